What follows belongs to an exercise in optimizing a design on an open flow for small area; a production flow would make more cautious choices.
Only simulation tests tie the RTL to the original design; equivalence was not proved.
The runs stand in the order in which they began. Some may have run side by side, so a run need not build on the results above it, and the first need not be the original design.
The series may have gaps, and a smaller design here may also do less where the tests do not look.

==> run.sh <==
#!/bin/bash
# synth_recipe.tcl (not shown) runs the flow's synth.tcl, then flattens the netlist and writes it again
# the make line also repeats each setting of config.mk as NAME=value (left out here)
make -C /OpenROAD-flow-scripts/flow DESIGN_CONFIG=/design/flow/config.mk WORK_HOME=/design/flow/orfs CLKGATE_MAP_FILE= SYNTH_SCRIPT=/design/flow/synth_recipe.tcl finish
==> constraint.sdc <==
create_clock -name core_clock -period 36.0 [get_ports {clk}]
set_input_delay 7.2000 -clock core_clock [delete_from_list [all_inputs] [get_ports {clk}]]
set_output_delay 7.2000 -clock core_clock [all_outputs]
set_load 0.01 [all_outputs]
==> config.mk <==
export PLATFORM = sky130hd
export DESIGN_NAME = top
export DESIGN_NICKNAME = top
export VERILOG_FILES = /design/flow/design.v
export SDC_FILE = /design/flow/constraint.sdc
export NUM_CORES = 4
export LEC_CHECK = 0
export CAP_MARGIN = 20
export CORE_MARGIN = 2
export CORE_UTILIZATION = 40
export SLEW_MARGIN = 20
==> design.v <==
module mux( in0, in1, select, out );
input select;
input [7:0] in0, in1;
output reg [7:0] out;
always @(*)
	out = (select)?in1:in0;
endmodule
module min_of_3(in_a, in_b, in_c, out);
input [7:0] in_a, in_b, in_c;
output reg [7:0] out;
always @(*)
begin
	if(in_a > in_b)
		begin
			if(in_b > in_c)
				out = in_c;
			else
				out = in_b;
		end
	else
		begin
			if(in_a > in_c)
				out = in_c;
			else
				out = in_a;
		end
end
endmodule
module min_of_3_20b(in_a, in_b, in_c, out);
input [19:0] in_a, in_b, in_c;
output reg [19:0] out;
always @(*)
begin
	if(in_a > in_b)
		begin
			if(in_a > in_c)
				out = in_a;
			else
				out = in_c;
		end
	else
		begin
			if(in_b > in_c)
				out = in_b;
			else
				out = in_c;
		end
end
endmodule
module p(d,clk,q);
input [7:0]d;
input clk;
output reg [7:0]q;
always @(posedge clk)
	q <= d;
endmodule
module p_en(d,clk,en,q);
input [7:0]d;
input clk, en;
output reg [7:0]q;
always @(posedge clk)
	if (en)
		q <= d;
endmodule
module lut(number,inverse);
 input [7:0] number;
 output reg [11:0] inverse;
always @(*)
begin
case(number)
8'b00000001 : inverse = 12'b111111111111;
8'b00000010 : inverse = 12'b100000000000;
8'b00000011 : inverse = 12'b010101010101;
8'b00000100 : inverse = 12'b010000000000;
8'b00000101 : inverse = 12'b001100110011;
8'b00000110 : inverse = 12'b001010101010;
8'b00000111 : inverse = 12'b001001001001;
8'b00001000 : inverse = 12'b001000000000;
8'b00001001 : inverse = 12'b000111000111;
8'b00001010 : inverse = 12'b000110011001;
8'b00001011 : inverse = 12'b000101110100;
8'b00001100 : inverse = 12'b000101010101;
8'b00001101 : inverse = 12'b000100111011;
8'b00001110 : inverse = 12'b000100100100;
8'b00001111 : inverse = 12'b000100010001;
8'b00010000 : inverse = 12'b000100000000;
8'b00010001 : inverse = 12'b000011110000;
8'b00010010 : inverse = 12'b000011100011;
8'b00010011 : inverse = 12'b000011010111;
8'b00010100 : inverse = 12'b000011001100;
8'b00010101 : inverse = 12'b000011000011;
8'b00010110 : inverse = 12'b000010111010;
8'b00010111 : inverse = 12'b000010110010;
8'b00011000 : inverse = 12'b000010101010;
8'b00011001 : inverse = 12'b000010100011;
8'b00011010 : inverse = 12'b000010011101;
8'b00011011 : inverse = 12'b000010010111;
8'b00011100 : inverse = 12'b000010010010;
8'b00011101 : inverse = 12'b000010001101;
8'b00011110 : inverse = 12'b000010001000;
8'b00011111 : inverse = 12'b000010000100;
8'b00100000 : inverse = 12'b000010000000;
8'b00100001 : inverse = 12'b000001111100;
8'b00100010 : inverse = 12'b000001111000;
8'b00100011 : inverse = 12'b000001110101;
8'b00100100 : inverse = 12'b000001110001;
8'b00100101 : inverse = 12'b000001101110;
8'b00100110 : inverse = 12'b000001101011;
8'b00100111 : inverse = 12'b000001101001;
8'b00101000 : inverse = 12'b000001100110;
8'b00101001 : inverse = 12'b000001100011;
8'b00101010 : inverse = 12'b000001100001;
8'b00101011 : inverse = 12'b000001011111;
8'b00101100 : inverse = 12'b000001011101;
8'b00101101 : inverse = 12'b000001011011;
8'b00101110 : inverse = 12'b000001011001;
8'b00101111 : inverse = 12'b000001010111;
8'b00110000 : inverse = 12'b000001010101;
8'b00110001 : inverse = 12'b000001010011;
8'b00110010 : inverse = 12'b000001010001;
8'b00110011 : inverse = 12'b000001010000;
8'b00110100 : inverse = 12'b000001001110;
8'b00110101 : inverse = 12'b000001001101;
8'b00110110 : inverse = 12'b000001001011;
8'b00110111 : inverse = 12'b000001001010;
8'b00111000 : inverse = 12'b000001001001;
8'b00111001 : inverse = 12'b000001000111;
8'b00111010 : inverse = 12'b000001000110;
8'b00111011 : inverse = 12'b000001000101;
8'b00111100 : inverse = 12'b000001000100;
8'b00111101 : inverse = 12'b000001000011;
8'b00111110 : inverse = 12'b000001000010;
8'b00111111 : inverse = 12'b000001000001;
8'b01000000 : inverse = 12'b000001000000;
8'b01000001 : inverse = 12'b000000111111;
8'b01000010 : inverse = 12'b000000111110;
8'b01000011 : inverse = 12'b000000111101;
8'b01000100 : inverse = 12'b000000111100;
8'b01000101 : inverse = 12'b000000111011;
8'b01000110 : inverse = 12'b000000111010;
8'b01000111 : inverse = 12'b000000111001;
8'b01001000 : inverse = 12'b000000111000;
8'b01001001 : inverse = 12'b000000111000;
8'b01001010 : inverse = 12'b000000110111;
8'b01001011 : inverse = 12'b000000110110;
8'b01001100 : inverse = 12'b000000110101;
8'b01001101 : inverse = 12'b000000110101;
8'b01001110 : inverse = 12'b000000110100;
8'b01001111 : inverse = 12'b000000110011;
8'b01010000 : inverse = 12'b000000110011;
8'b01010001 : inverse = 12'b000000110010;
8'b01010010 : inverse = 12'b000000110001;
8'b01010011 : inverse = 12'b000000110001;
8'b01010100 : inverse = 12'b000000110000;
8'b01010101 : inverse = 12'b000000110000;
8'b01010110 : inverse = 12'b000000101111;
8'b01010111 : inverse = 12'b000000101111;
8'b01011000 : inverse = 12'b000000101110;
8'b01011001 : inverse = 12'b000000101110;
8'b01011010 : inverse = 12'b000000101101;
8'b01011011 : inverse = 12'b000000101101;
8'b01011100 : inverse = 12'b000000101100;
8'b01011101 : inverse = 12'b000000101100;
8'b01011110 : inverse = 12'b000000101011;
8'b01011111 : inverse = 12'b000000101011;
8'b01100000 : inverse = 12'b000000101010;
8'b01100001 : inverse = 12'b000000101010;
8'b01100010 : inverse = 12'b000000101001;
8'b01100011 : inverse = 12'b000000101001;
8'b01100100 : inverse = 12'b000000101000;
8'b01100101 : inverse = 12'b000000101000;
8'b01100110 : inverse = 12'b000000101000;
8'b01100111 : inverse = 12'b000000100111;
8'b01101000 : inverse = 12'b000000100111;
8'b01101001 : inverse = 12'b000000100111;
8'b01101010 : inverse = 12'b000000100110;
8'b01101011 : inverse = 12'b000000100110;
8'b01101100 : inverse = 12'b000000100101;
8'b01101101 : inverse = 12'b000000100101;
8'b01101110 : inverse = 12'b000000100101;
8'b01101111 : inverse = 12'b000000100100;
8'b01110000 : inverse = 12'b000000100100;
8'b01110001 : inverse = 12'b000000100100;
8'b01110010 : inverse = 12'b000000100011;
8'b01110011 : inverse = 12'b000000100011;
8'b01110100 : inverse = 12'b000000100011;
8'b01110101 : inverse = 12'b000000100011;
8'b01110110 : inverse = 12'b000000100010;
8'b01110111 : inverse = 12'b000000100010;
8'b01111000 : inverse = 12'b000000100010;
8'b01111001 : inverse = 12'b000000100001;
8'b01111010 : inverse = 12'b000000100001;
8'b01111011 : inverse = 12'b000000100001;
8'b01111100 : inverse = 12'b000000100001;
8'b01111101 : inverse = 12'b000000100000;
8'b01111110 : inverse = 12'b000000100000;
8'b01111111 : inverse = 12'b000000100000;
8'b10000000 : inverse = 12'b000000100000;
8'b10000001 : inverse = 12'b000000011111;
8'b10000010 : inverse = 12'b000000011111;
8'b10000011 : inverse = 12'b000000011111;
8'b10000100 : inverse = 12'b000000011111;
8'b10000101 : inverse = 12'b000000011110;
8'b10000110 : inverse = 12'b000000011110;
8'b10000111 : inverse = 12'b000000011110;
8'b10001000 : inverse = 12'b000000011110;
8'b10001001 : inverse = 12'b000000011101;
8'b10001010 : inverse = 12'b000000011101;
8'b10001011 : inverse = 12'b000000011101;
8'b10001100 : inverse = 12'b000000011101;
8'b10001101 : inverse = 12'b000000011101;
8'b10001110 : inverse = 12'b000000011100;
8'b10001111 : inverse = 12'b000000011100;
8'b10010000 : inverse = 12'b000000011100;
8'b10010001 : inverse = 12'b000000011100;
8'b10010010 : inverse = 12'b000000011100;
8'b10010011 : inverse = 12'b000000011011;
8'b10010100 : inverse = 12'b000000011011;
8'b10010101 : inverse = 12'b000000011011;
8'b10010110 : inverse = 12'b000000011011;
8'b10010111 : inverse = 12'b000000011011;
8'b10011000 : inverse = 12'b000000011010;
8'b10011001 : inverse = 12'b000000011010;
8'b10011010 : inverse = 12'b000000011010;
8'b10011011 : inverse = 12'b000000011010;
8'b10011100 : inverse = 12'b000000011010;
8'b10011101 : inverse = 12'b000000011010;
8'b10011110 : inverse = 12'b000000011001;
8'b10011111 : inverse = 12'b000000011001;
8'b10100000 : inverse = 12'b000000011001;
8'b10100001 : inverse = 12'b000000011001;
8'b10100010 : inverse = 12'b000000011001;
8'b10100011 : inverse = 12'b000000011001;
8'b10100100 : inverse = 12'b000000011000;
8'b10100101 : inverse = 12'b000000011000;
8'b10100110 : inverse = 12'b000000011000;
8'b10100111 : inverse = 12'b000000011000;
8'b10101000 : inverse = 12'b000000011000;
8'b10101001 : inverse = 12'b000000011000;
8'b10101010 : inverse = 12'b000000011000;
8'b10101011 : inverse = 12'b000000010111;
8'b10101100 : inverse = 12'b000000010111;
8'b10101101 : inverse = 12'b000000010111;
8'b10101110 : inverse = 12'b000000010111;
8'b10101111 : inverse = 12'b000000010111;
8'b10110000 : inverse = 12'b000000010111;
8'b10110001 : inverse = 12'b000000010111;
8'b10110010 : inverse = 12'b000000010111;
8'b10110011 : inverse = 12'b000000010110;
8'b10110100 : inverse = 12'b000000010110;
8'b10110101 : inverse = 12'b000000010110;
8'b10110110 : inverse = 12'b000000010110;
8'b10110111 : inverse = 12'b000000010110;
8'b10111000 : inverse = 12'b000000010110;
8'b10111001 : inverse = 12'b000000010110;
8'b10111010 : inverse = 12'b000000010110;
8'b10111011 : inverse = 12'b000000010101;
8'b10111100 : inverse = 12'b000000010101;
8'b10111101 : inverse = 12'b000000010101;
8'b10111110 : inverse = 12'b000000010101;
8'b10111111 : inverse = 12'b000000010101;
8'b11000000 : inverse = 12'b000000010101;
8'b11000001 : inverse = 12'b000000010101;
8'b11000010 : inverse = 12'b000000010101;
8'b11000011 : inverse = 12'b000000010101;
8'b11000100 : inverse = 12'b000000010100;
8'b11000101 : inverse = 12'b000000010100;
8'b11000110 : inverse = 12'b000000010100;
8'b11000111 : inverse = 12'b000000010100;
8'b11001000 : inverse = 12'b000000010100;
8'b11001001 : inverse = 12'b000000010100;
8'b11001010 : inverse = 12'b000000010100;
8'b11001011 : inverse = 12'b000000010100;
8'b11001100 : inverse = 12'b000000010100;
8'b11001101 : inverse = 12'b000000010011;
8'b11001110 : inverse = 12'b000000010011;
8'b11001111 : inverse = 12'b000000010011;
8'b11010000 : inverse = 12'b000000010011;
8'b11010001 : inverse = 12'b000000010011;
8'b11010010 : inverse = 12'b000000010011;
8'b11010011 : inverse = 12'b000000010011;
8'b11010100 : inverse = 12'b000000010011;
8'b11010101 : inverse = 12'b000000010011;
8'b11010110 : inverse = 12'b000000010011;
8'b11010111 : inverse = 12'b000000010011;
8'b11011000 : inverse = 12'b000000010010;
8'b11011001 : inverse = 12'b000000010010;
8'b11011010 : inverse = 12'b000000010010;
8'b11011011 : inverse = 12'b000000010010;
8'b11011100 : inverse = 12'b000000010010;
8'b11011101 : inverse = 12'b000000010010;
8'b11011110 : inverse = 12'b000000010010;
8'b11011111 : inverse = 12'b000000010010;
8'b11100000 : inverse = 12'b000000010010;
8'b11100001 : inverse = 12'b000000010010;
8'b11100010 : inverse = 12'b000000010010;
8'b11100011 : inverse = 12'b000000010010;
8'b11100100 : inverse = 12'b000000010001;
8'b11100101 : inverse = 12'b000000010001;
8'b11100110 : inverse = 12'b000000010001;
8'b11100111 : inverse = 12'b000000010001;
8'b11101000 : inverse = 12'b000000010001;
8'b11101001 : inverse = 12'b000000010001;
8'b11101010 : inverse = 12'b000000010001;
8'b11101011 : inverse = 12'b000000010001;
8'b11101100 : inverse = 12'b000000010001;
8'b11101101 : inverse = 12'b000000010001;
8'b11101110 : inverse = 12'b000000010001;
8'b11101111 : inverse = 12'b000000010001;
8'b11110000 : inverse = 12'b000000010001;
8'b11110001 : inverse = 12'b000000010000;
8'b11110010 : inverse = 12'b000000010000;
8'b11110011 : inverse = 12'b000000010000;
8'b11110100 : inverse = 12'b000000010000;
8'b11110101 : inverse = 12'b000000010000;
8'b11110110 : inverse = 12'b000000010000;
8'b11110111 : inverse = 12'b000000010000;
8'b11111000 : inverse = 12'b000000010000;
8'b11111001 : inverse = 12'b000000010000;
8'b11111010 : inverse = 12'b000000010000;
8'b11111011 : inverse = 12'b000000010000;
8'b11111100 : inverse = 12'b000000010000;
8'b11111101 : inverse = 12'b000000010000;
8'b11111110 : inverse = 12'b000000010000;
default : inverse = 12'b1111_1111_1111;
endcase 
end
endmodule
module ED(en, a, b, c, d, e, f, g, h, i, out);
input [7:0] a,b,c,d,e,f,g,h,i;
input en;
output reg out;
reg [7:0] edge_1, edge_2, edge_3, edge_4;
always @(*)
	begin
			edge_1 = (a>i)?(a-i):(i-a);
			edge_2 = (b>h)?(b-h):(h-b);
			edge_3 = (c>g)?(c-g):(g-c);
			edge_4 = (d>f)?(d-f):(f-d);
			out = ( (edge_1 > 'd50) || (edge_2 > 'd50) || (edge_3 > 'd50) || (edge_4 > 'd50) );
	end
endmodule
module alpha_calculation(dark_diff,denom,alpha);
input [7:0] dark_diff, denom;
output reg [6:0] alpha;
reg [15:0] temp;
integer i;
always @(*)
	begin
		temp = dark_diff<<1;
		for(i=6;i>=1;i=i-1)
			begin
				alpha[i] = temp>=denom;
				temp = (temp>=denom)?((temp-denom)<<1):(temp<<1);	
			end 
		alpha[0] = temp>denom;
	end
endmodule
module three_channel_edge_detection(en,a,b,c,d,e,f,g,h,i,out);
input [23:0] a,b,c,d,e,f,g,h,i;
input en;
output reg out;
wire  EDr_o,EDg_o,EDb_o;
ED EDr(en, a[23:16],b[23:16],c[23:16],d[23:16],e[23:16],f[23:16],g[23:16],h[23:16],i[23:16],EDr_o);
ED EDg(en, a[15:8],b[15:8],c[15:8],d[15:8],e[15:8],f[15:8],g[15:8],h[15:8],i[15:8],EDg_o);
ED EDb(en, a[7:0],b[7:0],c[7:0],d[7:0],e[7:0],f[7:0],g[7:0],h[7:0],i[7:0],EDb_o);
always @(*) begin
if (en == 0 )
	out = EDr_o || EDg_o || EDb_o;
else
	out = 1'b0;
end
endmodule
module modified_dark_channel(ED_in, a, b, c, d, e, f, g, h, i, out,mr,mg,mb,min_all);  
input [23:0] a,b,c,d,e,f,g,h,i;
input ED_in;
output [7:0]out;  
wire [7:0] mr_1, mr_2, mr_3, mg_1, mg_2, mg_3,mb_1, mb_2, mb_3;
wire [7:0] dc_r, dc_g, dc_b;
output [7:0] mr, mg, mb, min_all;
		min_of_3 min_r_1(a[7:0],b[7:0],c[7:0],mr_1);
		min_of_3 min_r_2(d[7:0],e[7:0],f[7:0],mr_2);
		min_of_3 min_r_3(g[7:0],h[7:0],i[7:0],mr_3);
		min_of_3 min_r(mr_1, mr_2, mr_3, mr);
		min_of_3 min_g_1(a[15:8],b[15:8],c[15:8],mg_1);
		min_of_3 min_g_2(d[15:8],e[15:8],f[15:8],mg_2);
		min_of_3 min_g_3(g[15:8],h[15:8],i[15:8],mg_3);
		min_of_3 min_g(mg_1, mg_2, mg_3, mg);
		min_of_3 min_b_1(a[23:16],b[23:16],c[23:16],mb_1);
		min_of_3 min_b_2(d[23:16],e[23:16],f[23:16],mb_2);
		min_of_3 min_b_3(g[23:16],h[23:16],i[23:16],mb_3);
		min_of_3 min_b(mb_1, mb_2, mb_3, mb);
		min_of_3 min_all1(mr,mg,mb,min_all);
	mux mux_r(mr, e[7:0], ED_in, dc_r);
	mux mux_g(mg, e[15:8], ED_in, dc_g);
	mux mux_b(mb, e[23:16], ED_in, dc_b);
	min_of_3 dark_channel_op(dc_r,dc_g, dc_b, out);
endmodule
module transmission_calculation(en, I_dark, Ar_local, Ag_local, Ab_local,clk, tx_inv,w);  
input [7:0] Ar_local, Ag_local, Ab_local, I_dark;
input clk, en;
output reg [11:0] tx_inv;
wire [7:0]Ar_localo, Ag_localo, Ab_localo, wr, wg, wb,wro,wgo,wbo;
wire [19:0] min_r_in, min_g_in, min_b_in,shift_w;
input [4:0] w;
wire [11:0] wro_inv, wgo_inv, wbo_inv;
wire [7:0]shiftedwxI_dark;
wire [12:0] I_darkxw;
assign I_darkxw = (I_dark*w)>>5;
assign shiftedwxI_dark = I_darkxw[7:0];
assign wr = Ar_local - shiftedwxI_dark;
assign wg = Ag_local - shiftedwxI_dark;
assign wb = Ab_local - shiftedwxI_dark;
p p1(wr,clk,wro);
p p2(Ar_local,clk,Ar_localo);
p p3(wg,clk,wgo);
p_en p4(Ag_local,clk,en,Ag_localo);
p p5(wb,clk,wbo);
p_en p6(Ab_local,clk,en,Ab_localo);
lut lut1(wro,wro_inv);
lut lut2(wgo,wgo_inv);
lut lut3(wbo,wbo_inv);
assign min_r_in = wro_inv*Ar_localo;
assign min_g_in = wgo_inv*Ag_localo;
assign min_b_in = wbo_inv*Ab_localo;
min_of_3_20b min(min_r_in, min_g_in, min_b_in, shift_w);
always @(*)
begin
	if (en == 1)
	tx_inv = shift_w>>9;  
	else 
	tx_inv = min_r_in>>9;
end
endmodule
module local_atmospheric_light_calculation_alternate(Ar_global, Ag_global, Ab_global, I_dark, clk, clk_en, Ar_local,Ag_local, Ab_local);
input [7:0] Ar_global, Ag_global, Ab_global, I_dark;
input clk, clk_en;
output reg [7:0] Ar_local, Ag_local, Ab_local;
wire [7:0] Ar_go, Ag_go, Ab_go, Ar_dark, Ag_dark, Ab_dark, Ar_darko, Ag_darko, Ab_darko, Ar_go_o, Ag_go_o, Ab_go_o, w_min, w_mino;
wire [7:0] dark_diff, Th_dark;
wire [6:0] al;
wire [7:0] one_minus_al, Ar_alpha_o, Ag_alpha_o, Ab_alpha_o;
wire [15:0] Ar_alpha_s1, Ag_alpha_s1, Ab_alpha_s1;
wire [11:0] alt_varr, alt_varg, alt_varb;
min_of_3 min_rgb(Ar_global, Ag_global, Ab_global, w_min);
p_en p1(w_min,clk,clk_en,w_mino);
p_en p2(Ar_global, clk,clk_en, Ar_go);
p_en p3(Ag_global, clk,clk_en, Ag_go);
p_en p4(Ab_global, clk,clk_en, Ab_go);
assign  alt_varr = Ar_go*4'b1111;
assign  alt_varg = Ag_go*4'b1111;
assign  alt_varb = Ab_go*4'b1111;
assign Ar_dark = alt_varr [11:4];
assign Ag_dark = alt_varg [11:4];
assign Ab_dark = alt_varb [11:4];
p_en p5(Ar_dark, clk,clk_en, Ar_darko);
p_en p6(Ar_go, clk,clk_en, Ar_go_o);
p_en p7(Ag_dark, clk,clk_en, Ag_darko);
p_en p8(Ag_go, clk,clk_en, Ag_go_o);
p_en p9(Ab_dark, clk,clk_en, Ab_darko);
p_en p10(Ab_go, clk,clk_en, Ab_go_o);
assign Th_dark = w_mino>>1;
assign dark_diff = I_dark - Th_dark;
alpha_calculation alc1(dark_diff,Th_dark,al);
assign one_minus_al = 8'd128 - al;
assign Ar_alpha_s1 = ((Ar_go_o*al) + (one_minus_al*Ar_darko));
assign Ag_alpha_s1 = ((Ag_go_o*al) + (one_minus_al*Ag_darko));
assign Ab_alpha_s1 = ((Ab_go_o*al) + (one_minus_al*Ab_darko));
assign Ar_alpha_o = Ar_alpha_s1>>7;
assign Ag_alpha_o = Ag_alpha_s1>>7;
assign Ab_alpha_o = Ab_alpha_s1>>7;
always @(*)
	begin
		if(I_dark > 2'd2*Th_dark)
			begin
				Ar_local = Ar_go_o;
				Ag_local = Ag_go_o;
				Ab_local = Ab_go_o;
			end
		else if (2'd2*Th_dark > I_dark && I_dark >= Th_dark)
			begin
				Ar_local = Ar_alpha_o;	
				Ag_local = Ag_alpha_o;	
				Ab_local = Ab_alpha_o;	
			end
		else
			begin
				Ar_local = Ar_darko;
				Ag_local = Ag_darko;
				Ab_local = Ab_darko;
			end
	end
endmodule
module global_atmospheric_light_calculation(clk, rst, min_all, rmin, gmin, bmin, Ar_global, Ag_global, Ab_global);
input clk, rst;
input [7:0] min_all, rmin, gmin, bmin;
output reg [7:0] Ar_global, Ag_global, Ab_global;
reg [7:0] maxt, Ar_held, Ag_held, Ab_held;
always @(*)
	begin
		if(maxt > min_all)
			begin
				Ar_global = Ar_held;
				Ag_global = Ag_held;
				Ab_global = Ab_held;
			end
		else
			begin
				Ar_global = rmin;
				Ag_global = gmin;
				Ab_global = bmin;
			end 
	end
always @(posedge clk)
	begin
		if (rst)
			maxt <= 8'd0;
		else if (!(maxt > min_all))
			maxt <= min_all;
		Ar_held <= Ar_global;
		Ag_held <= Ag_global;
		Ab_held <= Ab_global;
	end
endmodule
module register_bank (load, w, clk, R_window, G_window, B_window);  
input  [215:0] w;
input load,clk;
output reg [71:0] R_window, G_window, B_window;
always @(posedge clk)
	begin
		if(load)
		begin
			R_window <= {w[215:208],w[191:184],w[167:160],w[143:136],w[119:112],w[95:88],w[71:64],w[47:40],w[23:16]};  
			G_window <= {w[207:200],w[183:176],w[159:152],w[135:128],w[111:104],w[87:80],w[63:56],w[39:32],w[15:8]};  
			B_window <= {w[199:192],w[175:168],w[151:144],w[127:120],w[103:96],w[79:72],w[55:48],w[31:24],w[7:0]};   
		end
		else 
		begin
			R_window <= R_window;
			G_window <= G_window;
			B_window <= B_window;
		end
	end
endmodule
module p_9bit(d,clk,q);
input [7:0]d;
input clk;
output reg [7:0]q;
always @(posedge clk)
	q <= d;
endmodule
module restoration(en, t_inv, clk, er, eg, eb, Ar_local, Ag_local, Ab_local, O_R, O_G, O_B);
input [11:0] t_inv;
input [7:0] er, eg, eb, Ar_local, Ag_local, Ab_local;
wire [7:0] Ag,Ab;
input clk, en;
output reg [7:0] O_R, O_G, O_B;
wire [7:0] wsrp, wsgp, wsbp, wsrop, wsgop, wsbop;
assign wsrp = Ar_local - er;
assign wsgp = Ag - eg;
assign wsbp = Ab - eb;
p_9bit p1(wsrp,clk,wsrop);
p_9bit p2(wsgp,clk,wsgop);
p_9bit p3(wsbp,clk,wsbop);
assign Ag = en?Ar_local:Ag_local;
assign Ab = en?Ar_local:Ab_local;
always @(*)
begin
  O_R = Ar_local - ((wsrop*t_inv)>>3);
  O_G = Ag - ((wsgop*t_inv)>>3);
  O_B = Ab - ((wsbop*t_inv)>>3);
end
endmodule
module Transmission_Map_Estimation (en,a,b,c,d,e,f,g,h,i,Ar_local, Ag_local, Ab_local,clk, tx_inv, mr, mg, mb, I_dark, min_all,w,w1);
input [23:0] a,b,c,d,e,f,g,h,i;
input clk, en;
input [4:0] w;
input [7:0] Ar_local, Ag_local, Ab_local;
output [7:0] mr, mg, mb, min_all, I_dark;  
output [11:0] tx_inv; 
output w1;
wire [7:0] I_dark_w, I_dark_tc;
wire en_inv, w2;
wire [7:0] Ag_local_en, Ab_local_en;
three_channel_edge_detection tced(en, a, b, c, d, e, f, g, h, i, w1);
and edge_output_control(w2, en_inv, w1);
modified_dark_channel mdc(w2,a,b,c,d,e,f,g,h,i,I_dark_w,mr,mg,mb,min_all);
p p_I_dark(I_dark_w,clk,I_dark);
p p_I_dark_to_tc(I_dark,clk,I_dark_tc);
assign Ag_local_en = en?Ar_local:Ag_local;
assign Ab_local_en = en?Ar_local:Ab_local;
assign en_inv = ~en;
transmission_calculation tc(en_inv,I_dark_tc, Ar_local, Ag_local_en, Ab_local_en,clk, tx_inv, w);
endmodule
module Dynamic_Atmosphere_Light_Estimation (en, rst, min_all, rmin, gmin, bmin,Ar_global_in, Ag_global_in, Ab_global_in,I_dark, clk, Ar_global_o, Ag_global_o, Ab_global_o,Ar_local_o, Ag_local_o, Ab_local_o);
input [7:0] Ar_global_in, Ag_global_in, Ab_global_in, I_dark, min_all, rmin, gmin, bmin;
input clk, en, rst;
output [7:0] Ar_local_o, Ag_local_o, Ab_local_o, Ar_global_o, Ag_global_o, Ab_global_o;
wire [7:0] min_all_o, rmin_o, gmin_o, bmin_o;
wire [7:0] Ar_global, Ag_global, Ab_global, Ar_local_tomux;
wire en_inv;
assign en_inv = ~en;
local_atmospheric_light_calculation_alternate lalc(Ar_global_in, Ag_global_in, Ab_global_in, I_dark, clk, en_inv, Ar_local_tomux, Ag_local_o, Ab_local_o);
assign Ar_local_o = en?Ar_global_in:Ar_local_tomux;
p p_DALE_to_GALC_1(min_all,clk,min_all_o);
p p_DALE_to_GALC_2(rmin,clk,rmin_o);
p p_DALE_to_GALC_3(gmin,clk,gmin_o);
p p_DALE_to_GALC_4(bmin,clk,bmin_o);
global_atmospheric_light_calculation galc(clk, rst, min_all_o, rmin_o, gmin_o, bmin_o, Ar_global, Ag_global, Ab_global);
p p_DALE_from_GALC_1(Ar_global,clk,Ar_global_o);
p_en p_DALE_from_GALC_2(Ag_global,clk,en_inv,Ag_global_o);
p_en p_DALE_from_GALC_3(Ab_global,clk,en_inv,Ab_global_o);
endmodule
module p_24_bit(d,clk,q);
input [23:0]d;
input clk;
output reg [23:0]q;
always @(posedge clk)
	q <= d;
endmodule
module p_72bit(in,clk,out);
input [71:0]in;
input clk;
output reg [71:0]out;
always @(posedge clk)
	out <= in;
endmodule
module top(mode, clk, rst, load, RGB_window, w, Ar_global_prev, Ag_global_prev, Ab_global_prev, Ar_global, Ag_global, Ab_global, O_R, O_G, O_B,tx_invxhundred, ed_bit);  
input clk, rst, load, mode;  
input [215:0] RGB_window;
input [7:0] Ar_global_prev, Ag_global_prev, Ab_global_prev;
input [4:0] w;
output [7:0] Ar_global, Ag_global, Ab_global, O_R, O_G, O_B;
output ed_bit;
wire [71:0] R_window, G_window, B_window, R_window_o, G_window_o, B_window_o;
wire [23:0] a,b,c,d,e,f,g,h,i,e3,e4,e5,e6;
wire [11:0] tx_inv; 
wire [7:0] mr, mg, mb, min_all, I_dark; 
wire [7:0] Ar_local, Ag_local, Ab_local;
output wire [11:0] tx_invxhundred;
assign tx_invxhundred = tx_inv;
register_bank  register_bank1(load,RGB_window, clk,R_window, G_window, B_window);
p_72bit p1_top_rwindow(R_window, clk, R_window_o);
p_72bit p2_top_gwindow(G_window, clk, G_window_o);
p_72bit p3_top_bwindow(B_window, clk, B_window_o);
Transmission_Map_Estimation tme (mode ,a,b,c,d,e,f,g,h,i,Ar_local,Ag_local,Ab_local,clk,tx_inv, mr,mg,mb,I_dark,min_all,w,ed_bit); 
Dynamic_Atmosphere_Light_Estimation dale(mode, rst, min_all,mr,mg,mb,Ar_global_prev, Ag_global_prev, Ab_global_prev, I_dark, clk, Ar_global, Ag_global, Ab_global, Ar_local, Ag_local, Ab_local);
restoration Scene_Recovery(mode ,tx_invxhundred, clk,e6[23:16], e6[15:8], e6[7:0], Ar_local, Ag_local, Ab_local, O_R, O_G, O_B);
assign a = {R_window_o[71:64], G_window_o[71:64], B_window_o[71:64]};
assign b = {R_window_o[63:56], G_window_o[63:56], B_window_o[63:56]};
assign c = {R_window_o[55:48], G_window_o[55:48], B_window_o[55:48]};
assign d = {R_window_o[47:40], G_window_o[47:40], B_window_o[47:40]};
assign e = {R_window_o[39:32], G_window_o[39:32], B_window_o[39:32]}; 
assign f = {R_window_o[31:24], G_window_o[31:24], B_window_o[31:24]};
assign g = {R_window_o[23:16], G_window_o[23:16], B_window_o[23:16]};
assign h = {R_window_o[15:8], G_window_o[15:8], B_window_o[15:8]};
assign i = {R_window_o[7:0], G_window_o[7:0], B_window_o[7:0]};
p_24_bit e23(e,clk,e3);
p_24_bit e34(e3,clk,e4);
p_24_bit e45(e4,clk,e5);
p_24_bit e56(e5,clk,e6);
endmodule
==> flow_summary.toml, run 1 <==
[clock_network]
cts_sinks = 787
cts_max_level = 3
cts_buffers = 89
clock_latency_ps = 750
clk_pin_slew_worst_paths_ps = 60
cts_tree = "yes"
root_buffer = "clkbuf_16"
max-clock-path-buffers = 3

[floorplanning]
die_area_sq_mm = 0.198
die-width_um = 445
die_height_um = 445
start_util_pct = 40.3
placement_rows = 161
core_sq_mm = 0.193
ios = 310

[synth]
syn_area_sq_mm = 0.0777
synthXorXnorAreaFrac_pct = 3.57
yosysSeqAreaShare_pct = 24.6
synthMuxAreaShare_pct = 2.47
ys.flop_type = "dfxtp_1"
synth_compound_area_share_pct = 14.3
synth_area_leader_cell = "ha_1"
synth_area_leaders = "ha_1 (18%), fa_1 (16%), edfxtp_1 (13%)"
synthSimpleGateAreaFrac_pct = 14.0
yosysUniqueCellTypes = 99
synth_seq_cells = 787
syn_inst = 8373
async_reset_ff_share_pct = 0
synth_top_family_by_area = "adder cells"
yosysWarnings = 17
synth.top_cell.area_share_pct = 18.1
synth_edf_count = 335
synthAdderAreaFrac_pct = 34.1
synth_area_per_cell_sq_um = 9.27

[worst_setup_path]
critPathCaptureType = "output pin"
cp_slowest_cell = "or4b_2"
cpPeakStageDelay_ps = 640
crit_required_ps = 28800
crit_start = "dale.lalc.p1.q[2]"
critPathArrivalTime_ps = 27050
critPathLaunchType = "register"
critical_path_class = "reg -> out"
r2r-start = "dale.lalc.p1.q[2]"
reg2regPathDepth = 103
cp_max_fo = 37

[sta]
clock-skew-final_ps = 46.4
rsz0062_at_grt = "false"
slew_headroom_pct = 24.7
setup_viol = 0
min_period_over_period_pct = 95.1
fmax_mhz = 29.2
worstMarginPinSlew_ps = 1130
hold_viol_final = 0
finalSetupTns_ps = 0
post-route-min-period_ps = 34250
setup_slack_ps = 1750
slew_violations = 0

[placement]
gp_congestion = 0.917
pre_cts_slack_ps = 1410
io_buffers = 308
hpwlAfterDp_um = 184000

[route]
vias = 61100
drt_drc_violations_left = 0
drt_first_pass_iters = 8
drt_iter0_drc = 4443
via_per_inst = 5.43
wl_per_cell_um = 20.5
finalWirelength_um = 231000
antenna_left = 0

[grt]
grt_pass1_wl_um = 362000
met3_usage_pct = 2.74
antenna_found_initial = 7
busiest_layer = "met2"
track_usage_pct = 23.3
grt_overflow = 0
use_met1_pct = 29.5
grt_max_degree = 88
grt_pass1_vias = 63000
met2_usage_pct = 40.4

[hold_path]
min_path_cells = 0
hp-class = "reg -> reg"
min_from = "register_bank1.B_window[47]"

[finish]
nNetsFinal = 10600
ff_latch_area_sq_mm = 0.0191
drive_gt1_share_pct = 4.47
fin_util_pct = 45.2
syn2layout_area_growth_pct = 12.1
multi_input_area_sq_mm = 0.0534
fillers = 18400

[job]
maxCapViolations = 0

[run_status]
status = "complete, no violations"
## cells in the mapped netlist, types with 13 or more instances
| library cell | n |
|---|---|
| o31ai_1 | 33 |
| a22o_1 | 17 |
| a21oi_1 | 451 |
| xor2_1 | 84 |
| clkbuf_1 | 199 |
| o221ai_1 | 23 |
| and3_1 | 32 |
| nor3_1 | 87 |
| a22oi_1 | 55 |
| and2_1 | 444 |
| mux2i_1 | 131 |
| a311oi_1 | 16 |
| o211ai_1 | 49 |
| or3_1 | 15 |
| o21a_1 | 93 |
| inv_1 | 1180 |
| buf_1 | 32 |
| xnor2_1 | 229 |
| nor4_1 | 16 |
| a211oi_1 | 73 |
| a31oi_1 | 38 |
| fa_1 | 616 |
| a222oi_1 | 13 |
| a21o_1 | 187 |
| nor2_1 | 374 |
| o21ai_0 | 369 |
| nand2_1 | 737 |
| o21bai_1 | 58 |
| dfxtp_1 | 452 |
| o22ai_1 | 43 |
| edfxtp_1 | 335 |
| nor2b_1 | 149 |
| a221oi_1 | 63 |
| nand4_1 | 71 |
| nand2b_1 | 82 |
| nand3_1 | 129 |
| o22a_1 | 17 |
| ha_1 | 1125 |
| a221o_1 | 16 |
| o311ai_0 | 16 |
| mux2_2 | 43 |
## cell usage in the layout, fill, tap and decap left out, types with 93 or more instances in the layout
cell | Yosys | routed
dfxtp_1 | 452 | 452
nand3_1 | 129 | 129
fa_1 | 616 | 616
inv_1 | 1180 | 1177
o21a_1 | 93 | 93
buf_4 | 3 | 107
ha_1 | 1125 | 1123
edfxtp_1 | 335 | 335
a21oi_1 | 451 | 448
and2_1 | 444 | 444
clkdlybuf4s50_1 | 0 | 306
a21o_1 | 187 | 187
clkbuf_16 | 0 | 93
nand2_1 | 737 | 736
o21ai_0 | 369 | 365
nor2b_1 | 149 | 149
mux2i_1 | 131 | 131
xnor2_1 | 229 | 216
nor2_1 | 374 | 374
## stage by stage
step	cell area, sq um	hold slack (ps)	cells
after floorplan	77700	310	8373
after global placement	83800	311	11100
after detailed placement	83900	312	11100
after CTS	86900	323	11200
after global routing	87000	326	11200
final	87000	321	11200
## state kept, by name, indices dropped and copies added (netlist names), 12 cells and up
signal                   cells
tme.tc.wgo_inv              12
register_bank1.G_window     72
tme.tc.wro_inv              12
e56.q                       24
register_bank1.B_window     72
tme.tc.wbo_inv              12
e23.q                       24
e34.q                       24
register_bank1.R_window     72
p1_top_rwindow.out          72
e45.q                       24
p2_top_gwindow.out          72
p3_top_bwindow.out          72
## final timing paths
| path | slack, ps | endpoint |
|---|---|---|
| setup / recovery | 1750 | O_R[7] |
| hold / removal | 320 | p3_top_bwindow.out[47] |
| setup reg to reg | 9120 | tme.tc.wgo_inv[0] |
| hold reg to reg | 320 | p3_top_bwindow.out[47] |
## per-layer routing
metal,vias to the layer above,routed length [um]
li1,29000,-
met3,404,11500
met5,-,0
met2,1839,112000
met4,0,10300
met1,29800,96900
## final cells by class
type	instances	area share, %
clock buffer	122	2.90
clock inverter	45	0.555
antenna	6	0.0172
sequential	787	22.0
timing repair buffer	417	4.49
inverter	1184	5.12
tap	2526	3.63
multi-input combinational	6156	61.3
## worst max-delay path: cells and delay by family (launching register included)
family	cells	cell delay, ps
mux	4	1430
compound gates	44	8570
simple gates	25	5430
flops	1	510
buf+inv	9	2260
xor+xnor	9	1710
fa+ha+maj	17	6340
## timing repair
item                                    4_1_cts  5_1_grt
endpoints found under the setup margin        0       10
gates resized for setup                       0       19
hold buffers                                  0        0
setup buffers                                 0       10
## kinds of logic after synthesis
kind of cell               after synthesis
DFF                                    787
muxes                                  180
buffers and inverters                 1430
and+or+nand+nor                       2197
adders and majority gates             1748
AOI/OAI and AO/OA                     1716
other                                    1
xor gates and xnor gates               314
Power of run 1 is left out: the tool's default activity adds up to more than one toggle a clock period on the data nets, which glitch-free logic cannot reach.
==> run 2, diff against run 1 <==
==> design.v (replaced) <==
module minN #(parameter N = 3) (input [8*N-1:0] v, output reg [7:0] m);
	reg [N-1:0] alive;
	integer i, k;
	always @(*) begin
		alive = {N{1'b1}};
		for (k = 7; k >= 0; k = k - 1) begin
			m[k] = 1'b1;
			for (i = 0; i < N; i = i + 1) m[k] = m[k] & (~alive[i] | v[8*i+k]);
			for (i = 0; i < N; i = i + 1) alive[i] = alive[i] & (~v[8*i+k] | m[k]);
		end
	end
endmodule
module maxN #(parameter N = 3, parameter W = 11) (input [W*N-1:0] v, output reg [W-1:0] m);
	reg [N-1:0] alive;
	integer i, k;
	always @(*) begin
		alive = {N{1'b1}};
		for (k = W-1; k >= 0; k = k - 1) begin
			m[k] = 1'b0;
			for (i = 0; i < N; i = i + 1) m[k] = m[k] | (alive[i] & v[W*i+k]);
			for (i = 0; i < N; i = i + 1) alive[i] = alive[i] & (v[W*i+k] | ~m[k]);
		end
	end
endmodule
module subW #(parameter W = 8) (input [W-1:0] x, input [W-1:0] y, output reg [W-1:0] d, output reg b);
	integer i;
	reg c;
	always @(*) begin
		c = 1'b1;
		for (i = 0; i < W; i = i + 1) begin
			d[i] = x[i] ^ ~y[i] ^ c;
			c = (x[i] & ~y[i]) | (x[i] & c) | (~y[i] & c);
		end
		b = ~c;
	end
endmodule
module addW #(parameter W = 8) (input [W-1:0] x, input [W-1:0] y, output reg [W-1:0] s);
	integer i;
	reg c;
	always @(*) begin
		c = 1'b0;
		for (i = 0; i < W; i = i + 1) begin
			s[i] = x[i] ^ y[i] ^ c;
			c = (x[i] & y[i]) | (x[i] & c) | (y[i] & c);
		end
	end
endmodule
module ltW #(parameter W = 8) (input [W-1:0] x, input [W-1:0] y, output reg lt);
	integer i;
	always @(*) begin
		lt = 1'b0;
		for (i = 0; i < W; i = i + 1)
			lt = (~x[i] & y[i]) | (~x[i] & lt) | (y[i] & lt);
	end
endmodule
module edge1 (input [7:0] x, input [7:0] y, output e);
	wire [7:0] d;
	wire b;
	subW #(8) s (x, y, d, b);
	assign e = b ? (d < 8'd206) : (d > 8'd50);
endmodule
module ed_ch (input [71:0] v, output e);
	wire e1, e2, e3, e4;
	edge1 u1 (v[71:64], v[7:0], e1);
	edge1 u2 (v[63:56], v[15:8], e2);
	edge1 u3 (v[55:48], v[23:16], e3);
	edge1 u4 (v[47:40], v[31:24], e4);
	assign e = e1 | e2 | e3 | e4;
endmodule
module inv_lut (input [7:0] x, output reg [11:0] inv);
	always @(*)
		case (x)
		8'd2: inv = 12'd2048;
		8'd3: inv = 12'd1365;
		8'd4: inv = 12'd1024;
		8'd5: inv = 12'd819;
		8'd6: inv = 12'd682;
		8'd7: inv = 12'd585;
		8'd8: inv = 12'd512;
		8'd9: inv = 12'd455;
		8'd10: inv = 12'd409;
		8'd11: inv = 12'd372;
		8'd12: inv = 12'd341;
		8'd13: inv = 12'd315;
		8'd14: inv = 12'd292;
		8'd15: inv = 12'd273;
		8'd16: inv = 12'd256;
		8'd17: inv = 12'd240;
		8'd18: inv = 12'd227;
		8'd19: inv = 12'd215;
		8'd20: inv = 12'd204;
		8'd21: inv = 12'd195;
		8'd22: inv = 12'd186;
		8'd23: inv = 12'd178;
		8'd24: inv = 12'd170;
		8'd25: inv = 12'd163;
		8'd26: inv = 12'd157;
		8'd27: inv = 12'd151;
		8'd28: inv = 12'd146;
		8'd29: inv = 12'd141;
		8'd30: inv = 12'd136;
		8'd31: inv = 12'd132;
		8'd32: inv = 12'd128;
		8'd33: inv = 12'd124;
		8'd34: inv = 12'd120;
		8'd35: inv = 12'd117;
		8'd36: inv = 12'd113;
		8'd37: inv = 12'd110;
		8'd38: inv = 12'd107;
		8'd39: inv = 12'd105;
		8'd40: inv = 12'd102;
		8'd41: inv = 12'd99;
		8'd42: inv = 12'd97;
		8'd43: inv = 12'd95;
		8'd44: inv = 12'd93;
		8'd45: inv = 12'd91;
		8'd46: inv = 12'd89;
		8'd47: inv = 12'd87;
		8'd48: inv = 12'd85;
		8'd49: inv = 12'd83;
		8'd50: inv = 12'd81;
		8'd51: inv = 12'd80;
		8'd52: inv = 12'd78;
		8'd53: inv = 12'd77;
		8'd54: inv = 12'd75;
		8'd55: inv = 12'd74;
		8'd56: inv = 12'd73;
		8'd57: inv = 12'd71;
		8'd58: inv = 12'd70;
		8'd59: inv = 12'd69;
		8'd60: inv = 12'd68;
		8'd61: inv = 12'd67;
		8'd62: inv = 12'd66;
		8'd63: inv = 12'd65;
		8'd64: inv = 12'd64;
		8'd65: inv = 12'd63;
		8'd66: inv = 12'd62;
		8'd67: inv = 12'd61;
		8'd68: inv = 12'd60;
		8'd69: inv = 12'd59;
		8'd70: inv = 12'd58;
		8'd71: inv = 12'd57;
		8'd72: inv = 12'd56;
		8'd73: inv = 12'd56;
		8'd74: inv = 12'd55;
		8'd75: inv = 12'd54;
		8'd76: inv = 12'd53;
		8'd77: inv = 12'd53;
		8'd78: inv = 12'd52;
		8'd79: inv = 12'd51;
		8'd80: inv = 12'd51;
		8'd81: inv = 12'd50;
		8'd82: inv = 12'd49;
		8'd83: inv = 12'd49;
		8'd84: inv = 12'd48;
		8'd85: inv = 12'd48;
		8'd86: inv = 12'd47;
		8'd87: inv = 12'd47;
		8'd88: inv = 12'd46;
		8'd89: inv = 12'd46;
		8'd90: inv = 12'd45;
		8'd91: inv = 12'd45;
		8'd92: inv = 12'd44;
		8'd93: inv = 12'd44;
		8'd94: inv = 12'd43;
		8'd95: inv = 12'd43;
		8'd96: inv = 12'd42;
		8'd97: inv = 12'd42;
		8'd98: inv = 12'd41;
		8'd99: inv = 12'd41;
		8'd100: inv = 12'd40;
		8'd101: inv = 12'd40;
		8'd102: inv = 12'd40;
		8'd103: inv = 12'd39;
		8'd104: inv = 12'd39;
		8'd105: inv = 12'd39;
		8'd106: inv = 12'd38;
		8'd107: inv = 12'd38;
		8'd108: inv = 12'd37;
		8'd109: inv = 12'd37;
		8'd110: inv = 12'd37;
		8'd111: inv = 12'd36;
		8'd112: inv = 12'd36;
		8'd113: inv = 12'd36;
		8'd114: inv = 12'd35;
		8'd115: inv = 12'd35;
		8'd116: inv = 12'd35;
		8'd117: inv = 12'd35;
		8'd118: inv = 12'd34;
		8'd119: inv = 12'd34;
		8'd120: inv = 12'd34;
		8'd121: inv = 12'd33;
		8'd122: inv = 12'd33;
		8'd123: inv = 12'd33;
		8'd124: inv = 12'd33;
		8'd125: inv = 12'd32;
		8'd126: inv = 12'd32;
		8'd127: inv = 12'd32;
		8'd128: inv = 12'd32;
		8'd129: inv = 12'd31;
		8'd130: inv = 12'd31;
		8'd131: inv = 12'd31;
		8'd132: inv = 12'd31;
		8'd133: inv = 12'd30;
		8'd134: inv = 12'd30;
		8'd135: inv = 12'd30;
		8'd136: inv = 12'd30;
		8'd137: inv = 12'd29;
		8'd138: inv = 12'd29;
		8'd139: inv = 12'd29;
		8'd140: inv = 12'd29;
		8'd141: inv = 12'd29;
		8'd142: inv = 12'd28;
		8'd143: inv = 12'd28;
		8'd144: inv = 12'd28;
		8'd145: inv = 12'd28;
		8'd146: inv = 12'd28;
		8'd147: inv = 12'd27;
		8'd148: inv = 12'd27;
		8'd149: inv = 12'd27;
		8'd150: inv = 12'd27;
		8'd151: inv = 12'd27;
		8'd152: inv = 12'd26;
		8'd153: inv = 12'd26;
		8'd154: inv = 12'd26;
		8'd155: inv = 12'd26;
		8'd156: inv = 12'd26;
		8'd157: inv = 12'd26;
		8'd158: inv = 12'd25;
		8'd159: inv = 12'd25;
		8'd160: inv = 12'd25;
		8'd161: inv = 12'd25;
		8'd162: inv = 12'd25;
		8'd163: inv = 12'd25;
		8'd164: inv = 12'd24;
		8'd165: inv = 12'd24;
		8'd166: inv = 12'd24;
		8'd167: inv = 12'd24;
		8'd168: inv = 12'd24;
		8'd169: inv = 12'd24;
		8'd170: inv = 12'd24;
		8'd171: inv = 12'd23;
		8'd172: inv = 12'd23;
		8'd173: inv = 12'd23;
		8'd174: inv = 12'd23;
		8'd175: inv = 12'd23;
		8'd176: inv = 12'd23;
		8'd177: inv = 12'd23;
		8'd178: inv = 12'd23;
		8'd179: inv = 12'd22;
		8'd180: inv = 12'd22;
		8'd181: inv = 12'd22;
		8'd182: inv = 12'd22;
		8'd183: inv = 12'd22;
		8'd184: inv = 12'd22;
		8'd185: inv = 12'd22;
		8'd186: inv = 12'd22;
		8'd187: inv = 12'd21;
		8'd188: inv = 12'd21;
		8'd189: inv = 12'd21;
		8'd190: inv = 12'd21;
		8'd191: inv = 12'd21;
		8'd192: inv = 12'd21;
		8'd193: inv = 12'd21;
		8'd194: inv = 12'd21;
		8'd195: inv = 12'd21;
		8'd196: inv = 12'd20;
		8'd197: inv = 12'd20;
		8'd198: inv = 12'd20;
		8'd199: inv = 12'd20;
		8'd200: inv = 12'd20;
		8'd201: inv = 12'd20;
		8'd202: inv = 12'd20;
		8'd203: inv = 12'd20;
		8'd204: inv = 12'd20;
		8'd205: inv = 12'd19;
		8'd206: inv = 12'd19;
		8'd207: inv = 12'd19;
		8'd208: inv = 12'd19;
		8'd209: inv = 12'd19;
		8'd210: inv = 12'd19;
		8'd211: inv = 12'd19;
		8'd212: inv = 12'd19;
		8'd213: inv = 12'd19;
		8'd214: inv = 12'd19;
		8'd215: inv = 12'd19;
		8'd216: inv = 12'd18;
		8'd217: inv = 12'd18;
		8'd218: inv = 12'd18;
		8'd219: inv = 12'd18;
		8'd220: inv = 12'd18;
		8'd221: inv = 12'd18;
		8'd222: inv = 12'd18;
		8'd223: inv = 12'd18;
		8'd224: inv = 12'd18;
		8'd225: inv = 12'd18;
		8'd226: inv = 12'd18;
		8'd227: inv = 12'd18;
		8'd228: inv = 12'd17;
		8'd229: inv = 12'd17;
		8'd230: inv = 12'd17;
		8'd231: inv = 12'd17;
		8'd232: inv = 12'd17;
		8'd233: inv = 12'd17;
		8'd234: inv = 12'd17;
		8'd235: inv = 12'd17;
		8'd236: inv = 12'd17;
		8'd237: inv = 12'd17;
		8'd238: inv = 12'd17;
		8'd239: inv = 12'd17;
		8'd240: inv = 12'd17;
		8'd241: inv = 12'd16;
		8'd242: inv = 12'd16;
		8'd243: inv = 12'd16;
		8'd244: inv = 12'd16;
		8'd245: inv = 12'd16;
		8'd246: inv = 12'd16;
		8'd247: inv = 12'd16;
		8'd248: inv = 12'd16;
		8'd249: inv = 12'd16;
		8'd250: inv = 12'd16;
		8'd251: inv = 12'd16;
		8'd252: inv = 12'd16;
		8'd253: inv = 12'd16;
		8'd254: inv = 12'd16;
		default: inv = 12'd4095;
		endcase
endmodule
module tx_chan (input [7:0] wv, input [7:0] a, output [10:0] q);
	wire [11:0] l;
	inv_lut u (wv, l);
	wire [19:0] p = l * a;
	assign q = p[19:9];
endmodule
module restore_chan (input [7:0] a, input [7:0] ws, input [10:0] t, output [7:0] o);
	wire [10:0] p = ws * t;
	wire [7:0] d;
	wire b;
	subW #(8) s (a, p[10:3], d, b);
	assign o = d;
endmodule
module local_chan (input [7:0] x, input [6:0] al, input sg, input sa, output [7:0] o);
	wire [4:0] c = x[7:4] + (x[3:0] != 4'd0);
	wire [7:0] xd;
	wire bb;
	subW #(8) s (x, {3'd0, c}, xd, bb);
	wire [11:0] pr = al * c;
	wire [7:0] xa;
	addW #(8) a (xd, {3'd0, pr[11:7]}, xa);
	assign o = sg ? x : sa ? xa : xd;
endmodule
module top(mode, clk, rst, load, RGB_window, w, Ar_global_prev, Ag_global_prev, Ab_global_prev,
           Ar_global, Ag_global, Ab_global, O_R, O_G, O_B, tx_invxhundred, ed_bit);
input clk, rst, load, mode;
input [215:0] RGB_window;
input [7:0] Ar_global_prev, Ag_global_prev, Ab_global_prev;
input [4:0] w;
output [7:0] Ar_global, Ag_global, Ab_global, O_R, O_G, O_B;
output [11:0] tx_invxhundred;
output ed_bit;
wire [71:0] ch0, ch1, ch2;
genvar n;
generate
	for (n = 0; n < 9; n = n + 1) begin : g_px
		assign ch2[71-8*n -: 8] = RGB_window[215 - 24*n -: 8];
		assign ch1[71-8*n -: 8] = RGB_window[207 - 24*n -: 8];
		assign ch0[71-8*n -: 8] = RGB_window[199 - 24*n -: 8];
	end
endgenerate
wire [7:0] mn0, mn1, mn2;
minN #(9) u_mn0 (ch0, mn0);
minN #(9) u_mn1 (ch1, mn1);
minN #(9) u_mn2 (ch2, mn2);
wire ed0, ed1, ed2;
ed_ch u_ed0 (ch0, ed0);
ed_ch u_ed1 (ch1, ed1);
ed_ch u_ed2 (ch2, ed2);
reg [7:0] m0_1, m1_1, m2_1, m0_2, m1_2, m2_2;
reg [23:0] e_1, e_2, e_3, e_4, e_5, e_6;
reg ed_1, ed_2;
always @(posedge clk) begin
	if (load) begin
		m0_1 <= mn0;
		m1_1 <= mn1;
		m2_1 <= mn2;
		e_1 <= RGB_window[119:96];
		ed_1 <= ed0 | ed1 | ed2;
	end
	m0_2 <= m0_1; m1_2 <= m1_1; m2_2 <= m2_1;
	e_2 <= e_1; ed_2 <= ed_1;
	e_3 <= e_2; e_4 <= e_3; e_5 <= e_4; e_6 <= e_5;
end
assign ed_bit = ~mode & ed_2;
wire [7:0] min_all2, min_e2;
minN #(3) u_mall (ed_bit ? e_2 : {m2_2, m1_2, m0_2}, min_all2);
wire [7:0] I_dark_w = min_all2;
reg [7:0] I_dark, I_dark_tc, Dr, Dg, Db;
always @(posedge clk) begin
	I_dark <= I_dark_w;
	I_dark_tc <= I_dark;
	Dr <= m0_2; Dg <= m1_2; Db <= m2_2;
end
wire [7:0] Dall;
minN #(3) u_dall ({Dr, Dg, Db}, Dall);
reg [7:0] maxt, Ar_g, Ag_h, Ab_h, Ag_g, Ab_g;
wire keep;
ltW #(8) u_keep (Dall, maxt, keep);
wire [7:0] Ar_c = keep ? Ar_g : Dr;
wire [7:0] Ag_c = keep ? Ag_h : Dg;
wire [7:0] Ab_c = keep ? Ab_h : Db;
always @(posedge clk) begin
	if (rst) maxt <= 8'd0;
	else if (!keep) maxt <= Dall;
	Ar_g <= Ar_c;
	Ag_h <= Ag_c;
	Ab_h <= Ab_c;
	if (!mode) begin
		Ag_g <= Ag_c;
		Ab_g <= Ab_c;
	end
end
assign Ar_global = Ar_g;
assign Ag_global = Ag_g;
assign Ab_global = Ab_g;
reg [7:0] Ar_go, Ag_go, Ab_go, Ar_go2, Ag_go2, Ab_go2;
always @(posedge clk)
	if (!mode) begin
		Ar_go <= Ar_global_prev; Ag_go <= Ag_global_prev; Ab_go <= Ab_global_prev;
		Ar_go2 <= Ar_go; Ag_go2 <= Ag_go; Ab_go2 <= Ab_go;
	end
wire [7:0] wmin;
minN #(3) u_wmin ({Ar_go, Ag_go, Ab_go}, wmin);
wire [6:0] Th = wmin[7:1];
wire [7:0] Th2 = {Th, 1'b0};
wire [7:0] dd;
wire i_lt_th;
subW #(8) u_dd (I_dark, {1'b0, Th}, dd, i_lt_th);
wire i_gt_th2, th2_gt_i;
ltW #(8) u_c1 (Th2, I_dark, i_gt_th2);
ltW #(8) u_c2 (I_dark, Th2, th2_gt_i);
wire sel_go = i_gt_th2;
wire sel_al = th2_gt_i & ~i_lt_th;
wire [6:0] al;
wire [7:0] t6 = {dd[6:0], 1'b0};
wire [7:0] r6, r5, r4, r3, r2, r1;
wire b6, b5, b4, b3, b2, b1;
subW #(8) u_q6 (t6, {1'b0, Th}, r6, b6);
wire [7:0] t5 = {(b6 ? t6[6:0] : r6[6:0]), 1'b0};
subW #(8) u_q5 (t5, {1'b0, Th}, r5, b5);
wire [7:0] t4 = {(b5 ? t5[6:0] : r5[6:0]), 1'b0};
subW #(8) u_q4 (t4, {1'b0, Th}, r4, b4);
wire [7:0] t3 = {(b4 ? t4[6:0] : r4[6:0]), 1'b0};
subW #(8) u_q3 (t3, {1'b0, Th}, r3, b3);
wire [7:0] t2 = {(b3 ? t3[6:0] : r3[6:0]), 1'b0};
subW #(8) u_q2 (t2, {1'b0, Th}, r2, b2);
wire [7:0] t1 = {(b2 ? t2[6:0] : r2[6:0]), 1'b0};
subW #(8) u_q1 (t1, {1'b0, Th}, r1, b1);
wire [7:0] t0 = {(b1 ? t1[6:0] : r1[6:0]), 1'b0};
wire b0;
ltW #(8) u_q0 ({1'b0, Th}, t0, b0);
assign al = {~b6, ~b5, ~b4, ~b3, ~b2, ~b1, b0};
wire [7:0] Ar_ll, Ag_ll, Ab_ll;
local_chan u_lr (Ar_go2, al, sel_go, sel_al, Ar_ll);
local_chan u_lg (Ag_go2, al, sel_go, sel_al, Ag_ll);
local_chan u_lb (Ab_go2, al, sel_go, sel_al, Ab_ll);
wire [7:0] Ar_local = mode ? Ar_global_prev : Ar_ll;
wire [7:0] Ag_m = mode ? Ar_local : Ag_ll;
wire [7:0] Ab_m = mode ? Ar_local : Ab_ll;
wire [12:0] Ixw = I_dark_tc * w;
wire [7:0] s = Ixw[12:5];
wire [7:0] wr, wg, wb;
wire xr, xg, xb;
subW #(8) u_wr (Ar_local, s, wr, xr);
subW #(8) u_wg (Ag_m, s, wg, xg);
subW #(8) u_wb (Ab_m, s, wb, xb);
reg [7:0] wro, wgo, wbo, Arlo, Aglo, Ablo;
always @(posedge clk) begin
	wro <= wr;
	wgo <= wg;
	wbo <= wb;
	Arlo <= Ar_local;
	if (!mode) begin
		Aglo <= Ag_ll;
		Ablo <= Ab_ll;
	end
end
wire [10:0] Qr, Qg, Qb, Qmax;
tx_chan u_tr (wro, Arlo, Qr);
tx_chan u_tg (wgo, Aglo, Qg);
tx_chan u_tb (wbo, Ablo, Qb);
maxN #(3, 11) u_qmax ({Qr, Qg, Qb}, Qmax);
wire [10:0] tx = mode ? Qr : Qmax;
assign tx_invxhundred = {1'b0, tx};
wire [7:0] sr, sg, sb;
wire yr, yg, yb;
subW #(8) u_sr (Ar_local, e_6[23:16], sr, yr);
subW #(8) u_sg (Ag_m, e_6[15:8], sg, yg);
subW #(8) u_sb (Ab_m, e_6[7:0], sb, yb);
reg [7:0] wsro, wsgo, wsbo;
always @(posedge clk) begin
	wsro <= sr;
	wsgo <= sg;
	wsbo <= sb;
end
restore_chan u_or (Ar_local, wsro, tx, O_R);
restore_chan u_og (Ag_m, wsgo, tx, O_G);
restore_chan u_ob (Ab_m, wsbo, tx, O_B);
endmodule
--- a/config.mk
+++ b/config.mk
@@ -7,5 +7,5 @@
 export LEC_CHECK = 0
 export CAP_MARGIN = 20
 export CORE_MARGIN = 2
-export CORE_UTILIZATION = 40
+export CORE_UTILIZATION = 60
 export SLEW_MARGIN = 20
==> run 2 against run 1 <==
Clock skew fell by 14 ps. Global-route usage increased by 12 points. Routed wire length fell by 36%. Still clean. Utilization up 24 points. Clock-buffer cell count down 65. Critical path depth is 12 higher. Via count fell by 31%. Largest cell class unchanged. Sequential cell count fell by 373. Hold slack got worse by 16 ps. Highest routed layer is now met5. Register-to-register slack worse by 810 ps. Final area fell by 37%.
==> flow_summary.toml, run 2 <==
[synth]
synth.top_cell.area_share_pct = 20.7
synth_seq_cells = 414
syn_inst = 5397
synth_common_cells = "inv_1 (677), nand2_1 (599), fa_1 (489), ha_1 (349), dfxtp_1 (277)"
async_reset_ff_share_pct = 0
synth_area_leaders = "fa_1 (21%), dfxtp_1 (12%), ha_1 (9.2%)"
yosysWarnings = 8
yosysSeqAreaShare_pct = 20.4
synth_area_leader_cell = "fa_1"
ys.flop_type = "dfxtp_1"
synth.most_common_cell = "inv_1"
synth_edf_count = 137
yosysUniqueCellTypes = 115
syn_area_sq_mm = 0.0474
synth_area_per_cell_sq_um = 8.78

[worst_setup_path]
critical_path_class = "reg -> out"
cp_common_cell = "fa_2"
cpPeakStageDelay_ps = 530
critPathArrivalTime_ps = 27840
critPathLaunchType = "register"
critPathCaptureType = "output pin"
crit_required_ps = 28800
r2r-start = "Ag_go[6]"
cp_max_fo = 5
reg2regPathDepth = 116
cp_slowest_cell = "fa_2"
reg2reg_slack_ps = 8310
path_delay_family = "adder cells"
cp.buffers_inverters = 20
r2r_end = "u_tg.l[5]"

[finish]
layout.cells.most_common = "inv_1"
fin_util_pct = 69.3
syn2layout_area_growth_pct = 15.0
drive_gt1_share_pct = 9.09
nNetsFinal = 6817
final_cell_mix = "inv_1 (664), nand2_1 (597), fa_1 (441), ha_1 (345), clkdlybuf4s50_1 (303)"

[route]
antenna_left = 0
drt_drc_violations_left = 0
wl_per_cell_um = 21.5
vias = 42400
finalWirelength_um = 147000
drt_iter0_drc = 4462
drt_first_pass_iters = 7
via_per_inst = 6.23

[floorplanning]
die_height_um = 285
placement_rows = 103
die-width_um = 285
start_util_pct = 60.3
core_sq_mm = 0.0786
die_area_sq_mm = 0.0813
ios = 310

[sta]
clock-skew-final_ps = 32.7
min_period_over_period_pct = 97.3
rsz0062_at_grt = "true"
slew_violations = 0
hold_viol_final = 0
setup_viol = 0
hold-worst-slack_ps = 305
finalSetupTns_ps = 0
slew_headroom_pct = 28.1
post-route-min-period_ps = 35040
worstMarginPinSlew_ps = 1070
fmax_mhz = 28.5

[hold_path]
hp-class = "reg -> reg"
holdPathEnd = "e_5[15]"
min_from = "e_4[15]"
min_path_cells = 0

[grt]
grt_pass1_vias = 41500
grt_max_degree = 60
antenna_found_initial = 5
grt_overflow = 0
track_usage_pct = 35.6
grt_pass1_wl_um = 231000

[clock_network]
max-clock-path-buffers = 3
clock_latency_ps = 620
cts_buffers = 43
clk_pin_slew_worst_paths_ps = 70
cts_max_level = 2
cts_sinks = 414
cts_tree = "yes"
root_buffer = "clkbuf_16"

[placement]
io_buffers = 308
hpwlAfterDp_um = 117000
gp_congestion = 0.978

[job]
maxCapViolations = 0

[run_status]
status = "complete, no violations"
run 2: cell types whose count changed after synthesis, moves of 94 or more:
cell | previous run | this run
a21oi_1 | 451 | 229
nor2_1 | 374 | 256
dfxtp_1 | 452 | 277
edfxtp_1 | 335 | 137
xnor2_1 | 229 | 135
nand2_1 | 737 | 599
and2_1 | 444 | 266
fa_1 | 616 | 489
a21o_1 | 187 | 66
o21ai_0 | 369 | 199
inv_1 | 1180 | 677
ha_1 | 1125 | 349
run 2: stage by stage:
| stage | instances | setup WS [ps] | cell area, sq um |
|---|---|---|---|
| floorplan | 5397 | -104 | 47600 |
| global placement | 6716 | -688 | 52500 |
| detailed placement | 6716 | -1190 | 52500 |
| CTS | 6799 | -18.8 | 54100 |
| global route | 6816 | -200 | 54500 |
| finish | 6817 | 963 | 54500 |
run 2: kinds of logic (layout without fill, tap and decap cells):
kind of cell | Yosys count | in the layout | share of synthesized area, %
flops | 414 | 414 | 20.4
simple gates | 1691 | 1691 | 17.7
xor+xnor | 200 | 200 | 3.84
fa+ha+maj | 847 | 847 | 30.1
compound gates | 1263 | 1263 | 18.9
mux | 76 | 76 | 1.70
other cells | 1 | 3 | 0.00791
buf+inv | 905 | 1273 | 7.38
run 2: layout make-up:
type	count	area, sq um
Multi-Input combinational cell	4078	34800
Fill cell	6406	24100
Sequential cell	414	9660
Timing Repair Buffer	512	4640
Inverter	681	2560
Tap cell	1050	1310
Clock buffer	57	1270
Clock inverter	23	229
Antenna cell	2	5.00
run 2: worst max path at each step:
stage | end | startpoint | cells after the start
4_1_cts | O_B[7] | Ag_go[6] | 114
6_report | O_G[7] | Ag_go[6] | 120
5_1_grt | O_G[7] | Ag_go[6] | 120
3_3_place_gp | O_B[7] | Ag_go[6] | 113
2_1_floorplan | O_B[7] | Ag_go[6] | 114
3_5_place_dp | O_B[7] | Ag_go[6] | 113
run 2: layer usage:
layer / GRT usage [%] / vias to the layer above / routed length [um]
li1: - / 19500 / -
met1: 48.0 / 20600 / 59900
met2: 58.6 / 2063 / 68600
met3: 4.85 / 340 / 11800
met4: 13.4 / 6 / 6350
met5: 0 / - / 41
run 2: repair_timing:
action	CTS	global route
endpoints found under the setup margin	3	3
buffers inserted	3	16
gates resized for setup	43	84
endpoints found under the hold margin	0	0
hold buffers	0	0
pin swaps	34	83
Power of run 2 is left out for the same reason.
==> run 3, diff against run 2 <==
==> design.v (replaced) <==
module minN #(parameter N = 3) (input [8*N-1:0] v, output reg [7:0] m);
	reg [N-1:0] alive;
	integer i, k;
	always @(*) begin
		alive = {N{1'b1}};
		for (k = 7; k >= 0; k = k - 1) begin
			m[k] = 1'b1;
			for (i = 0; i < N; i = i + 1) m[k] = m[k] & (~alive[i] | v[8*i+k]);
			for (i = 0; i < N; i = i + 1) alive[i] = alive[i] & (~v[8*i+k] | m[k]);
		end
	end
endmodule
module maxN #(parameter N = 3, parameter W = 11) (input [W*N-1:0] v, output reg [W-1:0] m);
	reg [N-1:0] alive;
	integer i, k;
	always @(*) begin
		alive = {N{1'b1}};
		for (k = W-1; k >= 0; k = k - 1) begin
			m[k] = 1'b0;
			for (i = 0; i < N; i = i + 1) m[k] = m[k] | (alive[i] & v[W*i+k]);
			for (i = 0; i < N; i = i + 1) alive[i] = alive[i] & (v[W*i+k] | ~m[k]);
		end
	end
endmodule
module subW #(parameter W = 8) (input [W-1:0] x, input [W-1:0] y, output reg [W-1:0] d, output reg b);
	integer i;
	reg c;
	always @(*) begin
		c = 1'b1;
		for (i = 0; i < W; i = i + 1) begin
			d[i] = x[i] ^ ~y[i] ^ c;
			c = (x[i] & ~y[i]) | (x[i] & c) | (~y[i] & c);
		end
		b = ~c;
	end
endmodule
module ltW #(parameter W = 8) (input [W-1:0] x, input [W-1:0] y, output reg lt);
	integer i;
	always @(*) begin
		lt = 1'b0;
		for (i = 0; i < W; i = i + 1)
			lt = (~x[i] & y[i]) | (~x[i] & lt) | (y[i] & lt);
	end
endmodule
module edge1 (input [7:0] x, input [7:0] y, output e);
	wire [7:0] d;
	wire b;
	subW #(8) s (x, y, d, b);
	assign e = b ? (d < 8'd206) : (d > 8'd50);
endmodule
module ed_ch (input [71:0] v, output e);
	wire e1, e2, e3, e4;
	edge1 u1 (v[71:64], v[7:0], e1);
	edge1 u2 (v[63:56], v[15:8], e2);
	edge1 u3 (v[55:48], v[23:16], e3);
	edge1 u4 (v[47:40], v[31:24], e4);
	assign e = e1 | e2 | e3 | e4;
endmodule
module alpha (input [6:0] dd, input [6:0] th, output [6:0] al);
	wire [7:0] t6 = {dd, 1'b0};
	wire [7:0] r6, r5, r4, r3, r2, r1;
	wire b6, b5, b4, b3, b2, b1, b0;
	subW #(8) u_q6 (t6, {1'b0, th}, r6, b6);
	wire [7:0] t5 = {(b6 ? t6[6:0] : r6[6:0]), 1'b0};
	subW #(8) u_q5 (t5, {1'b0, th}, r5, b5);
	wire [7:0] t4 = {(b5 ? t5[6:0] : r5[6:0]), 1'b0};
	subW #(8) u_q4 (t4, {1'b0, th}, r4, b4);
	wire [7:0] t3 = {(b4 ? t4[6:0] : r4[6:0]), 1'b0};
	subW #(8) u_q3 (t3, {1'b0, th}, r3, b3);
	wire [7:0] t2 = {(b3 ? t3[6:0] : r3[6:0]), 1'b0};
	subW #(8) u_q2 (t2, {1'b0, th}, r2, b2);
	wire [7:0] t1 = {(b2 ? t2[6:0] : r2[6:0]), 1'b0};
	subW #(8) u_q1 (t1, {1'b0, th}, r1, b1);
	wire [7:0] t0 = {(b1 ? t1[6:0] : r1[6:0]), 1'b0};
	ltW #(8) u_q0 ({1'b0, th}, t0, b0);
	assign al = {~b6, ~b5, ~b4, ~b3, ~b2, ~b1, b0};
endmodule
module tx_chan (input [7:0] wv, input [7:0] a, output [10:0] q);
	reg [11:0] l;
	always @(*)
		case (wv)
		8'd2: l = 12'd2048;
		8'd3: l = 12'd1365;
		8'd4: l = 12'd1024;
		8'd5: l = 12'd819;
		8'd6: l = 12'd682;
		8'd7: l = 12'd585;
		8'd8: l = 12'd512;
		8'd9: l = 12'd455;
		8'd10: l = 12'd409;
		8'd11: l = 12'd372;
		8'd12: l = 12'd341;
		8'd13: l = 12'd315;
		8'd14: l = 12'd292;
		8'd15: l = 12'd273;
		8'd16: l = 12'd256;
		8'd17: l = 12'd240;
		8'd18: l = 12'd227;
		8'd19: l = 12'd215;
		8'd20: l = 12'd204;
		8'd21: l = 12'd195;
		8'd22: l = 12'd186;
		8'd23: l = 12'd178;
		8'd24: l = 12'd170;
		8'd25: l = 12'd163;
		8'd26: l = 12'd157;
		8'd27: l = 12'd151;
		8'd28: l = 12'd146;
		8'd29: l = 12'd141;
		8'd30: l = 12'd136;
		8'd31: l = 12'd132;
		8'd32: l = 12'd128;
		8'd33: l = 12'd124;
		8'd34: l = 12'd120;
		8'd35: l = 12'd117;
		8'd36: l = 12'd113;
		8'd37: l = 12'd110;
		8'd38: l = 12'd107;
		8'd39: l = 12'd105;
		8'd40: l = 12'd102;
		8'd41: l = 12'd99;
		8'd42: l = 12'd97;
		8'd43: l = 12'd95;
		8'd44: l = 12'd93;
		8'd45: l = 12'd91;
		8'd46: l = 12'd89;
		8'd47: l = 12'd87;
		8'd48: l = 12'd85;
		8'd49: l = 12'd83;
		8'd50: l = 12'd81;
		8'd51: l = 12'd80;
		8'd52: l = 12'd78;
		8'd53: l = 12'd77;
		8'd54: l = 12'd75;
		8'd55: l = 12'd74;
		8'd56: l = 12'd73;
		8'd57: l = 12'd71;
		8'd58: l = 12'd70;
		8'd59: l = 12'd69;
		8'd60: l = 12'd68;
		8'd61: l = 12'd67;
		8'd62: l = 12'd66;
		8'd63: l = 12'd65;
		8'd64: l = 12'd64;
		8'd65: l = 12'd63;
		8'd66: l = 12'd62;
		8'd67: l = 12'd61;
		8'd68: l = 12'd60;
		8'd69: l = 12'd59;
		8'd70: l = 12'd58;
		8'd71: l = 12'd57;
		8'd72: l = 12'd56;
		8'd73: l = 12'd56;
		8'd74: l = 12'd55;
		8'd75: l = 12'd54;
		8'd76: l = 12'd53;
		8'd77: l = 12'd53;
		8'd78: l = 12'd52;
		8'd79: l = 12'd51;
		8'd80: l = 12'd51;
		8'd81: l = 12'd50;
		8'd82: l = 12'd49;
		8'd83: l = 12'd49;
		8'd84: l = 12'd48;
		8'd85: l = 12'd48;
		8'd86: l = 12'd47;
		8'd87: l = 12'd47;
		8'd88: l = 12'd46;
		8'd89: l = 12'd46;
		8'd90: l = 12'd45;
		8'd91: l = 12'd45;
		8'd92: l = 12'd44;
		8'd93: l = 12'd44;
		8'd94: l = 12'd43;
		8'd95: l = 12'd43;
		8'd96: l = 12'd42;
		8'd97: l = 12'd42;
		8'd98: l = 12'd41;
		8'd99: l = 12'd41;
		8'd100: l = 12'd40;
		8'd101: l = 12'd40;
		8'd102: l = 12'd40;
		8'd103: l = 12'd39;
		8'd104: l = 12'd39;
		8'd105: l = 12'd39;
		8'd106: l = 12'd38;
		8'd107: l = 12'd38;
		8'd108: l = 12'd37;
		8'd109: l = 12'd37;
		8'd110: l = 12'd37;
		8'd111: l = 12'd36;
		8'd112: l = 12'd36;
		8'd113: l = 12'd36;
		8'd114: l = 12'd35;
		8'd115: l = 12'd35;
		8'd116: l = 12'd35;
		8'd117: l = 12'd35;
		8'd118: l = 12'd34;
		8'd119: l = 12'd34;
		8'd120: l = 12'd34;
		8'd121: l = 12'd33;
		8'd122: l = 12'd33;
		8'd123: l = 12'd33;
		8'd124: l = 12'd33;
		8'd125: l = 12'd32;
		8'd126: l = 12'd32;
		8'd127: l = 12'd32;
		8'd128: l = 12'd32;
		8'd129: l = 12'd31;
		8'd130: l = 12'd31;
		8'd131: l = 12'd31;
		8'd132: l = 12'd31;
		8'd133: l = 12'd30;
		8'd134: l = 12'd30;
		8'd135: l = 12'd30;
		8'd136: l = 12'd30;
		8'd137: l = 12'd29;
		8'd138: l = 12'd29;
		8'd139: l = 12'd29;
		8'd140: l = 12'd29;
		8'd141: l = 12'd29;
		8'd142: l = 12'd28;
		8'd143: l = 12'd28;
		8'd144: l = 12'd28;
		8'd145: l = 12'd28;
		8'd146: l = 12'd28;
		8'd147: l = 12'd27;
		8'd148: l = 12'd27;
		8'd149: l = 12'd27;
		8'd150: l = 12'd27;
		8'd151: l = 12'd27;
		8'd152: l = 12'd26;
		8'd153: l = 12'd26;
		8'd154: l = 12'd26;
		8'd155: l = 12'd26;
		8'd156: l = 12'd26;
		8'd157: l = 12'd26;
		8'd158: l = 12'd25;
		8'd159: l = 12'd25;
		8'd160: l = 12'd25;
		8'd161: l = 12'd25;
		8'd162: l = 12'd25;
		8'd163: l = 12'd25;
		8'd164: l = 12'd24;
		8'd165: l = 12'd24;
		8'd166: l = 12'd24;
		8'd167: l = 12'd24;
		8'd168: l = 12'd24;
		8'd169: l = 12'd24;
		8'd170: l = 12'd24;
		8'd171: l = 12'd23;
		8'd172: l = 12'd23;
		8'd173: l = 12'd23;
		8'd174: l = 12'd23;
		8'd175: l = 12'd23;
		8'd176: l = 12'd23;
		8'd177: l = 12'd23;
		8'd178: l = 12'd23;
		8'd179: l = 12'd22;
		8'd180: l = 12'd22;
		8'd181: l = 12'd22;
		8'd182: l = 12'd22;
		8'd183: l = 12'd22;
		8'd184: l = 12'd22;
		8'd185: l = 12'd22;
		8'd186: l = 12'd22;
		8'd187: l = 12'd21;
		8'd188: l = 12'd21;
		8'd189: l = 12'd21;
		8'd190: l = 12'd21;
		8'd191: l = 12'd21;
		8'd192: l = 12'd21;
		8'd193: l = 12'd21;
		8'd194: l = 12'd21;
		8'd195: l = 12'd21;
		8'd196: l = 12'd20;
		8'd197: l = 12'd20;
		8'd198: l = 12'd20;
		8'd199: l = 12'd20;
		8'd200: l = 12'd20;
		8'd201: l = 12'd20;
		8'd202: l = 12'd20;
		8'd203: l = 12'd20;
		8'd204: l = 12'd20;
		8'd205: l = 12'd19;
		8'd206: l = 12'd19;
		8'd207: l = 12'd19;
		8'd208: l = 12'd19;
		8'd209: l = 12'd19;
		8'd210: l = 12'd19;
		8'd211: l = 12'd19;
		8'd212: l = 12'd19;
		8'd213: l = 12'd19;
		8'd214: l = 12'd19;
		8'd215: l = 12'd19;
		8'd216: l = 12'd18;
		8'd217: l = 12'd18;
		8'd218: l = 12'd18;
		8'd219: l = 12'd18;
		8'd220: l = 12'd18;
		8'd221: l = 12'd18;
		8'd222: l = 12'd18;
		8'd223: l = 12'd18;
		8'd224: l = 12'd18;
		8'd225: l = 12'd18;
		8'd226: l = 12'd18;
		8'd227: l = 12'd18;
		8'd228: l = 12'd17;
		8'd229: l = 12'd17;
		8'd230: l = 12'd17;
		8'd231: l = 12'd17;
		8'd232: l = 12'd17;
		8'd233: l = 12'd17;
		8'd234: l = 12'd17;
		8'd235: l = 12'd17;
		8'd236: l = 12'd17;
		8'd237: l = 12'd17;
		8'd238: l = 12'd17;
		8'd239: l = 12'd17;
		8'd240: l = 12'd17;
		8'd241: l = 12'd16;
		8'd242: l = 12'd16;
		8'd243: l = 12'd16;
		8'd244: l = 12'd16;
		8'd245: l = 12'd16;
		8'd246: l = 12'd16;
		8'd247: l = 12'd16;
		8'd248: l = 12'd16;
		8'd249: l = 12'd16;
		8'd250: l = 12'd16;
		8'd251: l = 12'd16;
		8'd252: l = 12'd16;
		8'd253: l = 12'd16;
		8'd254: l = 12'd16;
		default: l = 12'd4095;
		endcase
	wire t_1 = (l[0] & a[6]) ^ (l[1] & a[5]);
	wire t_2 = (l[0] & a[6]) & (l[1] & a[5]);
	wire t_3 = (l[0] & a[7]) ^ (l[1] & a[6]) ^ (l[2] & a[5]);
	wire t_4 = ((l[0] & a[7]) & (l[1] & a[6])) | ((l[0] & a[7]) & (l[2] & a[5])) | ((l[1] & a[6]) & (l[2] & a[5]));
	wire t_5 = (l[3] & a[4]) ^ (l[4] & a[3]);
	wire t_6 = (l[3] & a[4]) & (l[4] & a[3]);
	wire t_7 = (l[1] & a[7]) ^ (l[2] & a[6]) ^ (l[3] & a[5]);
	wire t_8 = ((l[1] & a[7]) & (l[2] & a[6])) | ((l[1] & a[7]) & (l[3] & a[5])) | ((l[2] & a[6]) & (l[3] & a[5]));
	wire t_9 = (l[4] & a[4]) ^ (l[5] & a[3]) ^ (l[6] & a[2]);
	wire t_10 = ((l[4] & a[4]) & (l[5] & a[3])) | ((l[4] & a[4]) & (l[6] & a[2])) | ((l[5] & a[3]) & (l[6] & a[2]));
	wire t_11 = (l[2] & a[7]) ^ (l[3] & a[6]) ^ (l[4] & a[5]);
	wire t_12 = ((l[2] & a[7]) & (l[3] & a[6])) | ((l[2] & a[7]) & (l[4] & a[5])) | ((l[3] & a[6]) & (l[4] & a[5]));
	wire t_13 = (l[5] & a[4]) ^ (l[6] & a[3]) ^ (l[7] & a[2]);
	wire t_14 = ((l[5] & a[4]) & (l[6] & a[3])) | ((l[5] & a[4]) & (l[7] & a[2])) | ((l[6] & a[3]) & (l[7] & a[2]));
	wire t_15 = (l[3] & a[7]) ^ (l[4] & a[6]) ^ (l[5] & a[5]);
	wire t_16 = ((l[3] & a[7]) & (l[4] & a[6])) | ((l[3] & a[7]) & (l[5] & a[5])) | ((l[4] & a[6]) & (l[5] & a[5]));
	wire t_17 = (l[6] & a[4]) ^ (l[7] & a[3]) ^ (l[8] & a[2]);
	wire t_18 = ((l[6] & a[4]) & (l[7] & a[3])) | ((l[6] & a[4]) & (l[8] & a[2])) | ((l[7] & a[3]) & (l[8] & a[2]));
	wire t_19 = (l[4] & a[7]) ^ (l[5] & a[6]) ^ (l[6] & a[5]);
	wire t_20 = ((l[4] & a[7]) & (l[5] & a[6])) | ((l[4] & a[7]) & (l[6] & a[5])) | ((l[5] & a[6]) & (l[6] & a[5]));
	wire t_21 = (l[7] & a[4]) ^ (l[8] & a[3]) ^ (l[9] & a[2]);
	wire t_22 = ((l[7] & a[4]) & (l[8] & a[3])) | ((l[7] & a[4]) & (l[9] & a[2])) | ((l[8] & a[3]) & (l[9] & a[2]));
	wire t_23 = (l[5] & a[7]) ^ (l[6] & a[6]) ^ (l[7] & a[5]);
	wire t_24 = ((l[5] & a[7]) & (l[6] & a[6])) | ((l[5] & a[7]) & (l[7] & a[5])) | ((l[6] & a[6]) & (l[7] & a[5]));
	wire t_25 = (l[8] & a[4]) ^ (l[9] & a[3]);
	wire t_26 = (l[8] & a[4]) & (l[9] & a[3]);
	wire t_27 = (l[6] & a[7]) ^ (l[7] & a[6]) ^ (l[8] & a[5]);
	wire t_28 = ((l[6] & a[7]) & (l[7] & a[6])) | ((l[6] & a[7]) & (l[8] & a[5])) | ((l[7] & a[6]) & (l[8] & a[5]));
	wire t_29 = (l[0] & a[4]) ^ (l[1] & a[3]);
	wire t_30 = (l[0] & a[4]) & (l[1] & a[3]);
	wire t_31 = (l[0] & a[5]) ^ (l[1] & a[4]) ^ (l[2] & a[3]);
	wire t_32 = ((l[0] & a[5]) & (l[1] & a[4])) | ((l[0] & a[5]) & (l[2] & a[3])) | ((l[1] & a[4]) & (l[2] & a[3]));
	wire t_33 = (l[3] & a[2]) ^ (l[4] & a[1]);
	wire t_34 = (l[3] & a[2]) & (l[4] & a[1]);
	wire t_35 = (l[2] & a[4]) ^ (l[3] & a[3]) ^ (l[4] & a[2]);
	wire t_36 = ((l[2] & a[4]) & (l[3] & a[3])) | ((l[2] & a[4]) & (l[4] & a[2])) | ((l[3] & a[3]) & (l[4] & a[2]));
	wire t_37 = (l[5] & a[1]) ^ (l[6] & a[0]) ^ t_1;
	wire t_38 = ((l[5] & a[1]) & (l[6] & a[0])) | ((l[5] & a[1]) & t_1) | ((l[6] & a[0]) & t_1);
	wire t_39 = (l[5] & a[2]) ^ (l[6] & a[1]) ^ (l[7] & a[0]);
	wire t_40 = ((l[5] & a[2]) & (l[6] & a[1])) | ((l[5] & a[2]) & (l[7] & a[0])) | ((l[6] & a[1]) & (l[7] & a[0]));
	wire t_41 = t_2 ^ t_3 ^ t_5;
	wire t_42 = (t_2 & t_3) | (t_2 & t_5) | (t_3 & t_5);
	wire t_43 = (l[7] & a[1]) ^ (l[8] & a[0]) ^ t_4;
	wire t_44 = ((l[7] & a[1]) & (l[8] & a[0])) | ((l[7] & a[1]) & t_4) | ((l[8] & a[0]) & t_4);
	wire t_45 = t_6 ^ t_7 ^ t_9;
	wire t_46 = (t_6 & t_7) | (t_6 & t_9) | (t_7 & t_9);
	wire t_47 = (l[8] & a[1]) ^ (l[9] & a[0]) ^ t_8;
	wire t_48 = ((l[8] & a[1]) & (l[9] & a[0])) | ((l[8] & a[1]) & t_8) | ((l[9] & a[0]) & t_8);
	wire t_49 = t_10 ^ t_11 ^ t_13;
	wire t_50 = (t_10 & t_11) | (t_10 & t_13) | (t_11 & t_13);
	wire t_51 = (l[9] & a[1]) ^ (l[10] & a[0]) ^ t_12;
	wire t_52 = ((l[9] & a[1]) & (l[10] & a[0])) | ((l[9] & a[1]) & t_12) | ((l[10] & a[0]) & t_12);
	wire t_53 = t_14 ^ t_15 ^ t_17;
	wire t_54 = (t_14 & t_15) | (t_14 & t_17) | (t_15 & t_17);
	wire t_55 = (l[10] & a[1]) ^ (l[11] & a[0]) ^ t_16;
	wire t_56 = ((l[10] & a[1]) & (l[11] & a[0])) | ((l[10] & a[1]) & t_16) | ((l[11] & a[0]) & t_16);
	wire t_57 = t_18 ^ t_19 ^ t_21;
	wire t_58 = (t_18 & t_19) | (t_18 & t_21) | (t_19 & t_21);
	wire t_59 = (l[10] & a[2]) ^ (l[11] & a[1]) ^ t_20;
	wire t_60 = ((l[10] & a[2]) & (l[11] & a[1])) | ((l[10] & a[2]) & t_20) | ((l[11] & a[1]) & t_20);
	wire t_61 = t_22 ^ t_23 ^ t_25;
	wire t_62 = (t_22 & t_23) | (t_22 & t_25) | (t_23 & t_25);
	wire t_63 = (l[9] & a[4]) ^ (l[10] & a[3]) ^ (l[11] & a[2]);
	wire t_64 = ((l[9] & a[4]) & (l[10] & a[3])) | ((l[9] & a[4]) & (l[11] & a[2])) | ((l[10] & a[3]) & (l[11] & a[2]));
	wire t_65 = t_24 ^ t_26 ^ t_27;
	wire t_66 = (t_24 & t_26) | (t_24 & t_27) | (t_26 & t_27);
	wire t_67 = (l[7] & a[7]) ^ (l[8] & a[6]) ^ (l[9] & a[5]);
	wire t_68 = ((l[7] & a[7]) & (l[8] & a[6])) | ((l[7] & a[7]) & (l[9] & a[5])) | ((l[8] & a[6]) & (l[9] & a[5]));
	wire t_69 = (l[10] & a[4]) ^ (l[11] & a[3]) ^ t_28;
	wire t_70 = ((l[10] & a[4]) & (l[11] & a[3])) | ((l[10] & a[4]) & t_28) | ((l[11] & a[3]) & t_28);
	wire t_71 = (l[8] & a[7]) ^ (l[9] & a[6]) ^ (l[10] & a[5]);
	wire t_72 = ((l[8] & a[7]) & (l[9] & a[6])) | ((l[8] & a[7]) & (l[10] & a[5])) | ((l[9] & a[6]) & (l[10] & a[5]));
	wire t_73 = (l[0] & a[3]) ^ (l[1] & a[2]);
	wire t_74 = (l[0] & a[3]) & (l[1] & a[2]);
	wire t_75 = (l[2] & a[2]) ^ (l[3] & a[1]) ^ (l[4] & a[0]);
	wire t_76 = ((l[2] & a[2]) & (l[3] & a[1])) | ((l[2] & a[2]) & (l[4] & a[0])) | ((l[3] & a[1]) & (l[4] & a[0]));
	wire t_77 = (l[5] & a[0]) ^ t_30 ^ t_31;
	wire t_78 = ((l[5] & a[0]) & t_30) | ((l[5] & a[0]) & t_31) | (t_30 & t_31);
	wire t_79 = t_32 ^ t_34 ^ t_35;
	wire t_80 = (t_32 & t_34) | (t_32 & t_35) | (t_34 & t_35);
	wire t_81 = t_36 ^ t_38 ^ t_39;
	wire t_82 = (t_36 & t_38) | (t_36 & t_39) | (t_38 & t_39);
	wire t_83 = t_40 ^ t_42 ^ t_43;
	wire t_84 = (t_40 & t_42) | (t_40 & t_43) | (t_42 & t_43);
	wire t_85 = t_44 ^ t_46 ^ t_47;
	wire t_86 = (t_44 & t_46) | (t_44 & t_47) | (t_46 & t_47);
	wire t_87 = t_48 ^ t_50 ^ t_51;
	wire t_88 = (t_48 & t_50) | (t_48 & t_51) | (t_50 & t_51);
	wire t_89 = t_52 ^ t_54 ^ t_55;
	wire t_90 = (t_52 & t_54) | (t_52 & t_55) | (t_54 & t_55);
	wire t_91 = t_56 ^ t_58 ^ t_59;
	wire t_92 = (t_56 & t_58) | (t_56 & t_59) | (t_58 & t_59);
	wire t_93 = t_60 ^ t_62 ^ t_63;
	wire t_94 = (t_60 & t_62) | (t_60 & t_63) | (t_62 & t_63);
	wire t_95 = t_64 ^ t_66 ^ t_67;
	wire t_96 = (t_64 & t_66) | (t_64 & t_67) | (t_66 & t_67);
	wire t_97 = (l[11] & a[4]) ^ t_68 ^ t_70;
	wire t_98 = ((l[11] & a[4]) & t_68) | ((l[11] & a[4]) & t_70) | (t_68 & t_70);
	wire t_99 = (l[9] & a[7]) ^ (l[10] & a[6]) ^ (l[11] & a[5]);
	wire t_100 = ((l[9] & a[7]) & (l[10] & a[6])) | ((l[9] & a[7]) & (l[11] & a[5])) | ((l[10] & a[6]) & (l[11] & a[5]));
	wire t_101 = (l[0] & a[2]) ^ (l[1] & a[1]);
	wire t_102 = (l[0] & a[2]) & (l[1] & a[1]);
	wire t_103 = (l[2] & a[1]) ^ (l[3] & a[0]) ^ t_73;
	wire t_104 = ((l[2] & a[1]) & (l[3] & a[0])) | ((l[2] & a[1]) & t_73) | ((l[3] & a[0]) & t_73);
	wire t_105 = t_29 ^ t_74 ^ t_75;
	wire t_106 = (t_29 & t_74) | (t_29 & t_75) | (t_74 & t_75);
	wire t_107 = t_33 ^ t_76 ^ t_77;
	wire t_108 = (t_33 & t_76) | (t_33 & t_77) | (t_76 & t_77);
	wire t_109 = t_37 ^ t_78 ^ t_79;
	wire t_110 = (t_37 & t_78) | (t_37 & t_79) | (t_78 & t_79);
	wire t_111 = t_41 ^ t_80 ^ t_81;
	wire t_112 = (t_41 & t_80) | (t_41 & t_81) | (t_80 & t_81);
	wire t_113 = t_45 ^ t_82 ^ t_83;
	wire t_114 = (t_45 & t_82) | (t_45 & t_83) | (t_82 & t_83);
	wire t_115 = t_49 ^ t_84 ^ t_85;
	wire t_116 = (t_49 & t_84) | (t_49 & t_85) | (t_84 & t_85);
	wire t_117 = t_53 ^ t_86 ^ t_87;
	wire t_118 = (t_53 & t_86) | (t_53 & t_87) | (t_86 & t_87);
	wire t_119 = t_57 ^ t_88 ^ t_89;
	wire t_120 = (t_57 & t_88) | (t_57 & t_89) | (t_88 & t_89);
	wire t_121 = t_61 ^ t_90 ^ t_91;
	wire t_122 = (t_61 & t_90) | (t_61 & t_91) | (t_90 & t_91);
	wire t_123 = t_65 ^ t_92 ^ t_93;
	wire t_124 = (t_65 & t_92) | (t_65 & t_93) | (t_92 & t_93);
	wire t_125 = t_69 ^ t_94 ^ t_95;
	wire t_126 = (t_69 & t_94) | (t_69 & t_95) | (t_94 & t_95);
	wire t_127 = t_71 ^ t_96 ^ t_97;
	wire t_128 = (t_71 & t_96) | (t_71 & t_97) | (t_96 & t_97);
	wire t_129 = t_72 ^ t_98 ^ t_99;
	wire t_130 = (t_72 & t_98) | (t_72 & t_99) | (t_98 & t_99);
	wire t_131 = (l[10] & a[7]) ^ (l[11] & a[6]) ^ t_100;
	wire t_132 = ((l[10] & a[7]) & (l[11] & a[6])) | ((l[10] & a[7]) & t_100) | ((l[11] & a[6]) & t_100);
	wire t_133 = (l[0] & a[1]) ^ (l[1] & a[0]);
	wire t_134 = (l[0] & a[1]) & (l[1] & a[0]);
	wire t_135 = (l[2] & a[0]) ^ t_101 ^ t_134;
	wire t_136 = ((l[2] & a[0]) & t_101) | ((l[2] & a[0]) & t_134) | (t_101 & t_134);
	wire t_137 = t_102 ^ t_103 ^ t_136;
	wire t_138 = (t_102 & t_103) | (t_102 & t_136) | (t_103 & t_136);
	wire t_139 = t_104 ^ t_105 ^ t_138;
	wire t_140 = (t_104 & t_105) | (t_104 & t_138) | (t_105 & t_138);
	wire t_141 = t_106 ^ t_107 ^ t_140;
	wire t_142 = (t_106 & t_107) | (t_106 & t_140) | (t_107 & t_140);
	wire t_143 = t_108 ^ t_109 ^ t_142;
	wire t_144 = (t_108 & t_109) | (t_108 & t_142) | (t_109 & t_142);
	wire t_145 = t_110 ^ t_111 ^ t_144;
	wire t_146 = (t_110 & t_111) | (t_110 & t_144) | (t_111 & t_144);
	wire t_147 = t_112 ^ t_113 ^ t_146;
	wire t_148 = (t_112 & t_113) | (t_112 & t_146) | (t_113 & t_146);
	wire t_149 = t_114 ^ t_115 ^ t_148;
	wire t_150 = (t_114 & t_115) | (t_114 & t_148) | (t_115 & t_148);
	wire t_151 = t_116 ^ t_117 ^ t_150;
	wire t_152 = (t_116 & t_117) | (t_116 & t_150) | (t_117 & t_150);
	wire t_153 = t_118 ^ t_119 ^ t_152;
	wire t_154 = (t_118 & t_119) | (t_118 & t_152) | (t_119 & t_152);
	wire t_155 = t_120 ^ t_121 ^ t_154;
	wire t_156 = (t_120 & t_121) | (t_120 & t_154) | (t_121 & t_154);
	wire t_157 = t_122 ^ t_123 ^ t_156;
	wire t_158 = (t_122 & t_123) | (t_122 & t_156) | (t_123 & t_156);
	wire t_159 = t_124 ^ t_125 ^ t_158;
	wire t_160 = (t_124 & t_125) | (t_124 & t_158) | (t_125 & t_158);
	wire t_161 = t_126 ^ t_127 ^ t_160;
	wire t_162 = (t_126 & t_127) | (t_126 & t_160) | (t_127 & t_160);
	wire t_163 = t_128 ^ t_129 ^ t_162;
	wire t_164 = (t_128 & t_129) | (t_128 & t_162) | (t_129 & t_162);
	wire t_165 = t_130 ^ t_131 ^ t_164;
	wire t_166 = (t_130 & t_131) | (t_130 & t_164) | (t_131 & t_164);
	wire t_167 = (l[11] & a[7]) ^ t_132 ^ t_166;
	wire t_168 = ((l[11] & a[7]) & t_132) | ((l[11] & a[7]) & t_166) | (t_132 & t_166);
	assign q = {t_168, t_167, t_165, t_163, t_161, t_159, t_157, t_155, t_153, t_151, t_149};
endmodule
module restore_chan (input [7:0] a, input [7:0] ws, input [10:0] t, output [7:0] o);
	wire r_1 = ~(ws[0] & t[8]) ^ ~(ws[1] & t[7]);
	wire r_2 = ~(ws[0] & t[8]) & ~(ws[1] & t[7]);
	wire r_3 = ~(ws[0] & t[9]) ^ ~(ws[1] & t[8]);
	wire r_4 = ~(ws[0] & t[9]) & ~(ws[1] & t[8]);
	wire r_5 = ~(ws[0] & t[10]) ^ ~(ws[1] & t[9]);
	wire r_6 = ~(ws[0] & t[10]) & ~(ws[1] & t[9]);
	wire r_7 = ~(ws[0] & t[5]) ^ ~(ws[1] & t[4]);
	wire r_8 = ~(ws[0] & t[5]) & ~(ws[1] & t[4]);
	wire r_9 = ~(ws[0] & t[6]) ^ ~(ws[1] & t[5]) ^ ~(ws[2] & t[4]);
	wire r_10 = (~(ws[0] & t[6]) & ~(ws[1] & t[5])) | (~(ws[0] & t[6]) & ~(ws[2] & t[4])) | (~(ws[1] & t[5]) & ~(ws[2] & t[4]));
	wire r_11 = ~(ws[3] & t[3]) ^ ~(ws[4] & t[2]);
	wire r_12 = ~(ws[3] & t[3]) & ~(ws[4] & t[2]);
	wire r_13 = ~(ws[0] & t[7]) ^ ~(ws[1] & t[6]) ^ ~(ws[2] & t[5]);
	wire r_14 = (~(ws[0] & t[7]) & ~(ws[1] & t[6])) | (~(ws[0] & t[7]) & ~(ws[2] & t[5])) | (~(ws[1] & t[6]) & ~(ws[2] & t[5]));
	wire r_15 = ~(ws[3] & t[4]) ^ ~(ws[4] & t[3]) ^ ~(ws[5] & t[2]);
	wire r_16 = (~(ws[3] & t[4]) & ~(ws[4] & t[3])) | (~(ws[3] & t[4]) & ~(ws[5] & t[2])) | (~(ws[4] & t[3]) & ~(ws[5] & t[2]));
	wire r_17 = ~(ws[6] & t[1]) ^ ~(ws[7] & t[0]);
	wire r_18 = ~(ws[6] & t[1]) & ~(ws[7] & t[0]);
	wire r_19 = ~(ws[2] & t[6]) ^ ~(ws[3] & t[5]) ^ ~(ws[4] & t[4]);
	wire r_20 = (~(ws[2] & t[6]) & ~(ws[3] & t[5])) | (~(ws[2] & t[6]) & ~(ws[4] & t[4])) | (~(ws[3] & t[5]) & ~(ws[4] & t[4]));
	wire r_21 = ~(ws[5] & t[3]) ^ ~(ws[6] & t[2]) ^ ~(ws[7] & t[1]);
	wire r_22 = (~(ws[5] & t[3]) & ~(ws[6] & t[2])) | (~(ws[5] & t[3]) & ~(ws[7] & t[1])) | (~(ws[6] & t[2]) & ~(ws[7] & t[1]));
	wire r_23 = a[5] ^ 1'b1 ^ r_1;
	wire r_24 = (a[5] & 1'b1) | (a[5] & r_1) | (1'b1 & r_1);
	wire r_25 = ~(ws[2] & t[7]) ^ ~(ws[3] & t[6]) ^ ~(ws[4] & t[5]);
	wire r_26 = (~(ws[2] & t[7]) & ~(ws[3] & t[6])) | (~(ws[2] & t[7]) & ~(ws[4] & t[5])) | (~(ws[3] & t[6]) & ~(ws[4] & t[5]));
	wire r_27 = ~(ws[5] & t[4]) ^ ~(ws[6] & t[3]) ^ ~(ws[7] & t[2]);
	wire r_28 = (~(ws[5] & t[4]) & ~(ws[6] & t[3])) | (~(ws[5] & t[4]) & ~(ws[7] & t[2])) | (~(ws[6] & t[3]) & ~(ws[7] & t[2]));
	wire r_29 = a[6] ^ r_2 ^ r_3;
	wire r_30 = (a[6] & r_2) | (a[6] & r_3) | (r_2 & r_3);
	wire r_31 = ~(ws[2] & t[8]) ^ ~(ws[3] & t[7]) ^ ~(ws[4] & t[6]);
	wire r_32 = (~(ws[2] & t[8]) & ~(ws[3] & t[7])) | (~(ws[2] & t[8]) & ~(ws[4] & t[6])) | (~(ws[3] & t[7]) & ~(ws[4] & t[6]));
	wire r_33 = ~(ws[5] & t[5]) ^ ~(ws[6] & t[4]) ^ ~(ws[7] & t[3]);
	wire r_34 = (~(ws[5] & t[5]) & ~(ws[6] & t[4])) | (~(ws[5] & t[5]) & ~(ws[7] & t[3])) | (~(ws[6] & t[4]) & ~(ws[7] & t[3]));
	wire r_35 = a[7] ^ r_4 ^ r_5;
	wire r_36 = (a[7] & r_4) | (a[7] & r_5) | (r_4 & r_5);
	wire r_37 = ~(ws[0] & t[3]) ^ ~(ws[1] & t[2]);
	wire r_38 = ~(ws[0] & t[3]) & ~(ws[1] & t[2]);
	wire r_39 = ~(ws[0] & t[4]) ^ ~(ws[1] & t[3]) ^ ~(ws[2] & t[2]);
	wire r_40 = (~(ws[0] & t[4]) & ~(ws[1] & t[3])) | (~(ws[0] & t[4]) & ~(ws[2] & t[2])) | (~(ws[1] & t[3]) & ~(ws[2] & t[2]));
	wire r_41 = ~(ws[3] & t[1]) ^ ~(ws[4] & t[0]);
	wire r_42 = ~(ws[3] & t[1]) & ~(ws[4] & t[0]);
	wire r_43 = ~(ws[2] & t[3]) ^ ~(ws[3] & t[2]) ^ ~(ws[4] & t[1]);
	wire r_44 = (~(ws[2] & t[3]) & ~(ws[3] & t[2])) | (~(ws[2] & t[3]) & ~(ws[4] & t[1])) | (~(ws[3] & t[2]) & ~(ws[4] & t[1]));
	wire r_45 = ~(ws[5] & t[0]) ^ a[2] ^ r_7;
	wire r_46 = (~(ws[5] & t[0]) & a[2]) | (~(ws[5] & t[0]) & r_7) | (a[2] & r_7);
	wire r_47 = ~(ws[5] & t[1]) ^ ~(ws[6] & t[0]) ^ a[3];
	wire r_48 = (~(ws[5] & t[1]) & ~(ws[6] & t[0])) | (~(ws[5] & t[1]) & a[3]) | (~(ws[6] & t[0]) & a[3]);
	wire r_49 = r_8 ^ r_9 ^ r_11;
	wire r_50 = (r_8 & r_9) | (r_8 & r_11) | (r_9 & r_11);
	wire r_51 = a[4] ^ r_10 ^ r_12;
	wire r_52 = (a[4] & r_10) | (a[4] & r_12) | (r_10 & r_12);
	wire r_53 = r_13 ^ r_15 ^ r_17;
	wire r_54 = (r_13 & r_15) | (r_13 & r_17) | (r_15 & r_17);
	wire r_55 = r_14 ^ r_16 ^ r_18;
	wire r_56 = (r_14 & r_16) | (r_14 & r_18) | (r_16 & r_18);
	wire r_57 = r_19 ^ r_21 ^ r_23;
	wire r_58 = (r_19 & r_21) | (r_19 & r_23) | (r_21 & r_23);
	wire r_59 = r_20 ^ r_22 ^ r_24;
	wire r_60 = (r_20 & r_22) | (r_20 & r_24) | (r_22 & r_24);
	wire r_61 = r_25 ^ r_27 ^ r_29;
	wire r_62 = (r_25 & r_27) | (r_25 & r_29) | (r_27 & r_29);
	wire r_63 = r_26 ^ r_28 ^ r_30;
	wire r_64 = (r_26 & r_28) | (r_26 & r_30) | (r_28 & r_30);
	wire r_65 = r_31 ^ r_33 ^ r_35;
	wire r_66 = (r_31 & r_33) | (r_31 & r_35) | (r_33 & r_35);
	wire r_67 = ~(ws[0] & t[2]) ^ ~(ws[1] & t[1]);
	wire r_68 = ~(ws[0] & t[2]) & ~(ws[1] & t[1]);
	wire r_69 = ~(ws[2] & t[1]) ^ ~(ws[3] & t[0]) ^ a[0];
	wire r_70 = (~(ws[2] & t[1]) & ~(ws[3] & t[0])) | (~(ws[2] & t[1]) & a[0]) | (~(ws[3] & t[0]) & a[0]);
	wire r_71 = a[1] ^ r_38 ^ r_39;
	wire r_72 = (a[1] & r_38) | (a[1] & r_39) | (r_38 & r_39);
	wire r_73 = r_40 ^ r_42 ^ r_43;
	wire r_74 = (r_40 & r_42) | (r_40 & r_43) | (r_42 & r_43);
	wire r_75 = r_44 ^ r_46 ^ r_47;
	wire r_76 = (r_44 & r_46) | (r_44 & r_47) | (r_46 & r_47);
	wire r_77 = r_48 ^ r_50 ^ r_51;
	wire r_78 = (r_48 & r_50) | (r_48 & r_51) | (r_50 & r_51);
	wire r_79 = r_52 ^ r_54 ^ r_55;
	wire r_80 = (r_52 & r_54) | (r_52 & r_55) | (r_54 & r_55);
	wire r_81 = r_56 ^ r_58 ^ r_59;
	wire r_82 = (r_56 & r_58) | (r_56 & r_59) | (r_58 & r_59);
	wire r_83 = r_60 ^ r_62 ^ r_63;
	wire r_84 = (r_60 & r_62) | (r_60 & r_63) | (r_62 & r_63);
	wire r_85 = ~(ws[0] & t[1]) ^ ~(ws[1] & t[0]);
	wire r_86 = ~(ws[0] & t[1]) & ~(ws[1] & t[0]);
	wire r_87 = ~(ws[2] & t[0]) ^ 1'b1 ^ r_67;
	wire r_88 = (~(ws[2] & t[0]) & 1'b1) | (~(ws[2] & t[0]) & r_67) | (1'b1 & r_67);
	wire r_89 = r_37 ^ r_68 ^ r_69;
	wire r_90 = (r_37 & r_68) | (r_37 & r_69) | (r_68 & r_69);
	wire r_91 = r_41 ^ r_70 ^ r_71;
	wire r_92 = (r_41 & r_70) | (r_41 & r_71) | (r_70 & r_71);
	wire r_93 = r_45 ^ r_72 ^ r_73;
	wire r_94 = (r_45 & r_72) | (r_45 & r_73) | (r_72 & r_73);
	wire r_95 = r_49 ^ r_74 ^ r_75;
	wire r_96 = (r_49 & r_74) | (r_49 & r_75) | (r_74 & r_75);
	wire r_97 = r_53 ^ r_76 ^ r_77;
	wire r_98 = (r_53 & r_76) | (r_53 & r_77) | (r_76 & r_77);
	wire r_99 = r_57 ^ r_78 ^ r_79;
	wire r_100 = (r_57 & r_78) | (r_57 & r_79) | (r_78 & r_79);
	wire r_101 = r_61 ^ r_80 ^ r_81;
	wire r_102 = (r_61 & r_80) | (r_61 & r_81) | (r_80 & r_81);
	wire r_103 = r_65 ^ r_82 ^ r_83;
	wire r_104 = (r_65 & r_82) | (r_65 & r_83) | (r_82 & r_83);
	wire r_105 = 1'b1 ^ r_85;
	wire r_106 = 1'b1 & r_85;
	wire r_107 = r_86 ^ r_87 ^ r_106;
	wire r_108 = (r_86 & r_87) | (r_86 & r_106) | (r_87 & r_106);
	wire r_109 = r_88 ^ r_89 ^ r_108;
	wire r_110 = (r_88 & r_89) | (r_88 & r_108) | (r_89 & r_108);
	wire r_111 = r_90 ^ r_91 ^ r_110;
	wire r_112 = (r_90 & r_91) | (r_90 & r_110) | (r_91 & r_110);
	wire r_113 = r_92 ^ r_93 ^ r_112;
	wire r_114 = (r_92 & r_93) | (r_92 & r_112) | (r_93 & r_112);
	wire r_115 = r_94 ^ r_95 ^ r_114;
	wire r_116 = (r_94 & r_95) | (r_94 & r_114) | (r_95 & r_114);
	wire r_117 = r_96 ^ r_97 ^ r_116;
	wire r_118 = (r_96 & r_97) | (r_96 & r_116) | (r_97 & r_116);
	wire r_119 = r_98 ^ r_99 ^ r_118;
	wire r_120 = (r_98 & r_99) | (r_98 & r_118) | (r_99 & r_118);
	wire r_121 = r_100 ^ r_101 ^ r_120;
	wire r_122 = (r_100 & r_101) | (r_100 & r_120) | (r_101 & r_120);
	wire r_123 = r_102 ^ r_103 ^ r_122;
	wire r_124 = (r_102 & r_103) | (r_102 & r_122) | (r_103 & r_122);
	assign o = {r_123, r_121, r_119, r_117, r_115, r_113, r_111, r_109};
endmodule
module local_chan (input [7:0] x, input [6:0] al, input sg, input sa, output [7:0] o);
	wire [4:0] c = x[7:4] + {3'd0, x[3:0] != 4'd0};
	wire [7:0] xd;
	wire bb;
	subW #(8) s (x, {3'd0, c}, xd, bb);
	wire b_1 = (al[0] & c[4]) ^ (al[1] & c[3]);
	wire b_2 = (al[0] & c[4]) & (al[1] & c[3]);
	wire b_3 = (al[1] & c[4]) ^ (al[2] & c[3]) ^ (al[3] & c[2]);
	wire b_4 = ((al[1] & c[4]) & (al[2] & c[3])) | ((al[1] & c[4]) & (al[3] & c[2])) | ((al[2] & c[3]) & (al[3] & c[2]));
	wire b_5 = (al[2] & c[4]) ^ (al[3] & c[3]) ^ (al[4] & c[2]);
	wire b_6 = ((al[2] & c[4]) & (al[3] & c[3])) | ((al[2] & c[4]) & (al[4] & c[2])) | ((al[3] & c[3]) & (al[4] & c[2]));
	wire b_7 = (al[3] & c[4]) ^ (al[4] & c[3]) ^ (al[5] & c[2]);
	wire b_8 = ((al[3] & c[4]) & (al[4] & c[3])) | ((al[3] & c[4]) & (al[5] & c[2])) | ((al[4] & c[3]) & (al[5] & c[2]));
	wire b_9 = (al[4] & c[4]) ^ (al[5] & c[3]);
	wire b_10 = (al[4] & c[4]) & (al[5] & c[3]);
	wire b_11 = (al[0] & c[3]) ^ (al[1] & c[2]);
	wire b_12 = (al[0] & c[3]) & (al[1] & c[2]);
	wire b_13 = (al[2] & c[2]) ^ (al[3] & c[1]) ^ (al[4] & c[0]);
	wire b_14 = ((al[2] & c[2]) & (al[3] & c[1])) | ((al[2] & c[2]) & (al[4] & c[0])) | ((al[3] & c[1]) & (al[4] & c[0]));
	wire b_15 = (al[4] & c[1]) ^ (al[5] & c[0]) ^ b_2;
	wire b_16 = ((al[4] & c[1]) & (al[5] & c[0])) | ((al[4] & c[1]) & b_2) | ((al[5] & c[0]) & b_2);
	wire b_17 = (al[5] & c[1]) ^ (al[6] & c[0]) ^ b_4;
	wire b_18 = ((al[5] & c[1]) & (al[6] & c[0])) | ((al[5] & c[1]) & b_4) | ((al[6] & c[0]) & b_4);
	wire b_19 = (al[6] & c[1]) ^ xd[0] ^ b_6;
	wire b_20 = ((al[6] & c[1]) & xd[0]) | ((al[6] & c[1]) & b_6) | (xd[0] & b_6);
	wire b_21 = (al[6] & c[2]) ^ xd[1] ^ b_8;
	wire b_22 = ((al[6] & c[2]) & xd[1]) | ((al[6] & c[2]) & b_8) | (xd[1] & b_8);
	wire b_23 = (al[5] & c[4]) ^ (al[6] & c[3]) ^ xd[2];
	wire b_24 = ((al[5] & c[4]) & (al[6] & c[3])) | ((al[5] & c[4]) & xd[2]) | ((al[6] & c[3]) & xd[2]);
	wire b_25 = (al[0] & c[2]) ^ (al[1] & c[1]);
	wire b_26 = (al[0] & c[2]) & (al[1] & c[1]);
	wire b_27 = (al[2] & c[1]) ^ (al[3] & c[0]) ^ b_11;
	wire b_28 = ((al[2] & c[1]) & (al[3] & c[0])) | ((al[2] & c[1]) & b_11) | ((al[3] & c[0]) & b_11);
	wire b_29 = b_1 ^ b_12 ^ b_13;
	wire b_30 = (b_1 & b_12) | (b_1 & b_13) | (b_12 & b_13);
	wire b_31 = b_3 ^ b_14 ^ b_15;
	wire b_32 = (b_3 & b_14) | (b_3 & b_15) | (b_14 & b_15);
	wire b_33 = b_5 ^ b_16 ^ b_17;
	wire b_34 = (b_5 & b_16) | (b_5 & b_17) | (b_16 & b_17);
	wire b_35 = b_7 ^ b_18 ^ b_19;
	wire b_36 = (b_7 & b_18) | (b_7 & b_19) | (b_18 & b_19);
	wire b_37 = b_9 ^ b_20 ^ b_21;
	wire b_38 = (b_9 & b_20) | (b_9 & b_21) | (b_20 & b_21);
	wire b_39 = b_10 ^ b_22 ^ b_23;
	wire b_40 = (b_10 & b_22) | (b_10 & b_23) | (b_22 & b_23);
	wire b_41 = (al[6] & c[4]) ^ xd[3] ^ b_24;
	wire b_42 = ((al[6] & c[4]) & xd[3]) | ((al[6] & c[4]) & b_24) | (xd[3] & b_24);
	wire b_43 = (al[0] & c[1]) ^ (al[1] & c[0]);
	wire b_44 = (al[0] & c[1]) & (al[1] & c[0]);
	wire b_45 = (al[2] & c[0]) ^ b_25 ^ b_44;
	wire b_46 = ((al[2] & c[0]) & b_25) | ((al[2] & c[0]) & b_44) | (b_25 & b_44);
	wire b_47 = b_26 ^ b_27 ^ b_46;
	wire b_48 = (b_26 & b_27) | (b_26 & b_46) | (b_27 & b_46);
	wire b_49 = b_28 ^ b_29 ^ b_48;
	wire b_50 = (b_28 & b_29) | (b_28 & b_48) | (b_29 & b_48);
	wire b_51 = b_30 ^ b_31 ^ b_50;
	wire b_52 = (b_30 & b_31) | (b_30 & b_50) | (b_31 & b_50);
	wire b_53 = b_32 ^ b_33 ^ b_52;
	wire b_54 = (b_32 & b_33) | (b_32 & b_52) | (b_33 & b_52);
	wire b_55 = b_34 ^ b_35 ^ b_54;
	wire b_56 = (b_34 & b_35) | (b_34 & b_54) | (b_35 & b_54);
	wire b_57 = b_36 ^ b_37 ^ b_56;
	wire b_58 = (b_36 & b_37) | (b_36 & b_56) | (b_37 & b_56);
	wire b_59 = b_38 ^ b_39 ^ b_58;
	wire b_60 = (b_38 & b_39) | (b_38 & b_58) | (b_39 & b_58);
	wire b_61 = b_40 ^ b_41 ^ b_60;
	wire b_62 = (b_40 & b_41) | (b_40 & b_60) | (b_41 & b_60);
	wire b_63 = xd[4] ^ b_42 ^ b_62;
	wire b_64 = (xd[4] & b_42) | (xd[4] & b_62) | (b_42 & b_62);
	wire b_65 = xd[5] ^ b_64;
	wire b_66 = xd[5] & b_64;
	wire b_67 = xd[6] ^ b_66;
	wire b_68 = xd[6] & b_66;
	wire b_69 = xd[7] ^ b_68;
	wire b_70 = xd[7] & b_68;
	wire [7:0] xa = {b_69, b_67, b_65, b_63, b_61, b_59, b_57, b_55};
	assign o = sg ? x : sa ? xa : xd;
endmodule
module ixw (input [7:0] x, input [4:0] w, output [7:0] s);
	wire i_1 = (x[0] & w[4]) ^ (x[1] & w[3]);
	wire i_2 = (x[0] & w[4]) & (x[1] & w[3]);
	wire i_3 = (x[1] & w[4]) ^ (x[2] & w[3]) ^ (x[3] & w[2]);
	wire i_4 = ((x[1] & w[4]) & (x[2] & w[3])) | ((x[1] & w[4]) & (x[3] & w[2])) | ((x[2] & w[3]) & (x[3] & w[2]));
	wire i_5 = (x[2] & w[4]) ^ (x[3] & w[3]) ^ (x[4] & w[2]);
	wire i_6 = ((x[2] & w[4]) & (x[3] & w[3])) | ((x[2] & w[4]) & (x[4] & w[2])) | ((x[3] & w[3]) & (x[4] & w[2]));
	wire i_7 = (x[3] & w[4]) ^ (x[4] & w[3]) ^ (x[5] & w[2]);
	wire i_8 = ((x[3] & w[4]) & (x[4] & w[3])) | ((x[3] & w[4]) & (x[5] & w[2])) | ((x[4] & w[3]) & (x[5] & w[2]));
	wire i_9 = (x[4] & w[4]) ^ (x[5] & w[3]);
	wire i_10 = (x[4] & w[4]) & (x[5] & w[3]);
	wire i_11 = (x[0] & w[3]) ^ (x[1] & w[2]);
	wire i_12 = (x[0] & w[3]) & (x[1] & w[2]);
	wire i_13 = (x[2] & w[2]) ^ (x[3] & w[1]) ^ (x[4] & w[0]);
	wire i_14 = ((x[2] & w[2]) & (x[3] & w[1])) | ((x[2] & w[2]) & (x[4] & w[0])) | ((x[3] & w[1]) & (x[4] & w[0]));
	wire i_15 = (x[4] & w[1]) ^ (x[5] & w[0]) ^ i_2;
	wire i_16 = ((x[4] & w[1]) & (x[5] & w[0])) | ((x[4] & w[1]) & i_2) | ((x[5] & w[0]) & i_2);
	wire i_17 = (x[5] & w[1]) ^ (x[6] & w[0]) ^ i_4;
	wire i_18 = ((x[5] & w[1]) & (x[6] & w[0])) | ((x[5] & w[1]) & i_4) | ((x[6] & w[0]) & i_4);
	wire i_19 = (x[6] & w[1]) ^ (x[7] & w[0]) ^ i_6;
	wire i_20 = ((x[6] & w[1]) & (x[7] & w[0])) | ((x[6] & w[1]) & i_6) | ((x[7] & w[0]) & i_6);
	wire i_21 = (x[6] & w[2]) ^ (x[7] & w[1]) ^ i_8;
	wire i_22 = ((x[6] & w[2]) & (x[7] & w[1])) | ((x[6] & w[2]) & i_8) | ((x[7] & w[1]) & i_8);
	wire i_23 = (x[5] & w[4]) ^ (x[6] & w[3]) ^ (x[7] & w[2]);
	wire i_24 = ((x[5] & w[4]) & (x[6] & w[3])) | ((x[5] & w[4]) & (x[7] & w[2])) | ((x[6] & w[3]) & (x[7] & w[2]));
	wire i_25 = (x[0] & w[2]) ^ (x[1] & w[1]);
	wire i_26 = (x[0] & w[2]) & (x[1] & w[1]);
	wire i_27 = (x[2] & w[1]) ^ (x[3] & w[0]) ^ i_11;
	wire i_28 = ((x[2] & w[1]) & (x[3] & w[0])) | ((x[2] & w[1]) & i_11) | ((x[3] & w[0]) & i_11);
	wire i_29 = i_1 ^ i_12 ^ i_13;
	wire i_30 = (i_1 & i_12) | (i_1 & i_13) | (i_12 & i_13);
	wire i_31 = i_3 ^ i_14 ^ i_15;
	wire i_32 = (i_3 & i_14) | (i_3 & i_15) | (i_14 & i_15);
	wire i_33 = i_5 ^ i_16 ^ i_17;
	wire i_34 = (i_5 & i_16) | (i_5 & i_17) | (i_16 & i_17);
	wire i_35 = i_7 ^ i_18 ^ i_19;
	wire i_36 = (i_7 & i_18) | (i_7 & i_19) | (i_18 & i_19);
	wire i_37 = i_9 ^ i_20 ^ i_21;
	wire i_38 = (i_9 & i_20) | (i_9 & i_21) | (i_20 & i_21);
	wire i_39 = i_10 ^ i_22 ^ i_23;
	wire i_40 = (i_10 & i_22) | (i_10 & i_23) | (i_22 & i_23);
	wire i_41 = (x[6] & w[4]) ^ (x[7] & w[3]) ^ i_24;
	wire i_42 = ((x[6] & w[4]) & (x[7] & w[3])) | ((x[6] & w[4]) & i_24) | ((x[7] & w[3]) & i_24);
	wire i_43 = (x[0] & w[1]) ^ (x[1] & w[0]);
	wire i_44 = (x[0] & w[1]) & (x[1] & w[0]);
	wire i_45 = (x[2] & w[0]) ^ i_25 ^ i_44;
	wire i_46 = ((x[2] & w[0]) & i_25) | ((x[2] & w[0]) & i_44) | (i_25 & i_44);
	wire i_47 = i_26 ^ i_27 ^ i_46;
	wire i_48 = (i_26 & i_27) | (i_26 & i_46) | (i_27 & i_46);
	wire i_49 = i_28 ^ i_29 ^ i_48;
	wire i_50 = (i_28 & i_29) | (i_28 & i_48) | (i_29 & i_48);
	wire i_51 = i_30 ^ i_31 ^ i_50;
	wire i_52 = (i_30 & i_31) | (i_30 & i_50) | (i_31 & i_50);
	wire i_53 = i_32 ^ i_33 ^ i_52;
	wire i_54 = (i_32 & i_33) | (i_32 & i_52) | (i_33 & i_52);
	wire i_55 = i_34 ^ i_35 ^ i_54;
	wire i_56 = (i_34 & i_35) | (i_34 & i_54) | (i_35 & i_54);
	wire i_57 = i_36 ^ i_37 ^ i_56;
	wire i_58 = (i_36 & i_37) | (i_36 & i_56) | (i_37 & i_56);
	wire i_59 = i_38 ^ i_39 ^ i_58;
	wire i_60 = (i_38 & i_39) | (i_38 & i_58) | (i_39 & i_58);
	wire i_61 = i_40 ^ i_41 ^ i_60;
	wire i_62 = (i_40 & i_41) | (i_40 & i_60) | (i_41 & i_60);
	wire i_63 = (x[7] & w[4]) ^ i_42 ^ i_62;
	wire i_64 = ((x[7] & w[4]) & i_42) | ((x[7] & w[4]) & i_62) | (i_42 & i_62);
	assign s = {i_64, i_63, i_61, i_59, i_57, i_55, i_53, i_51};
endmodule
module top(mode, clk, rst, load, RGB_window, w, Ar_global_prev, Ag_global_prev, Ab_global_prev,
           Ar_global, Ag_global, Ab_global, O_R, O_G, O_B, tx_invxhundred, ed_bit);
input clk, rst, load, mode;
input [215:0] RGB_window;
input [7:0] Ar_global_prev, Ag_global_prev, Ab_global_prev;
input [4:0] w;
output [7:0] Ar_global, Ag_global, Ab_global, O_R, O_G, O_B;
output [11:0] tx_invxhundred;
output ed_bit;
wire [71:0] ch0, ch1, ch2;
genvar n;
generate
	for (n = 0; n < 9; n = n + 1) begin : g_px
		assign ch2[71-8*n -: 8] = RGB_window[215 - 24*n -: 8];
		assign ch1[71-8*n -: 8] = RGB_window[207 - 24*n -: 8];
		assign ch0[71-8*n -: 8] = RGB_window[199 - 24*n -: 8];
	end
endgenerate
wire [7:0] mn0, mn1, mn2;
minN #(9) u_mn0 (ch0, mn0);
minN #(9) u_mn1 (ch1, mn1);
minN #(9) u_mn2 (ch2, mn2);
wire ed0, ed1, ed2;
ed_ch u_ed0 (ch0, ed0);
ed_ch u_ed1 (ch1, ed1);
ed_ch u_ed2 (ch2, ed2);
reg [7:0] m0_1, m1_1, m2_1, m0_2, m1_2, m2_2;
reg [23:0] e_1, e_2, e_3, e_4, e_5, e_6;
reg ed_1, ed_2;
always @(posedge clk) begin
	if (load) begin
		m0_1 <= mn0;
		m1_1 <= mn1;
		m2_1 <= mn2;
		e_1 <= RGB_window[119:96];
		ed_1 <= ed0 | ed1 | ed2;
	end
	m0_2 <= m0_1; m1_2 <= m1_1; m2_2 <= m2_1;
	e_2 <= e_1; ed_2 <= ed_1;
	e_3 <= e_2; e_4 <= e_3; e_5 <= e_4; e_6 <= e_5;
end
assign ed_bit = ~mode & ed_2;
wire [7:0] I_dark_w;
minN #(3) u_idark (ed_bit ? e_2 : {m2_2, m1_2, m0_2}, I_dark_w);
reg [7:0] I_dark, I_dark_tc, Dr, Dg, Db;
always @(posedge clk) begin
	I_dark <= I_dark_w;
	I_dark_tc <= I_dark;
	Dr <= m0_2; Dg <= m1_2; Db <= m2_2;
end
wire [7:0] Dall;
minN #(3) u_dall ({Dr, Dg, Db}, Dall);
reg [7:0] maxt, Ar_g, Ag_h, Ab_h, Ag_g, Ab_g;
wire keep;
ltW #(8) u_keep (Dall, maxt, keep);
wire [7:0] Ar_c = keep ? Ar_g : Dr;
wire [7:0] Ag_c = keep ? Ag_h : Dg;
wire [7:0] Ab_c = keep ? Ab_h : Db;
always @(posedge clk) begin
	if (rst) maxt <= 8'd0;
	else if (!keep) maxt <= Dall;
	Ar_g <= Ar_c;
	Ag_h <= Ag_c;
	Ab_h <= Ab_c;
	if (!mode) begin
		Ag_g <= Ag_c;
		Ab_g <= Ab_c;
	end
end
assign Ar_global = Ar_g;
assign Ag_global = Ag_g;
assign Ab_global = Ab_g;
reg [7:0] Ar_go, Ag_go, Ab_go, Ar_go2, Ag_go2, Ab_go2;
always @(posedge clk)
	if (!mode) begin
		Ar_go <= Ar_global_prev; Ag_go <= Ag_global_prev; Ab_go <= Ab_global_prev;
		Ar_go2 <= Ar_go; Ag_go2 <= Ag_go; Ab_go2 <= Ab_go;
	end
wire [7:0] wmin_n;
minN #(3) u_wmin (mode ? {Ar_go, Ag_go, Ab_go} : {Ar_global_prev, Ag_global_prev, Ab_global_prev}, wmin_n);
wire [6:0] th_n = wmin_n[7:1];
wire [7:0] th2_n = {th_n, 1'b0};
wire [7:0] dd_n;
wire i_lt_th_n, i_gt_th2_n, th2_gt_i_n;
subW #(8) u_dd (I_dark_w, {1'b0, th_n}, dd_n, i_lt_th_n);
ltW #(8) u_c1 (th2_n, I_dark_w, i_gt_th2_n);
ltW #(8) u_c2 (I_dark_w, th2_n, th2_gt_i_n);
wire [6:0] al_n;
alpha u_alpha (dd_n[6:0], th_n, al_n);
reg [6:0] al;
reg sel_go, sel_al;
always @(posedge clk) begin
	al <= al_n;
	sel_go <= i_gt_th2_n;
	sel_al <= th2_gt_i_n & ~i_lt_th_n;
end
wire [7:0] Ar_ll, Ag_ll, Ab_ll;
local_chan u_lr (Ar_go2, al, sel_go, sel_al, Ar_ll);
local_chan u_lg (Ag_go2, al, sel_go, sel_al, Ag_ll);
local_chan u_lb (Ab_go2, al, sel_go, sel_al, Ab_ll);
wire [7:0] Ar_local = mode ? Ar_global_prev : Ar_ll;
wire [7:0] Ag_m = mode ? Ar_local : Ag_ll;
wire [7:0] Ab_m = mode ? Ar_local : Ab_ll;
wire [7:0] s;
ixw u_ixw (I_dark_tc, w, s);
wire [7:0] wr, wg, wb;
wire xr, xg, xb;
subW #(8) u_wr (Ar_local, s, wr, xr);
subW #(8) u_wg (Ag_m, s, wg, xg);
subW #(8) u_wb (Ab_m, s, wb, xb);
reg [7:0] Aglo, Ablo;
wire [7:0] Ag_n = mode ? Aglo : Ag_ll;
wire [7:0] Ab_n = mode ? Ablo : Ab_ll;
always @(posedge clk)
	if (!mode) begin
		Aglo <= Ag_ll;
		Ablo <= Ab_ll;
	end
wire [10:0] Qr_n, Qg_n, Qb_n;
tx_chan u_tr (wr, Ar_local, Qr_n);
tx_chan u_tg (wg, Ag_n, Qg_n);
tx_chan u_tb (wb, Ab_n, Qb_n);
reg [10:0] Qr, Qg, Qb;
always @(posedge clk) begin
	Qr <= Qr_n;
	Qg <= Qg_n;
	Qb <= Qb_n;
end
wire [10:0] Qmax;
maxN #(3, 11) u_qmax ({Qr, Qg, Qb}, Qmax);
wire [10:0] tx = mode ? Qr : Qmax;
assign tx_invxhundred = {1'b0, tx};
wire [7:0] sr, sg, sb;
wire yr, yg, yb;
subW #(8) u_sr (Ar_local, e_6[23:16], sr, yr);
subW #(8) u_sg (Ag_m, e_6[15:8], sg, yg);
subW #(8) u_sb (Ab_m, e_6[7:0], sb, yb);
reg [7:0] wsro, wsgo, wsbo;
always @(posedge clk) begin
	wsro <= sr;
	wsgo <= sg;
	wsbo <= sb;
end
restore_chan u_or (Ar_local, wsro, tx, O_R);
restore_chan u_og (Ag_m, wsgo, tx, O_G);
restore_chan u_ob (Ab_m, wsbo, tx, O_B);
endmodule
==> flow/run.sh (new file) <==
#!/bin/bash
# Own flow: the standard synthesis, then the combinational logic between
# the registers (and full adders) is re-mapped by ABC with an area script;
# registers keep their cells and names. The rest is the standard layout.
set -euo pipefail
W=$(pwd)
F=$W/flow
R=$W/orfs/results/${FLOW_PLATFORM}/top/base
L=$W/orfs/logs/${FLOW_PLATFORM}/top/base
LIB=$FLOW_HOME/platforms/${FLOW_PLATFORM}/lib/sky130_fd_sc_hd__tt_025C_1v80.lib

bash standard.sh synth > $W/std_synth.log 2>&1

cp $R/1_2_yosys.v $W/std_1_2_yosys.v
python3 $F/mkmap.py $LIB $W/comb_map.v > $W/mkmap.log 2>&1
DU=$(grep -o -- '-dont_use [A-Za-z0-9_]*' $L/1_2_yosys.log | sort -u | tr '\n' ' ')
SCRIPT=$(cat $F/abc.script)
cat > $W/reopt.ys <<EOF
read_liberty -lib $LIB
read_verilog $W/std_1_2_yosys.v
hierarchy -top $FLOW_TOP
techmap -map $W/comb_map.v
techmap
opt -fast
abc -liberty $LIB $DU -script "+$SCRIPT"
opt_clean -purge
hilomap -singleton -hicell sky130_fd_sc_hd__conb_1 HI -locell sky130_fd_sc_hd__conb_1 LO
insbuf -buf sky130_fd_sc_hd__buf_4 A X
stat -liberty $LIB
check -assert
write_verilog -noattr -nohex -nodec $W/reopt_1_2_yosys.v
EOF
yosys -s $W/reopt.ys > $W/reopt.log 2>&1
cp $W/reopt_1_2_yosys.v $R/1_2_yosys.v
rm -f $R/1_synth.odb $R/1_synth.sdc
touch $R/1_2_yosys.v
bash standard.sh > $W/std_layout.log 2>&1
==> flow/abc.script (new file) <==
strash;&get,-n;&deepsyn,-T,60;&put;dch,-f;map,-a;topo
==> flow/mkmap.py (new file) <==
# Writes a Yosys techmap file that turns each combinational cell of the
# liberty file (except full adders and tie cells) back into logic.
import re, sys
lib = open(sys.argv[1]).read()
keep_fa = True
out = []

def block(s, i):
    d = 1
    while d:
        c = s[i]
        if c == '{': d += 1
        elif c == '}': d -= 1
        i += 1
    return i

def conv(f):
    f = f.replace('!', '~').replace('*', '&').replace('+', '|')
    f = re.sub(r'\)\s*\(', ')&(', f)
    f = re.sub(r'(\w|\))\s+(?=[\w~(])', r'\1&', f)
    return f

for m in re.finditer(r'\n\s*cell\s*\(\s*"?(\w+)"?\s*\)\s*\{', lib):
    name = m.group(1)
    body = lib[m.end():block(lib, m.end())]
    if re.search(r'\b(ff|latch|statetable)\s*\(', body):
        continue
    if re.search(r'__(fa|fah|fahcin|fahcon)_\d', name) or 'conb' in name:
        continue
    pins = []
    for pm in re.finditer(r'\n\s*pin\s*\(\s*"?(\w+)"?\s*\)\s*\{', body):
        pb = body[pm.end():block(body, pm.end())]
        dm = re.search(r'direction\s*:\s*"?(\w+)"?', pb)
        fm = re.search(r'function\s*:\s*"([^"]*)"', pb)
        pins.append((pm.group(1), dm.group(1) if dm else None, fm.group(1) if fm else None))
    ins = [p for p in pins if p[1] == 'input']
    outs = [p for p in pins if p[1] == 'output']
    if not outs or any(o[2] is None for o in outs):
        continue
    s = '(* techmap_celltype = "%s" *)\nmodule _tm_%s(%s);\n' % (name, name, ",".join(p[0] for p in ins + outs))
    for p in ins:
        s += "input %s;\n" % p[0]
    for p in outs:
        s += "output %s;\nassign %s = %s;\n" % (p[0], p[0], conv(p[2]))
    s += "endmodule\n"
    out.append(s)
open(sys.argv[2], 'w').write("\n".join(out))
==> standard.sh (new file) <==
#!/bin/bash
# synth_recipe.tcl (not shown) runs the flow's synth.tcl, then flattens the netlist and writes it again
# the make line also repeats each setting of config.mk as NAME=value (left out here)
make -C /OpenROAD-flow-scripts/flow DESIGN_CONFIG=/design/flow/config.mk WORK_HOME=/design/flow/orfs CLKGATE_MAP_FILE= SYNTH_SCRIPT=/design/flow/synth_recipe.tcl "${@:-finish}"
removed: run.sh
==> run 3 against run 2 <==
Still clean on timing, DRC and antenna. Critical path depth is 14 lower. Via count shrank 18%. Routed wire length down 17%. Non-clock buffer count down 178. Global-route usage up 1.6 points. Hold slack improved by 5.0 ps. Utilization grew 0.50 points. Highest routed layer unchanged.
==> flow_summary.toml, run 3 <==
[worst_setup_path]
cp_common_cell = "fa_1"
path_delay_family = "adder cells"
critPathCaptureType = "register"
cpPeakStageDelay_ps = 840
cp_max_fo = 57
critPathLaunchType = "input pin"
critical_path_class = "in -> reg"
reg2reg_slack_ps = 10810
cp.buffers_inverters = 25
crit_required_ps = 36480
critPathArrivalTime_ps = 33090
cp_slowest_cell = "nand2_1"

[sta]
slew_headroom_pct = 29.3
post-route-min-period_ps = 32610
hold_viol_final = 0
worstMarginPinSlew_ps = 1050
rsz0062_at_grt = "false"
min_period_over_period_pct = 90.6
clock-skew-final_ps = 43.8
hold-worst-slack_ps = 310
slew_violations = 0
fmax_mhz = 30.7
finalSetupTns_ps = 0
setup_viol = 0

[clock_network]
cts_resized = 0
post_cts_buffers = 0
max-clock-path-buffers = 3
cts_tree = "yes"
clk_pin_slew_worst_paths_ps = 60
cts_sinks = 412
hold_buffers = 0
cts_max_level = 2
clock_latency_ps = 600
cts_buffers = 45
root_buffer = "clkbuf_16"

[synth]
syn_area_sq_mm = 0.0386
synth_area_per_cell_sq_um = 8.08
yosysWarnings = 7
syn_inst = 4774

[grt]
grt_overflow = 0
antenna_found_initial = 1
grt_pass1_vias = 35500
grt_max_degree = 59
track_usage_pct = 37.2
grt_pass1_wl_um = 192000

[finish]
num_antenna_cells = 0
syn2layout_area_growth_pct = 14.7
drive_gt1_share_pct = 2.98
nNetsFinal = 5964
final_cell_mix = "clkinv_1 (1077), nor2_1 (776), nand2_1 (675), fa_1 (590), clkdlybuf4s50_1 (306)"
layout.cells.most_common = "clkinv_1"

[floorplanning]
die_area_sq_mm = 0.0663
ios = 310
core_sq_mm = 0.0633
start_util_pct = 60.9
die_height_um = 258
die-width_um = 258
placement_rows = 92

[route]
wl_per_cell_um = 20.3
antenna_left = 0
drt_drc_violations_left = 0
drt_first_pass_iters = 7
drt_iter0_drc = 3583
finalWirelength_um = 122000
via_per_inst = 5.81
vias = 34900

[run_status]
status = "complete, no violations"

[hold_path]
hp-class = "reg -> reg"

[placement]
hpwlAfterDp_um = 101000
io_buffers = 308
gp_congestion = 1.05

[job]
maxCapViolations = 0
-- run 3: layout make-up --
cell class              count  area, sq um
flip-flops and latches    412         9460
clock inverters            21          206
multi-input cells        3256        24800
well taps                 846         1060
fillers                  5131        19100
inverters                1076         4040
clock buffers              61         1370
repair buffers            334         3270
-- run 3: path summary, 6_finish.rpt --
kind | cells past startpoint | startpoint | endpoint
hold / removal | 0 | e_4[16] | e_5[16]
hold reg to reg | 0 | e_4[16] | e_5[16]
setup / recovery | 106 | mode | al[0]
setup reg to reg | 102 | Ab_go[7] | al[0]
-- run 3: metrics by stage --
stage,area (sq um),setup WS (ps),std cells,utilization (%)
floorplan,38600,3500,4778,-
global placement,42700,3620,5924,67.4
detailed placement,42700,3070,5924,67.4
CTS,44200,3620,6006,69.8
global route,44200,1360,6006,69.8
finish,44200,3390,6006,69.8
-- run 3: routing by layer --
layer	track usage, %	vias up	share of wire [%]
met5	0	-	0.012
met4	23.2	2	7.6
met3	6.24	455	9.0
met2	60.5	1986	46
met1	46.7	16600	37
li1	-	15900	-
Power of run 3 is left out for the same reason.
==> run 4, diff against run 3 <==
--- a/config.mk
+++ b/config.mk
@@ -7,5 +7,5 @@
 export LEC_CHECK = 0
 export CAP_MARGIN = 20
 export CORE_MARGIN = 2
-export CORE_UTILIZATION = 60
+export CORE_UTILIZATION = 75
 export SLEW_MARGIN = 20
==> run 4 against run 3 <==
Still clean on timing, DRC and antenna. Sequential share of layout area is 0.20 points higher. Die area down 20%. Critical path depth did not move. Global-route usage rose by 14 points. Worst setup slack got worse by 1000 ps. Utilization increased by 16 points. Critical endpoint unchanged.
==> flow_summary.toml, run 4 <==
[run_status]
status = "complete, no violations"

[floorplanning]
core_sq_mm = 0.0511
placement_rows = 83
die_area_sq_mm = 0.0532
ios = 310
die-width_um = 231
die_height_um = 231
start_util_pct = 75.5

[finish]
syn2layout_area_growth_pct = 13.7
layout.cells.most_common = "clkinv_1"
fin_util_pct = 85.8
final_cell_mix = "clkinv_1 (1076), nor2_1 (776), nand2_1 (674), fa_1 (590), clkdlybuf4s50_1 (306)"
nNetsFinal = 5960
drive_gt1_share_pct = 2.91

[clock_network]
root_buffer = "clkbuf_16"
cts_buffers = 42
cts_tree = "yes"
hold_buffers = 0
max-clock-path-buffers = 3
cts_sinks = 412
cts_resized = 0
clk_pin_slew_worst_paths_ps = 70
clock_latency_ps = 600
cts_max_level = 2
post_cts_buffers = 0

[grt]
grt_pass1_vias = 39400
grt_overflow = 0
track_usage_pct = 50.8
grt_pass1_wl_um = 208000
grt_max_degree = 50
antenna_found_initial = 7

[route]
finalWirelength_um = 134000
drt_first_pass_iters = 13
via_per_inst = 6.59
wl_per_cell_um = 22.9
vias = 38500
antenna_left = 0
drt_iter0_drc = 5911
drt_drc_violations_left = 0

[worst_setup_path]
critPathLaunchType = "input pin"
cp_common_cell = "fa_1"
cpPeakStageDelay_ps = 810
critPathArrivalTime_ps = 34120
critical_path_class = "in -> reg"
cp_slowest_cell = "nand2_1"
crit_required_ps = 36470
cp.buffers_inverters = 25
critPathCaptureType = "register"
path_delay_family = "adder cells"
cp_max_fo = 38

[sta]
clock-skew-final_ps = 24.3
setup_viol = 0
hold_viol_final = 0
fmax_mhz = 29.7
post-route-min-period_ps = 33650
slew_headroom_pct = 18.8
min_period_over_period_pct = 93.5
rsz0062_at_grt = "false"
finalSetupTns_ps = 0
worstMarginPinSlew_ps = 1210
slew_violations = 0

[synth]
syn_inst = 4774
syn_area_sq_mm = 0.0386
synth_area_per_cell_sq_um = 8.08
yosysWarnings = 7

[placement]
hpwlAfterDp_um = 99900
gp_congestion = 1.16
io_buffers = 308

[job]
maxCapViolations = 0

[hold_path]
hp-class = "reg -> reg"
## run 4: final timing paths
check / start / to / slack, ps / cells after the start
min: e_4[10] / e_5[10] / 320 / 0
max reg2reg: Ab_go[7] / al[0] / 9600 / 104
max: mode / al[0] / 2350 / 106
min reg2reg: e_4[10] / e_5[10] / 320 / 0
## run 4: area by class of cell
cell class	instances	area, sq um
diodes	4	10.0
clock buffers	53	1160
clock inverters	25	209
fillers	2763	7270
inverters	1076	4040
multi-input cells	3256	24800
flip-flops and latches	412	9460
well taps	680	851
repair buffers	333	3260
## run 4: through the flow
| step | hold WS (ps) | cell area (sq um) | cells | setup WS, ps |
|---|---|---|---|---|
| 6_report | 316 | 43800 | 5839 | 2350 |
| 5_1_grt | 318 | 43800 | 5835 | 935 |
| 4_1_cts | 319 | 43800 | 5835 | 2830 |
| 3_5_place_dp | 312 | 42400 | 5757 | 2770 |
| 3_3_place_gp | 310 | 42400 | 5757 | 4010 |
| 2_1_floorplan | 310 | 38600 | 4778 | 3500 |
## run 4: layer usage
layer / global-route usage, % / share of wire (%)
met1: 56.5 / 31
met2: 79.9 / 44
met3: 17.2 / 14
met4: 41.3 / 11
met5: 0 / 0.13
Power of run 4 is left out for the same reason.
==> run 5, diff against run 4 <==
==> flow/run.sh (replaced) <==
#!/bin/bash
# Own flow: the standard synthesis, then the combinational logic between
# the registers and full adders is re-mapped: full-adder polarities are chosen
# to drop inverters (fapol.py) and ABC maps the rest with an area script.
# Registers keep their cells and names. The rest is the standard layout.
set -euo pipefail
W=$(pwd)
F=$W/flow
R=$W/orfs/results/${FLOW_PLATFORM}/top/base
L=$W/orfs/logs/${FLOW_PLATFORM}/top/base
LIB=$FLOW_HOME/platforms/${FLOW_PLATFORM}/lib/sky130_fd_sc_hd__tt_025C_1v80.lib

bash standard.sh synth > $W/std_synth.log 2>&1

cp $R/1_2_yosys.v $W/std_1_2_yosys.v
python3 $F/mkmap.py $LIB $W/comb_map.v > $W/mkmap.log 2>&1
DU=$(grep -o -- '-dont_use [A-Za-z0-9_]*' $L/1_2_yosys.log | sort -u | tr '\n' ' ')
SCRIPT=$(cat $F/abc.script)
cat > $W/reopt_a.ys <<EOF
read_liberty -lib $LIB
read_verilog $W/std_1_2_yosys.v
hierarchy -top $FLOW_TOP
techmap -map $W/comb_map.v
techmap
opt -fast
write_json $W/reopt_a.json
EOF
yosys -s $W/reopt_a.ys > $W/reopt_a.log 2>&1
python3 $F/fapol.py $W/reopt_a.json $W/reopt_b.json $FLOW_TOP > $W/fapol.log 2>&1
cat > $W/reopt_b.ys <<EOF
read_liberty -lib $LIB
read_json $W/reopt_b.json
hierarchy -top $FLOW_TOP
opt_clean
abc -liberty $LIB $DU -script "+$SCRIPT"
opt_clean -purge
hilomap -singleton -hicell sky130_fd_sc_hd__conb_1 HI -locell sky130_fd_sc_hd__conb_1 LO
insbuf -buf sky130_fd_sc_hd__buf_4 A X
stat -liberty $LIB
check -assert
write_verilog -noattr -nohex -nodec $W/reopt_1_2_yosys.v
EOF
yosys -s $W/reopt_b.ys > $W/reopt_b.log 2>&1
cp $W/reopt_1_2_yosys.v $R/1_2_yosys.v
rm -f $R/1_synth.odb $R/1_synth.sdc
touch $R/1_2_yosys.v
# every port still gets a buffer, of the smallest buffer cell
export BUFFER_PORTS_ARGS="-buffer_cell sky130_fd_sc_hd__buf_1"
bash standard.sh > $W/std_layout.log 2>&1
==> flow/fapol.py (new file) <==
# Chooses the polarity of each full-adder cell so that fewer inverters sit
# between full adders: fa(~a,~b,~c) = ~fa(a,b,c). Reads and writes Yosys JSON.
import json, sys
FA = ('sky130_fd_sc_hd__fa_1', 'sky130_fd_sc_hd__fa_2', 'sky130_fd_sc_hd__fa_4')
IN, OUT = ('A', 'B', 'CIN'), ('SUM', 'COUT')
d = json.load(open(sys.argv[1]))
top = [m for m in d['modules'].values() if m.get('attributes', {}).get('top')][0] \
    if any(m.get('attributes', {}).get('top') for m in d['modules'].values()) else d['modules'][sys.argv[3]]
cells = top['cells']
nxt = [max([b for n in top['netnames'].values() for b in n['bits'] if isinstance(b, int)] + [1]) + 1]
def newbit():
    nxt[0] += 1
    top['netnames']['$fapol_w%d' % nxt[0]] = {'hide_name': 1, 'bits': [nxt[0]], 'attributes': {}}
    return nxt[0]
LOGIC = lambda t: t.startswith('$_')
drv = {}
cons = {}
for name, c in cells.items():
    for p, bits in c['connections'].items():
        dirn = c.get('port_directions', {}).get(p)
        if dirn is None:
            dirn = 'output' if p in ('Y', 'X', 'Q', 'Q_N', 'SUM', 'COUT', 'HI', 'LO') else 'input'
        for b in bits:
            if not isinstance(b, int):
                continue
            if dirn == 'output':
                drv[b] = (name, p)
            else:
                cons.setdefault(b, []).append((name, p))
for pn, p in top['ports'].items():
    for b in p['bits']:
        if isinstance(b, int):
            if p['direction'] == 'input':
                drv[b] = ('$port', pn)
            else:
                cons.setdefault(b, []).append(('$port', pn))
# root of a bit through NOT gates: (root bit, inversion)
def root(b):
    q = 0
    while isinstance(b, int) and b in drv and cells.get(drv[b][0], {}).get('type') == '$_NOT_':
        b = cells[drv[b][0]]['connections']['A'][0]
        q ^= 1
    return b, q
fas = [n for n, c in cells.items() if c['type'] in FA]
f = {n: 0 for n in fas}
# for each fa input pin: (root, q)
pin = {}
users = {}  # root -> list of (fa, pin)
for n in fas:
    for p in IN:
        b = cells[n]['connections'][p][0]
        r, q = root(b)
        pin[(n, p)] = (r, q)
        users.setdefault(r, []).append((n, p))
# rigid consumers of a root (flops, ports, other black boxes) that read the root itself or via NOTs
def rigid_needs(r):
    # polarities needed by non-logic, non-fa consumers, following NOT chains
    need = set()
    stack = [(r, 0)]
    seen = set()
    while stack:
        b, q = stack.pop()
        if (b, q) in seen or not isinstance(b, int):
            continue
        seen.add((b, q))
        for (cn, p) in cons.get(b, []):
            if cn == '$port':
                need.add(q)
                continue
            t = cells[cn]['type']
            if t == '$_NOT_':
                stack.append((cells[cn]['connections']['Y'][0], q ^ 1))
            elif t in FA:
                pass
            elif LOGIC(t):
                pass
            else:
                need.add(q)
    return need
rig = {}
def produced(r):
    if isinstance(r, int) and r in drv:
        cn = drv[r][0]
        if cn != '$port':
            t = cells[cn]['type']
            if t in FA:
                return f[cn]
            if LOGIC(t):
                return None  # either
    return 0
def cost(r):
    if r not in rig:
        rig[r] = rigid_needs(r)
    needs = set(rig[r])
    for (n, p) in users.get(r, []):
        needs.add(pin[(n, p)][1] ^ f[n])
    pr = produced(r)
    if pr is None:
        return 1 if len(needs) == 2 else 0
    return 1 if (pr ^ 1) in needs else 0
def fa_roots(n):
    rs = set(pin[(n, p)][0] for p in IN)
    for p in OUT:
        rs.add(cells[n]['connections'][p][0])
    return rs
changed = True
it = 0
while changed and it < 50:
    changed = False
    it += 1
    for n in fas:
        rs = fa_roots(n)
        before = sum(cost(r) for r in rs)
        f[n] ^= 1
        after = sum(cost(r) for r in rs)
        if after < before:
            changed = True
        else:
            f[n] ^= 1
base = sum(1 for n in fas if f[n])
# rebuild: flipped fa outputs get new bits; old bits driven by NOT of the new ones
phys = {}  # root -> (bit carrying root ^ pol, pol)
k = [0]
def add_not(a):
    y = newbit()
    k[0] += 1
    cells['$fapol_not_%d' % k[0]] = {'hide_name': 1, 'type': '$_NOT_', 'parameters': {}, 'attributes': {},
                                     'port_directions': {'A': 'input', 'Y': 'output'},
                                     'connections': {'A': [a], 'Y': [y]}}
    return y
for n in fas:
    if f[n]:
        for p in OUT:
            old = cells[n]['connections'][p][0]
            nb = newbit()
            cells[n]['connections'][p] = [nb]
            k[0] += 1
            cells['$fapol_not_%d' % k[0]] = {'hide_name': 1, 'type': '$_NOT_', 'parameters': {}, 'attributes': {},
                                             'port_directions': {'A': 'input', 'Y': 'output'},
                                             'connections': {'A': [nb], 'Y': [old]}}
            phys[old] = (nb, 1)
inv_cache = {}
for n in fas:
    for p in IN:
        r, q = pin[(n, p)]
        want = q ^ f[n]
        if not isinstance(r, int):
            v = r if want == 0 else {'0': '1', '1': '0'}.get(r, r)
            cells[n]['connections'][p] = [v]
            continue
        b, pol = phys.get(r, (r, 0))
        if pol == want:
            cells[n]['connections'][p] = [b]
        else:
            if b not in inv_cache:
                inv_cache[b] = add_not(b)
            cells[n]['connections'][p] = [inv_cache[b]]
d['modules'] = {k: v for k, v in d['modules'].items() if v is top}
json.dump(d, open(sys.argv[2], 'w'))
print("fa cells %d, flipped %d, iterations %d" % (len(fas), base, it))
--- a/config.mk
+++ b/config.mk
@@ -7,5 +7,6 @@
 export LEC_CHECK = 0
 export CAP_MARGIN = 20
 export CORE_MARGIN = 2
-export CORE_UTILIZATION = 75
+export CORE_UTILIZATION = 70
+export CTS_BUF_LIST = sky130_fd_sc_hd__clkbuf_4 sky130_fd_sc_hd__clkbuf_8
 export SLEW_MARGIN = 20
==> run 5 against run 4 <==
Still clean. Worst setup slack improved by 120 ps. Non-clock buffer count increased by 6. Routed wire length rose by 2.3%. Clock-buffer cell count is 25 higher. Die area increased by 4.4%. Critical endpoint unchanged.
==> flow_summary.toml, run 5 <==
[clock_network]
clk_pin_slew_worst_paths_ps = 70
cts_max_level = 2
cts_resized = 0
hold_buffers = 0
cts_sinks = 412
clock_latency_ps = 720
post_cts_buffers = 0
cts_buffers = 59
max-clock-path-buffers = 3
cts_tree = "yes"
root_buffer = "clkbuf_8"

[worst_setup_path]
r2r_end = "al[0]"
cp.buffers_inverters = 24
critPathCaptureType = "register"
crit_required_ps = 36520
critPathLaunchType = "input pin"
critical_path_class = "in -> reg"
cpPeakStageDelay_ps = 670
reg2reg_slack_ps = 9530
reg2regPathDepth = 107
critPathArrivalTime_ps = 34050
cp.depth = 109
cp_max_fo = 60
cp_common_cell = "fa_1"
r2r-start = "Ag_go[7]"
path_delay_family = "adder cells"
cp_slowest_cell = "clkinv_1"

[finish]
multi_input_area_sq_mm = 0.0248
syn2layout_area_growth_pct = 9.09
final_cell_mix = "clkinv_1 (819), nand2_1 (757), nor2_1 (693), fa_1 (590), buf_1 (306)"
fillers = 3439
layout.cells.most_common = "clkinv_1"
nNetsFinal = 5718
drive_gt1_share_pct = 3.92
ff_latch_area_sq_mm = 0.00946

[grt]
grt_max_degree = 65
grt_pass1_vias = 37700
track_usage_pct = 49.7
grt_pass1_wl_um = 210000
grt_overflow = 0
antenna_found_initial = 13

[run_status]
status = "complete, no violations"

[job]
maxCapViolations = 0

[hold_path]
hp-class = "reg -> reg"
min_path_cells = 0
min_from = "e_5[12]"
holdPathEnd = "e_6[12]"

[route]
wl_per_cell_um = 24.3
drt_first_pass_iters = 14
finalWirelength_um = 137000
drt_drc_violations_left = 0
via_per_inst = 6.64
antenna_left = 0
drt_iter0_drc = 5247
vias = 37400

[floorplanning]
placement_rows = 84
die_height_um = 236
die-width_um = 236
core_sq_mm = 0.0529
die_area_sq_mm = 0.0556
start_util_pct = 71.1
ios = 310

[sta]
hold_viol_final = 0
setup_viol = 0
slew_violations = 0
rsz0062_at_grt = "false"
min_period_over_period_pct = 93.1
fmax_mhz = 29.8
clock-skew-final_ps = 81.5
slew_headroom_pct = 12.8
finalSetupTns_ps = 0
worstMarginPinSlew_ps = 1310
post-route-min-period_ps = 33530

[synth]
yosysWarnings = 7
synth_area_per_cell_sq_um = 8.33
syn_inst = 4513
syn_area_sq_mm = 0.0376

[placement]
hpwlAfterDp_um = 102000
io_buffers = 308
gp_congestion = 1.05
-- run 5: cell types whose count changed in the layout (fill, tap and decap cells not counted), sizes merged, moves of 10 or more --
cell / before / now
clkinv: 1089 / 833
nand2: 675 / 757
a21oi: 270 / 234
buf: 27 / 337
o21ai: 241 / 259
nor2: 776 / 695
xor2: 69 / 51
xnor2: 24 / 34
a31oi: 35 / 50
clkbuf: 53 / 80
clkdlybuf4s50: 306 / 0
-- run 5: cell type report --
class / count / area share [%]
well taps: 688 / 2.10
diodes: 9 / 0.0549
repair buffers: 339 / 3.41
multi-input cells: 3251 / 60.6
clock inverters: 31 / 0.824
inverters: 816 / 7.48
flip-flops and latches: 412 / 23.1
clock buffers: 78 / 2.50
-- run 5: worst max-delay path by stage --
stage | from | end | slack, ps
after floorplan | mode | al[0] | 3510
after global placement | mode | al[0] | 3090
after detailed placement | mode | al[0] | 2380
after CTS | mode | al[0] | 2930
after global routing | mode | al[0] | 570
final | mode | al[0] | 2470
-- run 5: worst reg2reg max path: cells and delay by family, from the launching register on --
family,cells,cell delay [ps]
AO/OA/AOI/OAI,23,3930
XOR/XNOR,1,230
adder cells (fa/ha/maj),34,12720
buffers and inverters,22,4320
flip-flops,1,360
multiplexers,1,90
AND/OR/NAND/NOR,26,4710
-- run 5: through the flow --
step	instance area [sq um]	setup WS, ps	hold WS (ps)	std cells	util, %
final	41000	2470	277	5624	77.6
after global routing	41000	571	282	5621	77.5
after CTS	40900	2930	292	5614	77.5
after detailed placement	39600	2380	312	5505	74.9
after global placement	39600	3090	310	5504	74.9
after floorplan	37600	3510	310	4517	-
-- run 5: metal layers --
metal | global-route usage (%) | share of wire (%) | vias up
met2 | 73.5 | 43 | 3528
met1 | 56.4 | 31 | 17300
met5 | 0.952 | 0.11 | -
li1 | - | - | 15400
met4 | 42.0 | 11 | 14
met3 | 20.1 | 15 | 1136
Power of run 5 is left out for the same reason.
==> run 6, diff against run 5 <==
--- a/design.v
+++ b/design.v
@@ -898,14 +898,13 @@
 tx_chan u_tr (wr, Ar_local, Qr_n);
 tx_chan u_tg (wg, Ag_n, Qg_n);
 tx_chan u_tb (wb, Ab_n, Qb_n);
-reg [10:0] Qr, Qg, Qb;
+wire [10:0] Qmax_n;
+maxN #(3, 11) u_qmax ({Qr_n, Qg_n, Qb_n}, Qmax_n);
+reg [10:0] Qr, Qmax;
 always @(posedge clk) begin
 	Qr <= Qr_n;
-	Qg <= Qg_n;
-	Qb <= Qb_n;
+	Qmax <= Qmax_n;
 end
-wire [10:0] Qmax;
-maxN #(3, 11) u_qmax ({Qr, Qg, Qb}, Qmax);
 wire [10:0] tx = mode ? Qr : Qmax;
 assign tx_invxhundred = {1'b0, tx};
 wire [7:0] sr, sg, sb;
==> flow/abc.script (replaced) <==
strash;&get,-n;&deepsyn,-T,300;&put;dch,-f;amap;topo
--- a/config.mk
+++ b/config.mk
@@ -7,6 +7,8 @@
 export LEC_CHECK = 0
 export CAP_MARGIN = 20
 export CORE_MARGIN = 2
-export CORE_UTILIZATION = 70
-export CTS_BUF_LIST = sky130_fd_sc_hd__clkbuf_4 sky130_fd_sc_hd__clkbuf_8
+export CORE_UTILIZATION = 50
+export CTS_BUF_LIST = sky130_fd_sc_hd__clkbuf_8
+export CTS_CLUSTER_DIAMETER = 60
+export CTS_CLUSTER_SIZE = 12
 export SLEW_MARGIN = 20
==> run 6 against run 5 <==
Still clean. Sequential share of layout area increased by 0.27 points. Hold slack improved by 46 ps. Non-clock buffer count increased by 19. Synthesized area is 3.2% lower. Global-route usage down 18 points. Critical endpoint unchanged. Largest cell class unchanged. Highest routed layer is now met4.
==> flow_summary.toml, run 6 <==
[grt]
antenna_found_initial = 4
grt_pass1_wl_um = 183000
track_usage_pct = 31.8
grt_max_degree = 55
grt_pass1_vias = 32000
grt_overflow = 0

[floorplanning]
die-width_um = 274
ios = 310
core_sq_mm = 0.0717
die_height_um = 274
start_util_pct = 50.7
placement_rows = 98
die_area_sq_mm = 0.0749

[worst_setup_path]
cp_max_fo = 54
critical_path_class = "in -> reg"
cp_slowest_cell = "buf_4"
critPathCaptureType = "register"
critPathLaunchType = "input pin"
crit_required_ps = 36570
critPathArrivalTime_ps = 33090
cpPeakStageDelay_ps = 600
cp_common_cell = "fa_1"

[clock_network]
clock_latency_ps = 620
cts_buffers = 41
hold_buffers = 0
cts_tree = "yes"
clk_pin_slew_worst_paths_ps = 90
cts_resized = 0
max-clock-path-buffers = 3
cts_sinks = 401
root_buffer = "clkbuf_8"
post_cts_buffers = 0
cts_max_level = 2

[route]
finalWirelength_um = 118000
vias = 31700
drt_drc_violations_left = 0
wl_per_cell_um = 22.0
antenna_left = 0
drt_first_pass_iters = 6
drt_iter0_drc = 2922
via_per_inst = 5.90

[sta]
post-route-min-period_ps = 32520
worstMarginPinSlew_ps = 1090
finalSetupTns_ps = 0
rsz0062_at_grt = "false"
slew_violations = 0
setup_viol = 0
clock-skew-final_ps = 26.6
fmax_mhz = 30.8
hold_viol_final = 0
min_period_over_period_pct = 90.3
slew_headroom_pct = 26.7

[job]
maxCapViolations = 0

[placement]
gp_congestion = 0.993
hpwlAfterDp_um = 96900
io_buffers = 308

[finish]
drive_gt1_share_pct = 2.38
final_cell_mix = "nor2_1 (663), fa_1 (590), clkinv_1 (573), nand2_1 (332), buf_1 (306)"
syn2layout_area_growth_pct = 8.83
layout.cells.most_common = "nor2_1"
nNetsFinal = 5233

[synth]
synth_area_per_cell_sq_um = 9.03
yosysWarnings = 7
syn_area_sq_mm = 0.0364
syn_inst = 4027

[run_status]
status = "complete, no violations"

[hold_path]
hp-class = "reg -> reg"
-- run 6: layout make-up --
type,count,area (sq um)
diodes,4,10.0
clock buffers,43,592
clock inverters,25,120
fillers,6821,32100
inverters,574,2160
multi-input cells,3018,24700
flip-flops and latches,401,9240
well taps,950,1190
repair buffers,358,1530
-- run 6: stage by stage --
stage               setup slack [ps]  hold slack (ps)  instance area (sq um)  util (%)  std cells
floorplan                       3130              310                  36400         -       4031
global placement                3060              310                  38900      54.2       5301
detailed placement              2920              312                  38900      54.2       5301
CTS                             3530              323                  39600      55.2       5369
global route                    1220              328                  39600      55.2       5373
finish                          3480              323                  39600      55.2       5373
-- run 6: metal layers --
| layer | vias up | GRT usage (%) | routed length (um) |
|---|---|---|---|
| met3 | 294 | 5.52 | 9010 |
| met5 | - | 0 | 0 |
| li1 | 14600 | - | - |
| met2 | 1495 | 53.8 | 56600 |
| met1 | 15400 | 40.2 | 46800 |
| met4 | 0 | 13.6 | 5690 |
-- run 6: worst max-delay path: cells and delay by family --
family | cells | cell delay (ps)
AOI/OAI and AO/OA | 28 | 4320
adders and majority gates | 34 | 12390
buffers and inverters | 21 | 5020
and+or+nand+nor | 20 | 4130
-- run 6: path summary, 6_finish.rpt --
check	endpoint	slack, ps	startpoint	cells after the start
worst min-delay path	e_5[3]	320	e_4[3]	0
worst max register to register	al[0]	10200	ed_2	99
worst min register to register	e_5[3]	320	e_4[3]	0
worst max-delay path	al[0]	3480	mode	103
Power of run 6 is left out for the same reason.
==> run 7, diff against run 6 <==
--- a/flow/run.sh
+++ b/flow/run.sh
@@ -46,4 +46,5 @@
 touch $R/1_2_yosys.v
 # every port still gets a buffer, of the smallest buffer cell
 export BUFFER_PORTS_ARGS="-buffer_cell sky130_fd_sc_hd__buf_1"
+export CTS_ARGS="-sink_clustering_enable -repair_clock_nets -dont_use_dummy_load -buf_list {sky130_fd_sc_hd__clkbuf_8} -sink_clustering_size 12 -sink_clustering_max_diameter 60"
 bash standard.sh > $W/std_layout.log 2>&1
==> run 7 against run 6 <==
Final area down 0.37%. Global-route usage about the same. Largest cell class unchanged. Register-to-register slack about the same. Via count about the same. Routed wire length down 0.16%. Critical path depth unchanged. Sequential cell count unchanged. Final cell count down 0.50%. First-iteration DRC count up 2.1%. Clock skew up 16 ps. Worst setup slack better by 7.4 ps.
==> flow_summary.toml, run 7 <==
[run_status]
status = "complete, no violations"

[floorplanning]
core_sq_mm = 0.0717
die-width_um = 274
die_height_um = 274
ios = 310
die_area_sq_mm = 0.0749
start_util_pct = 50.7
placement_rows = 98

[route]
via_per_inst = 5.93
wl_met3_um = 9230
antenna_left = 0
drt_drc_violations_left = 0
drt_iter0_drc = 2983
finalWirelength_um = 118000
highest_layer = "met4"
vias = 31700
wl_met1_um = 46500
route.met2.wl_um = 56500
wl_per_cell_um = 22.1
drt_first_pass_iters = 7

[grt]
grt_max_degree = 55
grt_overflow = 0
track_usage_pct = 31.8
antenna_found_initial = 4
grt_pass1_wl_um = 183000
grt_pass1_vias = 32000

[hold_path]
hp-class = "reg -> reg"

[sta]
post-route-min-period_ps = 32510
slew_violations = 0
fmax_mhz = 30.8
setup_slack_ps = 3490
clock-skew-final_ps = 42.3
worstMarginPinSlew_ps = 1120
slew_headroom_pct = 24.8
hold_viol_final = 0
min_period_over_period_pct = 90.3
finalSetupTns_ps = 0
rsz0062_at_grt = "false"
setup_viol = 0

[clock_network]
cts_tree = "yes"
clock_latency_ps = 610
clk_pin_slew_worst_paths_ps = 90
cts_resized = 0
hold_buffers = 0
cts_buffers = 41
post_cts_buffers = 0
cts_sinks = 401
cts_max_level = 2
root_buffer = "clkbuf_8"
max-clock-path-buffers = 3

[synth]
synth_area_per_cell_sq_um = 9.03
syn_area_sq_mm = 0.0364
syn_inst = 4027
yosysWarnings = 7

[placement]
io_buffers = 308
hpwlAfterDp_um = 96900
pre_cts_slack_ps = 2920
gp_congestion = 0.993

[finish]
drive_gt1_share_pct = 2.21
syn2layout_area_growth_pct = 8.43
final_cell_mix = "nor2_1 (663), fa_1 (590), clkinv_1 (573), nand2_1 (332), buf_1 (306)"
layout.cells.most_common = "nor2_1"
nNetsFinal = 5233

[worst_setup_path]
cp_max_fo = 54
critPathArrivalTime_ps = 33060
critPathCaptureType = "register"
crit_required_ps = 36550
critPathLaunchType = "input pin"
cp_slowest_cell = "buf_4"
cpPeakStageDelay_ps = 600
cp_common_cell = "fa_1"
critical_path_class = "in -> reg"

[job]
maxCapViolations = 0
-- run 7: stage by stage --
stage	cells	util, %	hold WS [ps]	instance area (sq um)
5_1_grt	5346	55.0	320	39400
6_report	5346	55.0	308	39400
2_1_floorplan	4031	-	310	36400
3_5_place_dp	5301	54.2	312	38900
4_1_cts	5342	55.0	312	39400
3_3_place_gp	5301	54.2	310	38900
-- run 7: worst paths after layout --
check	endpoint	slack (ps)	from	cells after the start
setup / recovery	al[0]	3490	mode	103
hold / removal	e_5[13]	310	e_4[13]	0
setup reg to reg	al[0]	10190	ed_2	99
hold reg to reg	e_5[13]	310	e_4[13]	0
-- run 7: final cells by class --
cell class	count	area [sq um]
fill	6816	32300
multi-input combinational	3018	24700
sequential	401	9240
inverter	574	2160
timing repair buffer	358	1530
tap	950	1190
clock buffer	41	564
antenna	4	10.0
-- run 7: routing by layer --
layer	global-route usage [%]	vias up
li1	-	14500
met1	40.2	15400
met2	53.6	1510
met3	5.54	294
met4	13.8	0
met5	0	-
-- run 7: worst max-delay path: cells and delay by family --
kind / cells / cell delay [ps]
fa+ha+maj: 34 / 12390
buf+inv: 21 / 5020
compound gates: 28 / 4300
simple gates: 20 / 4120
Power of run 7 is left out for the same reason.
==> run 8, diff against run 7 <==
--- a/design.v
+++ b/design.v
@@ -631,7 +631,7 @@
 	wire r_124 = (r_102 & r_103) | (r_102 & r_122) | (r_103 & r_122);
 	assign o = {r_123, r_121, r_119, r_117, r_115, r_113, r_111, r_109};
 endmodule
-module local_chan (input [7:0] x, input [6:0] al, input sg, input sa, output [7:0] o);
+module local_chan (input [7:0] x, input [6:0] al, input sg, output [7:0] o);
 	wire [4:0] c = x[7:4] + {3'd0, x[3:0] != 4'd0};
 	wire [7:0] xd;
 	wire bb;
@@ -707,7 +707,7 @@
 	wire b_69 = xd[7] ^ b_68;
 	wire b_70 = xd[7] & b_68;
 	wire [7:0] xa = {b_69, b_67, b_65, b_63, b_61, b_59, b_57, b_55};
-	assign o = sg ? x : sa ? xa : xd;
+	assign o = sg ? x : xa;
 endmodule
 module ixw (input [7:0] x, input [4:0] w, output [7:0] s);
 	wire i_1 = (x[0] & w[4]) ^ (x[1] & w[3]);
@@ -866,16 +866,15 @@
 wire [6:0] al_n;
 alpha u_alpha (dd_n[6:0], th_n, al_n);
 reg [6:0] al;
-reg sel_go, sel_al;
+reg sel_go;
 always @(posedge clk) begin
-	al <= al_n;
+	al <= al_n & {7{th2_gt_i_n & ~i_lt_th_n}};
 	sel_go <= i_gt_th2_n;
-	sel_al <= th2_gt_i_n & ~i_lt_th_n;
 end
 wire [7:0] Ar_ll, Ag_ll, Ab_ll;
-local_chan u_lr (Ar_go2, al, sel_go, sel_al, Ar_ll);
-local_chan u_lg (Ag_go2, al, sel_go, sel_al, Ag_ll);
-local_chan u_lb (Ab_go2, al, sel_go, sel_al, Ab_ll);
+local_chan u_lr (Ar_go2, al, sel_go, Ar_ll);
+local_chan u_lg (Ag_go2, al, sel_go, Ag_ll);
+local_chan u_lb (Ab_go2, al, sel_go, Ab_ll);
 wire [7:0] Ar_local = mode ? Ar_global_prev : Ar_ll;
 wire [7:0] Ag_m = mode ? Ar_local : Ag_ll;
 wire [7:0] Ab_m = mode ? Ar_local : Ab_ll;
==> run 8 against run 7 <==
Final cell count is 1.0% higher. Hold slack worse by 4.6 ps. First-iteration DRC count shrank 6.2%. Non-clock buffer count shrank 3. Final area rose by 0.31%. Register-to-register slack better by 650 ps. Still clean.
==> flow_summary.toml, run 8 <==
[route]
drt_drc_violations_left = 0
drt_first_pass_iters = 6
antenna_left = 0
via_per_inst = 5.87
vias = 31700
finalWirelength_um = 119000
wl_per_cell_um = 22.1
drt_iter0_drc = 2798

[synth]
synth_area_per_cell_sq_um = 8.95
yosysWarnings = 7
syn_area_sq_mm = 0.0365
syn_inst = 4074

[clock_network]
hold_buffers = 0
cts_sinks = 400
max-clock-path-buffers = 3
clock_latency_ps = 640
root_buffer = "clkbuf_8"
post_cts_buffers = 0
cts_tree = "yes"
cts_max_level = 2
clk_pin_slew_worst_paths_ps = 80
cts_buffers = 43
cts_resized = 0

[worst_setup_path]
critPathLaunchType = "input pin"
cp_common_cell = "fa_1"
reg2reg_slack_ps = 10840
crit_required_ps = 36490
r2r-start = "ed_2"
critPathArrivalTime_ps = 32920
critical_path_class = "in -> reg"
cp_slowest_cell = "clkinv_1"
reg2regPathDepth = 87
cpPeakStageDelay_ps = 840
critPathCaptureType = "register"
r2r_end = "al[0]"
cp_max_fo = 42

[grt]
grt_overflow = 0
grt_pass1_wl_um = 185000
antenna_found_initial = 2
grt_pass1_vias = 32200
track_usage_pct = 32.1
grt_max_degree = 65

[placement]
hpwlAfterDp_um = 98900
gp_congestion = 0.989
pre_cts_slack_ps = 3100
io_buffers = 308

[sta]
finalSetupTns_ps = 0
slew_violations = 0
post-route-min-period_ps = 32430
setup_viol = 0
rsz0062_at_grt = "false"
min_period_over_period_pct = 90.1
slew_headroom_pct = 25.7
worstMarginPinSlew_ps = 1110
clock-skew-final_ps = 75.2
hold_viol_final = 0
setup_slack_ps = 3570
fmax_mhz = 30.8

[finish]
nNetsFinal = 5281
drive_gt1_share_pct = 2.21
multi_input_area_sq_mm = 0.0248
syn2layout_area_growth_pct = 8.50
final_cell_mix = "nor2_1 (697), clkinv_1 (597), fa_1 (589), nand2_1 (329), buf_1 (306)"
ff_latch_area_sq_mm = 0.00922
fillers = 6846
layout.cells.most_common = "nor2_1"

[hold_path]
holdPathEnd = "e_2[12]"
min_path_cells = 0
hp-class = "reg -> reg"
min_from = "e_1[12]"

[floorplanning]
placement_rows = 99
ios = 310
die-width_um = 274
die_height_um = 274
die_area_sq_mm = 0.0751
start_util_pct = 50.2
core_sq_mm = 0.0726

[run_status]
status = "complete, no violations"

[job]
maxCapViolations = 0
run 8: changes by cell type in the layout (fill, tap and decap cells not counted), sizes merged, moves of 10 or more:
cell    delta
a211oi    +10
a21o      -12
a221oi    -13
a22oi     +10
a31oi     +12
clkinv    +24
nand3     -12
nor2      +34
o21a      -12
o21ai     +21
o22ai     -27
or2       +27
or3       +14
run 8: metrics by stage:
stage / instances / util, % / cell area, sq um / hold slack, ps
finish: 5402 / 54.5 / 39600 / 303
global route: 5401 / 54.5 / 39600 / 316
CTS: 5400 / 54.5 / 39600 / 311
detailed placement: 5357 / 53.7 / 39000 / 312
global placement: 5357 / 53.7 / 39000 / 310
floorplan: 4078 / - / 36500 / 310
run 8: per-layer routing:
layer  wire, um  up-vias  share of wire [%]  GRT usage, %
met1      47200    15500                 40          40.8
met2      57800     1393                 48          54.4
li1           -    14600                  -             -
met3       8490      276                7.1          4.86
met4       5820        2                4.9          14.0
met5         16        -              0.013             0
run 8: worst max-delay path by stage:
stage               startpoint     to  slack (ps)  depth (start not counted)
floorplan                 mode  al[0]        3080                         81
global placement          mode  al[0]        3390                         89
detailed placement        mode  al[0]        3100                         89
CTS                       mode  al[0]        3790                         89
global route              mode  al[0]        1980                         89
finish                    mode  al[0]        3570                         89
run 8: area by class of cell:
type                    instances  share of cell area, %
multi-input cells            3045                   62.7
flip-flops and latches        400                   23.3
inverters                     598                   5.68
repair buffers                355                   3.82
well taps                     959                   3.03
clock buffers                  43                   1.50
diodes                          2                 0.0127
run 8: worst max-delay path, delay by kind of cell:
family	cells	cell delay [ps]
AO/OA/AOI/OAI	20	3950
adder cells (fa/ha/maj)	35	14090
buffers and inverters	14	3530
AND/OR/NAND/NOR	20	4080
Power of run 8 is left out for the same reason.
==> run 9, diff against run 8 <==
--- a/flow/run.sh
+++ b/flow/run.sh
@@ -46,5 +46,5 @@
 touch $R/1_2_yosys.v
 # every port still gets a buffer, of the smallest buffer cell
 export BUFFER_PORTS_ARGS="-buffer_cell sky130_fd_sc_hd__buf_1"
-export CTS_ARGS="-sink_clustering_enable -repair_clock_nets -dont_use_dummy_load -buf_list {sky130_fd_sc_hd__clkbuf_8} -sink_clustering_size 12 -sink_clustering_max_diameter 60"
+export CTS_ARGS="-sink_clustering_enable -repair_clock_nets -dont_use_dummy_load -buf_list {sky130_fd_sc_hd__clkbuf_8} -sink_clustering_size 14 -sink_clustering_max_diameter 60"
 bash standard.sh > $W/std_layout.log 2>&1
==> flow/abc.script (replaced) <==
strash;&get,-n;&deepsyn,-T,150;&put;dch,-f;amap;strash;&get,-n;&deepsyn,-T,150;&put;dch,-f;amap;topo
--- a/config.mk
+++ b/config.mk
@@ -10,5 +10,5 @@
 export CORE_UTILIZATION = 50
 export CTS_BUF_LIST = sky130_fd_sc_hd__clkbuf_8
 export CTS_CLUSTER_DIAMETER = 60
-export CTS_CLUSTER_SIZE = 12
+export CTS_CLUSTER_SIZE = 14
 export SLEW_MARGIN = 20
==> run 9 against run 8 <==
Synthesized area down 0.21%. Hold slack got worse by 16 ps. Final cell count decreased by 0.17%. Synthesized cell count about the same. Clock-buffer cell count shrank 2. Sequential cell count unchanged. First-iteration DRC count up 18%. Register-to-register slack better by 450 ps. Critical path depth unchanged. Critical endpoint unchanged. Global-route usage decreased by 0.46 points.
==> flow_summary.toml, run 9 <==
[floorplanning]
die-width_um = 274
start_util_pct = 50.7
ios = 310
die_area_sq_mm = 0.0749
die_height_um = 274
placement_rows = 98
core_sq_mm = 0.0717

[finish]
syn2layout_area_growth_pct = 8.47
multi_input_area_sq_mm = 0.0247
fillers = 6879
ff_latch_area_sq_mm = 0.00922
final_cells = 5393
layout.cells.most_common = "nor2_1"
nNetsFinal = 5280
final_cell_mix = "nor2_1 (672), clkinv_1 (609), fa_1 (589), nand2_1 (341), buf_1 (306)"
drive_gt1_share_pct = 2.23

[clock_network]
hold_buffers = 0
cts_resized = 0
post_cts_buffers = 0
cts_max_level = 2
cts_buffers = 41
clock_latency_ps = 620
cts_tree = "yes"
max-clock-path-buffers = 3
cts_sinks = 400
clk_pin_slew_worst_paths_ps = 90
root_buffer = "clkbuf_8"

[grt]
grt_max_degree = 53
grt_pass1_wl_um = 182000
met3_usage_pct = 4.92
antenna_found_initial = 5
busiest_layer = "met2"
track_usage_pct = 31.6
use_met1_pct = 40.9
grt_overflow = 0
met2_usage_pct = 53.2
grt_pass1_vias = 31800

[worst_setup_path]
reg2regPathDepth = 85
critPathLaunchType = "input pin"
critPathCaptureType = "register"
critical_path_class = "in -> reg"
cp_max_fo = 52
cp_common_cell = "fa_1"
crit_required_ps = 36540
cpPeakStageDelay_ps = 540
critPathArrivalTime_ps = 32910
cp_slowest_cell = "o21ai_0"

[sta]
post-route-min-period_ps = 32360
hold_viol_final = 0
slew_violations = 0
slew_headroom_pct = 28.6
fmax_mhz = 30.9
worstMarginPinSlew_ps = 1060
min_period_over_period_pct = 89.9
clock-skew-final_ps = 68.3
finalSetupTns_ps = 0
rsz0062_at_grt = "false"
setup_viol = 0

[synth]
yosysWarnings = 7
syn_area_sq_mm = 0.0364
synth_area_per_cell_sq_um = 8.94
syn_inst = 4072

[hold_path]
hp-class = "reg -> reg"
min_path_cells = 0

[placement]
hpwlAfterDp_um = 96600
dp_cells = 5348
io_buffers = 308
gp_congestion = 0.963

[route]
finalWirelength_um = 118000
via_per_inst = 5.89
drt_iter0_drc = 3295
wl_per_cell_um = 21.8
vias = 31800
drt_first_pass_iters = 9
drt_drc_violations_left = 0
antenna_left = 0

[run_status]
status = "complete, no violations"

[job]
maxCapViolations = 0
-- run 9: cell types whose count changed in the layout (fill, tap and decap cells not counted), sizes merged, moves of 11 or more --
cell	before	now
or3	25	13
o21ai	260	296
nand3	17	30
nor2	697	672
a31oi	60	43
o22a	31	20
clkinv	597	609
or2	180	160
nand2	329	341
-- run 9: worst max-delay path, delay by kind of cell --
family	cells	cell delay, ps
buf+inv	16	4730
simple gates	17	2360
fa+ha+maj	33	13220
compound gates	23	5310
-- run 9: path summary, 6_finish.rpt --
path | from | end | slack (ps)
hold / removal | e_3[9] | e_4[9] | 290
setup / recovery | mode | al[0] | 3640
setup reg to reg | Ab_go[7] | al[0] | 11290
hold reg to reg | e_3[9] | e_4[9] | 290
-- run 9: through the flow --
step                      cell area [sq um]  worst slack (ps)  utilization, %  hold slack (ps)
after global placement                38900              3330            54.2              310
after detailed placement              38900              2940            54.2              312
after floorplan                       36400              3440               -              310
after CTS                             39500              3600            55.0              281
after global routing                  39500              1570            55.0              282
final                                 39500              3640            55.0              288
-- run 9: layout make-up --
type / count / share of cell area, %
Antenna cell: 3 / 0.0190
Tap cell: 950 / 3.01
Clock buffer: 41 / 1.43
Inverter: 610 / 5.81
Multi-Input combinational cell: 3031 / 62.5
Timing Repair Buffer: 358 / 3.88
Sequential cell: 400 / 23.4
-- run 9: per-layer routing --
| metal | wire length [um] | vias up |
|---|---|---|
| met5 | 40 | - |
| met4 | 5510 | 6 |
| met3 | 8560 | 302 |
| met2 | 56500 | 1493 |
| met1 | 47000 | 15400 |
| li1 | - | 14600 |
Power of run 9 is left out for the same reason.
==> run 10, diff against run 9 <==
--- a/flow/run.sh
+++ b/flow/run.sh
@@ -35,7 +35,7 @@
 abc -liberty $LIB $DU -script "+$SCRIPT"
 opt_clean -purge
 hilomap -singleton -hicell sky130_fd_sc_hd__conb_1 HI -locell sky130_fd_sc_hd__conb_1 LO
-insbuf -buf sky130_fd_sc_hd__buf_4 A X
+insbuf -buf sky130_fd_sc_hd__buf_1 A X
 stat -liberty $LIB
 check -assert
 write_verilog -noattr -nohex -nodec $W/reopt_1_2_yosys.v
--- a/config.mk
+++ b/config.mk
@@ -11,4 +11,5 @@
 export CTS_BUF_LIST = sky130_fd_sc_hd__clkbuf_8
 export CTS_CLUSTER_DIAMETER = 60
 export CTS_CLUSTER_SIZE = 14
+export GPL_TIMING_DRIVEN = 0
 export SLEW_MARGIN = 20
==> run 10 against run 9 <==
Non-clock buffer count up 5. Global-route usage shrank 0.49 points. Hold slack better by 12 ps. Die area shrank 0.34%. Still clean on timing, DRC and antenna. Worst setup slack worse by 1800 ps. Sequential cell count stayed put. First-iteration DRC count is 18% lower. Synthesized area fell by 0.34%. Critical path type unchanged.
==> flow_summary.toml, run 10 <==
[run_status]
status = "complete, no violations"

[finish]
stdcell_area_sq_mm = 0.0396
syn2layout_area_growth_pct = 9.14
multi_input_area_sq_mm = 0.0248
final_cell_mix = "nor2_1 (671), clkinv_1 (608), fa_1 (589), nand2_1 (341), buf_1 (341)"
ff_latch_area_sq_mm = 0.00922
nNetsFinal = 5286
fillers = 6724
drive_gt1_share_pct = 1.96
layout.cells.most_common = "nor2_1"

[synth]
syn_inst = 4072
yosysWarnings = 7
synth_area_per_cell_sq_um = 8.90
syn_area_sq_mm = 0.0363

[floorplanning]
ios = 310
placement_rows = 98
die_area_sq_mm = 0.0747
start_util_pct = 50.6
core_sq_mm = 0.0716
die-width_um = 273
die_height_um = 273

[grt]
grt_max_degree = 68
grt_overflow = 0
track_usage_pct = 31.2
antenna_found_initial = 2
grt_pass1_vias = 31800
grt_pass1_wl_um = 180000

[sta]
worstMarginPinSlew_ps = 1090
slew_violations = 0
fmax_mhz = 29.3
finalSetupTns_ps = 0
post-route-min-period_ps = 34150
hold-worst-slack_ps = 300
setup_viol = 0
clock-skew-final_ps = 82.0
hold_viol_final = 0
min_period_over_period_pct = 94.9
slew_headroom_pct = 26.7
rsz0062_at_grt = "false"

[route]
via_per_inst = 5.86
drt_first_pass_iters = 7
finalWirelength_um = 115000
antenna_left = 0
drt_iter0_drc = 2686
drt_drc_violations_left = 0
vias = 31600
wl_per_cell_um = 21.3

[placement]
gp_congestion = 0.969
io_buffers = 308
hpwlAfterDp_um = 95400
dpl-instance-area_sq_mm = 0.0390

[worst_setup_path]
critPathCaptureType = "register"
cp_max_fo = 67
critPathLaunchType = "input pin"
critical_path_class = "in -> reg"
critPathArrivalTime_ps = 34650
crit_required_ps = 36500
cp_common_cell = "fa_1"
reg2regPathDepth = 87
cp_slowest_cell = "nand2_1"
cpPeakStageDelay_ps = 820

[clock_network]
cts_sinks = 400
clk_pin_slew_worst_paths_ps = 90
clock_latency_ps = 630
cts_tree = "yes"
max-clock-path-buffers = 3
cts_max_level = 2
cts_buffers = 42
post_cts_buffers = 0
root_buffer = "clkbuf_8"

[job]
maxCapViolations = 0

[hold_path]
hp-class = "reg -> reg"
min_path_cells = 0
## run 10: critical path, delay by kind of cell
kind	cells	cell delay [ps]
AND/OR/NAND/NOR	20	4400
AO/OA/AOI/OAI	23	5280
buffers and inverters	15	4270
adder cells (fa/ha/maj)	33	13310
## run 10: final cells by class
type | instances | area share, %
clock buffer | 42 | 1.46
buffer | 35 | 0.332
tap | 950 | 3.00
multi-input combinational | 3031 | 62.6
antenna | 2 | 0.0126
timing repair buffer | 328 | 3.52
inverter | 610 | 5.81
sequential | 400 | 23.3
## run 10: final timing paths
kind,from,endpoint,slack (ps)
worst max-delay path,mode,al[0],1850
worst min-delay path,e_5[8],e_6[8],300
worst max register to register,ed_2,al[0],9880
worst min register to register,e_5[8],e_6[8],300
## run 10: per-layer routing
layer,vias up,share of wire [%],track usage [%]
met5,-,0,0
met4,0,4.3,11.8
met3,256,7.5,5.01
met2,1420,48,52.4
met1,15400,40,40.5
li1,14600,-,-
## run 10: repair_timing
action                     4_1_cts  5_1_grt
hold buffers                     0        0
hold endpoints to repair         0        0
setup endpoints to repair        0        1
gates resized for setup          0        1
## run 10: stage by stage
step	util, %	cells	setup slack (ps)
final	55.3	5398	1850
after global routing	55.3	5398	109
after CTS	55.2	5396	1690
after detailed placement	54.4	5354	1150
after global placement	53.9	5334	-5750
after floorplan	-	4076	3440
Power of run 10 is left out for the same reason.
==> run 11, diff against run 10 <==
--- a/design.v
+++ b/design.v
@@ -631,7 +631,7 @@
 	wire r_124 = (r_102 & r_103) | (r_102 & r_122) | (r_103 & r_122);
 	assign o = {r_123, r_121, r_119, r_117, r_115, r_113, r_111, r_109};
 endmodule
-module local_chan (input [7:0] x, input [6:0] al, input sg, output [7:0] o);
+module local_chan (input [7:0] x, input [6:0] al, input sg, input sa, output [7:0] o);
 	wire [4:0] c = x[7:4] + {3'd0, x[3:0] != 4'd0};
 	wire [7:0] xd;
 	wire bb;
@@ -707,7 +707,7 @@
 	wire b_69 = xd[7] ^ b_68;
 	wire b_70 = xd[7] & b_68;
 	wire [7:0] xa = {b_69, b_67, b_65, b_63, b_61, b_59, b_57, b_55};
-	assign o = sg ? x : xa;
+	assign o = sg ? x : sa ? xa : xd;
 endmodule
 module ixw (input [7:0] x, input [4:0] w, output [7:0] s);
 	wire i_1 = (x[0] & w[4]) ^ (x[1] & w[3]);
@@ -866,15 +866,16 @@
 wire [6:0] al_n;
 alpha u_alpha (dd_n[6:0], th_n, al_n);
 reg [6:0] al;
-reg sel_go;
+reg sel_go, sel_al;
 always @(posedge clk) begin
-	al <= al_n & {7{th2_gt_i_n & ~i_lt_th_n}};
+	al <= al_n;
 	sel_go <= i_gt_th2_n;
+	sel_al <= th2_gt_i_n & ~i_lt_th_n;
 end
 wire [7:0] Ar_ll, Ag_ll, Ab_ll;
-local_chan u_lr (Ar_go2, al, sel_go, Ar_ll);
-local_chan u_lg (Ag_go2, al, sel_go, Ag_ll);
-local_chan u_lb (Ab_go2, al, sel_go, Ab_ll);
+local_chan u_lr (Ar_go2, al, sel_go, sel_al, Ar_ll);
+local_chan u_lg (Ag_go2, al, sel_go, sel_al, Ag_ll);
+local_chan u_lb (Ab_go2, al, sel_go, sel_al, Ab_ll);
 wire [7:0] Ar_local = mode ? Ar_global_prev : Ar_ll;
 wire [7:0] Ag_m = mode ? Ar_local : Ag_ll;
 wire [7:0] Ab_m = mode ? Ar_local : Ab_ll;
--- a/flow/run.sh
+++ b/flow/run.sh
@@ -46,5 +46,5 @@
 touch $R/1_2_yosys.v
 # every port still gets a buffer, of the smallest buffer cell
 export BUFFER_PORTS_ARGS="-buffer_cell sky130_fd_sc_hd__buf_1"
-export CTS_ARGS="-sink_clustering_enable -repair_clock_nets -dont_use_dummy_load -buf_list {sky130_fd_sc_hd__clkbuf_8} -sink_clustering_size 14 -sink_clustering_max_diameter 60"
+export CTS_ARGS="-sink_clustering_enable -repair_clock_nets -dont_use_dummy_load -buf_list {sky130_fd_sc_hd__clkbuf_8} -sink_clustering_size 12 -sink_clustering_max_diameter 60"
 bash standard.sh > $W/std_layout.log 2>&1
==> flow/abc.script (replaced) <==
strash;&get,-n;&deepsyn,-T,300;&put;dch,-f;amap;topo
==> config.mk (replaced) <==
export PLATFORM = sky130hd
export DESIGN_NAME = top
export DESIGN_NICKNAME = top
export VERILOG_FILES = /design/flow/design.v
export SDC_FILE = /design/flow/constraint.sdc
export NUM_CORES = 4
export LEC_CHECK = 0
export CAP_MARGIN = 0
export CORE_MARGIN = 2
export CORE_UTILIZATION = 50
export CTS_BUF_LIST = sky130_fd_sc_hd__clkbuf_8
export CTS_CLUSTER_DIAMETER = 60
export CTS_CLUSTER_SIZE = 12
export SLEW_MARGIN = 0
==> run 11 against run 10 <==
Sequential cell count grew 1. Synthesized area is essentially flat. Clock-buffer cell count decreased by 1. Highest routed layer is now met5. Hold slack gained 11 ps. Largest cell class unchanged. Synthesized cell count decreased by 1.1%. Critical endpoint unchanged. Routed wire length increased by 4.3%. Non-clock buffer count unchanged. Final cell count shrank 0.87%. Sequential share of layout area rose by 0.11 points. Maximum frequency is 2.1% higher. Via count is 1.3% higher.
==> flow_summary.toml, run 11 <==
[sta]
fmax_mhz = 29.9
finalSetupTns_ps = 0
post-route-min-period_ps = 33450
worstMarginPinSlew_ps = 1150
hold_viol_final = 0
rsz0062_at_grt = "false"
clock-skew-final_ps = 65.2
slew_violations = 0
setup_viol = 0
slew_headroom_pct = 23.1
min_period_over_period_pct = 92.9

[finish]
layout.cells.most_common = "nor2_1"
syn2layout_area_growth_pct = 8.88
ff_latch_area_sq_mm = 0.00924
nNetsFinal = 5238
drive_gt1_share_pct = 2.30
fillers = 6800
multi_input_area_sq_mm = 0.0247
final_cell_mix = "nor2_1 (663), fa_1 (590), clkinv_1 (573), nand2_1 (332), buf_1 (306)"

[floorplanning]
placement_rows = 98
die-width_um = 273
die_height_um = 273
die_area_sq_mm = 0.0747
start_util_pct = 50.6
ios = 310
core_sq_mm = 0.0716

[route]
drt_drc_violations_left = 0
vias = 32000
wl_per_cell_um = 22.4
finalWirelength_um = 120000
via_per_inst = 5.99
drt_first_pass_iters = 7
drt_iter0_drc = 3392
antenna_left = 0

[worst_setup_path]
crit_start = "mode"
cpPeakStageDelay_ps = 820
cp.buffers_inverters = 17
crit_required_ps = 36540
r2r-start = "ed_2"
critical_path_class = "in -> reg"
critPathCaptureType = "register"
reg2regPathDepth = 99
endpoint = "al[0]"
cp_common_cell = "fa_1"
cp_max_fo = 55
cp.depth = 102
critPathLaunchType = "input pin"
r2r_end = "al[0]"
critPathArrivalTime_ps = 34000
cp_slowest_cell = "clkinv_1"
reg2reg_slack_ps = 9760
path_delay_family = "adder cells"

[clock_network]
max-clock-path-buffers = 3
cts_tree = "yes"
clk_pin_slew_worst_paths_ps = 80
cts_sinks = 401
cts_resized = 0
post_cts_buffers = 0
root_buffer = "clkbuf_8"
clock_latency_ps = 620
cts_max_level = 2
hold_buffers = 0
cts_buffers = 41

[job]
maxCapViolations = 0

[grt]
grt_max_degree = 56
track_usage_pct = 32.6
grt_overflow = 0
antenna_found_initial = 3
grt_pass1_vias = 31900
grt_pass1_wl_um = 186000

[synth]
syn_inst = 4027
syn_area_sq_mm = 0.0362
yosysWarnings = 7
synth_area_per_cell_sq_um = 9.00

[placement]
hpwlAfterDp_um = 97900
gp_congestion = 0.986
io_buffers = 308

[hold_path]
hp-class = "reg -> reg"
min_path_cells = 0

[run_status]
status = "complete, no violations"
-- run 11: final cells by class --
type / count / area share, %
Timing Repair Buffer: 363 / 3.98
Inverter: 574 / 5.47
Sequential cell: 401 / 23.4
Multi-Input combinational cell: 3018 / 62.7
Antenna cell: 4 / 0.0254
Clock buffer: 41 / 1.43
Tap cell: 950 / 3.01
-- run 11: stage by stage --
stage / cell area (sq um) / hold slack, ps / setup WS (ps) / cells / util (%)
2_1_floorplan: 36300 / 310 / 3130 / 4031 / -
3_3_place_gp: 38900 / 310 / 2400 / 5306 / 54.3
3_5_place_dp: 38900 / 312 / 2100 / 5306 / 54.3
4_1_cts: 39500 / 306 / 2690 / 5347 / 55.1
5_1_grt: 39500 / 310 / 455 / 5349 / 55.1
6_report: 39500 / 311 / 2550 / 5351 / 55.1
-- run 11: worst min-delay path by stage --
stage,from,slack (ps),end
finish,e_4[0],310,e_5[0]
global route,e_5[3],310,e_6[3]
floorplan,I_dark[0],310,I_dark_tc[0]
detailed placement,I_dark[6],310,I_dark_tc[6]
CTS,e_4[0],310,e_5[0]
global placement,I_dark[7],310,I_dark_tc[7]
-- run 11: layer usage --
metal,up-vias,track usage (%),wire [um],share of wire (%)
met5,-,0,13,0.011
li1,14500,-,-,-
met4,2,14.2,6130,5.1
met1,15500,42.1,47000,39
met2,1694,54.0,56900,47
met3,342,5.52,9920,8.3
Power of run 11 is left out for the same reason.
==> run 12, diff against run 11 <==
--- a/design.v
+++ b/design.v
@@ -631,7 +631,7 @@
 	wire r_124 = (r_102 & r_103) | (r_102 & r_122) | (r_103 & r_122);
 	assign o = {r_123, r_121, r_119, r_117, r_115, r_113, r_111, r_109};
 endmodule
-module local_chan (input [7:0] x, input [6:0] al, input sg, input sa, output [7:0] o);
+module local_chan (input [7:0] x, input [6:0] al, input sg, output [7:0] o);
 	wire [4:0] c = x[7:4] + {3'd0, x[3:0] != 4'd0};
 	wire [7:0] xd;
 	wire bb;
@@ -707,7 +707,7 @@
 	wire b_69 = xd[7] ^ b_68;
 	wire b_70 = xd[7] & b_68;
 	wire [7:0] xa = {b_69, b_67, b_65, b_63, b_61, b_59, b_57, b_55};
-	assign o = sg ? x : sa ? xa : xd;
+	assign o = sg ? x : xa;
 endmodule
 module ixw (input [7:0] x, input [4:0] w, output [7:0] s);
 	wire i_1 = (x[0] & w[4]) ^ (x[1] & w[3]);
@@ -866,16 +866,15 @@
 wire [6:0] al_n;
 alpha u_alpha (dd_n[6:0], th_n, al_n);
 reg [6:0] al;
-reg sel_go, sel_al;
+reg sel_go;
 always @(posedge clk) begin
-	al <= al_n;
+	al <= al_n & {7{th2_gt_i_n & ~i_lt_th_n}};
 	sel_go <= i_gt_th2_n;
-	sel_al <= th2_gt_i_n & ~i_lt_th_n;
 end
 wire [7:0] Ar_ll, Ag_ll, Ab_ll;
-local_chan u_lr (Ar_go2, al, sel_go, sel_al, Ar_ll);
-local_chan u_lg (Ag_go2, al, sel_go, sel_al, Ag_ll);
-local_chan u_lb (Ab_go2, al, sel_go, sel_al, Ab_ll);
+local_chan u_lr (Ar_go2, al, sel_go, Ar_ll);
+local_chan u_lg (Ag_go2, al, sel_go, Ag_ll);
+local_chan u_lb (Ab_go2, al, sel_go, Ab_ll);
 wire [7:0] Ar_local = mode ? Ar_global_prev : Ar_ll;
 wire [7:0] Ag_m = mode ? Ar_local : Ag_ll;
 wire [7:0] Ab_m = mode ? Ar_local : Ab_ll;
==> run 12 against run 11 <==
Hold slack better by 8.8 ps. Non-clock buffer count decreased by 6. Clock skew up 42 ps. Via count decreased by 1.0%. Final cell count is 0.97% higher. Routed wire length decreased by 2.4%. Still clean on timing, DRC and antenna. First-iteration DRC count down 6.9%.
==> flow_summary.toml, run 12 <==
[run_status]
status = "complete, no violations"

[placement]
io_buffers = 308
hpwlAfterDp_um = 96300
gp_congestion = 0.984

[sta]
slew_violations = 0
fmax_mhz = 31.6
hold_viol_final = 0
slew_headroom_pct = 19.8
min_period_over_period_pct = 87.8
setup_viol = 0
clock-skew-final_ps = 108
worstMarginPinSlew_ps = 1200
rsz0062_at_grt = "false"
post-route-min-period_ps = 31620
finalSetupTns_ps = 0

[clock_network]
root_buffer = "clkbuf_8"
cts_tree = "yes"
cts_sinks = 400
max-clock-path-buffers = 3
post_cts_buffers = 0
cts_max_level = 2
cts_resized = 0
clock_latency_ps = 640
hold_buffers = 0
clk_pin_slew_worst_paths_ps = 80
cts_buffers = 44

[route]
vias = 31700
wl_per_cell_um = 21.7
via_per_inst = 5.87
drt_drc_violations_left = 0
drt_iter0_drc = 3158
finalWirelength_um = 117000
drt_first_pass_iters = 6
antenna_left = 0

[finish]
final_cell_mix = "nor2_1 (731), fa_1 (589), clkinv_1 (586), nand2_1 (343), buf_1 (306)"
drive_gt1_share_pct = 2.29
syn2layout_area_growth_pct = 8.95
layout.cells.most_common = "nor2_1"
nNetsFinal = 5292

[floorplanning]
start_util_pct = 50.6
ios = 310
placement_rows = 98
die_area_sq_mm = 0.0746
die-width_um = 273
core_sq_mm = 0.0716
die_height_um = 273

[grt]
track_usage_pct = 31.6
antenna_found_initial = 1
grt_overflow = 0
grt_max_degree = 60
grt_pass1_vias = 31600
grt_pass1_wl_um = 181000

[synth]
syn_inst = 4082
syn_area_sq_mm = 0.0362
synth_area_per_cell_sq_um = 8.88
yosysWarnings = 7

[worst_setup_path]
cpPeakStageDelay_ps = 790
cp_common_cell = "fa_1"
cp_slowest_cell = "clkinv_1"
critical_path_class = "in -> reg"
cp_max_fo = 36
critPathArrivalTime_ps = 32100
crit_required_ps = 36480
critPathCaptureType = "register"
critPathLaunchType = "input pin"

[hold_path]
hp-class = "reg -> reg"

[job]
maxCapViolations = 0
-- run 12: final timing paths --
| check | startpoint | to | slack, ps | cells past startpoint |
|---|---|---|---|---|
| hold reg to reg | e_3[18] | e_4[18] | 320 | 0 |
| setup / recovery | mode | al[0] | 4380 | 88 |
| setup reg to reg | ed_2 | al[0] | 10970 | 86 |
| hold / removal | e_3[18] | e_4[18] | 320 | 0 |
-- run 12: layer usage --
| metal | track usage (%) | vias up | wire length, um |
|---|---|---|---|
| li1 | - | 14600 | - |
| met1 | 41.8 | 15500 | 47600 |
| met2 | 53.5 | 1392 | 56800 |
| met3 | 4.70 | 235 | 8530 |
| met4 | 10.0 | 0 | 4090 |
| met5 | 0 | - | 0 |
-- run 12: per-stage QoR --
stage	cells	utilization [%]	setup slack (ps)	hold slack, ps	cell area (sq um)
after global routing	5403	55.1	2450	324	39500
after CTS	5402	55.1	4490	324	39500
after global placement	5358	54.3	4120	310	38900
final	5403	55.1	4380	320	39500
after floorplan	4086	-	1700	310	36300
after detailed placement	5358	54.3	3780	312	38900
-- run 12: area by class of cell --
class | count | area [sq um]
diodes | 1 | 2.50
clock buffers | 44 | 606
fillers | 6776 | 32100
inverters | 587 | 2210
multi-input cells | 3064 | 24700
flip-flops and latches | 400 | 9220
well taps | 950 | 1190
repair buffers | 357 | 1530
-- run 12: worst max-delay path, delay by kind of cell --
| kind | cells | cell delay (ps) |
|---|---|---|
| adders and majority gates | 35 | 13800 |
| buffers and inverters | 14 | 2990 |
| and+or+nand+nor | 18 | 3660 |
| AOI/OAI and AO/OA | 21 | 4350 |
Power of run 12 is left out for the same reason.

[re-timing with driven ports]
Ports are ideal in the flow. The routed layouts listed here were re-timed in OpenROAD. Step 1 (the two cells are an assumption about what drives the block):
set clk [get_ports {clk}]
set_driving_cell -lib_cell sky130_fd_sc_hd__clkbuf_16 $clk
set_driving_cell -lib_cell sky130_fd_sc_hd__buf_2 [delete_from_list [all_inputs] $clk]
Step 2 adds t to the input delays and takes it off the output delays; t is the mean of the earliest and latest rising clock arrival at the registers after step 1. Input paths then give back, and output paths get back, about the clock's delay inside the block. a / b / c = ideal ports / drivers / drivers and shift; a / b = the first two.
run	t, ns	slack for setup (ns)	slew at the worst register clock pin (ns)
run 1	0.808	1.747 / 1.663 / 2.471	0.07 / 0.07
run 2	0.668	0.963 / 0.895 / 1.563	0.07 / 0.07
run 3	0.641	3.386 / 3.428 / 2.787	0.07 / 0.07
run 4	0.647	2.351 / 2.386 / 1.739	0.07 / 0.07
run 5	0.732	2.468 / 2.499 / 1.767	0.08 / 0.08
run 6	0.667	3.483 / 3.516 / 2.848	0.09 / 0.09
run 7	0.645	3.490 / 3.523 / 2.877	0.09 / 0.09
run 8	0.657	3.571 / 3.599 / 2.942	0.08 / 0.08
run 9	0.642	3.636 / 3.674 / 3.032	0.10 / 0.10
run 10	0.650	1.850 / 1.888 / 1.238	0.09 / 0.09
run 11	0.643	2.546 / 2.540 / 1.897	0.08 / 0.08
run 12	0.645	4.379 / 4.415 / 3.770	0.09 / 0.09
After both steps setup and hold are still met in every run listed. The setup slack of run 5, which loses most, moves by +0.031 ns with the drivers and by -0.701 ns with both steps.
